This design comes from an exercise in tuning for small area, a short achievable clock period and few clock cycles on the open sky130 flow, not from production work.
At most, simulation tests tie the RTL to the original design; equivalence was not proved.
Order is by start time. A run may have started before the one above it ended, and the first run may already hold edits.
Not every run is shown, and edits may drop behaviour that the tests do not exercise.
No functional check of the RTL was part of runs 3 and 4.
Power is estimated from default activity; no workload was simulated.

==> design/flow/design.v <==
module alu (
    input [15:0] a,
    input [15:0] b,
    input [3:0] op,
    output reg [15:0] result
);
    localparam OP_ZERO = 0;
    localparam OP_ADD = 1;
    localparam OP_SUB = 2;
    localparam OP_A_INC = 3;
    localparam OP_B = 4;
    always @* begin
        case (op)
            OP_ZERO: result = 0;
            OP_ADD: result = a + b;
            OP_SUB: result = a - b;
            OP_A_INC: result = a + 1;
            OP_B: result = b;
            default: result = 0;
        endcase
    end
endmodule
module memory (
    input             clk,
    input             memRq,
    input             readNotWrite,
    input      [15:0] addr,
    input      [15:0] dataIn,
    output reg [15:0] dataOut
);
    reg [15:0] memory[32];
    wire [4:0] mem_addr = addr[4:0];
    always @(posedge clk) begin
        if (memRq && !readNotWrite) begin
            memory[mem_addr] <= dataIn;
        end
    end
    always @(*) begin
        if (memRq && readNotWrite) begin
            dataOut = memory[mem_addr];
        end else begin
            dataOut = 16'hbfbf;
        end
    end
endmodule
module mu0 (
    input clk,
    input rst,
    input overrideMemControl,
    input overrideMemRnW,
    input [15:0] overrideMemAddr,
    input [15:0] overrideMemDataIn,
    output [15:0] overrideMemDataOut,
    output reg done,
    input start,
    output reg [15:0] pc,
    output reg [15:0] acc
);
    localparam ALUOP_ZERO = 0;
    localparam ALUOP_ADD = 1;
    localparam ALUOP_SUB = 2;
    localparam ALUOP_A_INC = 3;
    localparam ALUOP_B = 4;
    reg memRq;
    reg readNotWrite;
    wire [15:0] dataIn;
    wire _memRq;
    wire _readNotWrite;
    wire [15:0] _addr;
    wire [15:0] _dataIn;
    wire [15:0] dataOut;
    memory mem (
        .clk(clk),
        .memRq(_memRq),
        .readNotWrite(_readNotWrite),
        .addr(_addr),
        .dataIn(_dataIn),
        .dataOut(dataOut)
    );
    reg [15:0] ir;
    reg aSel;
    reg bSel;
    reg accOe;
    reg accIe;
    reg pcOe;
    reg pcIe;
    reg irIe;
    wire [15:0] busDataOut = accOe ? acc : (pcOe ? pc : 0);
    assign overrideMemDataOut = dataOut;
    assign _memRq = overrideMemControl ? 1 : memRq;
    assign _readNotWrite = overrideMemControl ? overrideMemRnW : readNotWrite;
    assign _addr = overrideMemControl ? overrideMemAddr : (aSel ? {4'b0, ir[11:0]} : busDataOut);
    assign _dataIn = overrideMemControl ? overrideMemDataIn : dataIn;
    assign dataIn = busDataOut;
    reg  [ 3:0] op;
    wire [15:0] aluA = busDataOut;
    wire [15:0] aluB = bSel ? dataOut : {4'b0, ir[11:0]};
    wire [15:0] aluResult;
    alu comp (
        .op(op),
        .a(aluA),
        .b(aluB),
        .result(aluResult)
    );
    localparam PROC_STATE_FETCH = 0;
    localparam PROC_STATE_FETCHSTORE = 1;
    localparam PROC_STATE_EXEC = 2;
    localparam PROC_STATE_STORE = 3;
    localparam OP_LDA = 4'b0000;
    localparam OP_STO = 4'b0001;
    localparam OP_ADD = 4'b0010;
    localparam OP_SUB = 4'b0011;
    localparam OP_JMP = 4'b0100;
    localparam OP_JGE = 4'b0101;
    localparam OP_JNE = 4'b0110;
    localparam OP_STP = 4'b0111;
    reg [1:0] state;
    reg running;
    reg oldStart;
    wire restart = oldStart != start;
    wire [1:0] curState = restart ? PROC_STATE_FETCH : state;
    always @(posedge clk) begin
        if (rst) begin
            oldStart <= start;
            running <= 0;
            state <= PROC_STATE_FETCH;
            acc <= 16'b0;
            pc <= 16'b0;
            ir <= 16'b0;
            done <= 0;
            aSel <= 0;
            bSel <= 0;
            accOe <= 0;
            accIe <= 0;
            pcOe <= 0;
            pcIe <= 0;
            irIe <= 0;
            op <= 0;
            memRq <= 0;
            readNotWrite <= 1;
        end else begin
            if (restart) begin
                oldStart <= start;
                running <= 1;
                acc <= 16'b0;
                pc <= 16'b0;
                done <= 0;
            end
            if (restart || running) begin
                case (curState)
                    PROC_STATE_FETCH: begin
                        aSel  <= 0;
                        accOe <= 0;
                        accIe <= 0;
                        pcOe  <= 1;
                        pcIe  <= 1;
                        irIe  <= 1;
                        op    <= ALUOP_A_INC;
                        memRq <= 1;
                        readNotWrite <= 1;
                        state <= PROC_STATE_FETCHSTORE;
                    end
                    PROC_STATE_EXEC: begin
                        state <= PROC_STATE_STORE;
                        case (ir[15:12])
                            OP_LDA: begin
                                aSel  <= 1;
                                bSel  <= 1;
                                accOe <= 0;
                                accIe <= 1;
                                pcOe  <= 0;
                                pcIe  <= 0;
                                irIe  <= 0;
                                op    <= ALUOP_B;
                                memRq <= 1;
                                readNotWrite <= 1;
                            end
                            OP_STO: begin
                                aSel <= 1;
                                accOe <= 1;
                                accIe <= 0;
                                pcOe <= 0;
                                pcIe <= 0;
                                irIe <= 0;
                                memRq <= 1;
                                readNotWrite <= 0;
                            end
                            OP_ADD: begin
                                aSel <= 1;
                                bSel <= 1;
                                accOe <= 1;
                                accIe <= 1;
                                pcOe <= 0;
                                pcIe <= 0;
                                irIe <= 0;
                                op <= ALUOP_ADD;
                                memRq <= 1;
                                readNotWrite <= 1;
                            end
                            OP_SUB: begin
                                aSel <= 1;
                                bSel <= 1;
                                accOe <= 1;
                                accIe <= 1;
                                pcOe <= 0;
                                pcIe <= 0;
                                irIe <= 0;
                                op <= ALUOP_SUB;
                                memRq <= 1;
                                readNotWrite <= 1;
                            end
                            OP_JMP: begin
                                bSel <= 0;
                                accOe <= 0;
                                accIe <= 0;
                                pcOe <= 0;
                                pcIe <= 1;
                                irIe <= 0;
                                op <= ALUOP_B;
                                memRq <= 0;
                                readNotWrite <= 1;
                            end
                            OP_JGE: begin
                                bSel <= 0;
                                accOe <= 0;
                                accIe <= 0;
                                pcOe <= 0;
                                pcIe <= ~acc[15];
                                irIe <= 0;
                                op <= ALUOP_B;
                                memRq <= 0;
                                readNotWrite <= 1;
                            end
                            OP_JNE: begin
                                bSel <= 0;
                                accOe <= 0;
                                accIe <= 0;
                                pcOe <= 0;
                                pcIe <= acc != 0;
                                irIe <= 0;
                                op <= ALUOP_B;
                                memRq <= 0;
                                readNotWrite <= 1;
                            end
                            OP_STP: begin
                                done <= 1'b1;
                                running <= 0;
                            end
                        endcase
                    end
                    PROC_STATE_FETCHSTORE, PROC_STATE_STORE: begin
                        if (accIe) begin
                            acc <= aluResult;
                        end
                        if (pcIe) begin
                            pc <= aluResult;
                        end
                        if (irIe) begin
                            ir <= dataOut;
                        end
                        if (curState == PROC_STATE_FETCHSTORE) begin
                            state <= PROC_STATE_EXEC;
                        end else begin
                            state <= PROC_STATE_FETCH;
                        end
                    end
                endcase
            end
        end
    end
endmodule
==> design/flow/run.sh <==
#!/bin/bash
# synth_recipe.tcl (not shown) runs the flow's synth.tcl, then flattens the netlist and writes it again
# the make line also repeats each setting of config.mk as NAME=value (left out here)
make -C /OpenROAD-flow-scripts/flow DESIGN_CONFIG=/design/flow/config.mk WORK_HOME=/design/flow/orfs CLKGATE_MAP_FILE= SYNTH_SCRIPT=/design/flow/synth_recipe.tcl finish
==> design/flow/config.mk <==
export PLATFORM = sky130hd
export DESIGN_NAME = mu0
export DESIGN_NICKNAME = mu0
export VERILOG_FILES = /design/flow/design.v
export SDC_FILE = /design/flow/constraint.sdc
export NUM_CORES = 4
export LEC_CHECK = 0
export CAP_MARGIN = 20
export CORE_MARGIN = 2
export CORE_UTILIZATION = 40
export SLEW_MARGIN = 20
==> design/flow/constraint.sdc <==
create_clock -name core_clock -period 7.5 [get_ports {clk}]
set_input_delay 1.5000 -clock core_clock [delete_from_list [all_inputs] [get_ports {clk}]]
set_output_delay 1.5000 -clock core_clock [all_outputs]
set_load 0.01 [all_outputs]
==> metrics.md, run 1 <==
| Metric | Value |
|---|---|
| Worst Reg-to-Reg Cells | `29` |
| Worst Setup Start Kind | `primary input` |
| Crit path to | `acc[15]$_SDFF_PP0_` |
| Top cell type's share of synthesized area | `between 60% and 70%` |
| Sequential group share of total power | `a little under half` |
| Post-Syn Instances | `1987` |
| GR Util met1 | `33.03%` |
| Layout Cells excl Fill | `3081` |
| Core area | `61600 µm²` |
| Routed wire length | `75910 µm` |
| CP endpoint kind | `register` |
| Fill cells | `around 5300` |
| Leakage | `about 11 nW` |
| Critical Path Fanout Max | `12` |
| DP Wirelength | `50270 µm` |
| Nets | `2252` |
| Cell area after synthesis | `24920 µm²` |
| Worst IR drop on VDD | `0.0001772 V` |
| Ports | `86` |
| Vias in the first global route | `16780` |
| PortBufs | `74` |
| GRT met2 Usage | `37.65%` |
| Placed cell count | `2969` |
| DR pass1 iterations | `6` |
| Chip width | `253.6 µm` |
| Maxcap violations | `0` |
| First-pass GRT wire length | `~110000 µm` |
| Post-synth cell types | `78` |
| Yosys warns | `3` |
| CTS tree | `built` |
| Die area | `64310 µm²` |
| Antenna diode count | `0` |
| Reg-to-Reg Start | `pcOe$_SDFFE_PP0P_` |
| Clock transition at path regs | `60 ps` |
| Overall routing resource usage | `between 20% and 30%` |
| Status | `no timing/DRC/antenna violations` |
| Final cycle utilization of the critical path | `97.16%` |
| Most frequent cells in the layout | `edfxtp_1 (513), nand2_1 (364), buf_4 (190)` |
| FF-to-FF End | `acc[15]$_SDFF_PP0_` |
| Fin Clk Skew | `24.43 ps` |
| Final hold vios | `0` |
| DRC viols | `0` |
| Global placement routability congestion | `between 0.9 and 1` |
| Multi-input gate area | `between 7000 and 8000 µm²` |
| Yosys reg bits | `576` |
| Post-DRT Antenna Nets | `0` |
| Final core utilization | `48.76%` |
| Clock buffer depth | `3` |
| Synth Flop Type | `edfxtp_1` |
| Area Overhead vs Synth | `20.53%` |
| # hold bufs at CTS | `0` |
| Power Density | `255.5 nW/µm²` |
| Largest net degree at the start of global routing | `64` |
| Syn Area/Cell | `12.54 µm²` |
| Req. time, crit path | `7990 ps` |
| Die height | `253.6 µm` |
| Worst skew pair latency | `620 ps` |
| R2R Setup Slk | `830 ps` |
| Max Clk Rate | `137.2 MHz` |
| Grt peak-use layer | `met2` |
| Std cell rows | `between 90 and 100` |
| Initial Util | `40.45%` |
| Crit path DAT | `just under 8000 ps` |
| Via density | `between 5 and 6` |
| Final worst path period need | `between 7000 and 8000 ps` |
| Switching Fraction | `25.73%` |
| Leading area contributor after synthesis | `edfxtp_1` |
| Setup-failing EPs final | `0` |
| Crit path from | `overrideMemControl` |
| Combinational Power Share | `15.2%` |
| EDFF count, synth | `513` |
| Fin. max-slew vios | `0` |
| Relative slew slack | `23.07%` |
| Top cells by area, synth | `edfxtp_1 (62%), nand2_1 (5.5%), dfxtp_1 (5.1%)` |
| Register area | `16670 µm²` |
| Register area share after synthesis | `66.88%` |
| Internal power | `5.698 mW` |
| Worst slew pin tran | `1153 ps` |
| Initial antenna violation count | `0` |
| Share of post-route cells with drive strength above 1 | `17.25%` |
| Post-DR wirelength/cell | `24.64 µm` |
| Asr flop ratio synth | `0%` |
| Sw Pwr | `1.974 mW` |
| TritonCTS Buffers | `59` |
| Root Driver | `clkbuf_16` |
| Sink Count | `576` |
| Setup CP Type | `primary input to register` |
| DR vias | `17830` |
| Met3 Usage GRT | `~3.2%` |
| Hold Crit Class | `register to register` |
| Gr ovfl total | `0` |
| Clock power frac | `38.6%` |
| Most common cell after layout, fill and taps aside | `edfxtp_1` |
| Number of H-tree levels | `2` |
| DR iter-0 viols | `2064` |
what timing repair did:
item	CTS	global route
resized for setup	0	8
setup endpoints to repair	0	6
setup buffers	0	1
state kept, by name, summed over array words and instances, names as in the netlist, 2 cells and up:
signal	cells
op	3
state	2
acc	16
pc	16
ir	16
mem.memory	512
power groups by stage:
| stage | clock network (mW) | logic, mW | registers, mW |
|---|---|---|---|
| final | 2.96 | 1.16 | 3.54 |
| after global routing | 3.11 | 1.24 | 3.55 |
| after CTS | 2.99 | 1.14 | 3.54 |
| after detailed placement | 0 | 1.14 | 3.61 |
| after global placement | 0 | 1.12 | 3.61 |
| after floorplan | 0 | 0.630 | 3.60 |
Yosys cell counts, drive strengths merged (21+ instances only):
library cell	number
o22ai	26
dfxtp	63
o21ai	25
a22o	30
buf	62
and3	106
nand3	76
nor2	90
inv	23
mux2i	21
a31oi	36
a311oi	73
nand2	367
clkbuf	74
edfxtp	513
a21oi	47
a211oi	105
metal layers:
metal / part of all wire [%] / routed length (µm)
met5: 0 / 0
met4: 2.6 / 2008
met3: 7.5 / 5704
met2: 46 / 35300
met1: 43 / 32900
worst min-delay path by stage:
stage,start,endpoint,cells past startpoint
floorplan,ir[5]$_SDFFE_PP0P_,ir[5]$_SDFFE_PP0P_,2
global placement,ir[9]$_SDFFE_PP0P_,ir[9]$_SDFFE_PP0P_,2
detailed placement,ir[9]$_SDFFE_PP0P_,ir[9]$_SDFFE_PP0P_,2
CTS,ir[9]$_SDFFE_PP0P_,ir[9]$_SDFFE_PP0P_,2
global route,state[1]$_SDFFE_PP0N_,state[1]$_SDFFE_PP0N_,2
finish,ir[9]$_SDFFE_PP0P_,ir[9]$_SDFFE_PP0P_,2
per-stage QoR:
stage | TNS (ps) | setup slack, ps | hold WS, ps | total power, mW | area [µm²]
after CTS | 0 | 153.4 | 454.5 | 7.682 | 29940
after floorplan | 0 | 688.8 | 431.1 | 4.227 | 24920
after detailed placement | -2535 | -473.2 | 444.9 | 4.750 | 28000
after global placement | -2593 | -490.1 | 438.6 | 4.732 | 27990
final | 0 | 213.2 | 454.1 | 7.672 | 30030
after global routing | -10.92 | -10.92 | 478.6 | 7.900 | 30030
cell families after synthesis:
logic type	synth area share (%)
buffers and inverters	2.772
adders and majority gates	0.9842
xor gates and xnor gates	0.5975
muxes	1.747
and+or+nand+nor	13.82
AOI/OAI and AO/OA	13.20
DFF	66.88
critical path, cell delays in order:
cell and delay (ps):
clkdlybuf4s50_1 520, or2_1 280, a221o_1 380, buf_12 200
buf_4 140, and3_1 160, a211oi_1 180, a311o_1 300
nand4_1 230, o31ai_1 300, buf_4 180, ha_1 230
nand3b_1 80, o21ai_0 120, ha_1 330, a21o_1 170
a21o_1 190, a21oi_1 220, o21ai_0 170, a41oi_1 340
a21oi_1 200, a211o_1 300, a21oi_1 180, xnor2_1 180
nor3_1 90, a211o_1 310, nor3_2 190, o31ai_1 90
cell type report:
type,count,area share (%)
tap,837,3.487
clock inverter,34,1.154
inverter,25,0.3125
multi-input combinational,1250,25.78
clock buffer,75,5.324
sequential,576,55.49
timing repair buffer,284,8.445
Testbench counts, summed over its fixed seeds: cycles 66,216.
==> run 2: changes to the inputs <==
==> design/flow/design.v (replaced) <==
module alu (
    input  [15:0] a,
    input  [15:0] b,
    input  [1:0]  op,
    output [15:0] result
);
    wire [15:0] sum = a + (op[0] ? ~b : b) + op[0];
    assign result = op[1] ? sum : b;
endmodule
module memory (
    input             clk,
    input             we,
    input      [4:0]  waddr,
    input      [15:0] wdata,
    input      [4:0]  raddrA,
    output     [15:0] rdataA,
    input      [4:0]  raddrB,
    output     [15:0] rdataB
);
    reg [15:0] mem [0:31];
    always @(posedge clk) begin
        if (we) mem[waddr] <= wdata;
    end
    assign rdataA = mem[raddrA];
    assign rdataB = mem[raddrB];
endmodule
module mu0 (
    input clk,
    input rst,
    input overrideMemControl,
    input overrideMemRnW,
    input [15:0] overrideMemAddr,
    input [15:0] overrideMemDataIn,
    output [15:0] overrideMemDataOut,
    output reg done,
    input start,
    output reg [15:0] pc,
    output reg [15:0] acc
);
    reg [15:0] ir;
    reg running;
    reg oldStart;
    wire restart = oldStart != start;
    wire [3:0] op = ir[15:12];
    wire taken = (op == 4'd4) ||
                 (op == 4'd5 && !acc[15]) ||
                 (op == 4'd6 && acc != 16'd0);
    wire [15:0] pcInc = pc + (op[3] ? 16'd2 : 16'd1);
    wire [15:0] nextPc = taken ? {4'b0, ir[11:0]} : pcInc;
    wire [4:0] fetchAddr = restart ? 5'd0 : nextPc[4:0];
    wire we = running ? (op == 4'd1) : (overrideMemControl && !overrideMemRnW);
    wire [4:0] waddr = running ? ir[4:0] : overrideMemAddr[4:0];
    wire [15:0] wdata = running ? acc : overrideMemDataIn;
    wire [15:0] fetchData;
    wire [15:0] operand;
    memory mem (
        .clk(clk),
        .we(we),
        .waddr(waddr),
        .wdata(wdata),
        .raddrA(fetchAddr),
        .rdataA(fetchData),
        .raddrB(running ? ir[4:0] : overrideMemAddr[4:0]),
        .rdataB(operand)
    );
    assign overrideMemDataOut = operand;
    wire [15:0] aluResult;
    alu comp (
        .a(acc),
        .b(operand),
        .op(op[1:0]),
        .result(aluResult)
    );
    wire [15:0] nextIr = (we && waddr == fetchAddr) ? wdata : fetchData;
    always @(posedge clk) begin
        if (rst) begin
            oldStart <= start;
            running <= 1'b0;
            done <= 1'b0;
            pc <= 16'd0;
            acc <= 16'd0;
        end else if (restart) begin
            oldStart <= start;
            running <= 1'b1;
            done <= 1'b0;
            pc <= 16'd0;
            acc <= 16'd0;
            ir <= nextIr;
        end else if (running) begin
            if (op == 4'd7) begin
                running <= 1'b0;
                done <= 1'b1;
            end
            pc <= nextPc;
            if (op == 4'd0 || op == 4'd2 || op == 4'd3) acc <= aluResult;
            ir <= nextIr;
        end
    end
endmodule
==> run 2 against run 1 <==
  * Register-to-register slack improved by 810 ps
  * Area after synthesis grew 13%
  * Via count is 20% higher
  * Largest power group is now combinational logic
  * Highest routed layer is now met5
  * Routed wire length increased by 32%
  * Global-route usage up 3.4 points
  * Power increased by 45%
  * Core utilization decreased by 2.7 points
  * Cell area up 7.3%
  * Sequential cell count fell by 13
  * Sequential power is 5% higher
  * Sequential share of layout area shrank 4.1 points
==> metrics.md, run 2 <==
| Metric | Value |
|---|---|
| Status | `no timing/DRC/antenna violations (unchanged)` |
| Maxcap violations | `0 (unchanged)` |
| Number of H-tree levels | `2 (unchanged)` |
| Power Density | `344.4 nW/µm² (was 255.5 nW/µm²)` |
| Design Power | `11.09 mW (was 7.672 mW)` |
| Vias in the first global route | `20780 (was 16780)` |
| Chip width | `269.3 µm (was 253.6 µm)` |
| Initial antenna violation count | `3 (was 0)` |
| Switching Fraction | `39.84% (was 25.73%)` |
| DR pass1 iterations | `6 (unchanged)` |
| Root Driver | `clkbuf_16 (unchanged)` |
| Largest Register | `mem.mem (was mem.memory)` |
| Post-synth cell types | `75 (was 78)` |
| Worst Setup Start Kind | `primary input (unchanged)` |
| Asr flop ratio synth | `0% (unchanged)` |
| Worst Reg-to-Reg Cells | `17 (was 29)` |
| Overall routing resource usage | `26.91% (was 23.47%)` |
| Std cell rows | `97 (was 91)` |
| Crit path DAT | `5550 ps (was 7770 ps)` |
| Share of post-route cells with drive strength above 1 | `16.77% (was 17.25%)` |
| Grt peak-use layer | `met2 (unchanged)` |
| Final hold vios | `0 (unchanged)` |
| Routed wire length | `99870 µm (was 75910 µm)` |
| DP Wirelength | `60120 µm (was 50270 µm)` |
| FF-to-FF End | `acc[12]$_SDFFE_PP0P_ (was acc[15]$_SDFF_PP0_)` |
| DR vias | `21460 (was 17830)` |
| Yosys warns | `2 (was 3)` |
| Syn Area/Cell | `12.60 µm² (was 12.54 µm²)` |
| WHS Endpoint | `done$_SDFFE_PP0P_ (was ir[9]$_SDFFE_PP0P_)` |
| Post-DR wirelength/cell | `30.57 µm (was 24.64 µm)` |
| Fin. max-slew vios | `0 (unchanged)` |
| Worst skew pair latency | `630 ps (was 620 ps)` |
| First-pass GRT wire length | `144400 µm (was 111400 µm)` |
| Clock transition at path regs | `70 ps (was 60 ps)` |
| Max reg flops | `512 (unchanged)` |
| R2R Setup Slk | `1640 ps (was 830 ps)` |
| Most frequent cell after synthesis | `edfxtp_1 (unchanged)` |
| Most common cell after layout, fill and taps aside | `edfxtp_1 (unchanged)` |
| Fin Clk Skew | `23.86 ps (was 24.43 ps)` |
| Reg-to-Reg Start | `running$_SDFF_PP0_ (was pcOe$_SDFFE_PP0P_)` |
| Top cell type's share of synthesized area | `56.41% (was 61.82%)` |
| Area Overhead vs Synth | `14.40% (was 20.53%)` |
| DR iter-0 viols | `2922 (was 2064)` |
| Sink Count | `563 (was 576)` |
| Nets | `2337 (was 2252)` |
| Post-Syn Instances | `2235 (was 1987)` |
| Combinational Power Share | `40.9% (was 15.2%)` |
| Die area | `72540 µm² (was 64310 µm²)` |
| Internal power | `6.674 mW (was 5.698 mW)` |
| Die height | `269.3 µm (was 253.6 µm)` |
| Total negative slack | `0 ps (unchanged)` |
| DRC viols | `0 (unchanged)` |
| Max Clk Rate | `141.9 MHz (was 137.2 MHz)` |
| Via density | `6.569 (was 5.785)` |
| Critical Path Fanout Max | `84 (was 12)` |
| Hold Path Cell Cnt | `2 (unchanged)` |
| Final worst path period need | `7045 ps (was 7287 ps)` |
| Clock power frac | `25.5% (was 38.6%)` |
| Global placement routability congestion | `0.9039 (was 0.9595)` |
| CTS tree | `built (unchanged)` |
| # hold bufs at CTS | `0 (unchanged)` |
| Clock buffer depth | `3 (unchanged)` |
| Hold Crit Class | `register to register (unchanged)` |
| Final cycle utilization of the critical path | `93.94% (was 97.16%)` |
| PortBufs | `74 (unchanged)` |
| Setup CP Type | `primary input to output pin (was primary input to register)` |
| Leakage | `10.24 nW (was 10.61 nW)` |
| Worst slew pin tran | `1120 ps (was 1153 ps)` |
| Hold_sp | `done$_SDFFE_PP0P_ (was ir[9]$_SDFFE_PP0P_)` |
| EDFF count, synth | `529 (was 513)` |
| GRT met2 Usage | `41.54% (was 37.65%)` |
| Gr ovfl total | `0 (unchanged)` |
| Synth Flop Type | `edfxtp_1 (unchanged)` |
| Most frequent cells in the layout | `edfxtp_1 (529), nand2_1 (312), mux4_2 (125) (was edfxtp_1 (513), nand2_1 (364), buf_4 (190))` |
| Cts repair resizes | `0 (unchanged)` |
| Sw Pwr | `4.420 mW (was 1.974 mW)` |
| Largest net degree at the start of global routing | `158 (was 64)` |
| Ports | `86 (unchanged)` |
| Worst IR drop on VDD | `0.0002767 V (was 0.0001772 V)` |
| Post-DRT Antenna Nets | `0 (unchanged)` |
| Sequential group share of total power | `33.6% (was 46.2%)` |
| GR Util met1 | `35.90% (was 33.03%)` |
| Register area share after synthesis | `58.83% (was 66.88%)` |
| CP endpoint kind | `output pin (was register)` |
| Cell area after synthesis | `28160 µm² (was 24920 µm²)` |
| RSZ-0062 raised after global routing | `false` |
| Setup bufs post-CTS | `0 (unchanged)` |
| TritonCTS Buffers | `57 (was 59)` |
| Initial Util | `40.28% (was 40.45%)` |
| Leading area contributor after synthesis | `edfxtp_1 (unchanged)` |
| Relative slew slack | `25.19% (was 23.07%)` |
| Core area | `69910 µm² (was 61600 µm²)` |
| Req. time, crit path | `6000 ps (was 7990 ps)` |
| Setup-failing EPs final | `0 (unchanged)` |
| Final core utilization | `46.08% (was 48.76%)` |
| Commonest cells post-synth | `edfxtp_1 (529), nand2_1 (314), clkbuf_1 (140), mux4_2 (125), nor2_1 (113) (was edfxtp_1 (513), nand2_1 (367), and3_1 (105), a211oi_1 (104), nor2_1 (89))` |
| Top cells by area, synth | `edfxtp_1 (56%), mux4_2 (10%), nand2_1 (4.2%) (was edfxtp_1 (62%), nand2_1 (5.5%), dfxtp_1 (5.1%))` |
| Met3 Usage GRT | `7.231% (was 3.237%)` |
| Yosys reg bits | `563 (was 576)` |
-- run 2: layout make-up --
| type | instances | area (µm²) |
|---|---|---|
| multi-input combinational | 1473 | 11090 |
| fill | 6213 | 37690 |
| tap | 940 | 1176 |
| inverter | 13 | 48.80 |
| clock inverter | 35 | 296.5 |
| sequential | 563 | 16570 |
| clock buffer | 71 | 1521 |
| timing repair buffer | 170 | 1511 |
| antenna | 2 | 5.005 |
-- run 2: cells by family after synthesis --
kind of cell / Yosys count / share of synthesized area [%]
flops: 563 / 58.83
xor+xnor: 38 / 1.182
fa+ha+maj: 22 / 1.031
compound gates: 492 / 12.06
simple gates: 763 / 12.83
buf+inv: 199 / 2.812
mux: 158 / 11.26
-- run 2: worst max-delay path by stage --
| stage | startpoint | endpoint | slack (ps) | depth (start not counted) |
|---|---|---|---|---|
| 2_1_floorplan | overrideMemAddr[0] | acc[12]$_SDFFE_PP0P_ | 1330 | 19 |
| 3_3_place_gp | overrideMemAddr[0] | acc[12]$_SDFFE_PP0P_ | 280 | 18 |
| 3_5_place_dp | overrideMemAddr[0] | acc[12]$_SDFFE_PP0P_ | 280 | 19 |
| 4_1_cts | overrideMemAddr[0] | overrideMemDataOut[10] | 450 | 7 |
| 5_1_grt | overrideMemAddr[0] | overrideMemDataOut[3] | 450 | 8 |
| 6_report | overrideMemAddr[0] | overrideMemDataOut[3] | 450 | 8 |
-- run 2: routing by layer --
| metal | share of wire (%) | vias to the layer above |
|---|---|---|
| met5 | 0.015 | - |
| met2 | 45 | 1456 |
| met4 | 4.8 | 2 |
| met1 | 38 | 10800 |
| met3 | 12 | 300 |
| li1 | - | 8906 |
-- run 2: power by group through the flow --
| stage | Sequential, mW | Combinational [mW] | Clock [mW] |
|---|---|---|---|
| floorplan | 3.72 | 2.75 | 0 |
| global placement | 3.78 | 4.36 | 0 |
| CTS | 3.72 | 4.41 | 2.86 |
| detailed placement | 3.79 | 4.41 | 0 |
| global route | 3.73 | 4.76 | 2.98 |
| finish | 3.72 | 4.54 | 2.83 |
-- run 2: stage by stage --
step	std cells	area [µm²]	hold WS (ps)	setup slack [ps]
after detailed placement	3159	30380	481.2	283.9
after global placement	3159	30380	478.6	280.8
after CTS	3265	32200	500.5	449.0
after floorplan	2235	28160	502.9	1331
after global routing	3265	32210	553.8	452.4
final	3267	32220	512.4	454.5
-- run 2: critical path, cell delays in order --
cell             delay, ps
clkdlybuf4s50_1        660
mux2i_4                550
buf_12                 590
mux4_2                 390
o22ai_1                 90
nor4_1                 810
buf_4                  280
clkdlybuf4s50_1        560
Testbench counts for the RTL of run 2, summed over its fixed seeds: cycles 16,954.
==> run 3: changes to the inputs <==
--- a/design/flow/design.v
+++ b/design/flow/design.v
@@ -14,7 +14,7 @@
     input      [15:0] wdata,
     input      [4:0]  raddrA,
-    output     [15:0] rdataA,
+    output reg [15:0] rdataA,
     input      [4:0]  raddrB,
-    output     [15:0] rdataB
+    output reg [15:0] rdataB
 );
     reg [15:0] mem [0:31];
@@ -22,6 +22,13 @@
         if (we) mem[waddr] <= wdata;
     end
-    assign rdataA = mem[raddrA];
-    assign rdataB = mem[raddrB];
+    integer i;
+    always @* begin
+        rdataA = 16'd0;
+        rdataB = 16'd0;
+        for (i = 0; i < 32; i = i + 1) begin
+            rdataA = rdataA | (mem[i] & {16{raddrA == i}});
+            rdataB = rdataB | (mem[i] & {16{raddrB == i}});
+        end
+    end
 endmodule
 module mu0 (
--- a/design/flow/config.mk
+++ b/design/flow/config.mk
@@ -9,3 +9,4 @@
 export CORE_MARGIN = 2
 export CORE_UTILIZATION = 40
+export SETUP_SLACK_MARGIN = 2.5
 export SLEW_MARGIN = 20
==> run 3 against run 2 <==
  * Cell area increased by 5.2%
  * Largest power group is now sequential cells
  * Count of clock-buffer cells in the layout fell by 4
  * Critical endpoint is now overrideMemDataOut[4]
  * Still clean
  * Clock skew up 5.1 ps
==> metrics.md, run 3 <==
| Metric | Value |
|---|---|
| Status | `no timing/DRC/antenna violations (unchanged)` |
| Syn Area/Cell | `13.38 µm² (was 12.60 µm²)` |
| Worst slew pin tran | `1162 ps (was 1120 ps)` |
| Commonest cells post-synth | `edfxtp_1 (529), a22oi_1 (186), a22o_1 (125), a221oi_1 (124), nor2_1 (107) (was edfxtp_1 (529), nand2_1 (314), clkbuf_1 (140), mux4_2 (125), nor2_1 (113))` |
| First-pass GRT wire length | `177100 µm (was 144400 µm)` |
| Worst Setup Start Kind | `primary input (unchanged)` |
| TritonCTS Buffers | `60 (was 57)` |
| Total negative slack | `0 ps (unchanged)` |
| Final hold vios | `0 (unchanged)` |
| R2R Setup Slk | `2180 ps (was 1640 ps)` |
| Adder-Cell Fraction of Synth Area | `0.9160% (was 1.031%)` |
| Req. time, crit path | `6000 ps (about the same)` |
| Crit path DAT | `3990 ps (was 5550 ps)` |
| Worst IR drop on VDD | `0.0001858 V (was 0.0002767 V)` |
| DRC viols | `0 (unchanged)` |
| Number of H-tree levels | `2 (unchanged)` |
| Most frequent cells in the layout | `edfxtp_1 (529), buf_4 (247), a22oi_1 (185) (was edfxtp_1 (529), nand2_1 (312), mux4_2 (125))` |
| Area Overhead vs Synth | `29.27% (was 14.40%)` |
| Critical Path Fanout Max | `10 (was 84)` |
| FF-to-FF End | `acc[12]$_SDFFE_PP0P_ (unchanged)` |
| Vias in the first global route | `22080 (was 20780)` |
| Crit path to | `overrideMemDataOut[4] (was overrideMemDataOut[3])` |
| Synth Flop Type | `edfxtp_1 (unchanged)` |
| DR iter-0 viols | `4753 (was 2922)` |
| Most frequent CP cell | `buf_12 (was clkdlybuf4s50_1)` |
| Setup CP Type | `primary input to output pin (unchanged)` |
| Post-DRT Antenna Nets | `0 (unchanged)` |
| Yosys reg bits | `563 (unchanged)` |
| Sink Count | `563 (unchanged)` |
| Die height | `260.1 µm (was 269.3 µm)` |
| Clock buffer depth | `3 (unchanged)` |
| Top cells by area, synth | `edfxtp_1 (61%), a22oi_1 (5.3%), a22o_1 (4.2%) (was edfxtp_1 (56%), mux4_2 (10%), nand2_1 (4.2%))` |
| Max Clk Rate | `182.1 MHz (was 141.9 MHz)` |
| CTS tree | `built (unchanged)` |
| Gr ovfl total | `0 (unchanged)` |
| Fill cells | `5367 (was 6213)` |
| EDFF count, synth | `529 (unchanged)` |
| Mux cell area share after synthesis | `2.104% (was 11.26%)` |
| Post-Synth Simple-Gate Area | `9.728% (was 12.83%)` |
| Largest net degree at the start of global routing | `48 (was 158)` |
| Ports | `86 (unchanged)` |
| Final Cell Area | `33900 µm² (was 32220 µm²)` |
| Max reg flops | `512 (unchanged)` |
| Power Density | `261.0 nW/µm² (was 344.4 nW/µm²)` |
| Slowest stage delay, CP | `410 ps (was 810 ps)` |
| Chip width | `260.1 µm (was 269.3 µm)` |
| DR vias | `24200 (was 21460)` |
| Hold Crit Class | `register to register (unchanged)` |
| Initial antenna violation count | `9 (was 3)` |
| Post-Syn Instances | `1960 (was 2235)` |
| DP Wirelength | `82610 µm (was 60120 µm)` |
| Nets | `2354 (was 2337)` |
| Leakage | `11.44 nW (was 10.24 nW)` |
| Maxcap violations | `0 (unchanged)` |
| Largest family of logic cells by synthesized area | `compound AO/OA/AOI/OAI gates (was simple AND/OR/NAND/NOR gates)` |
| Crit path from | `overrideMemAddr[0] (unchanged)` |
| Register area share after synthesis | `63.17% (was 58.83%)` |
| Root Driver | `clkbuf_16 (unchanged)` |
| Asr flop ratio synth | `0% (unchanged)` |
| Share of post-route cells with drive strength above 1 | `29.40% (was 16.77%)` |
| Largest Register | `mem.mem (unchanged)` |
| Fin Clk Skew | `28.93 ps (was 23.86 ps)` |
| Die area | `67630 µm² (was 72540 µm²)` |
| Most frequent cell after synthesis | `edfxtp_1 (unchanged)` |
| Post-DR wirelength/cell | `41.28 µm (was 30.57 µm)` |
| PortBufs | `74 (unchanged)` |
| # hold bufs at CTS | `0 (unchanged)` |
| Yosys warns | `2 (unchanged)` |
| Post-synth cell types | `89 (was 75)` |
| Post-DP Area | `29400 µm² (was 30380 µm²)` |
| Cell area after synthesis | `26230 µm² (was 28160 µm²)` |
| Via density | `7.529 (was 6.569)` |
| Initial Util | `40.61% (was 40.28%)` |
| Top cell type's share of synthesized area | `60.57% (was 56.41%)` |
| Leading area contributor after synthesis | `edfxtp_1 (unchanged)` |
| RSZ-0062 raised after global routing | `true (was false)` |
| Worst Reg-to-Reg Cells | `21 (was 17)` |
| Xor and xnor area share after synthesis | `1.369% (was 1.182%)` |
| Final cycle utilization of the critical path | `73.20% (was 93.94%)` |
| Overall routing resource usage | `38.10% (was 26.91%)` |
| Fin. max-slew vios | `0 (unchanged)` |
| Final worst path period need | `5490 ps (was 7045 ps)` |
| Setup-failing EPs final | `0 (unchanged)` |
| Multi-input gate area | `10350 µm² (was 11090 µm²)` |
| Std cell rows | `93 (was 97)` |
| Worst skew pair latency | `650 ps (was 630 ps)` |
| Core area | `64580 µm² (was 69910 µm²)` |
| Routed wire length | `132700 µm (was 99870 µm)` |
| Reg-to-Reg Start | `running$_SDFF_PP0_ (unchanged)` |
| Synth Area in Compound Gates | `20.42% (was 12.06%)` |
| Critical Path Slowest Stage Cell | `nor2_4 (was nor4_1)` |
| CP endpoint kind | `output pin (unchanged)` |
| Most common cell after layout, fill and taps aside | `edfxtp_1 (unchanged)` |
| Register area | `16570 µm² (about the same)` |
| Clock transition at path regs | `70 ps (about the same)` |
| Relative slew slack | `22.52% (was 25.19%)` |
| Global placement routability congestion | `1.040 (was 0.9039)` |
| DR pass1 iterations | `13 (was 6)` |
| Critical Path, Cell by Cell | `buf_12 > nor3b_4 > nor2_4 > nor2_2 > buf_12 > a22o_1 > a221oi_1 > nand4_1 > nor3_4 > inv_1 > dlygate4sd2_1 (was clkdlybuf4s50_1 > mux2i_4 > buf_12 > mux4_2 > o22ai_1 > nor4_1 > buf_4 > clkdlybuf4s50_1)` |
| Min Hold Slack | `505.0 ps (was 512.4 ps)` |
run 3: worst min path at each step:
stage | cells after the start | to | start | slack, ps
CTS | 2 | done$_SDFFE_PP0P_ | done$_SDFFE_PP0P_ | 500
finish | 2 | done$_SDFFE_PP0P_ | done$_SDFFE_PP0P_ | 500
global route | 2 | done$_SDFFE_PP0P_ | done$_SDFFE_PP0P_ | 520
global placement | 2 | done$_SDFFE_PP0P_ | done$_SDFFE_PP0P_ | 470
detailed placement | 2 | done$_SDFFE_PP0P_ | done$_SDFFE_PP0P_ | 490
floorplan | 2 | done$_SDFFE_PP0P_ | done$_SDFFE_PP0P_ | 500
run 3: kinds of logic after synthesis:
family | count (synthesis)
simple gates | 482
buf+inv | 149
flops | 563
fa+ha+maj | 18
compound gates | 656
mux | 51
xor+xnor | 41
run 3: layer usage:
layer | global-route usage, % | vias to the layer above | routed length, µm | part of all wire [%]
li1 | - | 9000 | - | -
met2 | 53.61 | 2739 | 53600 | 40
met1 | 46.99 | 11730 | 44510 | 34
met5 | 0 | - | 92 | 0.069
met3 | 18.56 | 722 | 24010 | 18
met4 | 23.00 | 6 | 10450 | 7.9
run 3: what timing repair did:
action | CTS | global route
setup buffers | 117 | 45
gates resized for setup | 265 | 62
gates cloned | 1 | 0
endpoints found under the setup margin | 46 | 42
pin swaps | 63 | 53
run 3: cell type report:
cell class / count / area share (%)
antenna: 9 / 0.06643
clock buffer: 67 / 4.569
clock inverter: 46 / 1.299
inverter: 18 / 0.2141
multi-input combinational: 1249 / 30.52
sequential: 563 / 48.87
tap: 855 / 3.155
timing repair buffer: 407 / 11.30
run 3: metrics by stage:
step | power [mW] | utilization, % | cells | setup WS, ps
2_1_floorplan | 4.562 | - | 1960 | 2110
3_5_place_dp | 5.318 | 45.53 | 2928 | 335.7
6_report | 8.848 | 52.50 | 3214 | 2010
3_3_place_gp | 5.302 | 45.51 | 2928 | 332.4
5_1_grt | 9.016 | 52.46 | 3205 | 1975
4_1_cts | 8.595 | 51.45 | 3159 | 2109
run 3: report_power, final:
part	leakage, nW	internal, mW	switching (mW)	total (mW)
sequential	5.09	3.55	0.0617	3.61
combinational	5.39	0.872	1.30	2.17
clock	0.962	1.73	1.33	3.06
total	11.4	6.15	2.69	8.85
run 3: critical path, delay by kind of cell:
kind            cells  cell delay (ps)
simple gates        5             1230
buf+inv             4              720
compound gates      2              500
==> run 4: changes to the inputs <==
==> design/flow/design.v (replaced) <==
module alu (
    input  [15:0] a,
    input  [15:0] b,
    input  [1:0]  op,
    output [15:0] result
);
    wire sub = op[0];
    wire [15:0] x = a & {16{op[1]}};
    wire [15:0] y = b ^ {16{sub}};
    wire [15:0] p = x ^ y;
    wire [15:0] g0 = (x & y) | {15'b0, p[0] & sub};
    wire [15:0] g1, t1, g2, t2, g3, t3, g4;
    genvar i;
    generate
        for (i = 0; i < 16; i = i + 1) begin : pre
            if (i >= 1) begin : l1
                assign g1[i] = g0[i] | (p[i] & g0[i-1]);
                assign t1[i] = p[i] & p[i-1];
            end else begin : l1z
                assign g1[i] = g0[i];
                assign t1[i] = p[i];
            end
            if (i >= 2) begin : l2
                assign g2[i] = g1[i] | (t1[i] & g1[i-2]);
                assign t2[i] = t1[i] & t1[i-2];
            end else begin : l2z
                assign g2[i] = g1[i];
                assign t2[i] = t1[i];
            end
            if (i >= 4) begin : l3
                assign g3[i] = g2[i] | (t2[i] & g2[i-4]);
                assign t3[i] = t2[i] & t2[i-4];
            end else begin : l3z
                assign g3[i] = g2[i];
                assign t3[i] = t2[i];
            end
            if (i >= 8) begin : l4
                assign g4[i] = g3[i] | (t3[i] & g3[i-8]);
            end else begin : l4z
                assign g4[i] = g3[i];
            end
        end
    endgenerate
    wire [15:0] c = {g4[14:0], sub};
    assign result = p ^ c;
endmodule
module rdbit (
    input  [31:0] d,
    input  [31:0] s,
    output        y
);
    wire [3:0] h;
    genvar k;
    generate
        for (k = 0; k < 4; k = k + 1) begin : quad
            rdgroup q (.d(d[8*k +: 8]), .s(s[8*k +: 8]), .yn(h[k]));
        end
    endgenerate
    nand4g o (.a(h[0]), .b(h[1]), .c(h[2]), .d(h[3]), .y(y));
endmodule
module rdgroup (
    input  [7:0] d,
    input  [7:0] s,
    output       yn
);
    wire [3:0] g = ~((d[3:0] & s[3:0]) | (d[7:4] & s[7:4]));
    assign yn = &g;
endmodule
module nand4g (
    input  a, b, c, d,
    output y
);
    assign y = ~(a & b & c & d);
endmodule
module rdport (
    input  [511:0] words,
    input  [4:0]   addr,
    output [15:0]  data
);
    wire [31:0] sel = 32'd1 << addr;
    genvar b, i;
    generate
        for (b = 0; b < 16; b = b + 1) begin : bt
            wire [31:0] d;
            for (i = 0; i < 32; i = i + 1) begin : w
                assign d[i] = words[16*i+b];
            end
            rdbit r (.d(d), .s(sel), .y(data[b]));
        end
    endgenerate
endmodule
module mu0 (
    input clk,
    input rst,
    input overrideMemControl,
    input overrideMemRnW,
    input [15:0] overrideMemAddr,
    input [15:0] overrideMemDataIn,
    output [15:0] overrideMemDataOut,
    output reg done,
    input start,
    output reg [15:0] pc,
    output reg [15:0] acc
);
    reg [15:0] ir;
    reg running;
    reg oldStart;
    wire restart = oldStart != start;
    wire [3:0] op = ir[15:12];
    wire taken = (op == 4'd4) ||
                 (op == 4'd5 && !acc[15]) ||
                 (op == 4'd6 && acc != 16'd0);
    wire [4:0] seqAddr = pc[4:0] + {4'b0, op[3]};
    wire [4:0] fetchAddr = restart ? 5'd0 : (taken ? ir[4:0] : seqAddr);
    wire [15:0] nextPc = taken ? {4'b0, ir[11:0]} + 16'd1 : pc + (op[3] ? 16'd2 : 16'd1);
    wire we = running ? (op == 4'd1) : (overrideMemControl && !overrideMemRnW);
    wire [4:0] waddr = running ? ir[4:0] : overrideMemAddr[4:0];
    wire [15:0] wdata = running ? acc : overrideMemDataIn;
    reg [15:0] mem [0:31];
    always @(posedge clk) begin
        if (we) mem[waddr] <= wdata;
    end
    wire [511:0] words;
    genvar i;
    generate
        for (i = 0; i < 32; i = i + 1) begin : wd
            assign words[16*i +: 16] = mem[i];
        end
    endgenerate
    wire [15:0] fetchData;
    wire [15:0] operand;
    rdport portA (.words(words), .addr(fetchAddr), .data(fetchData));
    rdport portB (.words(words), .addr(running ? ir[4:0] : overrideMemAddr[4:0]), .data(operand));
    assign overrideMemDataOut = operand;
    wire [15:0] aluResult;
    alu comp (
        .a(acc),
        .b(operand),
        .op(op[1:0]),
        .result(aluResult)
    );
    wire [15:0] nextIr = (we && waddr == fetchAddr) ? wdata : fetchData;
    wire nextStp = nextIr[15:12] == 4'd7;
    always @(posedge clk) begin
        if (rst) begin
            oldStart <= start;
            running <= 1'b0;
            done <= 1'b0;
        end else if (restart) begin
            oldStart <= start;
            running <= 1'b1;
            done <= 1'b0;
        end else if (running && (op == 4'd7 || nextStp)) begin
            running <= 1'b0;
            done <= 1'b1;
        end
    end
    always @(posedge clk) begin
        if (restart) begin
            pc <= 16'd1;
            acc <= 16'd0;
        end else if (running) begin
            if (op != 4'd7) pc <= nextPc;
            if (op == 4'd0 || op == 4'd2 || op == 4'd3) acc <= aluResult;
        end
    end
    always @(posedge clk) ir <= nextIr;
endmodule
--- a/design/flow/config.mk
+++ b/design/flow/config.mk
@@ -8,5 +8,7 @@
 export CAP_MARGIN = 20
 export CORE_MARGIN = 2
-export CORE_UTILIZATION = 40
+export CORE_UTILIZATION = 30
 export SETUP_SLACK_MARGIN = 2.5
 export SLEW_MARGIN = 20
+export SYNTH_HIERARCHICAL = 1
+export SYNTH_MINIMUM_KEEP_SIZE = 0
==> run 4 against run 3 <==
  * Count of clock-buffer cells in the layout up 4
  * Sequential share of layout area rose by 1.8 points
  * Worst setup slack better by 270 ps
  * Hold slack gained 4.3 ps
  * Routed wire length is 29% lower
  * Area after synthesis is 3.3% lower
  * Critical path type unchanged
  * Critical endpoint is now overrideMemDataOut[9]
  * Highest routed layer unchanged
==> metrics.md, run 4 <==
| Metric | Value |
|---|---|
| Hold Crit Class | `register to register (unchanged)` |
| Sequential group share of total power | `33.7% (was 40.8%)` |
| Final cycle utilization of the critical path | `69.54% (was 73.20%)` |
| Die height | `294.7 µm (was 260.1 µm)` |
| Crit path DAT | `3720 ps (was 3990 ps)` |
| DR vias | `20210 (was 24200)` |
| Root Driver | `clkbuf_16 (unchanged)` |
| Relative slew slack | `38.32% (was 22.52%)` |
| Core area | `83690 µm² (was 64580 µm²)` |
| Commonest cells post-synth | `a22oi_1 (519), edfxtp_1 (513), and4_1 (130), nor2_1 (130), nand2_1 (85) (was edfxtp_1 (529), a22oi_1 (186), a22o_1 (125), a221oi_1 (124), nor2_1 (107))` |
| Number of H-tree levels | `2 (unchanged)` |
| EDFF count, synth | `513 (was 529)` |
| Status | `no timing/DRC/antenna violations (unchanged)` |
| Clock buffer depth | `3 (unchanged)` |
| Hold_sp | `pc[12]$_SDFFE_PN0P_ (was done$_SDFFE_PP0P_)` |
| Yosys warns | `7 (was 2)` |
| DRC viols | `0 (unchanged)` |
| Power Density | `360.5 nW/µm² (was 261.0 nW/µm²)` |
| Asr flop ratio synth | `0% (unchanged)` |
| Post-DRT Antenna Nets | `0 (unchanged)` |
| Area Overhead vs Synth | `27.69% (was 29.27%)` |
| Fin. max-slew vios | `0 (unchanged)` |
| First-pass GRT wire length | `132900 µm (was 177100 µm)` |
| Synth Flop Type | `edfxtp_1 (unchanged)` |
| PortBufs | `74 (unchanged)` |
| Fin Clk Skew | `32.16 ps (was 28.93 ps)` |
| Cell area after synthesis | `25350 µm² (was 26230 µm²)` |
| Largest Register | `mem (was mem.mem)` |
| Register area share after synthesis | `64.71% (was 63.17%)` |
| Setup CP Type | `primary input to output pin (unchanged)` |
| Post-Syn Instances | `1839 (was 1960)` |
| CP endpoint kind | `output pin (unchanged)` |
| Post-DR wirelength/cell | `27.97 µm (was 41.28 µm)` |
| Most common cell after layout, fill and taps aside | `edfxtp_1 (unchanged)` |
| Design Power | `11.67 mW (was 8.848 mW)` |
| Syn Area/Cell | `13.79 µm² (was 13.38 µm²)` |
| Worst Reg-to-Reg Cells | `21 (unchanged)` |
| Worst IR drop on VDD | `0.0002097 V (was 0.0001858 V)` |
| Routed wire length | `93540 µm (was 132700 µm)` |
| Clock transition at path regs | `60 ps (was 70 ps)` |
| Vias in the first global route | `19710 (was 22080)` |
| Req. time, crit path | `6000 ps (about the same)` |
| # hold bufs at CTS | `0 (unchanged)` |
| Top cells by area, synth | `edfxtp_1 (61%), a22oi_1 (15%), and4_1 (4.5%) (was edfxtp_1 (61%), a22oi_1 (5.3%), a22o_1 (4.2%))` |
| Gr ovfl total | `0 (unchanged)` |
| Std cell rows | `106 (was 93)` |
| DP Wirelength | `56580 µm (was 82610 µm)` |
| Chip width | `294.7 µm (was 260.1 µm)` |
| DR iter-0 viols | `3006 (was 4753)` |
| Max Clk Rate | `191.7 MHz (was 182.1 MHz)` |
| Reg-to-Reg Start | `running$_SDFFE_PP0P_ (was running$_SDFF_PP0_)` |
| FF-to-FF End | `acc[14]$_SDFFE_PN0P_ (was acc[12]$_SDFFE_PP0P_)` |
| Sw Pwr | `4.468 mW (was 2.695 mW)` |
| Final hold vios | `0 (unchanged)` |
| Worst slew pin tran | `925.1 ps (was 1162 ps)` |
| Leading area contributor after synthesis | `edfxtp_1 (unchanged)` |
| CTS tree | `built (unchanged)` |
| Overall routing resource usage | `21.03% (was 38.10%)` |
| Post-synth cell types | `64 (was 89)` |
| Die area | `86850 µm² (was 67630 µm²)` |
| RSZ-0062 raised after global routing | `true (unchanged)` |
| R2R Setup Slk | `2500 ps (was 2180 ps)` |
| Total negative slack | `0 ps (unchanged)` |
| Top cell type's share of synthesized area | `60.76% (was 60.57%)` |
| Hold Path Cell Cnt | `2 (unchanged)` |
| Leakage | `9.816 nW (was 11.44 nW)` |
| Worst skew pair latency | `650 ps (about the same)` |
| Switching Fraction | `38.29% (was 30.46%)` |
| TritonCTS Buffers | `58 (was 60)` |
| Yosys reg bits | `563 (unchanged)` |
| Sink Count | `563 (unchanged)` |
| Final core utilization | `38.68% (was 52.50%)` |
| DR pass1 iterations | `6 (was 13)` |
| Setup-failing EPs final | `0 (unchanged)` |
| Most frequent cell after synthesis | `a22oi_1 (was edfxtp_1)` |
| Largest net degree at the start of global routing | `35 (was 48)` |
| Critical Path Fanout Max | `8 (was 10)` |
| Initial antenna violation count | `3 (was 9)` |
| Most frequent cells in the layout | `edfxtp_1 (513), a22oi_1 (496), buf_4 (146) (was edfxtp_1 (529), buf_4 (247), a22oi_1 (185))` |
| Via density | `6.044 (was 7.529)` |
| Worst Setup Start Kind | `primary input (unchanged)` |
| Final worst path period need | `5216 ps (was 5490 ps)` |
| Maxcap violations | `0 (unchanged)` |
| Initial Util | `30.29% (was 40.61%)` |
| Internal power | `7.203 mW (was 6.153 mW)` |
| Combinational Power Share | `42.1% (was 24.5%)` |
| Ports | `86 (unchanged)` |
| Share of post-route cells with drive strength above 1 | `23.22% (was 29.40%)` |
| WHS Endpoint | `pc[12]$_SDFFE_PN0P_ (was done$_SDFFE_PP0P_)` |
| Global placement routability congestion | `0.9687 (was 1.040)` |
| Clock power frac | `24.1% (was 34.6%)` |
| Nets | `2221 (was 2354)` |
| Max reg flops | `512 (unchanged)` |
-- run 4: kinds of logic (layout without fill, tap and decap cells) --
group,count (synthesis),after routing,synth area share [%]
xor gates and xnor gates,49,49,1.722
adders and majority gates,21,21,1.096
DFF,563,563,64.71
other,0,1,0
and+or+nand+nor,494,494,11.80
AOI/OAI and AO/OA,628,628,18.26
buffers and inverters,46,416,0.7551
muxes,38,38,1.658
-- run 4: power by group through the flow --
stage          Clock (mW)  Combinational, mW  Sequential [mW]
2_1_floorplan           0               2.43             3.94
3_5_place_dp            0               4.06             4.00
4_1_cts              2.84               4.53             3.94
3_3_place_gp            0               3.99             3.99
6_report             2.82               4.91             3.94
5_1_grt              2.96               5.09             3.96
-- run 4: critical path, stage by stage --
cell and delay [ps]:
buf_8 100, mux2i_4 280, clkinvlp_4 200, buf_6 150
buf_6 110, nand3_4 130, nor2_4 60, buf_12 150
buf_12 150, a22oi_2 160, and4_4 260, nand4_1 220
buf_2 220
-- run 4: worst max-delay path by stage --
| stage | from | slack, ps | cells after the start | endpoint |
|---|---|---|---|---|
| after floorplan | overrideMemAddr[4] | 2510 | 17 | acc[14]$_SDFFE_PN0P_ |
| after global placement | overrideMemAddr[2] | 890 | 16 | acc[14]$_SDFFE_PN0P_ |
| after detailed placement | overrideMemAddr[2] | 880 | 18 | acc[14]$_SDFFE_PN0P_ |
| after CTS | overrideMemAddr[4] | 2380 | 13 | overrideMemDataOut[9] |
| after global routing | overrideMemAddr[3] | 2260 | 12 | overrideMemDataOut[14] |
| final | overrideMemAddr[4] | 2280 | 13 | overrideMemDataOut[9] |
-- run 4: Yosys stat by module, one instance, submodules excluded, a selection --
| module | flip-flops and latches | area [µm²] | times used |
|---|---|---|---|
| rdport | 0 | 214.0 | 2 |
| nand4g | 0 | 6.256 | 32 |
| alu | 0 | 1061 | 1 |
| rdgroup | 0 | 38.79 | 128 |
| mu0 | 563 | 18700 | 1 |
-- run 4: routing by layer --
metal / vias up / share of wire (%) / GRT usage [%]
li1: 8426 / - / -
met1: 10050 / 36 / 25.13
met2: 1384 / 46 / 34.15
met3: 346 / 12 / 5.399
met4: 4 / 7.1 / 12.44
met5: - / 0.025 / 0
-- run 4: layout make-up --
class | count | area (µm²)
antenna | 1 | 2.502
fill | 7630 | 51320
clock inverter | 35 | 304.0
sequential | 563 | 16410
clock buffer | 71 | 1521
timing repair buffer | 291 | 3103
timing repair inverter | 2 | 15.01
inverter | 17 | 76.32
multi-input combinational | 1230 | 9522
tap | 1134 | 1419
-- run 4: metrics by stage --
step	hold slack (ps)	area, µm²	instances	setup slack (ps)
floorplan	508.0	25690	1839	2506
global placement	490.7	28210	3082	893.6
detailed placement	506.2	28210	3082	880.4
CTS	514.4	32020	3326	2375
global route	541.3	32370	3343	2258
finish	509.3	32370	3344	2284
-- run 4: what timing repair did --
item,CTS,global route
pin swaps,62,34
gates resized for setup,219,54
setup endpoints to repair,31,25
buffers inserted,132,16
gates cloned,6,0
==> run 5: changes to the inputs <==
--- a/design/flow/design.v
+++ b/design/flow/design.v
@@ -7,14 +7,20 @@
     wire sub = op[0];
     wire [15:0] x = a & {16{op[1]}};
-    wire [15:0] y = b ^ {16{sub}};
-    wire [15:0] p = x ^ y;
-    wire [15:0] g0 = (x & y) | {15'b0, p[0] & sub};
+    wire [15:0] p, g0;
+    genvar i;
+    generate
+        for (i = 0; i < 16; i = i + 1) begin : pg
+            if (i == 0) begin : c0
+                pgcell0 c (.x(x[i]), .b(b[i]), .sub(sub), .p(p[i]), .g(g0[i]));
+            end else begin : cn
+                pgcell c (.x(x[i]), .b(b[i]), .sub(sub), .p(p[i]), .g(g0[i]));
+            end
+        end
+    endgenerate
     wire [15:0] g1, t1, g2, t2, g3, t3, g4;
-    genvar i;
     generate
         for (i = 0; i < 16; i = i + 1) begin : pre
             if (i >= 1) begin : l1
-                assign g1[i] = g0[i] | (p[i] & g0[i-1]);
-                assign t1[i] = p[i] & p[i-1];
+                pnode n (.gh(g0[i]), .th(p[i]), .gl(g0[i-1]), .tl(p[i-1]), .g(g1[i]), .t(t1[i]));
             end else begin : l1z
                 assign g1[i] = g0[i];
@@ -22,6 +28,5 @@
             end
             if (i >= 2) begin : l2
-                assign g2[i] = g1[i] | (t1[i] & g1[i-2]);
-                assign t2[i] = t1[i] & t1[i-2];
+                pnode n (.gh(g1[i]), .th(t1[i]), .gl(g1[i-2]), .tl(t1[i-2]), .g(g2[i]), .t(t2[i]));
             end else begin : l2z
                 assign g2[i] = g1[i];
@@ -29,6 +34,5 @@
             end
             if (i >= 4) begin : l3
-                assign g3[i] = g2[i] | (t2[i] & g2[i-4]);
-                assign t3[i] = t2[i] & t2[i-4];
+                pnode n (.gh(g2[i]), .th(t2[i]), .gl(g2[i-4]), .tl(t2[i-4]), .g(g3[i]), .t(t3[i]));
             end else begin : l3z
                 assign g3[i] = g2[i];
@@ -36,5 +40,5 @@
             end
             if (i >= 8) begin : l4
-                assign g4[i] = g3[i] | (t3[i] & g3[i-8]);
+                gnode n (.gh(g3[i]), .th(t3[i]), .gl(g3[i-8]), .g(g4[i]));
             end else begin : l4z
                 assign g4[i] = g3[i];
@@ -43,5 +47,44 @@
     endgenerate
     wire [15:0] c = {g4[14:0], sub};
-    assign result = p ^ c;
+    generate
+        for (i = 0; i < 16; i = i + 1) begin : s
+            xorcell xs (.a(p[i]), .b(c[i]), .y(result[i]));
+        end
+    endgenerate
+endmodule
+module pgcell (
+    input  x, b, sub,
+    output p, g
+);
+    wire y = b ^ sub;
+    assign p = x ^ y;
+    assign g = x & y;
+endmodule
+module pgcell0 (
+    input  x, b, sub,
+    output p, g
+);
+    wire y = b ^ sub;
+    assign p = x ^ y;
+    assign g = (x & y) | (p & sub);
+endmodule
+module pnode (
+    input  gh, th, gl, tl,
+    output g, t
+);
+    assign g = gh | (th & gl);
+    assign t = th & tl;
+endmodule
+module gnode (
+    input  gh, th, gl,
+    output g
+);
+    assign g = gh | (th & gl);
+endmodule
+module xorcell (
+    input  a, b,
+    output y
+);
+    assign y = a ^ b;
 endmodule
 module rdbit (
@@ -75,8 +118,7 @@
 module rdport (
     input  [511:0] words,
-    input  [4:0]   addr,
+    input  [31:0]  sel,
     output [15:0]  data
 );
-    wire [31:0] sel = 32'd1 << addr;
     genvar b, i;
     generate
@@ -89,4 +131,41 @@
         end
     endgenerate
+endmodule
+module seldual (
+    input  [4:0]  addr_a,
+    input  [4:0]  addr_b,
+    input         en_a,
+    output [31:0] sel
+);
+    wire [3:0] la, lb;
+    wire [7:0] ha, hb;
+    genvar j, k;
+    generate
+        for (j = 0; j < 4; j = j + 1) begin : lo
+            pre3n pa (.a(addr_a[0] ^ !j[0]), .b(addr_a[1] ^ !j[1]), .c(en_a), .y(la[j]));
+            pre3n pb (.a(addr_b[0] ^ !j[0]), .b(addr_b[1] ^ !j[1]), .c(!en_a), .y(lb[j]));
+        end
+        for (k = 0; k < 8; k = k + 1) begin : hi
+            pre3n pa (.a(addr_a[2] ^ !k[0]), .b(addr_a[3] ^ !k[1]), .c(addr_a[4] ^ !k[2]), .y(ha[k]));
+            pre3n pb (.a(addr_b[2] ^ !k[0]), .b(addr_b[3] ^ !k[1]), .c(addr_b[4] ^ !k[2]), .y(hb[k]));
+        end
+        for (k = 0; k < 8; k = k + 1) begin : w
+            for (j = 0; j < 4; j = j + 1) begin : m
+                o22n o (.a(la[j]), .b(ha[k]), .c(lb[j]), .d(hb[k]), .y(sel[4*k+j]));
+            end
+        end
+    endgenerate
+endmodule
+module pre3n (
+    input  a, b, c,
+    output y
+);
+    assign y = ~(a & b & c);
+endmodule
+module o22n (
+    input  a, b, c, d,
+    output y
+);
+    assign y = ~((a | b) & (c | d));
 endmodule
 module mu0 (
@@ -130,6 +209,8 @@
     wire [15:0] fetchData;
     wire [15:0] operand;
-    rdport portA (.words(words), .addr(fetchAddr), .data(fetchData));
-    rdport portB (.words(words), .addr(running ? ir[4:0] : overrideMemAddr[4:0]), .data(operand));
+    wire [31:0] selB;
+    seldual dec (.addr_a(overrideMemAddr[4:0]), .addr_b(ir[4:0]), .en_a(!running), .sel(selB));
+    rdport portA (.words(words), .sel(32'd1 << fetchAddr), .data(fetchData));
+    rdport portB (.words(words), .sel(selB), .data(operand));
     assign overrideMemDataOut = operand;
     wire [15:0] aluResult;
==> run 5 against run 4 <==
  * Sequential share of layout area is 1.4 points higher
  * Sequential cell count stayed put
  * First-iteration DRC count is 15% lower
  * Clock skew is 14 ps lower
  * Critical path depth is 3 lower
  * Power is 5.7% lower
  * Global-route usage is 0.74 points higher
  * Core utilization is 1.6 points lower
  * Via count is 0.99% lower
  * Non-clock buffer count is 38 lower
  * Hold slack better by 29 ps
  * Clock power is 4% higher
==> metrics.md, run 5 <==
| Metric | Value |
|---|---|
| Most frequent cells in the layout | `a22oi_1 (513), edfxtp_1 (513), buf_4 (141) (was edfxtp_1 (513), a22oi_1 (496), buf_4 (146))` |
| Nets | `2191 (was 2221)` |
| Relative slew slack | `28.84% (was 38.32%)` |
| Layout Cells excl Fill | `3326 (was 3344)` |
| Yosys warns | `7 (unchanged)` |
| Vias in the first global route | `19190 (was 19710)` |
| R2R Setup Slk | `2800 ps (was 2500 ps)` |
| Total negative slack | `0 ps (unchanged)` |
| Internal power | `6.882 mW (was 7.203 mW)` |
| Largest Register | `mem (unchanged)` |
| Req. time, crit path | `6000 ps (about the same)` |
| Hold_sp | `pc[0]$_SDFFE_PP1P_ (was pc[12]$_SDFFE_PN0P_)` |
| CP endpoint kind | `output pin (unchanged)` |
| Core area | `84880 µm² (was 83690 µm²)` |
| Fin. max-slew vios | `0 (unchanged)` |
| Post-DR wirelength/cell | `29.43 µm (was 27.97 µm)` |
| DP Wirelength | `60430 µm (was 56580 µm)` |
| Worst slew pin tran | `1063 ps (was 925.1 ps)` |
| Final cycle utilization of the critical path | `68.08% (was 69.54%)` |
| Setup-failing EPs final | `0 (unchanged)` |
| TritonCTS Buffers | `57 (was 58)` |
| Largest net degree at the start of global routing | `35 (unchanged)` |
| Maxcap violations | `0 (unchanged)` |
| Cell area after synthesis | `25610 µm² (was 25350 µm²)` |
| Root Driver | `clkbuf_16 (unchanged)` |
| Initial antenna violation count | `8 (was 3)` |
| Max reg flops | `512 (unchanged)` |
| Max Clk Rate | `195.9 MHz (was 191.7 MHz)` |
| Std cell rows | `107 (was 106)` |
| Global placement routability congestion | `0.9764 (was 0.9687)` |
| DR pass1 iterations | `6 (unchanged)` |
| DR iter-0 viols | `2554 (was 3006)` |
| Pre-CTS setup slack | `1089 ps (was 880.4 ps)` |
| Routed wire length | `97880 µm (was 93540 µm)` |
| DRC viols | `0 (unchanged)` |
| Share of post-route cells with drive strength above 1 | `18.60% (was 23.22%)` |
| Power Density | `349.4 nW/µm² (was 360.5 nW/µm²)` |
| Sw Pwr | `4.126 mW (was 4.468 mW)` |
| CTS tree | `built (unchanged)` |
| Worst IR drop on VDD | `0.0001847 V (was 0.0002097 V)` |
| Sink Count | `563 (unchanged)` |
| Number of H-tree levels | `2 (unchanged)` |
| Area Overhead vs Synth | `23.02% (was 27.69%)` |
| Final worst path period need | `5106 ps (was 5216 ps)` |
| Chip width | `296.2 µm (was 294.7 µm)` |
| Leakage | `10.01 nW (was 9.816 nW)` |
| Gr ovfl total | `0 (unchanged)` |
| Post-Syn Instances | `1843 (was 1839)` |
| # hold bufs at CTS | `0 (unchanged)` |
| Switching Fraction | `37.48% (was 38.29%)` |
| Syn Area/Cell | `13.90 µm² (was 13.79 µm²)` |
| Post-DRT Antenna Nets | `0 (unchanged)` |
| Setup CP Type | `primary input to output pin (unchanged)` |
| Placed cell count | `3142 (was 3082)` |
| Sequential group share of total power | `35.9% (was 33.7%)` |
| Setup ws final | `2394 ps (was 2284 ps)` |
| Ports | `86 (unchanged)` |
| Final core utilization | `37.12% (was 38.68%)` |
| Overall routing resource usage | `21.77% (was 21.03%)` |
| Clock power frac | `26.5% (was 24.1%)` |
| Reg-to-Reg Start | `acc[3]$_SDFFE_PP0P_ (was running$_SDFFE_PP0P_)` |
| Via density | `6.017 (was 6.044)` |
| Clock buffer depth | `3 (unchanged)` |
| Worst Setup Start Kind | `primary input (unchanged)` |
| Hold Crit Class | `register to register (unchanged)` |
| Fin Clk Skew | `18.01 ps (was 32.16 ps)` |
| Initial Util | `30.17% (was 30.29%)` |
| Crit path DAT | `3610 ps (was 3720 ps)` |
| Crit path from | `overrideMemAddr[0] (was overrideMemAddr[4])` |
| DR vias | `20010 (was 20210)` |
| Combinational Power Share | `37.6% (was 42.1%)` |
| PortBufs | `74 (unchanged)` |
| Clock transition at path regs | `60 ps (about the same)` |
| Final hold vios | `0 (unchanged)` |
| Critical Path Fanout Max | `8 (unchanged)` |
| RSZ-0062 raised after global routing | `true (unchanged)` |
| Die area | `87720 µm² (was 86850 µm²)` |
| Die height | `296.2 µm (was 294.7 µm)` |
| Worst skew pair latency | `630 ps (was 650 ps)` |
| First-pass GRT wire length | `136900 µm (was 132900 µm)` |
| Status | `no timing/DRC/antenna violations (unchanged)` |
==> run 5: worst max-delay path: stages <==
cell and delay, ps:
buf_4 170, inv_2 80, nand3_4 190, o22ai_4 140
buf_8 170, buf_4 160, a22oi_1 170, and4_2 390
nand4_1 230, dlygate4sd2_1 370
==> run 5: layout make-up <==
type / instances / area [µm²]
Multi-Input combinational cell: 1239 / 9463
Clock inverter: 34 / 382.9
Clock buffer: 70 / 1518
Timing Repair Buffer: 253 / 2210
Tap cell: 1144 / 1431
Inverter: 19 / 81.33
Fill cell: 8077 / 53370
Sequential cell: 563 / 16410
Antenna cell: 4 / 10.01
==> run 5: path summary, 6_finish.rpt <==
| kind | endpoint | depth (start not counted) |
|---|---|---|
| max | overrideMemDataOut[12] | 10 |
| min | pc[0]$_SDFFE_PP1P_ | 2 |
| max reg2reg | done$_SDFFE_PP0P_ | 13 |
| min reg2reg | pc[0]$_SDFFE_PP1P_ | 2 |
==> run 5: power by group through the flow <==
stage / clock, mW / sequential (mW) / combinational [mW]
after floorplan: 0 / 3.94 / 2.11
after global placement: 0 / 3.99 / 3.78
after detailed placement: 0 / 4.00 / 3.81
after CTS: 2.95 / 3.94 / 3.99
after global routing: 3.07 / 3.96 / 4.31
final: 2.92 / 3.95 / 4.14
==> run 5: what timing repair did <==
action | 4_1_cts | 5_1_grt
resized for setup | 211 | 30
buffers inserted | 60 | 6
cloned | 9 | 1
endpoints found under the hold margin | 0 | 0
pin swaps | 23 | 9
setup endpoints to repair | 30 | 19
==> run 5: per-stage QoR <==
stage | hold slack [ps] | total power, mW | cell area, µm²
floorplan | 528.4 | 6.050 | 25610
finish | 538.2 | 11.01 | 31510
CTS | 537.0 | 10.88 | 31430
detailed placement | 524.1 | 7.813 | 28470
global route | 560.0 | 11.34 | 31500
global placement | 507.3 | 7.778 | 28470
==> run 5: metal layers <==
layer / wire, µm / vias to the layer above / share of wire, % / global-route usage, %
li1: - / 8419 / - / -
met3: 10440 / 269 / 11 / 4.752
met2: 44730 / 1287 / 46 / 34.72
met4: 5473 / 6 / 5.6 / 11.57
met1: 37200 / 10030 / 38 / 27.65
met5: 36 / - / 0.037 / 0
Testbench counts for the RTL of run 5, summed over its fixed seeds: cycles 16,649.
==> run 6: changes to the inputs <==
--- a/design/flow/config.mk
+++ b/design/flow/config.mk
@@ -9,4 +9,5 @@
 export CORE_MARGIN = 2
 export CORE_UTILIZATION = 30
+export CTS_BUF_LIST = sky130_fd_sc_hd__clkbuf_8
 export SETUP_SLACK_MARGIN = 2.5
 export SLEW_MARGIN = 20
==> run 6 against run 5 <==
  * Critical path depth unchanged
  * Cell area decreased by 0.27%
  * First-iteration DRC count increased by 1.8%
  * Still clean
  * Clock power decreased by 9.6%
  * Highest routed layer unchanged
==> metrics.md, run 6 <==
| Metric | Value |
|---|---|
| Hold Path Cell Cnt | `2 (unchanged)` |
| Sw Pwr | `4.163 mW (was 4.126 mW)` |
| Most frequent cells in the layout | `a22oi_1 (514), edfxtp_1 (513), buf_4 (135) (was a22oi_1 (513), edfxtp_1 (513), buf_4 (141))` |
| Chip width | `296.2 µm (unchanged)` |
| Final worst path period need | `5207 ps (was 5106 ps)` |
| Status | `no timing/DRC/antenna violations (unchanged)` |
| Total negative slack | `0 ps (unchanged)` |
| Worst Reg-to-Reg Cells | `14 (was 13)` |
| Vias in the first global route | `19570 (was 19190)` |
| CP endpoint kind | `output pin (unchanged)` |
| Share of post-route cells with drive strength above 1 | `19.61% (was 18.60%)` |
| Power Density | `342.0 nW/µm² (was 349.4 nW/µm²)` |
| WHS Endpoint | `done$_SDFFE_PP0P_ (was pc[0]$_SDFFE_PP1P_)` |
| TritonCTS Buffers | `91 (was 57)` |
| RSZ-0062 raised after global routing | `true (unchanged)` |
| CTS tree | `built (unchanged)` |
| Fin Clk Skew | `31.12 ps (was 18.01 ps)` |
| FF-to-FF End | `done$_SDFFE_PP0P_ (unchanged)` |
| Largest net degree at the start of global routing | `35 (unchanged)` |
| Fin. max-slew vios | `0 (unchanged)` |
| Req. time, crit path | `6000 ps (about the same)` |
| Syn Area/Cell | `13.90 µm² (unchanged)` |
| Worst skew pair latency | `710 ps (was 630 ps)` |
| Ports | `86 (unchanged)` |
| Gr ovfl total | `0 (unchanged)` |
| Critical Path Fanout Max | `14 (was 8)` |
| Clock power frac | `24.6% (was 26.5%)` |
| DRC viols | `0 (unchanged)` |
| Routed wire length | `98440 µm (was 97880 µm)` |
| DR pass1 iterations | `6 (unchanged)` |
| Min Hold Slack | `536.8 ps (was 538.2 ps)` |
| Placed cell count | `3142 (unchanged)` |
| Final hold vios | `0 (unchanged)` |
| Relative slew slack | `29.37% (was 28.84%)` |
| Post-DRT Antenna Nets | `0 (unchanged)` |
| Post-DR wirelength/cell | `29.07 µm (was 29.43 µm)` |
| Worst IR drop on VDD | `0.0001748 V (was 0.0001847 V)` |
| Critical Path Slowest Stage Cell | `clkdlybuf4s50_1 (was and4_2)` |
| Die height | `296.2 µm (unchanged)` |
| Worst slew pin tran | `1055 ps (was 1063 ps)` |
| Combinational Power Share | `38.6% (was 37.6%)` |
| Post-Syn Instances | `1843 (unchanged)` |
| CP bufs+invs | `5 (unchanged)` |
| Fill cells | `8129 (was 8077)` |
| Critical Path, Cell by Cell | `buf_4 > inv_2 > nand3_4 > o22ai_1 > buf_6 > a22oi_1 > and4_2 > nand4_1 > buf_4 > clkdlybuf4s50_1 (was buf_4 > inv_2 > nand3_4 > o22ai_4 > buf_8 > buf_4 > a22oi_1 > and4_2 > nand4_1 > dlygate4sd2_1)` |
| Cell area after synthesis | `25610 µm² (unchanged)` |
| Crit path max-delay family | `buffers and inverters (unchanged)` |
| Clock buffer depth | `3 (unchanged)` |
| Core area | `84880 µm² (unchanged)` |
| Worst Setup Start Kind | `primary input (unchanged)` |
| Initial antenna violation count | `17 (was 8)` |
| Maxcap violations | `0 (unchanged)` |
| Most frequent CP cell | `buf_4 (unchanged)` |
| Most common cell after layout, fill and taps aside | `a22oi_1` |
| Leakage | `10.13 nW (was 10.01 nW)` |
| # hold bufs at CTS | `0 (unchanged)` |
| PortBufs | `74 (unchanged)` |
| DR vias | `20260 (was 20010)` |
| Initial Util | `30.17% (unchanged)` |
| Max reg flops | `512 (unchanged)` |
| Layout Cells excl Fill | `3386 (was 3326)` |
| Number of H-tree levels | `3 (was 2)` |
| DP Wirelength | `60430 µm (unchanged)` |
| Internal power | `6.584 mW (was 6.882 mW)` |
| Std cell rows | `107 (unchanged)` |
| Setup-failing EPs final | `0 (unchanged)` |
| Max Clk Rate | `192.0 MHz (was 195.9 MHz)` |
| Switching Fraction | `38.74% (was 37.48%)` |
| Slowest stage delay, CP | `550 ps (was 390 ps)` |
| Hold Crit Class | `register to register (unchanged)` |
| Die area | `87720 µm² (unchanged)` |
| Hold_sp | `done$_SDFFE_PP0P_ (was pc[0]$_SDFFE_PP1P_)` |
| Overall routing resource usage | `22.00% (was 21.77%)` |
| Sink Count | `563 (unchanged)` |
| Area Overhead vs Synth | `22.68% (was 23.02%)` |
| Sequential group share of total power | `36.8% (was 35.9%)` |
| Nets | `2220 (was 2191)` |
| Yosys warns | `7 (unchanged)` |
| R2R Setup Slk | `2740 ps (was 2800 ps)` |
| Largest Register | `mem (unchanged)` |
| Global placement routability congestion | `0.9764 (unchanged)` |
| Clock transition at path regs | `60 ps (about the same)` |
| Reg-to-Reg Start | `acc[3]$_SDFFE_PP0P_ (unchanged)` |
| Via density | `5.983 (was 6.017)` |
| DR iter-0 viols | `2599 (was 2554)` |
| Final cycle utilization of the critical path | `69.43% (was 68.08%)` |
| Setup CP Type | `primary input to output pin (unchanged)` |
| Root Driver | `clkbuf_8 (was clkbuf_16)` |
| First-pass GRT wire length | `138000 µm (was 136900 µm)` |
| Crit path DAT | `3710 ps (was 3610 ps)` |
run 6: timing repair:
action / in CTS / in global routing
buffers inserted: 40 / 19
setup endpoints to repair: 29 / 16
resized for setup: 198 / 38
pin swaps: 22 / 17
gates cloned: 11 / 1
run 6: worst max-delay path by stage:
stage	start	endpoint	cells after the start
2_1_floorplan	overrideMemAddr[1]	acc[15]$_SDFFE_PP0P_	15
3_3_place_gp	overrideMemAddr[0]	overrideMemDataOut[12]	8
3_5_place_dp	overrideMemAddr[1]	overrideMemDataOut[8]	8
4_1_cts	overrideMemAddr[0]	overrideMemDataOut[7]	10
5_1_grt	overrideMemAddr[0]	overrideMemDataOut[7]	10
6_report	overrideMemAddr[0]	overrideMemDataOut[7]	10
run 6: through the flow:
stage	setup slack, ps	utilization [%]	instance area [µm²]	total power, mW
finish	2293	37.02	31420	10.75
CTS	2347	36.73	31170	10.60
global placement	1103	33.55	28470	7.778
global route	2294	37.00	31400	11.10
floorplan	2944	-	25610	6.050
detailed placement	1089	33.55	28470	7.813
run 6: worst register-to-register path, delay by kind of cell, from the launching register on:
family	cells	cell delay [ps]
and+or+nand+nor	8	2560
AOI/OAI and AO/OA	3	800
muxes	2	600
DFF	1	410
buffers and inverters	1	300
run 6: per-layer routing:
layer,part of all wire [%],vias up,global-route usage (%)
li1,-,8502,-
met1,37,10050,27.39
met2,45,1385,34.34
met3,11,303,5.936
met4,6.4,16,12.86
met5,0.11,-,0
run 6: area by class of cell:
type                            instances  area, µm²  share of cell area, %
Multi-Input combinational cell       1239       9470                  30.14
Antenna cell                            9      22.52                0.07168
Inverter                               19      83.83                 0.2668
Sequential cell                       563      16410                  52.23
Timing Repair Buffer                  248       2236                  7.116
Clock inverter                         68      442.9                  1.410
Tap cell                             1144       1431                  4.556
Clock buffer                           96       1321                  4.205
run 6: power groups by stage:
stage | sequential (mW) | clock, mW | combinational, mW
global placement | 3.99 | 0 | 3.78
global route | 3.97 | 2.81 | 4.32
CTS | 3.94 | 2.67 | 3.99
floorplan | 3.94 | 0 | 2.11
finish | 3.95 | 2.64 | 4.15
detailed placement | 4.00 | 0 | 3.81
==> run 7: changes to the inputs <==
--- a/design/flow/design.v
+++ b/design/flow/design.v
@@ -118,5 +118,6 @@
 module rdport (
     input  [511:0] words,
-    input  [31:0]  sel,
+    input  [31:0]  sello,
+    input  [31:0]  selhi,
     output [15:0]  data
 );
@@ -128,5 +129,5 @@
                 assign d[i] = words[16*i+b];
             end
-            rdbit r (.d(d), .s(sel), .y(data[b]));
+            rdbit r (.d(d), .s(b < 8 ? sello : selhi), .y(data[b]));
         end
     endgenerate
@@ -183,4 +184,5 @@
 );
     reg [15:0] ir;
+    reg accNz;   
     reg running;
     reg oldStart;
@@ -189,5 +191,5 @@
     wire taken = (op == 4'd4) ||
                  (op == 4'd5 && !acc[15]) ||
-                 (op == 4'd6 && acc != 16'd0);
+                 (op == 4'd6 && accNz);
     wire [4:0] seqAddr = pc[4:0] + {4'b0, op[3]};
     wire [4:0] fetchAddr = restart ? 5'd0 : (taken ? ir[4:0] : seqAddr);
@@ -209,8 +211,9 @@
     wire [15:0] fetchData;
     wire [15:0] operand;
-    wire [31:0] selB;
-    seldual dec (.addr_a(overrideMemAddr[4:0]), .addr_b(ir[4:0]), .en_a(!running), .sel(selB));
-    rdport portA (.words(words), .sel(32'd1 << fetchAddr), .data(fetchData));
-    rdport portB (.words(words), .sel(selB), .data(operand));
+    wire [31:0] selBlo, selBhi;
+    seldual declo (.addr_a(overrideMemAddr[4:0]), .addr_b(ir[4:0]), .en_a(!running), .sel(selBlo));
+    seldual dechi (.addr_a(overrideMemAddr[4:0]), .addr_b(ir[4:0]), .en_a(!running), .sel(selBhi));
+    rdport portA (.words(words), .sello(32'd1 << fetchAddr), .selhi(32'd1 << fetchAddr), .data(fetchData));
+    rdport portB (.words(words), .sello(selBlo), .selhi(selBhi), .data(operand));
     assign overrideMemDataOut = operand;
     wire [15:0] aluResult;
@@ -241,7 +244,11 @@
             pc <= 16'd1;
             acc <= 16'd0;
+            accNz <= 1'b0;
         end else if (running) begin
             if (op != 4'd7) pc <= nextPc;
-            if (op == 4'd0 || op == 4'd2 || op == 4'd3) acc <= aluResult;
+            if (op == 4'd0 || op == 4'd2 || op == 4'd3) begin
+                acc <= aluResult;
+                accNz <= aluResult != 16'd0;
+            end
         end
     end
--- a/design/flow/config.mk
+++ b/design/flow/config.mk
@@ -9,5 +9,4 @@
 export CORE_MARGIN = 2
 export CORE_UTILIZATION = 30
-export CTS_BUF_LIST = sky130_fd_sc_hd__clkbuf_8
 export SETUP_SLACK_MARGIN = 2.5
 export SLEW_MARGIN = 20
==> run 7 against run 6 <==
  * Maximum frequency up 4.6%
  * Sequential cell count increased by 1
  * Non-clock buffer count shrank 11
  * Critical path type unchanged
  * Largest power group unchanged
  * Highest routed layer unchanged
==> metrics.md, run 7 <==
| Metric | Value |
|---|---|
| Min Hold Slack | `494.9 ps (was 536.8 ps)` |
| Crit path max-delay family | `buffers and inverters (unchanged)` |
| Largest Register | `mem (unchanged)` |
| Clock buffer depth | `3 (unchanged)` |
| Total negative slack | `0 ps (unchanged)` |
| Routed wire length | `95500 µm (was 98440 µm)` |
| Setup CP Type | `primary input to output pin (unchanged)` |
| R2R Setup Slk | `2690 ps (was 2740 ps)` |
| Setup ws final | `2522 ps (was 2293 ps)` |
| Final core utilization | `36.72% (was 37.02%)` |
| Global placement routability congestion | `1.042 (was 0.9764)` |
| Worst Reg-to-Reg Cells | `19 (was 14)` |
| Worst skew pair latency | `650 ps (was 710 ps)` |
| CTS tree | `built (unchanged)` |
| Power Density | `361.0 nW/µm² (was 342.0 nW/µm²)` |
| Hold Crit Class | `register to register (unchanged)` |
| FF-to-FF End | `accNz$_SDFFE_PP0P_ (was done$_SDFFE_PP0P_)` |
| Post-DR wirelength/cell | `28.20 µm (was 29.07 µm)` |
| DRC viols | `0 (unchanged)` |
| TritonCTS Buffers | `56 (was 91)` |
| Initial Util | `30.13% (was 30.17%)` |
| Leakage | `10.02 nW (was 10.13 nW)` |
| # hold bufs at CTS | `0 (unchanged)` |
| Nets | `2243 (was 2220)` |
| Post-Syn Instances | `1917 (was 1843)` |
| CP Depth | `9 (was 10)` |
| Std cell rows | `108 (was 107)` |
| Post-DRT Antenna Nets | `0 (unchanged)` |
| Maxcap violations | `0 (unchanged)` |
| Yosys warns | `7 (unchanged)` |
| Layout Cells excl Fill | `3386 (unchanged)` |
| CP bufs+invs | `4 (was 5)` |
| CP endpoint kind | `output pin (unchanged)` |
| Via density | `6.109 (was 5.983)` |
| Area Overhead vs Synth | `21.86% (was 22.68%)` |
| Reg-to-Reg Start | `ir[0]$_DFF_P_ (was acc[3]$_SDFFE_PP0P_)` |
| Design Power | `11.45 mW (was 10.75 mW)` |
| Cell area after synthesis | `26020 µm² (was 25610 µm²)` |
| Final Cell Area | `31700 µm² (was 31420 µm²)` |
| Die area | `89090 µm² (was 87720 µm²)` |
| Initial antenna violation count | `4 (was 17)` |
| DR iter-0 viols | `2790 (was 2599)` |
| Critical Path Slowest Stage Cell | `dlygate4sd2_1 (was clkdlybuf4s50_1)` |
| Share of post-route cells with drive strength above 1 | `18.39% (was 19.61%)` |
| Syn Area/Cell | `13.57 µm² (was 13.90 µm²)` |
| Max Clk Rate | `200.9 MHz (was 192.0 MHz)` |
| Crit path DAT | `3480 ps (was 3710 ps)` |
| DR vias | `20690 (was 20260)` |
| Status | `no timing/DRC/antenna violations (unchanged)` |
| Gr ovfl total | `0 (unchanged)` |
| Max reg flops | `512 (unchanged)` |
| Final worst path period need | `4978 ps (was 5207 ps)` |
| RSZ-0062 raised after global routing | `true (unchanged)` |
| Crit path to | `overrideMemDataOut[13] (was overrideMemDataOut[7])` |
| Die height | `298.5 µm (was 296.2 µm)` |
| Pre-CTS setup slack | `775.1 ps (was 1089 ps)` |
| Post-DP Area | `29050 µm² (was 28470 µm²)` |
| Req. time, crit path | `6000 ps (about the same)` |
| Fin Clk Skew | `25.92 ps (was 31.12 ps)` |
| Most common cell after layout, fill and taps aside | `edfxtp_1 (was a22oi_1)` |
| PortBufs | `74 (unchanged)` |
| Worst Setup Start Kind | `primary input (unchanged)` |
| First-pass GRT wire length | `136300 µm (was 138000 µm)` |
| Setup-failing EPs final | `0 (unchanged)` |
| Clock transition at path regs | `70 ps (was 60 ps)` |
| Vias in the first global route | `19990 (was 19570)` |
| Critical Path, Cell by Cell | `buf_6 > inv_1 > nand3_2 > o22ai_1 > buf_4 > a22oi_1 > and4_2 > nand4_1 > dlygate4sd2_1 (was buf_4 > inv_2 > nand3_4 > o22ai_1 > buf_6 > a22oi_1 > and4_2 > nand4_1 > buf_4 > clkdlybuf4s50_1)` |
| Slowest stage delay, CP | `370 ps (was 550 ps)` |
| Placed cell count | `3243 (was 3142)` |
| Worst slew pin tran | `1085 ps (was 1055 ps)` |
| Overall routing resource usage | `20.68% (was 22.00%)` |
| Final cycle utilization of the critical path | `66.38% (was 69.43%)` |
| Critical Path Fanout Max | `11 (was 14)` |
| Number of H-tree levels | `2 (was 3)` |
| Core area | `86350 µm² (was 84880 µm²)` |
| Final hold vios | `0 (unchanged)` |
| Root Driver | `clkbuf_16 (was clkbuf_8)` |
| Fin. max-slew vios | `0 (unchanged)` |
| Relative slew slack | `27.61% (was 29.37%)` |
| Worst IR drop on VDD | `0.0002313 V (was 0.0001748 V)` |
| Ports | `86 (unchanged)` |
| DP Wirelength | `63860 µm (was 60430 µm)` |
| Most frequent cells in the layout | `edfxtp_1 (513), a22oi_1 (509), buf_4 (163) (was a22oi_1 (514), edfxtp_1 (513), buf_4 (135))` |
| Chip width | `298.5 µm (was 296.2 µm)` |
| Sink Count | `564 (was 563)` |
| Crit path from | `overrideMemAddr[2] (was overrideMemAddr[0])` |
| Largest net degree at the start of global routing | `37 (was 35)` |
| DR pass1 iterations | `9 (was 6)` |
## run 7: report_power, final
part / switching [mW] / internal, mW
clock network: 1.24 / 1.70
registers: 0.235 / 3.84
logic: 2.84 / 1.59
## run 7: final cells by class
class	count	area, µm²
Fill cell	8163	54640
Sequential cell	564	16430
Multi-Input combinational cell	1296	9844
Timing Repair Buffer	237	1961
Clock buffer	68	1466
Tap cell	1155	1445
Clock inverter	34	431.7
Inverter	30	117.6
Antenna cell	2	5.005
## run 7: repair_timing
action	in CTS	in global routing
gates resized for setup	135	34
setup buffers	32	6
gates cloned	1	0
pin swaps	19	11
endpoints found under the setup margin	33	20
## run 7: how the worst min path moves through the flow
stage                  startpoint                  to  slack, ps  cells past startpoint
4_1_cts        pc[9]$_SDFFE_PP0P_  pc[9]$_SDFFE_PP0P_        500                      2
6_report       pc[9]$_SDFFE_PP0P_  pc[9]$_SDFFE_PP0P_        490                      2
3_3_place_gp   pc[9]$_SDFFE_PP0P_  pc[9]$_SDFFE_PP0P_        490                      2
2_1_floorplan  accNz$_SDFFE_PP0P_  accNz$_SDFFE_PP0P_        480                      2
3_5_place_dp   pc[9]$_SDFFE_PP0P_  pc[9]$_SDFFE_PP0P_        490                      2
5_1_grt        pc[9]$_SDFFE_PP0P_  pc[9]$_SDFFE_PP0P_        530                      2
## run 7: metal layers
| metal | GRT usage [%] | wire length [µm] | part of all wire, % |
|---|---|---|---|
| met1 | 25.45 | 34510 | 36 |
| met2 | 33.07 | 43470 | 46 |
| met3 | 5.045 | 11320 | 12 |
| met4 | 12.14 | 6163 | 6.5 |
| met5 | 0 | 37 | 0.039 |
## run 7: tightest hold or removal path, stage by stage (launching register included)
cell and delay, ps:
dfxtp_1 310, inv_1 60, a221oi_1 70
Testbench counts for the RTL of run 7, summed over its fixed seeds: cycles 16,649.
==> run 8: changes to the inputs <==
--- a/design/flow/design.v
+++ b/design/flow/design.v
@@ -169,4 +169,47 @@
 );
     assign y = ~((a | b) & (c | d));
+endmodule
+module rdportc (
+    input  [511:0] words,
+    input  [31:0]  sel,
+    output [15:0]  data
+);
+    genvar b, i;
+    generate
+        for (b = 0; b < 16; b = b + 1) begin : bt
+            wire [31:0] d;
+            for (i = 0; i < 32; i = i + 1) begin : w
+                assign d[i] = words[16*i+b];
+            end
+            rdbitc r (.d(d), .s(sel), .y(data[b]));
+        end
+    endgenerate
+endmodule
+module rdbitc (
+    input  [31:0] d,
+    input  [31:0] s,
+    output        y
+);
+    wire [32:0] dx = {1'b0, d};
+    wire [32:0] sx = {1'b0, s};
+    wire [10:0] g;
+    genvar k;
+    generate
+        for (k = 0; k < 11; k = k + 1) begin : grp
+            ao222n a (
+                .a(dx[3*k]), .b(sx[3*k]),
+                .c(dx[3*k+1]), .d(sx[3*k+1]),
+                .e(dx[3*k+2]), .f(sx[3*k+2]),
+                .y(g[k])
+            );
+        end
+    endgenerate
+    assign y = ~&g;
+endmodule
+module ao222n (
+    input  a, b, c, d, e, f,
+    output y
+);
+    assign y = ~((a & b) | (c & d) | (e & f));
 endmodule
 module mu0 (
@@ -214,5 +257,5 @@
     seldual declo (.addr_a(overrideMemAddr[4:0]), .addr_b(ir[4:0]), .en_a(!running), .sel(selBlo));
     seldual dechi (.addr_a(overrideMemAddr[4:0]), .addr_b(ir[4:0]), .en_a(!running), .sel(selBhi));
-    rdport portA (.words(words), .sello(32'd1 << fetchAddr), .selhi(32'd1 << fetchAddr), .data(fetchData));
+    rdportc portA (.words(words), .sel(32'd1 << fetchAddr), .data(fetchData));
     rdport portB (.words(words), .sello(selBlo), .selhi(selBhi), .data(operand));
     assign overrideMemDataOut = operand;
==> run 8 against run 7 <==
  * Sequential cell count unchanged
  * Register-to-register slack got worse by 30 ps
  * Critical path depth is 1 higher
  * Die area decreased by 1.5%
  * Core utilization grew 1.4 points
  * Routed wire length grew 2.0%
  * Global-route usage increased by 0.80 points
  * Maximum frequency decreased by 4.5%
  * Sequential share of layout area decreased by 1.0 points
  * Critical path type is now register to output pin
==> metrics.md, run 8 <==
| Metric | Value |
|---|---|
| Worst IR drop on VDD | `0.0002111 V (was 0.0002313 V)` |
| Relative slew slack | `19.57% (was 27.61%)` |
| CP endpoint kind | `output pin (unchanged)` |
| Leakage | `10.52 nW (was 10.02 nW)` |
| Root Driver | `clkbuf_16 (unchanged)` |
| Global placement routability congestion | `0.9735 (was 1.042)` |
| Worst Setup Start Kind | `register (was primary input)` |
| Sw Pwr | `4.264 mW (was 4.311 mW)` |
| Routed wire length | `97390 µm (was 95500 µm)` |
| Switching Fraction | `37.17% (was 37.67%)` |
| Worst Reg-to-Reg Cells | `21 (was 19)` |
| Core area | `84880 µm² (was 86350 µm²)` |
| DR vias | `20720 (was 20690)` |
| Post-Syn Instances | `1837 (was 1917)` |
| Cell area after synthesis | `25610 µm² (was 26020 µm²)` |
| Critical Path, Cell by Cell | `clkinv_4 > inv_1 > nand3_1 > o22ai_1 > buf_4 > a22oi_1 > and4_1 > nand4_1 > buf_4 > clkdlybuf4s50_1 (was buf_6 > inv_1 > nand3_2 > o22ai_1 > buf_4 > a22oi_1 > and4_2 > nand4_1 > dlygate4sd2_1)` |
| Combinational Power Share | `39.7% (was 38.7%)` |
| Final worst path period need | `5212 ps (was 4978 ps)` |
| DP Wirelength | `66280 µm (was 63860 µm)` |
| TritonCTS Buffers | `56 (unchanged)` |
| Via density | `6.259 (was 6.109)` |
| Sink Count | `564 (unchanged)` |
| Syn Area/Cell | `13.94 µm² (was 13.57 µm²)` |
| Final cycle utilization of the critical path | `69.49% (was 66.38%)` |
| Worst slew pin tran | `1205 ps (was 1085 ps)` |
| Fin. max-slew vios | `0 (unchanged)` |
| Critical Path Slowest Stage Cell | `clkdlybuf4s50_1 (was dlygate4sd2_1)` |
| Final hold vios | `0 (unchanged)` |
| Number of H-tree levels | `2 (unchanged)` |
| First-pass GRT wire length | `136700 µm (was 136300 µm)` |
| Nets | `2179 (was 2243)` |
| Worst skew pair latency | `660 ps (was 650 ps)` |
| Initial antenna violation count | `4 (unchanged)` |
| Setup-failing EPs final | `0 (unchanged)` |
| Clock transition at path regs | `60 ps (was 70 ps)` |
| Antenna diode count | `0 (was 2)` |
| PortBufs | `74 (unchanged)` |
| CTS tree | `built (unchanged)` |
| DR pass1 iterations | `10 (was 9)` |
| Setup CP Type | `register to output pin (was primary input to output pin)` |
| Maxcap violations | `0 (unchanged)` |
| Critical Path Fanout Max | `18 (was 11)` |
| Die height | `296.2 µm (was 298.5 µm)` |
| Vias in the first global route | `19750 (was 19990)` |
| Chip width | `296.2 µm (was 298.5 µm)` |
| Std cell rows | `107 (was 108)` |
| Crit path DAT | `3710 ps (was 3480 ps)` |
| Initial Util | `30.17% (was 30.13%)` |
| Max Clk Rate | `191.9 MHz (was 200.9 MHz)` |
| Design Power | `11.47 mW (was 11.45 mW)` |
| Die area | `87720 µm² (was 89090 µm²)` |
| Power Density | `354.9 nW/µm² (was 361.0 nW/µm²)` |
| RSZ-0062 raised after global routing | `true (unchanged)` |
| Gr ovfl total | `0 (unchanged)` |
| Hold Crit Class | `register to register (unchanged)` |
| Overall routing resource usage | `21.48% (was 20.68%)` |
| Most frequent cells in the layout | `edfxtp_1 (513), a22oi_1 (221), a222oi_1 (176) (was edfxtp_1 (513), a22oi_1 (509), buf_4 (163))` |
| Max reg flops | `512 (unchanged)` |
| Hold Path Cell Cnt | `2 (unchanged)` |
| Min Hold Slack | `517.8 ps (was 494.9 ps)` |
| Fin Clk Skew | `49.15 ps (was 25.92 ps)` |
| Largest net degree at the start of global routing | `35 (was 37)` |
| Total negative slack | `0 ps (unchanged)` |
| Share of post-route cells with drive strength above 1 | `22.81% (was 18.39%)` |
| Area Overhead vs Synth | `26.21% (was 21.86%)` |
| Largest Register | `mem (unchanged)` |
| Clock power frac | `25.6% (was 25.7%)` |
| Yosys warns | `7 (unchanged)` |
| Most frequent CP cell | `buf_4` |
| Status | `no timing/DRC/antenna violations (unchanged)` |
| Sequential group share of total power | `34.6% (was 35.6%)` |
| Ports | `86 (unchanged)` |
| Clock buffer depth | `3 (unchanged)` |
| DRC viols | `0 (unchanged)` |
| Most common cell after layout, fill and taps aside | `edfxtp_1 (unchanged)` |
| Slowest stage delay, CP | `570 ps (was 370 ps)` |
| # hold bufs at CTS | `0 (unchanged)` |
| DR iter-0 viols | `3885 (was 2790)` |
| Internal power | `7.207 mW (was 7.134 mW)` |
| Req. time, crit path | `6000 ps (about the same)` |
| Post-DR wirelength/cell | `29.42 µm (was 28.20 µm)` |
| Post-DRT Antenna Nets | `0 (unchanged)` |
## run 8: metal layers
metal / part of all wire [%] / global-route usage, %
met1: 37 / 28.02
met2: 45 / 33.74
met3: 12 / 4.564
met4: 6.1 / 10.86
met5: 0 / 0
## run 8: power by group through the flow
| stage | logic (mW) | clock network (mW) | registers [mW] |
|---|---|---|---|
| after floorplan | 2.17 | 0 | 3.97 |
| after global placement | 3.73 | 0 | 4.02 |
| after detailed placement | 3.77 | 0 | 4.03 |
| after CTS | 4.02 | 2.97 | 3.96 |
| after global routing | 4.76 | 3.10 | 3.99 |
| final | 4.56 | 2.94 | 3.97 |
## run 8: critical path: cells and delay by family (launching register included)
| kind | cells | cell delay, ps |
|---|---|---|
| AND/OR/NAND/NOR | 3 | 700 |
| AO/OA/AOI/OAI | 2 | 480 |
| flip-flops | 1 | 380 |
| buffers and inverters | 5 | 1480 |
## run 8: final timing paths
check / from / end / slack [ps]
setup / recovery: running$_SDFFE_PP0P_ / overrideMemDataOut[7] / 2290
hold / removal: pc[9]$_SDFFE_PP0P_ / pc[9]$_SDFFE_PP0P_ / 520
hold reg to reg: pc[9]$_SDFFE_PP0P_ / pc[9]$_SDFFE_PP0P_ / 520
setup reg to reg: running$_SDFFE_PP0P_ / accNz$_SDFFE_PP0P_ / 2660
## run 8: per-stage QoR
step | instance area, µm² | std cells | setup slack [ps] | utilization [%]
global route | 32320 | 3310 | 2227 | 38.08
detailed placement | 28530 | 3142 | 727.1 | 33.61
CTS | 31300 | 3273 | 2322 | 36.88
finish | 32320 | 3310 | 2288 | 38.08
global placement | 28530 | 3142 | 840.6 | 33.61
floorplan | 25670 | 1853 | 2871 | -
## run 8: area by class of cell
type,count,area [µm²]
fillers,7958,52560
flip-flops and latches,564,16430
multi-input cells,1230,10160
repair buffers,238,2247
clock buffers,65,1456
well taps,1144,1431
clock inverters,38,459.2
inverters,31,140.1
## run 8: what timing repair did
action                                  in CTS  in global routing
endpoints found under the setup margin      31                 19
gates resized for setup                    177                147
gates cloned                                 0                  0
pin swaps                                   26                 85
buffers inserted                            28                 35
Testbench counts for the RTL of run 8, summed over its fixed seeds: cycles 16,649.
==> run 9: changes to the inputs <==
--- a/design/flow/design.v
+++ b/design/flow/design.v
@@ -169,47 +169,4 @@
 );
     assign y = ~((a | b) & (c | d));
-endmodule
-module rdportc (
-    input  [511:0] words,
-    input  [31:0]  sel,
-    output [15:0]  data
-);
-    genvar b, i;
-    generate
-        for (b = 0; b < 16; b = b + 1) begin : bt
-            wire [31:0] d;
-            for (i = 0; i < 32; i = i + 1) begin : w
-                assign d[i] = words[16*i+b];
-            end
-            rdbitc r (.d(d), .s(sel), .y(data[b]));
-        end
-    endgenerate
-endmodule
-module rdbitc (
-    input  [31:0] d,
-    input  [31:0] s,
-    output        y
-);
-    wire [32:0] dx = {1'b0, d};
-    wire [32:0] sx = {1'b0, s};
-    wire [10:0] g;
-    genvar k;
-    generate
-        for (k = 0; k < 11; k = k + 1) begin : grp
-            ao222n a (
-                .a(dx[3*k]), .b(sx[3*k]),
-                .c(dx[3*k+1]), .d(sx[3*k+1]),
-                .e(dx[3*k+2]), .f(sx[3*k+2]),
-                .y(g[k])
-            );
-        end
-    endgenerate
-    assign y = ~&g;
-endmodule
-module ao222n (
-    input  a, b, c, d, e, f,
-    output y
-);
-    assign y = ~((a & b) | (c & d) | (e & f));
 endmodule
 module mu0 (
@@ -257,5 +214,5 @@
     seldual declo (.addr_a(overrideMemAddr[4:0]), .addr_b(ir[4:0]), .en_a(!running), .sel(selBlo));
     seldual dechi (.addr_a(overrideMemAddr[4:0]), .addr_b(ir[4:0]), .en_a(!running), .sel(selBhi));
-    rdportc portA (.words(words), .sel(32'd1 << fetchAddr), .data(fetchData));
+    rdport portA (.words(words), .sello(32'd1 << fetchAddr), .selhi(32'd1 << fetchAddr), .data(fetchData));
     rdport portB (.words(words), .sello(selBlo), .selhi(selBhi), .data(operand));
     assign overrideMemDataOut = operand;
--- a/design/flow/config.mk
+++ b/design/flow/config.mk
@@ -8,5 +8,5 @@
 export CAP_MARGIN = 20
 export CORE_MARGIN = 2
-export CORE_UTILIZATION = 30
+export CORE_UTILIZATION = 45
 export SETUP_SLACK_MARGIN = 2.5
 export SLEW_MARGIN = 20
==> run 9 against run 8 <==
  * Maximum frequency grew 4.3%
  * Global-route usage grew 9.9 points
  * Cell area shrank 1.1%
  * Sequential share of layout area grew 0.59 points
  * Worst setup slack gained 210 ps
  * Routed wire length shrank 2.7%
  * Critical endpoint is now overrideMemDataOut[10]
==> metrics.md, run 9 <==
| Metric | Value |
|---|---|
| Sink Count | `564 (unchanged)` |
| Final hold vios | `0 (unchanged)` |
| Post-Syn Instances | `1917 (was 1837)` |
| Worst IR drop on VDD | `0.0002825 V (was 0.0002111 V)` |
| Yosys warns | `7 (unchanged)` |
| RSZ-0062 raised after global routing | `true (unchanged)` |
| Setup-failing EPs final | `0 (unchanged)` |
| FF-to-FF End | `accNz$_SDFFE_PP0P_ (unchanged)` |
| Fill cells | `4691 (was 7958)` |
| Most common cell after layout, fill and taps aside | `edfxtp_1 (unchanged)` |
| Worst Setup Start Kind | `primary input (was register)` |
| Clock buffer depth | `3 (unchanged)` |
| Initial antenna violation count | `6 (was 4)` |
| Design Power | `11.81 mW (was 11.47 mW)` |
| Largest net degree at the start of global routing | `37 (was 35)` |
| Worst slew pin tran | `974.1 ps (was 1205 ps)` |
| Syn Area/Cell | `13.57 µm² (was 13.94 µm²)` |
| Gr ovfl total | `0 (unchanged)` |
| DR pass1 iterations | `6 (was 10)` |
| Max Clk Rate | `200.1 MHz (was 191.9 MHz)` |
| Crit path DAT | `3500 ps (was 3710 ps)` |
| Hold_sp | `pc[9]$_SDFFE_PP0P_ (unchanged)` |
| Power Density | `369.7 nW/µm² (was 354.9 nW/µm²)` |
| Fin. max-slew vios | `0 (unchanged)` |
| Post-DRT Antenna Nets | `0 (unchanged)` |
| CP endpoint kind | `output pin (unchanged)` |
| Worst Reg-to-Reg Cells | `21 (unchanged)` |
| DR iter-0 viols | `2393 (was 3885)` |
| PortBufs | `74 (unchanged)` |
| Fin Clk Skew | `39.91 ps (was 49.15 ps)` |
| Crit path from | `overrideMemAddr[1] (was running$_SDFFE_PP0P_)` |
| TritonCTS Buffers | `58 (was 56)` |
| Leakage | `10.19 nW (was 10.52 nW)` |
| Worst skew pair latency | `640 ps (was 660 ps)` |
| Vias in the first global route | `19660 (was 19750)` |
| Crit path to | `overrideMemDataOut[10] (was overrideMemDataOut[7])` |
| Final core utilization | `55.59% (was 38.08%)` |
| First-pass GRT wire length | `135400 µm (was 136700 µm)` |
| Min Hold Slack | `508.8 ps (was 517.8 ps)` |
| Status | `no timing/DRC/antenna violations (unchanged)` |
| Largest Register | `mem (unchanged)` |
| Core area | `57480 µm² (was 84880 µm²)` |
| Routed wire length | `94720 µm (was 97390 µm)` |
| Ports | `86 (unchanged)` |
| Reg-to-Reg Start | `running$_SDFFE_PP0P_ (unchanged)` |
| Cell area after synthesis | `26020 µm² (was 25610 µm²)` |
| Relative slew slack | `34.82% (was 19.57%)` |
| Global placement routability congestion | `1.047 (was 0.9735)` |
| CTS tree | `built (unchanged)` |
| Critical Path Fanout Max | `10 (was 18)` |
| Setup CP Type | `primary input to output pin (was register to output pin)` |
| DR vias | `20230 (was 20720)` |
| Die height | `244.4 µm (was 296.2 µm)` |
| DRC viols | `0 (unchanged)` |
| Initial Util | `45.27% (was 30.17%)` |
| R2R Setup Slk | `2750 ps (was 2660 ps)` |
| Die area | `59750 µm² (was 87720 µm²)` |
| Share of post-route cells with drive strength above 1 | `21.18% (was 22.81%)` |
| Final worst path period need | `4998 ps (was 5212 ps)` |
| Most frequent CP cell | `buf_4 (unchanged)` |
| Via density | `6.730 (was 6.259)` |
| Std cell rows | `88 (was 107)` |
| Max reg flops | `512 (unchanged)` |
| Critical Path, Cell by Cell | `buf_8 > inv_2 > nand3_4 > o22ai_1 > buf_4 > buf_4 > a22oi_1 > and4_2 > nand4_1 > dlygate4sd2_1 (was clkinv_4 > inv_1 > nand3_1 > o22ai_1 > buf_4 > a22oi_1 > and4_1 > nand4_1 > buf_4 > clkdlybuf4s50_1)` |
| Nets | `2248 (was 2179)` |
| Chip width | `244.4 µm (was 296.2 µm)` |
| Post-DR wirelength/cell | `31.52 µm (was 29.42 µm)` |
| Root Driver | `clkbuf_16 (unchanged)` |
| Overall routing resource usage | `31.39% (was 21.48%)` |
| Maxcap violations | `0 (unchanged)` |
| DP Wirelength | `63370 µm (was 66280 µm)` |
| Hold Crit Class | `register to register (unchanged)` |
| Number of H-tree levels | `2 (unchanged)` |
| Most frequent cells in the layout | `edfxtp_1 (513), a22oi_1 (502), buf_4 (152) (was edfxtp_1 (513), a22oi_1 (221), a222oi_1 (176))` |
| Req. time, crit path | `6000 ps (about the same)` |
| Critical Path Slowest Stage Cell | `dlygate4sd2_1 (was clkdlybuf4s50_1)` |
| Slowest stage delay, CP | `370 ps (was 570 ps)` |
| Area Overhead vs Synth | `22.82% (was 26.21%)` |
| Total negative slack | `0 ps (unchanged)` |
| Final cycle utilization of the critical path | `66.64% (was 69.49%)` |
| Clock transition at path regs | `60 ps (about the same)` |
[run 9: worst min path at each step]
stage                               to  slack, ps  depth (start not counted)
finish              pc[9]$_SDFFE_PP0P_        510                          2
global route        pc[9]$_SDFFE_PP0P_        550                          2
CTS                 pc[9]$_SDFFE_PP0P_        510                          2
detailed placement  pc[9]$_SDFFE_PP0P_        500                          2
global placement    pc[9]$_SDFFE_PP0P_        490                          2
floorplan           accNz$_SDFFE_PP0P_        480                          2
[run 9: final cells by class]
cell class | instances | area [µm²] | share of cell area [%]
Sequential cell | 564 | 16430 | 51.42
Timing Repair Buffer | 241 | 2130 | 6.665
Clock inverter | 42 | 498.0 | 1.559
Multi-Input combinational cell | 1295 | 10260 | 32.11
Clock buffer | 66 | 1545 | 4.836
Inverter | 30 | 126.4 | 0.3955
Tap cell | 765 | 957.2 | 2.996
Antenna cell | 2 | 5.005 | 0.01566
[run 9: worst max-delay path, delay by kind of cell]
| family | cells | cell delay (ps) |
|---|---|---|
| simple gates | 3 | 770 |
| buf+inv | 5 | 940 |
| compound gates | 2 | 280 |
[run 9: routing by layer]
metal,wire length [µm],track usage (%)
met1,35650,39.62
met2,42670,48.89
met5,50,0
met3,10540,8.988
met4,5802,17.06
[run 9: per-stage QoR]
step	instances	setup slack [ps]	area [µm²]
6_report	3005	2502	31950
5_1_grt	3003	2411	31950
4_1_cts	2978	2392	31510
3_5_place_dp	2835	850.3	28430
3_3_place_gp	2834	866.0	28400
2_1_floorplan	1917	2873	26020
[run 9: power by group]
group	internal, mW	switching, mW	total (mW)
Clock	1.85	1.21	3.07
Sequential	3.84	0.205	4.05
Combinational	1.68	3.02	4.70
Total	7.37	4.44	11.8
[run 9: repair_timing]
item                                    4_1_cts  5_1_grt
pin swaps                                    28       30
hold endpoints to repair                      0        0
hold buffers                                  0        0
endpoints found under the setup margin       30       19
setup buffers                                35       25
gates resized for setup                     221       58
Testbench counts for the RTL of run 9, summed over its fixed seeds: cycles 16,649.
==> run 10: changes to the inputs <==
--- a/design/flow/config.mk
+++ b/design/flow/config.mk
@@ -8,6 +8,6 @@
 export CAP_MARGIN = 20
 export CORE_MARGIN = 2
-export CORE_UTILIZATION = 45
-export SETUP_SLACK_MARGIN = 2.5
+export CORE_UTILIZATION = 30
+export SETUP_SLACK_MARGIN = 2.8
 export SLEW_MARGIN = 20
 export SYNTH_HIERARCHICAL = 1
==> run 10 against run 9 <==
  * Routed wire length rose by 2.5%
  * Sequential power barely moved
  * Global-route usage fell by 11 points
  * Count of clock-buffer cells in the layout rose by 2
  * Final cell count rose by 14%
  * Still clean on timing, DRC and antenna
  * Power rose by 0.39%
  * Critical path type unchanged
  * Area after synthesis did not move
  * Core utilization fell by 17 points
  * Combinational power rose by 3%
  * Critical path depth did not move
  * Non-clock buffer count rose by 41
  * Maximum frequency rose by 2.2%
==> metrics.md, run 10 <==
| Metric | Value |
|---|---|
| Syn Area/Cell | `13.57 µm² (unchanged)` |
| Status | `no timing/DRC/antenna violations (unchanged)` |
| Final cycle utilization of the critical path | `65.20% (was 66.64%)` |
| Layout Cells excl Fill | `3433 (was 3005)` |
| Max Clk Rate | `204.5 MHz (was 200.1 MHz)` |
| Cell area after synthesis | `26020 µm² (unchanged)` |
| Post-DRT Antenna Nets | `0 (unchanged)` |
| Share of post-route cells with drive strength above 1 | `26.03% (was 21.18%)` |
| Ports | `86 (unchanged)` |
| DRC viols | `0 (unchanged)` |
| Initial Util | `30.13% (was 45.27%)` |
| Root Driver | `clkbuf_16 (unchanged)` |
| Power Density | `359.3 nW/µm² (was 369.7 nW/µm²)` |
| GR Util met1 | `25.93% (was 39.62%)` |
| Vias in the first global route | `20200 (was 19660)` |
| Global placement routability congestion | `1.042 (was 1.047)` |
| Area Overhead vs Synth | `26.86% (was 22.82%)` |
| Maxcap violations | `0 (unchanged)` |
| Largest Register | `mem (unchanged)` |
| Gr ovfl total | `0 (unchanged)` |
| Max reg flops | `512 (unchanged)` |
| DR pass1 iterations | `8 (was 6)` |
| Post-Syn Instances | `1917 (unchanged)` |
| Number of H-tree levels | `2 (unchanged)` |
| Met3 Usage GRT | `4.464% (was 8.988%)` |
| CTS tree | `built (unchanged)` |
| Worst IR drop on VDD | `0.0002348 V (was 0.0002825 V)` |
| PortBufs | `74 (unchanged)` |
| RSZ-0062 raised after global routing | `true (unchanged)` |
| Std cell rows | `108 (was 88)` |
| Crit path to | `overrideMemDataOut[14] (was overrideMemDataOut[10])` |
| Fin. max-slew vios | `0 (unchanged)` |
| Nets | `2288 (was 2248)` |
| FF-to-FF End | `accNz$_SDFFE_PP0P_ (unchanged)` |
| Yosys warns | `7 (unchanged)` |
| Worst Setup Start Kind | `primary input (unchanged)` |
| Sink Count | `564 (unchanged)` |
| Final core utilization | `38.22% (was 55.59%)` |
| Setup-failing EPs final | `0 (unchanged)` |
| DR vias | `21030 (was 20230)` |
| Total negative slack | `0 ps (unchanged)` |
| Crit path DAT | `3390 ps (was 3500 ps)` |
| Reg-to-Reg Start | `ir[2]$_DFF_P_ (was running$_SDFFE_PP0P_)` |
| Final hold vios | `0 (unchanged)` |
| Initial antenna violation count | `3 (was 6)` |
| Largest net degree at the start of global routing | `37 (unchanged)` |
| R2R Setup Slk | `2780 ps (was 2750 ps)` |
| Most common cell after layout, fill and taps aside | `edfxtp_1 (unchanged)` |
| Overall routing resource usage | `20.87% (was 31.39%)` |
| Die height | `298.5 µm (was 244.4 µm)` |
| TritonCTS Buffers | `56 (was 58)` |
| Final Cell Area | `33000 µm² (was 31950 µm²)` |
| First-pass GRT wire length | `137500 µm (was 135400 µm)` |
| DR iter-0 viols | `2885 (was 2393)` |
| CP endpoint kind | `output pin (unchanged)` |
| Routed wire length | `97130 µm (was 94720 µm)` |
| Most frequent cells in the layout | `edfxtp_1 (513), a22oi_1 (442), buf_4 (175) (was edfxtp_1 (513), a22oi_1 (502), buf_4 (152))` |
| Leakage | `10.44 nW (was 10.19 nW)` |
| Crit path from | `overrideMemAddr[3] (was overrideMemAddr[1])` |
| Worst slew pin tran | `1096 ps (was 974.1 ps)` |
| Critical Path Fanout Max | `8 (was 10)` |
| Chip width | `298.5 µm (was 244.4 µm)` |
| Grt peak-use layer | `met2 (unchanged)` |
| Post-DP Area | `29050 µm² (was 28430 µm²)` |
| Placed cell count | `3243 (was 2835)` |
| # hold bufs at CTS | `0 (unchanged)` |
| Setup CP Type | `primary input to output pin (unchanged)` |
| Clock buffer depth | `3 (unchanged)` |
| Fin Clk Skew | `26.76 ps (was 39.91 ps)` |
| Relative slew slack | `26.87% (was 34.82%)` |
| Design Power | `11.86 mW (was 11.81 mW)` |
| Hold Crit Class | `register to register (unchanged)` |
| Req. time, crit path | `6000 ps (about the same)` |
| DP Wirelength | `63860 µm (was 63370 µm)` |
| Clock transition at path regs | `70 ps (was 60 ps)` |
| Via density | `6.126 (was 6.730)` |
| GRT met2 Usage | `33.68% (was 48.89%)` |
| Die area | `89090 µm² (was 59750 µm²)` |
| Post-DR wirelength/cell | `28.29 µm (was 31.52 µm)` |
| Worst Reg-to-Reg Cells | `19 (was 21)` |
| Core area | `86350 µm² (was 57480 µm²)` |
| Final worst path period need | `4890 ps (was 4998 ps)` |
| Worst skew pair latency | `650 ps (was 640 ps)` |
==> run 10: how the worst min path moves through the flow <==
stage / start / to / slack (ps) / cells after the start
after CTS: pc[9]$_SDFFE_PP0P_ / pc[9]$_SDFFE_PP0P_ / 500 / 2
after floorplan: accNz$_SDFFE_PP0P_ / accNz$_SDFFE_PP0P_ / 480 / 2
after global routing: pc[9]$_SDFFE_PP0P_ / pc[9]$_SDFFE_PP0P_ / 530 / 2
final: pc[9]$_SDFFE_PP0P_ / pc[9]$_SDFFE_PP0P_ / 500 / 2
after detailed placement: pc[9]$_SDFFE_PP0P_ / pc[9]$_SDFFE_PP0P_ / 490 / 2
after global placement: pc[9]$_SDFFE_PP0P_ / pc[9]$_SDFFE_PP0P_ / 490 / 2
==> run 10: timing repair <==
item                                    CTS  global route
resized for setup                       286           137
pin swaps                                57            61
gates cloned                              2             1
endpoints found under the setup margin   49            28
buffers inserted                         56            25
==> run 10: worst max-delay path, cell delays in order <==
cell        delay, ps
buf_12            120
clkinvlp_4        210
nand3_4           190
o22ai_2            90
buf_6             170
a22oi_2           200
and4_4            290
nand4_1           240
buf_4             230
buf_2             130
==> run 10: per-stage QoR <==
stage                     hold WS [ps]  setup slack, ps
after floorplan                  478.8             2873
after global placement           492.7            856.5
after detailed placement         490.7            775.1
after CTS                        501.1             2777
after global routing             535.0             2603
final                            495.5             2610
==> run 10: cell type report <==
class / instances / area [µm²]
multi-input cells: 1296 / 10570
repair buffers: 282 / 2507
well taps: 1155 / 1445
fillers: 8009 / 53340
inverters: 30 / 136.4
clock buffers: 68 / 1466
diodes: 4 / 10.01
flip-flops and latches: 564 / 16430
clock inverters: 34 / 431.7
==> run 10: per-layer routing <==
metal / up-vias / wire length [µm]
li1: 8761 / -
met1: 10490 / 34780
met2: 1458 / 44390
met3: 322 / 11430
met4: 0 / 6535
met5: - / 0
==> run 10: power breakdown <==
part           switching [mW]  total [mW]  internal [mW]
clock network            1.24        2.94           1.70
registers               0.240        4.08           3.84
logic                    2.97        4.84           1.86
total                    4.45        11.9           7.41
==> run 11: changes to the inputs <==
--- a/design/flow/config.mk
+++ b/design/flow/config.mk
@@ -8,6 +8,6 @@
 export CAP_MARGIN = 20
 export CORE_MARGIN = 2
-export CORE_UTILIZATION = 30
-export SETUP_SLACK_MARGIN = 2.8
+export CORE_UTILIZATION = 22
+export SETUP_SLACK_MARGIN = 2.5
 export SLEW_MARGIN = 20
 export SYNTH_HIERARCHICAL = 1
==> run 11 against run 10 <==
  * Clock skew decreased by 7.3 ps
  * Non-clock buffer count increased by 15
  * Clock power grew 9.2%
  * Sequential cell count did not move
  * Power is 1.9% higher
  * Core utilization decreased by 9.9 points
  * Register-to-register slack got worse by 170 ps
  * Global-route usage is 5.5 points lower
  * Sequential share of layout area fell by 0.45 points
  * Cell area rose by 0.88%
  * Sequential power is 1% lower
  * Synthesized cell count is the same
  * Critical path type is now primary input to register
  * Largest power group unchanged
  * Highest routed layer is now met5
==> metrics.md, run 11 <==
| Metric | Value |
|---|---|
| DR vias | `20790 (was 21030)` |
| CP Depth | `10 (unchanged)` |
| Final cycle utilization of the critical path | `68.85% (was 65.20%)` |
| Largest Register | `mem (unchanged)` |
| Slowest stage delay, CP | `870 ps (was 290 ps)` |
| Std cell rows | `126 (was 108)` |
| Routed wire length | `97060 µm (was 97130 µm)` |
| Setup CP Type | `primary input to register (was primary input to output pin)` |
| Overall routing resource usage | `15.41% (was 20.87%)` |
| Final worst path period need | `5164 ps (was 4890 ps)` |
| Req. time, crit path | `8020 ps (was 6000 ps)` |
| GRT met2 Usage | `24.64% (was 33.68%)` |
| RSZ-0062 raised after global routing | `true (unchanged)` |
| Worst Setup Start Kind | `primary input (unchanged)` |
| # hold bufs at CTS | `0 (unchanged)` |
| Fin Clk Skew | `19.50 ps (was 26.76 ps)` |
| Ports | `86 (unchanged)` |
| Relative slew slack | `29.44% (was 26.87%)` |
| Final Cell Area | `33290 µm² (was 33000 µm²)` |
| Chip width | `347.9 µm (was 298.5 µm)` |
| Post-DP Area | `29530 µm² (was 29050 µm²)` |
| Critical Path Slowest Stage Cell | `a21oi_1 (was and4_4)` |
| Clock power frac | `26.6% (was 24.8%)` |
| DRC viols | `0 (unchanged)` |
| Final hold vios | `0 (unchanged)` |
| Die area | `121000 µm² (was 89090 µm²)` |
| Sequential group share of total power | `33.4% (was 34.4%)` |
| Syn Area/Cell | `13.57 µm² (unchanged)` |
| Sw Pwr | `4.501 mW (was 4.451 mW)` |
| Worst slew pin tran | `1058 ps (was 1096 ps)` |
| Reg-to-Reg Start | `ir[13]$_DFF_P_ (was ir[2]$_DFF_P_)` |
| Worst Reg-to-Reg Cells | `11 (was 19)` |
| Combinational Power Share | `40.1% (was 40.8%)` |
| Hold Crit Class | `register to register (unchanged)` |
| Worst IR drop on VDD | `0.0002142 V (was 0.0002348 V)` |
| Share of post-route cells with drive strength above 1 | `22.94% (was 26.03%)` |
| TritonCTS Buffers | `60 (was 56)` |
| Post-DRT Antenna Nets | `0 (unchanged)` |
| Fin. max-slew vios | `0 (unchanged)` |
| Layout Cells excl Fill | `3835 (was 3433)` |
| Clock transition at path regs | `60 ps (was 70 ps)` |
| CP endpoint kind | `register (was output pin)` |
| Crit path DAT | `5690 ps (was 3390 ps)` |
| CP bufs+invs | `3 (was 5)` |
| DR iter-0 viols | `3013 (was 2885)` |
| Switching Fraction | `37.24% (was 37.53%)` |
| DR pass1 iterations | `6 (was 8)` |
| Most common cell after layout, fill and taps aside | `edfxtp_1 (unchanged)` |
| Initial Util | `22.12% (was 30.13%)` |
| GR Util met1 | `19.50% (was 25.93%)` |
| Area Overhead vs Synth | `27.98% (was 26.86%)` |
| Met3 Usage GRT | `3.858% (was 4.464%)` |
| Critical Path, Cell by Cell | `clkdlybuf4s50_1 > xor2_4 > buf_4 > a21oi_1 > nor2_1 > buf_4 > a22oi_1 > and4_1 > nand4_1 > mux2_4 (was buf_12 > clkinvlp_4 > nand3_4 > o22ai_2 > buf_6 > a22oi_2 > and4_4 > nand4_1 > buf_4 > buf_2)` |
| Total negative slack | `0 ps (unchanged)` |
| Internal power | `7.586 mW (was 7.408 mW)` |
| Maxcap violations | `0 (unchanged)` |
| DP Wirelength | `63720 µm (was 63860 µm)` |
| Root Driver | `clkbuf_16 (unchanged)` |
| Die height | `347.9 µm (was 298.5 µm)` |
| Largest net degree at the start of global routing | `39 (was 37)` |
| Sink Count | `564 (unchanged)` |
| Worst skew pair latency | `640 ps (was 650 ps)` |
| Post-DR wirelength/cell | `25.31 µm (was 28.29 µm)` |
| Crit path max-delay family | `simple AND/OR/NAND/NOR gates (was buffers and inverters)` |
| Via density | `5.420 (was 6.126)` |
| Yosys warns | `7 (unchanged)` |
| CTS tree | `built (unchanged)` |
| Leakage | `10.52 nW (was 10.44 nW)` |
| PortBufs | `74 (unchanged)` |
| Crit path to | `ir[6]$_DFF_P_ (was overrideMemDataOut[14])` |
| Vias in the first global route | `19750 (was 20200)` |
| Gr ovfl total | `0 (unchanged)` |
| Status | `no timing/DRC/antenna violations (unchanged)` |
| Number of H-tree levels | `2 (unchanged)` |
| Most frequent cells in the layout | `edfxtp_1 (513), a22oi_1 (495), buf_4 (206) (was edfxtp_1 (513), a22oi_1 (442), buf_4 (175))` |
| Max Clk Rate | `193.7 MHz (was 204.5 MHz)` |
| Setup-failing EPs final | `0 (unchanged)` |
| Clock buffer depth | `3 (unchanged)` |
| Placed cell count | `3623 (was 3243)` |
| Post-Syn Instances | `1917 (unchanged)` |
| Nets | `2306 (was 2288)` |
| Cell area after synthesis | `26020 µm² (unchanged)` |
| Core area | `117600 µm² (was 86350 µm²)` |
| Fill cells | `11940 (was 8009)` |
| Grt peak-use layer | `met2 (unchanged)` |
| Critical Path Fanout Max | `38 (was 8)` |
| Most frequent CP cell | `buf_4` |
| First-pass GRT wire length | `137100 µm (was 137500 µm)` |
| Max reg flops | `512 (unchanged)` |
| Initial antenna violation count | `8 (was 3)` |
| Global placement routability congestion | `0.9824 (was 1.042)` |
| R2R Setup Slk | `2610 ps (was 2780 ps)` |
| Power Density | `363.0 nW/µm² (was 359.3 nW/µm²)` |
| Crit path from | `start (was overrideMemAddr[3])` |
| FF-to-FF End | `ir[6]$_DFF_P_ (was accNz$_SDFFE_PP0P_)` |
-- run 11: cell type report --
cell class                 instances  area, µm²  area share (%)
sequential                       564      16430           49.34
tap                             1536       1922           5.772
timing repair buffer             297       2527           7.591
clock buffer                      75       1599           4.803
multi-input combinational       1295      10160           30.53
inverter                          30      126.4          0.3796
antenna                            2      5.005         0.01503
clock inverter                    36      523.0           1.571
-- run 11: power by group through the flow --
| stage | logic, mW | registers (mW) | clock network [mW] |
|---|---|---|---|
| 2_1_floorplan | 2.33 | 4.05 | 0 |
| 3_3_place_gp | 4.18 | 4.08 | 0 |
| 6_report | 4.84 | 4.03 | 3.21 |
| 3_5_place_dp | 4.20 | 4.09 | 0 |
| 4_1_cts | 4.45 | 4.03 | 3.25 |
| 5_1_grt | 5.05 | 4.05 | 3.37 |
-- run 11: worst min path at each step --
stage | slack [ps] | from | endpoint | cells past startpoint
finish | 520 | pc[9]$_SDFFE_PP0P_ | pc[9]$_SDFFE_PP0P_ | 2
global route | 550 | pc[12]$_SDFFE_PP0P_ | pc[12]$_SDFFE_PP0P_ | 2
CTS | 520 | pc[9]$_SDFFE_PP0P_ | pc[9]$_SDFFE_PP0P_ | 2
detailed placement | 510 | pc[9]$_SDFFE_PP0P_ | pc[9]$_SDFFE_PP0P_ | 2
global placement | 510 | pc[9]$_SDFFE_PP0P_ | pc[9]$_SDFFE_PP0P_ | 2
floorplan | 480 | accNz$_SDFFE_PP0P_ | accNz$_SDFFE_PP0P_ | 2
-- run 11: repair_timing --
item,CTS,global route
endpoints found under the setup margin,32,16
setup buffers,59,39
pin swaps,26,44
gates resized for setup,164,110
cloned,1,0
-- run 11: per-layer routing --
layer	wire [µm]	share of wire, %
met1	35910	37
met2	44420	46
met3	11740	12
met4	4925	5.1
met5	63	0.065
-- run 11: tightest hold or removal path, stage by stage (launching register included) --
cell and delay (ps):
dfxtp_1 320, inv_1 70, a221oi_1 70
-- run 11: per-stage QoR --
| stage | util, % | worst slack, ps | power [mW] | hold slack, ps |
|---|---|---|---|---|
| global placement | 25.11 | 805.7 | 8.262 | 510.1 |
| detailed placement | 25.11 | 754.6 | 8.293 | 510.8 |
| global route | 28.31 | 2329 | 12.47 | 551.8 |
| CTS | 27.67 | 2344 | 11.73 | 522.7 |
| floorplan | - | 2873 | 6.384 | 478.8 |
| finish | 28.31 | 2336 | 12.09 | 515.6 |
==> run 12: changes to the inputs <==
--- a/design/flow/config.mk
+++ b/design/flow/config.mk
@@ -8,6 +8,6 @@
 export CAP_MARGIN = 20
 export CORE_MARGIN = 2
-export CORE_UTILIZATION = 22
-export SETUP_SLACK_MARGIN = 2.5
+export CORE_UTILIZATION = 30
+export SETUP_SLACK_MARGIN = 2.65
 export SLEW_MARGIN = 20
 export SYNTH_HIERARCHICAL = 1
==> run 12 against run 11 <==
  * Highest routed layer unchanged
  * Sequential cell count is the same
  * Area after synthesis unchanged
  * Final cell count decreased by 12%
  * Via count shrank 1.1%
==> metrics.md, run 12 <==
| Metric | Value |
|---|---|
| Status | `no timing/DRC/antenna violations (unchanged)` |
| Req. time, crit path | `6000 ps (was 8020 ps)` |
| Area Overhead vs Synth | `22.42% (was 27.98%)` |
| DR iter-0 viols | `2845 (was 3013)` |
| First-pass GRT wire length | `135800 µm (was 137100 µm)` |
| Gr ovfl total | `0 (unchanged)` |
| Post-DR wirelength/cell | `27.98 µm (was 25.31 µm)` |
| Worst Reg-to-Reg Cells | `20 (was 11)` |
| Fin Clk Skew | `25.32 ps (was 19.50 ps)` |
| Nets | `2248 (was 2306)` |
| # hold bufs at CTS | `0 (unchanged)` |
| Met1 wire length | `34220 µm (was 35910 µm)` |
| Clock transition at path regs | `70 ps (was 60 ps)` |
| Std cell rows | `108 (was 126)` |
| Most common cell after layout, fill and taps aside | `edfxtp_1 (unchanged)` |
| Core area | `86350 µm² (was 117600 µm²)` |
| Largest Register | `mem (unchanged)` |
| Crit path DAT | `3450 ps (was 5690 ps)` |
| Post-DP Area | `29050 µm² (was 29530 µm²)` |
| CP endpoint kind | `output pin (was register)` |
| Final hold vios | `0 (unchanged)` |
| Clock buffer depth | `3 (unchanged)` |
| Maxcap violations | `0 (unchanged)` |
| DRC viols | `0 (unchanged)` |
| Hold Path Cell Cnt | `2 (unchanged)` |
| Largest net degree at the start of global routing | `37 (was 39)` |
| Initial antenna violation count | `2 (was 8)` |
| R2R Setup Slk | `2730 ps (was 2610 ps)` |
| Syn Area/Cell | `13.57 µm² (unchanged)` |
| Slowest stage delay, CP | `300 ps (was 870 ps)` |
| Max Used Layer | `met5 (unchanged)` |
| Setup-failing EPs final | `0 (unchanged)` |
| Met3 wire len | `11290 µm (was 11740 µm)` |
| Max Clk Rate | `201.9 MHz (was 193.7 MHz)` |
| Most frequent cells in the layout | `edfxtp_1 (513), a22oi_1 (506), buf_4 (164) (was edfxtp_1 (513), a22oi_1 (495), buf_4 (206))` |
| Yosys warns | `7 (unchanged)` |
| Hold_sp | `pc[9]$_SDFFE_PP0P_ (unchanged)` |
| Routed wire length | `94880 µm (was 97060 µm)` |
| DR vias | `20550 (was 20790)` |
| Vias in the first global route | `19980 (was 19750)` |
| Overall routing resource usage | `20.61% (was 15.41%)` |
| Layout Cells excl Fill | `3391 (was 3835)` |
| DR pass1 iterations | `6 (unchanged)` |
| Setup CP Type | `primary input to output pin (was primary input to register)` |
| CTS tree | `built (unchanged)` |
| Relative slew slack | `26.93% (was 29.44%)` |
| WHS Endpoint | `pc[9]$_SDFFE_PP0P_ (unchanged)` |
| Reg-to-Reg Start | `running$_SDFFE_PP0P_ (was ir[13]$_DFF_P_)` |
| Final worst path period need | `4953 ps (was 5164 ps)` |
| Sink Count | `564 (unchanged)` |
| Root Driver | `clkbuf_16 (unchanged)` |
| RSZ-0062 raised after global routing | `true (unchanged)` |
| Hold Crit Class | `register to register (unchanged)` |
| Routed wl met2 | `42760 µm (was 44420 µm)` |
| Initial Util | `30.13% (was 22.12%)` |
| Die height | `298.5 µm (was 347.9 µm)` |
| TritonCTS Buffers | `56 (was 60)` |
| Post-DRT Antenna Nets | `0 (unchanged)` |
| Ports | `86 (unchanged)` |
| Worst skew pair latency | `650 ps (was 640 ps)` |
| Final core utilization | `36.88% (was 28.31%)` |
| PortBufs | `74 (unchanged)` |
| Critical Path, Cell by Cell | `buf_8 > clkinvlp_4 > nand3_2 > o22ai_1 > buf_4 > a22oi_1 > and4_4 > nand4_1 > buf_4 > clkdlybuf4s15_1 (was clkdlybuf4s50_1 > xor2_4 > buf_4 > a21oi_1 > nor2_1 > buf_4 > a22oi_1 > and4_1 > nand4_1 > mux2_4)` |
| Worst Setup Start Kind | `primary input (unchanged)` |
| Max reg flops | `512 (unchanged)` |
| Post-Syn Instances | `1917 (unchanged)` |
| Final cycle utilization of the critical path | `66.04% (was 68.85%)` |
| Share of post-route cells with drive strength above 1 | `19.79% (was 22.94%)` |
| Crit path from | `overrideMemAddr[3] (was start)` |
| Critical Path Fanout Max | `11 (was 38)` |
| Cell area after synthesis | `26020 µm² (unchanged)` |
| Most frequent CP cell | `buf_4 (unchanged)` |
| Final Cell Area | `31850 µm² (was 33290 µm²)` |
| Worst slew pin tran | `1095 ps (was 1058 ps)` |
| Die area | `89090 µm² (was 121000 µm²)` |
| Number of H-tree levels | `2 (unchanged)` |
| Worst IR drop on VDD | `0.0002299 V (was 0.0002142 V)` |
| Design Power | `11.45 mW (was 12.09 mW)` |
| Fin. max-slew vios | `0 (unchanged)` |
| Critical Path Slowest Stage Cell | `and4_4 (was a21oi_1)` |
| Total negative slack | `0 ps (unchanged)` |
| Chip width | `298.5 µm (was 347.9 µm)` |
| FF-to-FF End | `accNz$_SDFFE_PP0P_ (was ir[6]$_DFF_P_)` |
| Via density | `6.060 (was 5.420)` |
| DP Wirelength | `63860 µm (was 63720 µm)` |
| Power Density | `359.5 nW/µm² (was 363.0 nW/µm²)` |
| Placed cell count | `3243 (was 3623)` |
| Leakage | `10.09 nW (was 10.52 nW)` |
| Global placement routability congestion | `1.042 (was 0.9824)` |
run 12: how the worst max path moves through the flow:
stage | slack, ps | cells after the start | end
finish | 2550 | 10 | overrideMemDataOut[10]
floorplan | 2870 | 17 | accNz$_SDFFE_PP0P_
global route | 2500 | 22 | accNz$_SDFFE_PP0P_
detailed placement | 780 | 19 | accNz$_SDFFE_PP0P_
global placement | 860 | 17 | accNz$_SDFFE_PP0P_
CTS | 2550 | 10 | overrideMemDataOut[4]
run 12: cell type report:
| cell class | instances | area [µm²] |
|---|---|---|
| Clock buffer | 68 | 1466 |
| Fill cell | 8152 | 54500 |
| Sequential cell | 564 | 16430 |
| Inverter | 30 | 125.1 |
| Multi-Input combinational cell | 1296 | 9926 |
| Antenna cell | 2 | 5.005 |
| Tap cell | 1155 | 1445 |
| Timing Repair Buffer | 242 | 2018 |
| Clock inverter | 34 | 431.7 |
run 12: timing repair:
action                     4_1_cts  5_1_grt
cloned                           1        0
pin swaps                       24       17
setup endpoints to repair       40       20
resized for setup              165       65
setup buffers                   32       11
run 12: power breakdown:
group	leakage, nW	total [mW]	switching (mW)	internal [mW]
logic	4.09	4.44	2.84	1.60
clock network	0.919	2.94	1.23	1.70
registers	5.08	4.07	0.233	3.84
total	10.1	11.5	4.30	7.15
run 12: metrics by stage:
step	hold WS (ps)	setup WS [ps]
4_1_cts	501.1	2550
3_3_place_gp	492.7	856.5
5_1_grt	535.0	2501
2_1_floorplan	478.8	2873
3_5_place_dp	490.7	775.1
6_report	495.4	2547
run 12: layer usage:
layer	GRT usage [%]	up-vias
met2	32.92	1434
met5	0	-
met4	12.42	2
met1	25.34	10120
met3	4.885	312
li1	-	8687
run 12: critical path: cells and delay by family:
family / cells / cell delay (ps)
buffers and inverters: 5 / 1000
AND/OR/NAND/NOR: 3 / 650
AO/OA/AOI/OAI: 2 / 300
==> run 13: changes to the inputs <==
--- a/design/flow/config.mk
+++ b/design/flow/config.mk
@@ -9,4 +9,6 @@
 export CORE_MARGIN = 2
 export CORE_UTILIZATION = 30
+export CTS_CLUSTER_DIAMETER = 80
+export CTS_CLUSTER_SIZE = 20
 export SETUP_SLACK_MARGIN = 2.65
 export SLEW_MARGIN = 20
==> run 13 against run 12 <==
  * Still clean on timing, DRC and antenna
  * Area after synthesis unchanged
  * Core utilization increased by 0.090 points
  * Combinational power increased by 6.8%
  * Non-clock buffer count increased by 51
  * Clock power decreased by 32%
  * Clock skew increased by 1.5 ps
  * Die area unchanged
  * Critical path depth increased by 2
  * Worst setup slack got worse by 18 ps
  * Sequential share of layout area decreased by 0.13 points
  * Sequential cell count unchanged
  * Critical endpoint is now overrideMemDataOut[4]
==> metrics.md, run 13 <==
| Metric | Value |
|---|---|
| Sink Count | `564 (unchanged)` |
| Syn Area/Cell | `13.57 µm² (unchanged)` |
| Most frequent cells in the layout | `edfxtp_1 (513), a22oi_1 (466), buf_4 (195) (was edfxtp_1 (513), a22oi_1 (506), buf_4 (164))` |
| Global placement routability congestion | `1.042 (unchanged)` |
| DR vias | `20710 (was 20550)` |
| Most common cell after layout, fill and taps aside | `edfxtp_1 (unchanged)` |
| Largest net degree at the start of global routing | `37 (unchanged)` |
| Area Overhead vs Synth | `22.72% (was 22.42%)` |
| Relative slew slack | `25.02% (was 26.93%)` |
| Setup CP Type | `primary input to output pin (unchanged)` |
| Worst slew pin tran | `1124 ps (was 1095 ps)` |
| Met1 wire length | `34600 µm (was 34220 µm)` |
| Maxcap violations | `0 (unchanged)` |
| Layout Cells excl Fill | `3391 (unchanged)` |
| Final cycle utilization of the critical path | `66.29% (was 66.04%)` |
| Worst skew pair latency | `600 ps (was 650 ps)` |
| CTS tree | `built (unchanged)` |
| CP endpoint kind | `output pin (unchanged)` |
| Die height | `298.5 µm (unchanged)` |
| DRC viols | `0 (unchanged)` |
| RSZ-0062 raised after global routing | `true (unchanged)` |
| Hold Crit Class | `register to register (unchanged)` |
| First-pass GRT wire length | `134900 µm (was 135800 µm)` |
| Critical Path, Cell by Cell | `buf_16 > clkinvlp_4 > nand3_4 > o22ai_1 > buf_4 > buf_4 > buf_4 > a22oi_2 > and4_1 > nand4_1 > buf_4 > dlygate4sd2_1 (was buf_8 > clkinvlp_4 > nand3_2 > o22ai_1 > buf_4 > a22oi_1 > and4_4 > nand4_1 > buf_4 > clkdlybuf4s15_1)` |
| Slowest stage delay, CP | `280 ps (was 300 ps)` |
| DR pass1 iterations | `7 (was 6)` |
| Fin. max-slew vios | `0 (unchanged)` |
| DR iter-0 viols | `2966 (was 2845)` |
| Overall routing resource usage | `20.53% (was 20.61%)` |
| Final hold vios | `0 (unchanged)` |
| Core area | `86350 µm² (unchanged)` |
| Fill cells | `8135 (was 8152)` |
| PortBufs | `74 (unchanged)` |
| Cell area after synthesis | `26020 µm² (unchanged)` |
| Leakage | `10.03 nW (was 10.09 nW)` |
| Worst IR drop on VDD | `0.0002525 V (was 0.0002299 V)` |
| Crit path DAT | `3470 ps (was 3450 ps)` |
| Max Used Layer | `met5 (unchanged)` |
| Max Clk Rate | `201.1 MHz (was 201.9 MHz)` |
| Clock transition at path regs | `80 ps (was 70 ps)` |
| Worst Setup Start Kind | `primary input (unchanged)` |
| Root Driver | `clkbuf_16 (unchanged)` |
| DP Wirelength | `63860 µm (unchanged)` |
| Met3 wire len | `11030 µm (was 11290 µm)` |
| Via density | `6.108 (was 6.060)` |
| Largest Register | `mem (unchanged)` |
| Ports | `86 (unchanged)` |
| Initial Util | `30.13% (unchanged)` |
| Status | `no timing/DRC/antenna violations (unchanged)` |
| Number of H-tree levels | `2 (unchanged)` |
| Crit path max-delay family | `buffers and inverters (unchanged)` |
| Req. time, crit path | `6000 ps (about the same)` |
| Most frequent CP cell | `buf_4 (unchanged)` |
| Placed cell count | `3243 (unchanged)` |
| Die area | `89090 µm² (unchanged)` |
| Max reg flops | `512 (unchanged)` |
| Gr ovfl total | `0 (unchanged)` |
| Clock buffer depth | `3 (unchanged)` |
| Total negative slack | `0 ps (unchanged)` |
| TritonCTS Buffers | `36 (was 56)` |
| CP bufs+invs | `7 (was 5)` |
| Final worst path period need | `4972 ps (was 4953 ps)` |
| Vias in the first global route | `19590 (was 19980)` |
| Share of post-route cells with drive strength above 1 | `23.37% (was 19.79%)` |
| Nets | `2279 (was 2248)` |
| Setup-failing EPs final | `0 (unchanged)` |
| Post-DR wirelength/cell | `28.26 µm (was 27.98 µm)` |
| # hold bufs at CTS | `0 (unchanged)` |
| Std cell rows | `108 (unchanged)` |
| Power Density | `338.5 nW/µm² (was 359.5 nW/µm²)` |
| Chip width | `298.5 µm (unchanged)` |
| Post-Syn Instances | `1917 (unchanged)` |
| Fin Clk Skew | `26.85 ps (was 25.32 ps)` |
| Routed wl met2 | `44720 µm (was 42760 µm)` |
| Post-DRT Antenna Nets | `0 (unchanged)` |
| Initial antenna violation count | `5 (was 2)` |
| Critical Path Fanout Max | `7 (was 11)` |
| Critical Path Slowest Stage Cell | `dlygate4sd2_1 (was and4_4)` |
| Routed wire length | `95840 µm (was 94880 µm)` |
| Min Hold Slack | `497.7 ps (was 495.4 ps)` |
| Yosys warns | `7 (unchanged)` |
run 13: metrics by stage:
| stage | cell area, µm² | setup WS (ps) | power (mW) | utilization, % |
|---|---|---|---|---|
| after global placement | 29040 | 856.5 | 8.145 | 33.63 |
| after CTS | 30920 | 2561 | 10.37 | 35.81 |
| after detailed placement | 29050 | 775.1 | 8.193 | 33.64 |
| after global routing | 31920 | 2504 | 11.14 | 36.97 |
| final | 31930 | 2528 | 10.81 | 36.97 |
| after floorplan | 26020 | 2873 | 6.384 | - |
run 13: worst min-delay path, delay by kind of cell (launching register included):
family	cells	cell delay (ps)
DFF	1	310
AOI/OAI and AO/OA	1	70
buffers and inverters	1	60
run 13: worst paths after layout:
kind              cells past startpoint  slack, ps                from               endpoint
setup / recovery                     12       2530  overrideMemAddr[4]  overrideMemDataOut[4]
setup reg to reg                     19       2750       ir[2]$_DFF_P_     accNz$_SDFFE_PP0P_
hold reg to reg                       2        500  pc[9]$_SDFFE_PP0P_     pc[9]$_SDFFE_PP0P_
hold / removal                        2        500  pc[9]$_SDFFE_PP0P_     pc[9]$_SDFFE_PP0P_
run 13: timing repair:
| item | in CTS | in global routing |
|---|---|---|
| endpoints found under the setup margin | 43 | 21 |
| buffers inserted | 50 | 43 |
| cloned | 1 | 1 |
| pin swaps | 28 | 78 |
| resized for setup | 173 | 162 |
run 13: cell type report:
cell class / count / area (µm²) / share of cell area (%)
Tap cell: 1155 / 1445 / 4.526
Timing Repair Buffer: 293 / 2582 / 8.089
Inverter: 30 / 137.6 / 0.4311
Clock buffer: 40 / 915.9 / 2.869
Clock inverter: 11 / 120.1 / 0.3762
Multi-Input combinational cell: 1296 / 10290 / 32.23
Sequential cell: 564 / 16430 / 51.47
Antenna cell: 2 / 5.005 / 0.01568
run 13: routing by layer:
metal / global-route usage (%) / vias to the layer above
met5: 0 / -
met4: 9.631 / 6
met3: 4.333 / 264
met2: 33.60 / 1460
met1: 25.97 / 10270
li1: - / 8716
run 13: where the power goes:
part / leakage [nW] / total [mW] / internal (mW) / switching (mW)
sequential: 5.08 / 4.07 / 3.84 / 0.236
clock: 0.506 / 2.00 / 0.927 / 1.07
combinational: 4.44 / 4.74 / 1.81 / 2.92
total: 10.0 / 10.8 / 6.58 / 4.23
==> run 14: changes to the inputs <==
--- a/design/flow/config.mk
+++ b/design/flow/config.mk
@@ -9,6 +9,6 @@
 export CORE_MARGIN = 2
 export CORE_UTILIZATION = 30
-export CTS_CLUSTER_DIAMETER = 80
-export CTS_CLUSTER_SIZE = 20
+export CTS_CLUSTER_DIAMETER = 100
+export CTS_CLUSTER_SIZE = 24
 export SETUP_SLACK_MARGIN = 2.65
 export SLEW_MARGIN = 20
==> run 14 against run 13 <==
  * Critical path depth shrank 3
  * Final cell count shrank 1.1%
  * Via count shrank 1.1%
  * Non-clock buffer count shrank 38
  * Synthesized cell count is the same
  * Hold slack gained 2.8 ps
  * Die area is the same
==> metrics.md, run 14 <==
| Metric | Value |
|---|---|
| Design Power | `10.42 mW (was 10.81 mW)` |
| DR iter-0 viols | `2958 (was 2966)` |
| Met1 wire length | `34460 µm (was 34600 µm)` |
| Worst slew pin tran | `1162 ps (was 1124 ps)` |
| Most common cell after layout, fill and taps aside | `edfxtp_1 (unchanged)` |
| Largest net degree at the start of global routing | `37 (unchanged)` |
| Most frequent cells in the layout | `edfxtp_1 (513), a22oi_1 (492), buf_4 (174) (was edfxtp_1 (513), a22oi_1 (466), buf_4 (195))` |
| Initial antenna violation count | `1 (was 5)` |
| Die height | `298.5 µm (unchanged)` |
| Largest Register | `mem (unchanged)` |
| Area Overhead vs Synth | `19.48% (was 22.72%)` |
| Worst Setup Start Kind | `primary input (unchanged)` |
| Leakage | `9.665 nW (was 10.03 nW)` |
| Chip width | `298.5 µm (unchanged)` |
| Setup CP Type | `primary input to output pin (unchanged)` |
| Fin. max-slew vios | `0 (unchanged)` |
| Post-DR wirelength/cell | `28.41 µm (was 28.26 µm)` |
| Post-DRT Antenna Nets | `0 (unchanged)` |
| Share of post-route cells with drive strength above 1 | `19.73% (was 23.37%)` |
| Ports | `86 (unchanged)` |
| Total negative slack | `0 ps (unchanged)` |
| Hold Crit Class | `register to register (unchanged)` |
| Sink Count | `564 (unchanged)` |
| Setup ws final | `2619 ps (was 2528 ps)` |
| Req. time, crit path | `6000 ps (about the same)` |
| Max reg flops | `512 (unchanged)` |
| Gr ovfl total | `0 (unchanged)` |
| Routed wl met2 | `44210 µm (was 44720 µm)` |
| FF-to-FF End | `accNz$_SDFFE_PP0P_ (unchanged)` |
| Syn Area/Cell | `13.57 µm² (unchanged)` |
| Post-DP Area | `29050 µm² (unchanged)` |
| Crit path max-delay family | `buffers and inverters (unchanged)` |
| Root Driver | `clkbuf_16 (unchanged)` |
| Critical Path Slowest Stage Cell | `and4_2 (was dlygate4sd2_1)` |
| Status | `no timing/DRC/antenna violations (unchanged)` |
| Post-Syn Instances | `1917 (unchanged)` |
| CP bufs+invs | `4 (was 7)` |
| Vias in the first global route | `19500 (was 19590)` |
| Setup-failing EPs final | `0 (unchanged)` |
| Final worst path period need | `4881 ps (was 4972 ps)` |
| CP Depth | `9 (was 12)` |
| Slowest stage delay, CP | `290 ps (was 280 ps)` |
| DRC viols | `0 (unchanged)` |
| Final cycle utilization of the critical path | `65.09% (was 66.29%)` |
| Via density | `6.110 (was 6.108)` |
| Yosys warns | `7 (unchanged)` |
| RSZ-0062 raised after global routing | `true (unchanged)` |
| Reg-to-Reg Start | `ir[2]$_DFF_P_ (unchanged)` |
| DP Wirelength | `63860 µm (unchanged)` |
| Nets | `2232 (was 2279)` |
| First-pass GRT wire length | `134600 µm (was 134900 µm)` |
| Final hold vios | `0 (unchanged)` |
| Fill cells | `8223 (was 8135)` |
| Worst skew pair latency | `640 ps (was 600 ps)` |
| Fin Clk Skew | `31.14 ps (was 26.85 ps)` |
| DR vias | `20490 (was 20710)` |
| DR pass1 iterations | `6 (was 7)` |
| PortBufs | `74 (unchanged)` |
| TritonCTS Buffers | `27 (was 36)` |
| Crit path to | `overrideMemDataOut[12] (was overrideMemDataOut[4])` |
| Number of H-tree levels | `1 (was 2)` |
| Clock transition at path regs | `100 ps (was 80 ps)` |
| Critical Path, Cell by Cell | `buf_12 > inv_1 > nand3_2 > o22ai_1 > buf_4 > a22oi_1 > and4_2 > nand4_1 > clkdlybuf4s15_1 (was buf_16 > clkinvlp_4 > nand3_4 > o22ai_1 > buf_4 > buf_4 > buf_4 > a22oi_2 > and4_1 > nand4_1 > buf_4 > dlygate4sd2_1)` |
| Worst IR drop on VDD | `0.0003170 V (was 0.0002525 V)` |
| Max Clk Rate | `204.9 MHz (was 201.1 MHz)` |
| Pre-CTS setup slack | `775.1 ps (unchanged)` |
| Final Cell Area | `31080 µm² (was 31930 µm²)` |
| Relative slew slack | `21.73% (was 25.02%)` |
| Crit path from | `overrideMemAddr[3] (was overrideMemAddr[4])` |
| Die area | `89090 µm² (unchanged)` |
| Initial Util | `30.13% (unchanged)` |
| R2R Setup Slk | `2730 ps (was 2750 ps)` |
| Std cell rows | `108 (unchanged)` |
| Max Used Layer | `met5 (unchanged)` |
| Worst Reg-to-Reg Cells | `19 (unchanged)` |
| CTS tree | `built (unchanged)` |
| Core area | `86350 µm² (unchanged)` |
| Routed wire length | `95260 µm (was 95840 µm)` |
| Met3 wire len | `11040 µm (was 11030 µm)` |
| Clock buffer depth | `3 (unchanged)` |
| Global placement routability congestion | `1.042 (unchanged)` |
| CP endpoint kind | `output pin (unchanged)` |
| Maxcap violations | `0 (unchanged)` |
| Critical Path Fanout Max | `11 (was 7)` |
| Overall routing resource usage | `20.38% (was 20.53%)` |
| Cell area after synthesis | `26020 µm² (unchanged)` |
| Power Density | `335.3 nW/µm² (was 338.5 nW/µm²)` |
| Crit path DAT | `3380 ps (was 3470 ps)` |
run 14: per-stage QoR:
stage	cells	hold WS, ps	utilization (%)
floorplan	1917	478.8	-
global placement	3242	492.7	33.63
detailed placement	3243	490.7	33.64
CTS	3327	506.3	35.36
global route	3350	541.0	35.99
finish	3353	500.6	36.00
run 14: cell type report:
cell class,count,area (µm²),share of cell area (%)
Clock buffer,47,782.0,2.516
Multi-Input combinational cell,1296,10090,32.46
Clock inverter,3,53.80,0.1731
Tap cell,1155,1445,4.649
Inverter,30,125.1,0.4025
Antenna cell,3,7.507,0.02415
Sequential cell,564,16430,52.86
Timing Repair Buffer,255,2150,6.915
run 14: timing repair:
action / 4_1_cts / 5_1_grt
setup buffers: 33 / 23
gates cloned: 1 / 0
pin swaps: 23 / 46
setup endpoints to repair: 41 / 20
resized for setup: 168 / 102
hold buffers: 0 / 0
run 14: per-layer routing:
layer / vias up / GRT usage, %
met5: - / 0
met2: 1359 / 33.40
li1: 8625 / -
met3: 240 / 4.289
met1: 10260 / 25.67
met4: 2 / 9.835
run 14: worst min path at each step:
stage                             from                 end  slack [ps]  cells after the start
global placement    pc[9]$_SDFFE_PP0P_  pc[9]$_SDFFE_PP0P_         490                      2
global route        pc[9]$_SDFFE_PP0P_  pc[9]$_SDFFE_PP0P_         540                      2
CTS                 pc[9]$_SDFFE_PP0P_  pc[9]$_SDFFE_PP0P_         510                      2
finish              pc[9]$_SDFFE_PP0P_  pc[9]$_SDFFE_PP0P_         500                      2
detailed placement  pc[9]$_SDFFE_PP0P_  pc[9]$_SDFFE_PP0P_         490                      2
floorplan           accNz$_SDFFE_PP0P_  accNz$_SDFFE_PP0P_         480                      2
run 14: tightest hold or removal path, stage by stage, from the launching register on:
cell	delay (ps)
dfxtp_1	320
inv_1	60
a221oi_1	70
run 14: power by group:
group	leakage [nW]	switching (mW)	internal (mW)
logic	4.18	2.89	1.71
clock network	0.403	1.00	0.755
registers	5.08	0.239	3.84
total	9.67	4.13	6.30
==> run 15: changes to the inputs <==
--- a/design/flow/config.mk
+++ b/design/flow/config.mk
@@ -9,6 +9,6 @@
 export CORE_MARGIN = 2
 export CORE_UTILIZATION = 30
-export CTS_CLUSTER_DIAMETER = 100
-export CTS_CLUSTER_SIZE = 24
+export CTS_CLUSTER_DIAMETER = 110
+export CTS_CLUSTER_SIZE = 27
 export SETUP_SLACK_MARGIN = 2.65
 export SLEW_MARGIN = 20
==> run 15 against run 14 <==
  * Routed wire length shrank 0.90%
  * Largest power group unchanged
  * Area after synthesis is the same
  * Count of clock-buffer cells in the layout down 4
  * Still clean on timing, DRC and antenna
==> metrics.md, run 15 <==
| Metric | Value |
|---|---|
| Req. time, crit path | `6000 ps (about the same)` |
| Hold Path Cell Cnt | `2 (unchanged)` |
| Clock buffer depth | `3 (unchanged)` |
| Post-Syn Instances | `1917 (unchanged)` |
| Die area | `89090 µm² (unchanged)` |
| Most common cell after layout, fill and taps aside | `edfxtp_1 (unchanged)` |
| DR pass1 iterations | `7 (was 6)` |
| Die height | `298.5 µm (unchanged)` |
| Initial antenna violation count | `1 (unchanged)` |
| Cell area after synthesis | `26020 µm² (unchanged)` |
| Global placement routability congestion | `1.042 (unchanged)` |
| Core area | `86350 µm² (unchanged)` |
| Via density | `6.101 (was 6.110)` |
| Max reg flops | `512 (unchanged)` |
| Gr ovfl total | `0 (unchanged)` |
| DP Wirelength | `63860 µm (unchanged)` |
| Largest Register | `mem (unchanged)` |
| Total negative slack | `0 ps (unchanged)` |
| Crit path DAT | `3420 ps (was 3380 ps)` |
| Most frequent cells in the layout | `edfxtp_1 (513), a22oi_1 (499), buf_4 (158) (was edfxtp_1 (513), a22oi_1 (492), buf_4 (174))` |
| Relative slew slack | `28.51% (was 21.73%)` |
| Final worst path period need | `4920 ps (was 4881 ps)` |
| Sequential group share of total power | `40.0% (was 39.1%)` |
| Share of post-route cells with drive strength above 1 | `18.05% (was 19.73%)` |
| TritonCTS Buffers | `25 (was 27)` |
| Chip width | `298.5 µm (unchanged)` |
| Internal power | `6.111 mW (was 6.296 mW)` |
| Leakage | `9.491 nW (was 9.665 nW)` |
| Antenna diode count | `0 (was 3)` |
| Worst IR drop on VDD | `0.0002278 V (was 0.0003170 V)` |
| First-pass GRT wire length | `134300 µm (was 134600 µm)` |
| Number of H-tree levels | `1 (unchanged)` |
| Post-DR wirelength/cell | `28.37 µm (was 28.41 µm)` |
| Fin. max-slew vios | `0 (unchanged)` |
| RSZ-0062 raised after global routing | `true (unchanged)` |
| Ports | `86 (unchanged)` |
| Std cell rows | `108 (unchanged)` |
| Post-DRT Antenna Nets | `0 (unchanged)` |
| Clock transition at path regs | `110 ps (was 100 ps)` |
| Worst Reg-to-Reg Cells | `21 (was 19)` |
| Setup-failing EPs final | `0 (unchanged)` |
| Final hold vios | `0 (unchanged)` |
| Routed wire length | `94400 µm (was 95260 µm)` |
| Setup ws final | `2580 ps (was 2619 ps)` |
| Max Clk Rate | `203.2 MHz (was 204.9 MHz)` |
| Sink Count | `564 (unchanged)` |
| Root Driver | `clkbuf_16 (unchanged)` |
| # hold bufs at CTS | `0 (unchanged)` |
| Critical Path Fanout Max | `11 (unchanged)` |
| Sw Pwr | `4.067 mW (was 4.128 mW)` |
| DRC viols | `0 (unchanged)` |
| Final cycle utilization of the critical path | `65.60% (was 65.09%)` |
| DR vias | `20300 (was 20490)` |
| Clock power frac | `16.2% (was 16.8%)` |
| Syn Area/Cell | `13.57 µm² (unchanged)` |
| Worst skew pair latency | `630 ps (was 640 ps)` |
| Switching Fraction | `39.96% (was 39.60%)` |
| Hold Crit Class | `register to register (unchanged)` |
| Worst Setup Start Kind | `primary input (unchanged)` |
| Worst slew pin tran | `1061 ps (was 1162 ps)` |
| Combinational Power Share | `43.8% (was 44.1%)` |
| Nets | `2211 (was 2232)` |
| Power Density | `331.7 nW/µm² (was 335.3 nW/µm²)` |
| CP endpoint kind | `output pin (unchanged)` |
| Final core utilization | `35.54% (was 36.00%)` |
| Area Overhead vs Synth | `17.94% (was 19.48%)` |
| CTS tree | `built (unchanged)` |
| Overall routing resource usage | `20.31% (was 20.38%)` |
| Fin Clk Skew | `36.48 ps (was 31.14 ps)` |
| Initial Util | `30.13% (unchanged)` |
| Status | `no timing/DRC/antenna violations (unchanged)` |
| Vias in the first global route | `19470 (was 19500)` |
| DR iter-0 viols | `2828 (was 2958)` |
| Yosys warns | `7 (unchanged)` |
| Maxcap violations | `0 (unchanged)` |
| Pre-CTS setup slack | `775.1 ps (unchanged)` |
| Largest net degree at the start of global routing | `37 (unchanged)` |
| Setup CP Type | `primary input to output pin (unchanged)` |
| PortBufs | `74 (unchanged)` |
run 15: what timing repair did:
action                                  4_1_cts  5_1_grt
endpoints found under the setup margin       41       21
cloned                                        1        0
pin swaps                                    24       24
buffers inserted                             28        9
gates resized for setup                     166       73
run 15: worst max-delay path: stages:
cell           delay [ps]
buf_12                130
clkinvlp_4            170
nand3_4               130
o22ai_2               120
buf_4                 220
a22oi_1               180
and4_2                340
nand4_1               250
dlygate4sd2_1         360
run 15: power by group through the flow:
stage          Sequential [mW]  Clock, mW  Combinational (mW)
2_1_floorplan             4.05          0                2.33
3_3_place_gp              4.12          0                4.03
3_5_place_dp              4.13          0                4.07
4_1_cts                   4.06       1.67                4.25
5_1_grt                   4.09       1.77                4.65
6_report                  4.07       1.65                4.46
run 15: routing by layer:
layer  global-route usage [%]  part of all wire (%)
met4                    9.141                   5.4
met3                    3.788                    11
met1                    25.82                    37
met2                    33.66                    47
met5                        0                     0
run 15: layout make-up:
type / count / area, µm²
repair buffers: 236 / 1971
multi-input cells: 1296 / 9963
flip-flops and latches: 564 / 16430
inverters: 30 / 121.4
well taps: 1155 / 1445
fillers: 8262 / 55660
clock buffers: 43 / 693.2
clock inverters: 3 / 58.81
run 15: path summary, 6_finish.rpt:
path                              from                     end  slack, ps
setup / recovery    overrideMemAddr[2]  overrideMemDataOut[13]       2580
hold / removal      pc[9]$_SDFFE_PP0P_      pc[9]$_SDFFE_PP0P_        510
setup reg to reg  running$_SDFFE_PP0P_      accNz$_SDFFE_PP0P_       2780
hold reg to reg     pc[9]$_SDFFE_PP0P_      pc[9]$_SDFFE_PP0P_        510
run 15: metrics by stage:
step	total power, mW	instances	cell area (µm²)	hold WS (ps)
finish	10.18	3327	30680	505.6
global route	10.51	3327	30680	542.5
CTS	9.980	3318	30400	507.4
detailed placement	8.193	3243	29050	490.7
global placement	8.145	3242	29040	492.7
floorplan	6.384	1917	26020	478.8

==> separate check: timing with driven ports <==
No port has a modelled driver above. Below, the same layouts with a new extraction and two added sets of constraints.
Step 1 assumes that a clkbuf_16 drives the clock port and a buf_2 every other input.
Step 2 moves the port delays by t, midway between the first and last clock arrival at a register: inputs arrive t later, outputs are due t later. That takes back most of the time a late clock gives input paths.
Slacks: ideal / step 1 / step 2; pairs: ideal / step 1.
| run | t, ns | setup slack, ns | hold WS [ns] | clock arrival spread, ns | pins driven straight from the clock port |
|---|---|---|---|---|---|
| run 1 | 0.673 | 0.213 / 0.252 / -0.421 | 0.454 / 0.454 / 0.454 | 0.029 / 0.028 | 1 |
| run 2 | 0.689 | 0.455 / 0.396 / 0.077 | 0.512 / 0.512 / 0.512 | 0.024 / 0.024 | 1 |
| run 3 | 0.706 | 2.010 / 1.960 / 1.360 | 0.505 / 0.505 / 0.505 | 0.036 / 0.037 | 1 |
| run 4 | 0.708 | 2.284 / 2.240 / 1.756 | 0.509 / 0.509 / 0.509 | 0.038 / 0.037 | 1 |
| run 5 | 0.686 | 2.394 / 2.302 / 1.907 | 0.538 / 0.538 / 0.538 | 0.018 / 0.018 | 1 |
| run 6 | 0.758 | 2.293 / 2.216 / 1.848 | 0.537 / 0.537 / 0.537 | 0.031 / 0.031 | 1 |
| run 7 | 0.700 | 2.522 / 2.347 / 1.763 | 0.495 / 0.495 / 0.495 | 0.027 / 0.027 | 1 |
| run 8 | 0.702 | 2.288 / 2.225 / 1.815 | 0.518 / 0.518 / 0.518 | 0.050 / 0.051 | 1 |
| run 9 | 0.676 | 2.502 / 2.395 / 1.915 | 0.509 / 0.509 / 0.509 | 0.040 / 0.040 | 1 |
| run 10 | 0.701 | 2.610 / 2.346 / 1.808 | 0.496 / 0.496 / 0.496 | 0.028 / 0.028 | 1 |
| run 11 | 0.704 | 2.336 / 2.233 / 1.679 | 0.516 / 0.516 / 0.516 | 0.020 / 0.019 | 1 |
| run 12 | 0.700 | 2.547 / 2.360 / 1.790 | 0.495 / 0.495 / 0.495 | 0.027 / 0.026 | 1 |
| run 13 | 0.645 | 2.528 / 2.303 / 1.805 | 0.498 / 0.498 / 0.498 | 0.027 / 0.027 | 1 |
| run 14 | 0.686 | 2.619 / 2.434 / 1.814 | 0.501 / 0.501 / 0.501 | 0.033 / 0.033 | 1 |
| run 15 | 0.688 | 2.580 / 2.395 / 1.867 | 0.506 / 0.506 / 0.506 | 0.038 / 0.037 | 1 |
With both steps, setup timing fails in run 1, where it was met with ideal ports. For run 14, which loses most, drivers alone change the setup slack by -0.185 ns; drivers and shift together by -0.805 ns.
